From an optimization exercise on the open Yosys and OpenROAD flow, aimed at small area; shortcuts taken in it are not production practice.
At most, simulation tests tie the RTL to the original design; equivalence was not proved.
Runs are listed by start time; runs that overlapped did not see each other's results, and the first one shown may already differ from the original design.
Some runs may be left out. An edit can pass the tests and still lose a function that they never use.
For runs 2 to 4, only the layout was checked, not whether the RTL still works.
Power figures rest on the tool's default switching activity, not on a simulated workload.

## flow/config.mk

```make
export PLATFORM = sky130hd
export DESIGN_NAME = YM2149
export DESIGN_NICKNAME = YM2149
export VERILOG_FILES = /design/flow/design.v
export SDC_FILE = /design/flow/constraint.sdc
export NUM_CORES = 4
export LEC_CHECK = 0
export CAP_MARGIN = 20
export CORE_MARGIN = 2
export CORE_UTILIZATION = 40
export SLEW_MARGIN = 20
```

## flow/constraint.sdc

```tcl
create_clock -name core_clock -period 10.0 [get_ports {CLK}]
set_input_delay 2.0000 -clock core_clock [delete_from_list [all_inputs] [get_ports {CLK}]]
set_output_delay 2.0000 -clock core_clock [all_outputs]
set_load 0.01 [all_outputs]
```

## flow/design.v

```verilog
module YM2149 (
	input      [7:0] I_DA,
	output reg [7:0] O_DA,
	output           O_DA_OE_L,
	input            I_A9_L,
	input            I_A8,
	input            I_BDIR,
	input            I_BC2,
	input            I_BC1,
	input            I_SEL_L,
	input            I_STEREO,
	output reg [7:0] O_AUDIO,
	output reg [1:0] O_CHAN,
	output reg [9:0] O_AUDIO_L,
	output reg [9:0] O_AUDIO_R,
	input      [7:0] I_IOA,
	output     [7:0] O_IOA,
	output           O_IOA_OE_L,
	input      [7:0] I_IOB,
	output     [7:0] O_IOB,
	output           O_IOB_OE_L,
	input            ENA,  
	input            RESET_L,
	input            CLK
);
reg  [3:0] cnt_div;
reg  [3:0] cnt_div_t1;
reg        noise_div;
reg        ena_div;
reg        ena_div_noise;
reg [16:0] poly17;
reg  [7:0] addr;
reg        busctrl_addr;
reg        busctrl_we;
reg        busctrl_re;
reg  [7:0] regs [0:15];
reg        env_reset;
reg  [7:0] ioa_inreg;
reg  [7:0] iob_inreg;
reg  [4:0] noise_gen_cnt;
wire       noise_gen_op;
reg [11:0] tone_gen_cnt1, tone_gen_cnt2, tone_gen_cnt3;
reg  [3:1] tone_gen_op;
reg [15:0] env_gen_cnt;
reg        env_ena;
reg        env_hold;
reg        env_inc;
reg  [4:0] env_vol;
reg        tone_ena_l;
reg        tone_src;
reg        noise_ena_l;
reg  [4:0] chan_vol;
reg  [7:0] dac_amp;
reg  [9:0] vol_l;
reg  [9:0] vol_r;
reg  [9:0] vol_mixer_l;
reg  [9:0] vol_mixer_r;
always @(*) begin : p_busdecode
	reg cs;
	busctrl_addr = 1'b0;
	busctrl_we = 1'b0;
	busctrl_re = 1'b0;
	cs = (!I_A9_L) && I_A8 && (addr[7:4] == 4'b0000);
	case ({I_BDIR, I_BC2, I_BC1})
		3'b001: busctrl_addr = 1'b1;
		3'b011: busctrl_re   = cs;
		3'b100: busctrl_addr = 1'b1;
		3'b110: busctrl_we   = cs;
		3'b111: busctrl_addr = 1'b1;
		default: ;
	endcase
end
assign O_DA_OE_L = ~busctrl_re;
always @(posedge CLK or negedge RESET_L) begin : p_waddr
	if (!RESET_L)
		addr <= 8'd0;
	else if (busctrl_addr)
		addr <= I_DA;
end
always @(posedge CLK or negedge RESET_L) begin : p_wdata
	integer i;
	if (!RESET_L) begin
		for (i = 0; i < 16; i = i + 1) regs[i] <= 8'd0;
		env_reset <= 1'b1;
	end else begin
		env_reset <= 1'b0;
		if (busctrl_we) begin
			regs[addr[3:0]] <= I_DA;
			if (addr[3:0] == 4'hD)
				env_reset <= 1'b1;
		end
	end
end
always @(*) begin : p_rdata
	O_DA = 8'd0;
	if (busctrl_re) begin
		case (addr[3:0])
			4'h0: O_DA = regs[0];
			4'h1: O_DA = {4'b0000, regs[1][3:0]};
			4'h2: O_DA = regs[2];
			4'h3: O_DA = {4'b0000, regs[3][3:0]};
			4'h4: O_DA = regs[4];
			4'h5: O_DA = {4'b0000, regs[5][3:0]};
			4'h6: O_DA = {3'b000, regs[6][4:0]};
			4'h7: O_DA = regs[7];
			4'h8: O_DA = {3'b000, regs[8][4:0]};
			4'h9: O_DA = {3'b000, regs[9][4:0]};
			4'hA: O_DA = {3'b000, regs[10][4:0]};
			4'hB: O_DA = regs[11];
			4'hC: O_DA = regs[12];
			4'hD: O_DA = {4'b0000, regs[13][3:0]};
			4'hE: O_DA = ioa_inreg;  
			4'hF: O_DA = iob_inreg;
			default: ;
		endcase
	end
end
always @(posedge CLK or negedge RESET_L) begin : p_divider
	if (!RESET_L) begin
		cnt_div <= 4'd0;
		noise_div <= 1'b0;
		ena_div <= 1'b0;
		ena_div_noise <= 1'b0;
	end else if (ENA) begin
		ena_div <= 1'b0;
		ena_div_noise <= 1'b0;
		if (cnt_div == 4'b0000) begin
			cnt_div <= {~I_SEL_L, 3'b111};
			ena_div <= 1'b1;
			noise_div <= ~noise_div;
			if (noise_div)
				ena_div_noise <= 1'b1;
		end else
			cnt_div <= cnt_div - 4'd1;
	end
end
wire [4:0] noise_gen_comp = (regs[6][4:0] == 5'b00000) ? 5'b00000 : (regs[6][4:0] - 5'd1);
wire       poly17_zero = (poly17 == 17'd0);
always @(posedge CLK or negedge RESET_L) begin : p_noise_gen
	if (!RESET_L) begin
		noise_gen_cnt <= 5'd0;
		poly17 <= 17'd0;
	end else if (ENA && ena_div_noise) begin  
		if (noise_gen_cnt >= noise_gen_comp) begin
			noise_gen_cnt <= 5'b00000;
			poly17 <= {poly17[0] ^ poly17[2] ^ poly17_zero, poly17[16:1]};
		end else
			noise_gen_cnt <= noise_gen_cnt + 5'd1;
	end
end
assign noise_gen_op = poly17[0];
wire [11:0] tone_gen_freq1 = {regs[1][3:0], regs[0]};
wire [11:0] tone_gen_freq2 = {regs[3][3:0], regs[2]};
wire [11:0] tone_gen_freq3 = {regs[5][3:0], regs[4]};
wire [11:0] tone_gen_comp1 = (tone_gen_freq1 == 12'h000) ? 12'h000 : (tone_gen_freq1 - 12'd1);
wire [11:0] tone_gen_comp2 = (tone_gen_freq2 == 12'h000) ? 12'h000 : (tone_gen_freq2 - 12'd1);
wire [11:0] tone_gen_comp3 = (tone_gen_freq3 == 12'h000) ? 12'h000 : (tone_gen_freq3 - 12'd1);
always @(posedge CLK or negedge RESET_L) begin : p_tone_gens
	if (!RESET_L) begin
		tone_gen_cnt1 <= 12'd0;
		tone_gen_cnt2 <= 12'd0;
		tone_gen_cnt3 <= 12'd0;
		tone_gen_op <= 3'b000;
	end else if (ENA && ena_div) begin  
		if (tone_gen_cnt1 >= tone_gen_comp1) begin
			tone_gen_cnt1 <= 12'h000;
			tone_gen_op[1] <= ~tone_gen_op[1];
		end else
			tone_gen_cnt1 <= tone_gen_cnt1 + 12'd1;
		if (tone_gen_cnt2 >= tone_gen_comp2) begin
			tone_gen_cnt2 <= 12'h000;
			tone_gen_op[2] <= ~tone_gen_op[2];
		end else
			tone_gen_cnt2 <= tone_gen_cnt2 + 12'd1;
		if (tone_gen_cnt3 >= tone_gen_comp3) begin
			tone_gen_cnt3 <= 12'h000;
			tone_gen_op[3] <= ~tone_gen_op[3];
		end else
			tone_gen_cnt3 <= tone_gen_cnt3 + 12'd1;
	end
end
wire [15:0] env_gen_freq = {regs[12], regs[11]};
wire [15:0] env_gen_comp = (env_gen_freq == 16'h0000) ? 16'h0000 : (env_gen_freq - 16'd1);
always @(posedge CLK or negedge RESET_L) begin : p_envelope_freq
	if (!RESET_L) begin
		env_gen_cnt <= 16'd0;
		env_ena <= 1'b0;
	end else if (ENA) begin
		env_ena <= 1'b0;
		if (ena_div) begin  
			if (env_gen_cnt >= env_gen_comp) begin
				env_gen_cnt <= 16'h0000;
				env_ena <= 1'b1;
			end else
				env_gen_cnt <= env_gen_cnt + 16'd1;
		end
	end
end
wire is_bot    = (env_vol == 5'b00000);
wire is_bot_p1 = (env_vol == 5'b00001);
wire is_top_m1 = (env_vol == 5'b11110);
wire is_top    = (env_vol == 5'b11111);
always @(posedge CLK) begin : p_envelope_shape
	if (env_reset) begin
		if (!regs[13][2]) begin  
			env_vol <= 5'b11111;
			env_inc <= 1'b0;  
		end else begin
			env_vol <= 5'b00000;
			env_inc <= 1'b1;  
		end
		env_hold <= 1'b0;
	end else begin
		if (ENA && env_ena) begin
			if (!env_hold) begin
				if (env_inc)
					env_vol <= env_vol + 5'b00001;
				else
					env_vol <= env_vol + 5'b11111;
			end
			if (!regs[13][3]) begin
				if (!env_inc) begin  
					if (is_bot_p1) env_hold <= 1'b1;
				end else begin
					if (is_top) env_hold <= 1'b1;
				end
			end else begin
				if (regs[13][0]) begin  
					if (!env_inc) begin  
						if (regs[13][1]) begin  
							if (is_bot) env_hold <= 1'b1;
						end else begin
							if (is_bot_p1) env_hold <= 1'b1;
						end
					end else begin
						if (regs[13][1]) begin  
							if (is_top) env_hold <= 1'b1;
						end else begin
							if (is_top_m1) env_hold <= 1'b1;
						end
					end
				end else if (regs[13][1]) begin  
					if (!env_inc) begin  
						if (is_bot_p1) env_hold <= 1'b1;
						if (is_bot) begin env_hold <= 1'b0; env_inc <= 1'b1; end
					end else begin
						if (is_top_m1) env_hold <= 1'b1;
						if (is_top) begin env_hold <= 1'b0; env_inc <= 1'b0; end
					end
				end
			end
		end
	end
end
always @(*) begin : p_chan_mixer
	tone_ena_l  = 1'b1; tone_src = 1'b1;
	noise_ena_l = 1'b1; chan_vol = 5'b00000;
	case (cnt_div[1:0])
		2'b00: begin
			tone_ena_l  = regs[7][0]; tone_src = tone_gen_op[1]; chan_vol = regs[8][4:0];
			noise_ena_l = regs[7][3];
		end
		2'b01: begin
			tone_ena_l  = regs[7][1]; tone_src = tone_gen_op[2]; chan_vol = regs[9][4:0];
			noise_ena_l = regs[7][4];
		end
		2'b10: begin
			tone_ena_l  = regs[7][2]; tone_src = tone_gen_op[3]; chan_vol = regs[10][4:0];
			noise_ena_l = regs[7][5];
		end
		default: ;  
	endcase
end
wire       chan_mixed = (tone_ena_l | tone_src) & (noise_ena_l | noise_gen_op);
reg  [4:0] chan_amp;
always @(*) begin : p_chan_amp
	chan_amp = 5'b00000;
	if (chan_mixed) begin
		if (!chan_vol[4]) begin
			if (chan_vol[3:0] == 4'b0000)  
				chan_amp = 5'b00000;
			else
				chan_amp = {chan_vol[3:0], 1'b1};  
		end else
			chan_amp = env_vol[4:0];
	end
end
always @(posedge CLK or negedge RESET_L) begin : p_op_mixer
	if (!RESET_L) begin
		dac_amp <= 8'h00;
		cnt_div_t1 <= 4'd0;
	end else if (ENA) begin
		case (chan_amp)
			5'b11111: dac_amp <= 8'hFF;
			5'b11110: dac_amp <= 8'hD9;
			5'b11101: dac_amp <= 8'hBA;
			5'b11100: dac_amp <= 8'h9F;
			5'b11011: dac_amp <= 8'h88;
			5'b11010: dac_amp <= 8'h74;
			5'b11001: dac_amp <= 8'h63;
			5'b11000: dac_amp <= 8'h54;
			5'b10111: dac_amp <= 8'h48;
			5'b10110: dac_amp <= 8'h3D;
			5'b10101: dac_amp <= 8'h34;
			5'b10100: dac_amp <= 8'h2C;
			5'b10011: dac_amp <= 8'h25;
			5'b10010: dac_amp <= 8'h1F;
			5'b10001: dac_amp <= 8'h1A;
			5'b10000: dac_amp <= 8'h16;
			5'b01111: dac_amp <= 8'h13;
			5'b01110: dac_amp <= 8'h10;
			5'b01101: dac_amp <= 8'h0D;
			5'b01100: dac_amp <= 8'h0B;
			5'b01011: dac_amp <= 8'h09;
			5'b01010: dac_amp <= 8'h08;
			5'b01001: dac_amp <= 8'h07;
			5'b01000: dac_amp <= 8'h06;
			5'b00111: dac_amp <= 8'h05;
			5'b00110: dac_amp <= 8'h04;
			5'b00101: dac_amp <= 8'h03;
			5'b00100: dac_amp <= 8'h03;
			5'b00011: dac_amp <= 8'h02;
			5'b00010: dac_amp <= 8'h02;
			5'b00001: dac_amp <= 8'h01;
			default:  dac_amp <= 8'h00;
		endcase
		cnt_div_t1 <= cnt_div;
	end
end
always @(posedge CLK or negedge RESET_L) begin : p_audio_output
	if (!RESET_L) begin
		O_AUDIO <= 8'd0;
		O_CHAN  <= 2'd0;
	end else if (ENA) begin
		O_AUDIO <= dac_amp[7:0];
		O_CHAN  <= cnt_div_t1[1:0];
	end
end
always @(posedge CLK or negedge RESET_L) begin : p_chan_mixer_linear
	if (!RESET_L) begin
		vol_l <= 10'd0;
		vol_r <= 10'd0;
		vol_mixer_l <= 10'd0;
		vol_mixer_r <= 10'd0;
	end else if (ENA) begin
		case (cnt_div_t1[1:0])
			2'b10: begin  
				vol_r <= {2'b00, dac_amp};
				if (!I_STEREO)
					vol_l <= {2'b00, dac_amp};
				else
					vol_l <= 10'd0;
			end
			2'b01: begin  
				vol_l <= vol_l + dac_amp;
				vol_r <= vol_r + dac_amp;
			end
			2'b00: begin  
				if (!I_STEREO)
					vol_r <= vol_r + dac_amp;
				vol_l <= vol_l + dac_amp;
			end
			default: begin
				vol_mixer_l <= vol_l;
				vol_mixer_r <= vol_r;
			end
		endcase
	end
end
always @(posedge CLK) begin : p_vol_out
	if (!RESET_L) begin
		O_AUDIO_L <= 10'd0;
		O_AUDIO_R <= 10'd0;
	end else begin
		O_AUDIO_L <= vol_mixer_l;
		O_AUDIO_R <= vol_mixer_r;
	end
end
assign O_IOA      = regs[14];
assign O_IOA_OE_L = ~regs[7][6];
assign O_IOB      = regs[15];
assign O_IOB_OE_L = ~regs[7][7];
always @(posedge CLK) begin : p_io_ports_inreg
	ioa_inreg <= I_IOA;
	iob_inreg <= I_IOB;
end
endmodule
```

## flow/run.sh

```bash
#!/bin/bash
# synth_recipe.tcl (not shown) runs the flow's synth.tcl, then flattens the netlist and writes it again
# the make line also repeats each setting of config.mk as NAME=value (left out here)
make -C /OpenROAD-flow-scripts/flow DESIGN_CONFIG=/design/flow/config.mk WORK_HOME=/design/flow/orfs CLKGATE_MAP_FILE= SYNTH_SCRIPT=/design/flow/synth_recipe.tcl finish
```

==> summary.md, run 1 <==
| Metric | Value |
|---|---|
| Gr ovfl total | 0 |
| H-tree depth | 2 |
| Slew headroom | 0.273 |
| Synth Register Bits | between 200 and 300 |
| Mean post-synth cell area | around 10 um^2 |
| Synth Net Count | ~1,800 |
| Synth async-reset ratio | 0.855 |
| Max Cap Violations | 0 |
| Most frequent cells after synthesis | 253 x dfrtp_1, 166 x nand2_1, 155 x mux2_2, 122 x nor2_1, 102 x ha_1 |
| Antenna viol nets, final | 0 |
| Clock Skews | roughly 0.028 ns |
| Clock latency on the worst-skew pair | 0.55 ns |
| Synth top area cells | dfrtp_1 38%, mux2_2 11%, ha_1 7.7%, dfxtp_1 4.5%, nand2_1 3.8% |
| Worst path max stage delay | around 0.61 ns |
| Die area | 0.0428 mm^2 |
| Post-cts resize count | 0 |
| Hold Crit Class | flop to flop |
| Post-synth EDFFs | 6 |
| Netlist cell types | 79 |
| Worst setup EP type | primary output |
| Vias | 12,487 |
| Routability cong. | ~0.9 |
| Final period util | 0.611 |
| Initial Utilization | 0.404 |
| Detailed Route WL | ~41,000 um |
| Buf+Inv Stages, Crit Path | 3 |
| Initial antenna violation count | 0 |
| RSZ-0062 raised after global routing | false |
| Core Region | 0.0407 mm^2 |
| CP top delay family | buffers and inverters |
| Clock sink count | about 300 |
| Final TNS setup | 0 ns |
| Peak supply drop | between 0.09 and 0.1 mV |
| Drc violations | 0 |
| Seq/Total Area, Yosys | 0.442 |
| Cell Pwr Density | roughly 180 mW/mm^2 |
| Placed Cells | between 2,000 and 2,500 |
| Final Hold Viols | 0 |
| Static leakage power | ~8.8 nW |
| Io pins | between 90 and 100 |
| Vias in the first global route | around 12,000 |
| Area leader, netlist | dfrtp_1 |
| DP Wirelength | 29,400 um |
| Via/cell ratio | roughly 5.5 |
| Postcts setup bufs | 0 |
| Worst-path fanout max | 7 |
| Critical path's slowest cell | clkdlybuf4s50_1 |
| Worst path most repeated cell | clkdlybuf4s50_1 |
| Num CTS Buffers | 35 |
| Max Clk Rate | 164 MHz |
| Mapped Cells | about 1,600 |
| Synth Cell Area | 0.0165 mm^2 |
| Most numerous cell in the Yosys netlist | dfrtp_1 |
| Drt pass-1 iters | 5 |
| Status | timing/DRC/antenna clean |
| Nets | approximately 1,900 |
| Layout area overhead | 16.0% |
| WL per Instance | around 18 um |
| Cell Rows | 74 |
| Die width | 207 um |
| Yosys top cell area share | 0.384 |
| Final worst slack | roughly 3.9 ns |
| Share of post-route cells with drive strength above 1 | 0.139 |
| GRT Total Usage | 0.198 |
| Largest net degree at the start of global routing | approximately 110 |
| Count of input and output buffers | 90 |
| Final setup viols | 0 |
| Hold-fix buffers, CTS | 0 |
| Clock Tree Buf Depth | 3 |
| Clk root buf | clkbuf_16 |
| Worst Tran Pin Value | 1.09 ns |
| Non-filler cells, final | about 2,300 |
| Max Transition Viols Final | 0 |
| Placement Setup Slack | just under 4 ns |
| CP startpoint kind | input port |
| Clk pin slew, worst setup/hold paths | 0.06 ns |
| First DRT Iteration DRCs | 770 |
| First-pass GRT wire length | between 60,000 and 70,000 um |
| CP cell instances | clkdlybuf4s50_1, nand4b_1, nor3b_1, buf_4, o21ai_0, a21oi_1, clkdlybuf4s50_1 |
| WP data arrival | ~4.1 ns |
| Fin crit period | between 6 and 7 ns |
| Synth warn | 2 |
| Most used DFF post-synth | dfrtp_1 |
| Critical path class | input port to primary output |
| Height of the die | 207 um |
| CP required | approximately 8.0 ns |
| CTS tree | done |
## through the flow
| stage | total power [mW] | utilization | hold slack, ns | area [um^2] |
|---|---|---|---|---|
| 2_1_floorplan | 1.96 | - | 0.436 | 16500 |
| 3_3_place_gp | 2.17 | 0.439 | 0.457 | 17900 |
| 3_5_place_dp | 2.19 | 0.439 | 0.457 | 17900 |
| 4_1_cts | 3.55 | 0.469 | 0.473 | 19100 |
| 5_1_grt | 3.71 | 0.469 | 0.483 | 19100 |
| 6_report | 3.51 | 0.469 | 0.471 | 19100 |
## per-layer routing
layer | global-route usage | routed length, um
met2 | 0.316 | 19100
met3 | 0.0361 | 2180
met5 | 0 | 0
met1 | 0.271 | 19100
met4 | 0.0669 | 1070
## worst reg2reg max path: stages, from the launching register on
cell and delay, ns:
dfrtp_1 0.45, or4_1 0.61, nor4_1 0.29, nand4_1 0.55
and2_1 0.38, ha_1 0.26, nand2b_1 0.14, a21o_1 0.18
a211oi_1 0.26, o21ai_0 0.13, a21o_1 0.22, and2_1 0.36
nor3_1 0.27
## final timing paths
check                             endpoint           start  cells past startpoint  slack [ns]
min in group asynchronous   env_gen_cnt[5]         RESET_L                      1        1.46
min reg2reg                   O_AUDIO_L[0]  vol_mixer_l[0]                      1        0.47
max in group asynchronous       poly17[12]         RESET_L                      2        7.17
max reg2reg                env_gen_cnt[12]     regs[12][3]                     12        5.81
min                           O_AUDIO_L[0]  vol_mixer_l[0]                      1        0.47
max                                O_DA[3]           I_BC2                      7        3.89
## flip-flops by register name (all words and copies together), names as in the netlist, 2 cells and up
name	cells
vol_r	10
cnt_div	4
cnt_div_t1	2
tone_gen_op	3
vol_mixer_l	10
iob_inreg	8
addr	8
env_gen_cnt	16
dac_amp	8
noise_gen_cnt	5
poly17	17
O_AUDIO_L	10
O_CHAN	2
tone_gen_cnt1	12
vol_l	10
vol_mixer_r	10
env_vol	5
regs	100
O_AUDIO_R	10
ioa_inreg	8
tone_gen_cnt2	12
O_AUDIO	8
tone_gen_cnt3	12
## layout by cell type (no fill, tap or decap), types with 52 or more instances in the layout
cell / n
a21oi_1: 70
clkdlybuf4s50_1: 89
dfrtp_1: 253
ha_1: 102
inv_1: 62
mux2_2: 155
nand2_1: 166
nor2_1: 122
o21ai_0: 85
xor2_1: 52
## area by class of cell
class                           count  area [um^2]
Fill cell                        3874        21600
Multi-Input combinational cell   1213         8710
Sequential cell                   297         7280
Clock buffer                       48         1050
Timing Repair Buffer              102          996
Tap cell                          532          666
Inverter                           63          236
Clock inverter                     16          171
Antenna cell                        1         2.50
## logic make-up after synthesis
group	after synthesis	share of synthesized area
and+or+nand+nor	528	0.156
AOI/OAI and AO/OA	317	0.126
DFF	297	0.442
muxes	179	0.121
buffers and inverters	124	0.0292
adders and majority gates	105	0.0811
xor gates and xnor gates	84	0.0447
## power breakdown
| part | leakage [nW] | internal (mW) | switching [mW] | total, mW |
|---|---|---|---|---|
| logic | 4.40 | 0.317 | 0.381 | 0.698 |
| registers | 3.74 | 1.34 | 0.138 | 1.48 |
| clock network | 0.608 | 0.814 | 0.523 | 1.34 |
| total | 8.75 | 2.47 | 1.04 | 3.51 |
==> run 2: changes to the inputs <==
==> flow/design.v (replaced) <==
module YM2149 (
	input      [7:0] I_DA,
	output reg [7:0] O_DA,
	output           O_DA_OE_L,
	input            I_A9_L,
	input            I_A8,
	input            I_BDIR,
	input            I_BC2,
	input            I_BC1,
	input            I_SEL_L,
	input            I_STEREO,
	output reg [7:0] O_AUDIO,
	output reg [1:0] O_CHAN,
	output reg [9:0] O_AUDIO_L,
	output reg [9:0] O_AUDIO_R,
	input      [7:0] I_IOA,
	output     [7:0] O_IOA,
	output           O_IOA_OE_L,
	input      [7:0] I_IOB,
	output     [7:0] O_IOB,
	output           O_IOB_OE_L,
	input            ENA,  
	input            RESET_L,
	input            CLK
);
wire rst = ~RESET_L;
reg  [3:0] addr;      
reg        addr_lo;   
wire [2:0] mode = {I_BDIR, I_BC2, I_BC1};
wire busctrl_addr = (mode == 3'b001) | (mode == 3'b100) | (mode == 3'b111);
wire cs = ~I_A9_L & I_A8 & addr_lo;
wire busctrl_we = cs & (mode == 3'b110);
wire busctrl_re = cs & (mode == 3'b011);
assign O_DA_OE_L = ~busctrl_re;
always @(posedge CLK) begin
	if (rst) begin
		addr    <= 4'd0;
		addr_lo <= 1'b1;
	end else if (busctrl_addr) begin
		addr    <= I_DA[3:0];
		addr_lo <= (I_DA[7:4] == 4'd0);
	end
end
reg [7:0] r0, r2, r4, r7, r11, r12, r14, r15;
reg [3:0] r1, r3, r5, r13;
reg [4:0] r6, r8, r9, r10;
reg       env_reset;
wire [15:0] wsel = busctrl_we ? (16'd1 << addr) : 16'd0;
always @(posedge CLK) begin
	if (rst | wsel[0])  r0  <= rst ? 8'd0 : I_DA;
	if (rst | wsel[1])  r1  <= rst ? 4'd0 : I_DA[3:0];
	if (rst | wsel[2])  r2  <= rst ? 8'd0 : I_DA;
	if (rst | wsel[3])  r3  <= rst ? 4'd0 : I_DA[3:0];
	if (rst | wsel[4])  r4  <= rst ? 8'd0 : I_DA;
	if (rst | wsel[5])  r5  <= rst ? 4'd0 : I_DA[3:0];
	if (rst | wsel[6])  r6  <= rst ? 5'd0 : I_DA[4:0];
	if (rst | wsel[7])  r7  <= rst ? 8'd0 : I_DA;
	if (rst | wsel[8])  r8  <= rst ? 5'd0 : I_DA[4:0];
	if (rst | wsel[9])  r9  <= rst ? 5'd0 : I_DA[4:0];
	if (rst | wsel[10]) r10 <= rst ? 5'd0 : I_DA[4:0];
	if (rst | wsel[11]) r11 <= rst ? 8'd0 : I_DA;
	if (rst | wsel[12]) r12 <= rst ? 8'd0 : I_DA;
	if (rst | wsel[13]) r13 <= rst ? 4'd0 : I_DA[3:0];
	if (rst | wsel[14]) r14 <= rst ? 8'd0 : I_DA;
	if (rst | wsel[15]) r15 <= rst ? 8'd0 : I_DA;
	env_reset <= rst | wsel[13];
end
reg [7:0] ioa_inreg, iob_inreg;
always @(posedge CLK) begin
	ioa_inreg <= I_IOA;
	iob_inreg <= I_IOB;
end
always @(*) begin
	case (addr)
		4'h0: O_DA = r0;
		4'h1: O_DA = {4'd0, r1};
		4'h2: O_DA = r2;
		4'h3: O_DA = {4'd0, r3};
		4'h4: O_DA = r4;
		4'h5: O_DA = {4'd0, r5};
		4'h6: O_DA = {3'd0, r6};
		4'h7: O_DA = r7;
		4'h8: O_DA = {3'd0, r8};
		4'h9: O_DA = {3'd0, r9};
		4'hA: O_DA = {3'd0, r10};
		4'hB: O_DA = r11;
		4'hC: O_DA = r12;
		4'hD: O_DA = {4'd0, r13};
		4'hE: O_DA = ioa_inreg;
		default: O_DA = iob_inreg;
	endcase
end
reg [3:0] cnt_div;
reg       noise_div;
reg       ena_div;
wire div_zero = (cnt_div == 4'd0);
always @(posedge CLK) begin
	cnt_div   <= rst ? 4'd0 : (ENA & div_zero) ? {~I_SEL_L, 3'b111} : cnt_div - {3'b000, ENA};
	noise_div <= ~rst & (noise_div ^ (ENA & div_zero));
	ena_div   <= ~rst & (ENA ? div_zero : ena_div);
end
wire tick       = ENA & ena_div;
wire tick_noise = tick & ~noise_div;
reg  [4:0] noise_gen_cnt;
reg [16:0] poly17;
wire [5:0] noise_inc  = {1'b0, noise_gen_cnt} + {5'd0, tick_noise};
wire       noise_wrap = (noise_inc >= {1'b0, r6});
wire       noise_step = tick_noise & noise_wrap;
always @(posedge CLK) begin
	noise_gen_cnt <= (rst | noise_step) ? 5'd0 : noise_inc[4:0];
	if (rst | noise_step)
		poly17 <= rst ? 17'd0 : {poly17[0] ^ poly17[2] ^ (poly17 == 17'd0), poly17[16:1]};
end
reg [11:0] tone_gen_cnt1, tone_gen_cnt2, tone_gen_cnt3;
reg  [3:1] tone_gen_op;
wire [12:0] tinc1 = {1'b0, tone_gen_cnt1} + {12'd0, tick};
wire [12:0] tinc2 = {1'b0, tone_gen_cnt2} + {12'd0, tick};
wire [12:0] tinc3 = {1'b0, tone_gen_cnt3} + {12'd0, tick};
wire twrap1 = tick & (tinc1 >= {1'b0, r1, r0});
wire twrap2 = tick & (tinc2 >= {1'b0, r3, r2});
wire twrap3 = tick & (tinc3 >= {1'b0, r5, r4});
always @(posedge CLK) begin
	tone_gen_cnt1 <= (rst | twrap1) ? 12'd0 : tinc1[11:0];
	tone_gen_cnt2 <= (rst | twrap2) ? 12'd0 : tinc2[11:0];
	tone_gen_cnt3 <= (rst | twrap3) ? 12'd0 : tinc3[11:0];
	tone_gen_op   <= rst ? 3'd0 : (tone_gen_op ^ {twrap3, twrap2, twrap1});
end
reg [15:0] env_gen_cnt;
reg        env_ena;
wire [16:0] einc  = {1'b0, env_gen_cnt} + {16'd0, tick};
wire        ewrap = tick & (einc >= {1'b0, r12, r11});
always @(posedge CLK) begin
	env_gen_cnt <= (rst | ewrap) ? 16'd0 : einc[15:0];
	env_ena     <= ~rst & (ENA ? ewrap : env_ena);
end
reg        env_hold;
reg        env_inc;
reg  [4:0] env_vol;
wire is_bot    = (env_vol == 5'b00000);
wire is_bot_p1 = (env_vol == 5'b00001);
wire is_top_m1 = (env_vol == 5'b11110);
wire is_top    = (env_vol == 5'b11111);
always @(posedge CLK) begin
	if (env_reset) begin
		env_vol  <= r13[2] ? 5'b00000 : 5'b11111;
		env_inc  <= r13[2];
		env_hold <= 1'b0;
	end else if (ENA & env_ena) begin
		if (!env_hold)
			env_vol <= env_inc ? env_vol + 5'd1 : env_vol - 5'd1;
		if (!r13[3]) begin
			if (env_inc ? is_top : is_bot_p1) env_hold <= 1'b1;
		end else if (r13[0]) begin  
			if (!env_inc) begin
				if (r13[1] ? is_bot : is_bot_p1) env_hold <= 1'b1;
			end else begin
				if (r13[1] ? is_top : is_top_m1) env_hold <= 1'b1;
			end
		end else if (r13[1]) begin  
			if (!env_inc) begin
				if (is_bot_p1) env_hold <= 1'b1;
				if (is_bot) begin env_hold <= 1'b0; env_inc <= 1'b1; end
			end else begin
				if (is_top_m1) env_hold <= 1'b1;
				if (is_top) begin env_hold <= 1'b0; env_inc <= 1'b0; end
			end
		end
	end
end
reg       tone_ena_l, tone_src, noise_ena_l;
reg [4:0] chan_vol;
always @(*) begin
	tone_ena_l  = 1'b1; tone_src = 1'b1;
	noise_ena_l = 1'b1; chan_vol = 5'b00000;
	case (cnt_div[1:0])
		2'b00: begin tone_ena_l = r7[0]; tone_src = tone_gen_op[1]; chan_vol = r8;  noise_ena_l = r7[3]; end
		2'b01: begin tone_ena_l = r7[1]; tone_src = tone_gen_op[2]; chan_vol = r9;  noise_ena_l = r7[4]; end
		2'b10: begin tone_ena_l = r7[2]; tone_src = tone_gen_op[3]; chan_vol = r10; noise_ena_l = r7[5]; end
		default: ;
	endcase
end
wire chan_mixed = (tone_ena_l | tone_src) & (noise_ena_l | poly17[0]);
wire [4:0] chan_amp = ~chan_mixed ? 5'd0 :
                      chan_vol[4] ? env_vol :
                      (chan_vol[3:0] == 4'd0) ? 5'd0 : {chan_vol[3:0], 1'b1};
reg  [4:0] amp;         
reg  [1:0] cnt_div_t1;
reg  [7:0] dac_amp;
always @(*) begin
	case (amp)
		5'b11111: dac_amp = 8'hFF;
		5'b11110: dac_amp = 8'hD9;
		5'b11101: dac_amp = 8'hBA;
		5'b11100: dac_amp = 8'h9F;
		5'b11011: dac_amp = 8'h88;
		5'b11010: dac_amp = 8'h74;
		5'b11001: dac_amp = 8'h63;
		5'b11000: dac_amp = 8'h54;
		5'b10111: dac_amp = 8'h48;
		5'b10110: dac_amp = 8'h3D;
		5'b10101: dac_amp = 8'h34;
		5'b10100: dac_amp = 8'h2C;
		5'b10011: dac_amp = 8'h25;
		5'b10010: dac_amp = 8'h1F;
		5'b10001: dac_amp = 8'h1A;
		5'b10000: dac_amp = 8'h16;
		5'b01111: dac_amp = 8'h13;
		5'b01110: dac_amp = 8'h10;
		5'b01101: dac_amp = 8'h0D;
		5'b01100: dac_amp = 8'h0B;
		5'b01011: dac_amp = 8'h09;
		5'b01010: dac_amp = 8'h08;
		5'b01001: dac_amp = 8'h07;
		5'b01000: dac_amp = 8'h06;
		5'b00111: dac_amp = 8'h05;
		5'b00110: dac_amp = 8'h04;
		5'b00101: dac_amp = 8'h03;
		5'b00100: dac_amp = 8'h03;
		5'b00011: dac_amp = 8'h02;
		5'b00010: dac_amp = 8'h02;
		5'b00001: dac_amp = 8'h01;
		default:  dac_amp = 8'h00;
	endcase
end
always @(posedge CLK) begin
	if (rst | ENA) begin
		amp        <= rst ? 5'd0 : chan_amp;
		cnt_div_t1 <= rst ? 2'd0 : cnt_div[1:0];
		O_AUDIO    <= rst ? 8'd0 : dac_amp;
		O_CHAN     <= rst ? 2'd0 : cnt_div_t1;
	end
end
reg [9:0] vol_l, vol_r;
reg       mix_done;    
wire first = (cnt_div_t1 == 2'b10);  
wire acc   = ENA & (cnt_div_t1 != 2'b11);
wire [9:0] base_l = (ENA & first) ? 10'd0 : vol_l;
wire [9:0] base_r = (ENA & first) ? 10'd0 : vol_r;
wire [7:0] add_l  = (acc & ~(first & I_STEREO)) ? dac_amp : 8'd0;
wire [7:0] add_r  = (acc & ~(cnt_div_t1 == 2'b00 & I_STEREO)) ? dac_amp : 8'd0;
always @(posedge CLK) begin
	vol_l    <= rst ? 10'd0 : base_l + {2'b00, add_l};
	vol_r    <= rst ? 10'd0 : base_r + {2'b00, add_r};
	mix_done <= ~rst & ENA & (cnt_div_t1 == 2'b11);
	if (rst | mix_done) begin
		O_AUDIO_L <= vol_l;
		O_AUDIO_R <= vol_r;
	end
end
assign O_IOA      = r14;
assign O_IOA_OE_L = ~r7[6];
assign O_IOB      = r15;
assign O_IOB_OE_L = ~r7[7];
endmodule
==> run 2 against run 1 <==
Largest power group unchanged. Register-to-register slack improved by 0.49 ns. Global-route usage fell by 1.9 points. Clock skew rose by 0.0024 ns. Non-clock buffer count rose by 1. Utilization rose by 0.92 points. Highest routed layer unchanged.
==> summary.md, run 2 <==
| Metric | Value |
|---|---|
| Status | timing/DRC/antenna clean (unchanged) |
| Slew headroom | 0.290 (was 0.273) |
| Max reg flops | 17 (was 100) |
| Hold Crit Start | vol_r[4] (was vol_mixer_l[0]) |
| Switch share | 0.255 (was 0.297) |
| Synth warn | 1 (was 2) |
| DP Wirelength | 22,800 um (was 29,400 um) |
| Final period util | 0.611 (about the same) |
| Hold path endpoint | O_AUDIO_R[4] (was O_AUDIO_L[0]) |
| Synth top area cells | edfxtp_1 35%, dfxtp_1 17%, ha_1 9.1%, and2_1 3.0%, inv_1 2.6% (was dfrtp_1 38%, mux2_2 11%, ha_1 7.7%, dfxtp_1 4.5%, nand2_1 3.8%) |
| Post-cts resize count | 0 (unchanged) |
| Io pins | 91 (unchanged) |
| Cell Rows | 67 (was 74) |
| CP required | 8.00 ns (about the same) |
| H-tree depth | 1 (was 2) |
| Vias in the first global route | 9,380 (was 12,209) |
| Most numerous cell in the Yosys netlist | edfxtp_1 (was dfrtp_1) |
| Detailed Route WL | 31,900 um (was 41,400 um) |
| Core Region | 0.0335 mm^2 (was 0.0407 mm^2) |
| Gr ovfl total | 0 (unchanged) |
| Most frequent cells after synthesis | 160 x edfxtp_1, 119 x dfxtp_1, 99 x ha_1, 95 x inv_1, 86 x nor2_1 (was 253 x dfrtp_1, 166 x nand2_1, 155 x mux2_2, 122 x nor2_1, 102 x ha_1) |
| Combinational group share of total power | 0.134 (was 0.199) |
| Mean post-synth cell area | 10.7 um^2 (was 10.1 um^2) |
| ANT cells | 0 (was 1) |
| Post-synth EDFFs | 160 (was 6) |
| Hold Crit Class | flop to flop (unchanged) |
| R2R cell count | 16 (was 12) |
| Layout area overhead | 17.5% (was 16.0%) |
| Fin crit period | 6.11 ns (about the same) |
| RSZ-0062 raised after global routing | false (unchanged) |
| Most frequent cells in the layout | 160 x edfxtp_1, 119 x dfxtp_1, 99 x ha_1, 95 x inv_1, 89 x clkdlybuf4s50_1 (was 253 x dfrtp_1, 166 x nand2_1, 155 x mux2_2, 122 x nor2_1, 102 x ha_1) |
| Die area | 0.0356 mm^2 (was 0.0428 mm^2) |
| Worst setup EP type | primary output (unchanged) |
| Seq/Total Area, Yosys | 0.527 (was 0.442) |
| Area leader, netlist | edfxtp_1 (was dfrtp_1) |
| Routability cong. | 0.878 (was 0.895) |
| Synth Cell Area | 0.0136 mm^2 (was 0.0165 mm^2) |
| Max Clk Rate | 164 MHz (about the same) |
| RR Startpoint | ena_div (was regs[12][3]) |
| Netlist cell types | 75 (was 79) |
| Nets | 1,495 (was 1,851) |
| Final TNS setup | 0 ns (unchanged) |
| P_int | 2.17 mW (was 2.47 mW) |
| WP data arrival | 4.11 ns (about the same) |
| Cell Pwr Density | 182 mW/mm^2 (was 184 mW/mm^2) |
| Final setup viols | 0 (unchanged) |
| CP startpoint kind | flop (was input port) |
| Clock latency on the worst-skew pair | 0.58 ns (was 0.55 ns) |
| Final Hold Viols | 0 (unchanged) |
| Drt pass-1 iters | 5 (unchanged) |
| Most used DFF post-synth | edfxtp_1 (was dfrtp_1) |
| Antenna viol nets, final | 0 (unchanged) |
| Synth async-reset ratio | 0 (was 0.855) |
| WHS | 0.424 ns (was 0.471 ns) |
| WHS Path Cells | 0 (was 1) |
| Commonest non-fill, non-tap cell in the layout | edfxtp_1 (was dfrtp_1) |
| Vias | 9,607 (was 12,487) |
| Initial antenna violation count | 0 (unchanged) |
| Mapped Cells | 1,272 (was 1,634) |
| Clock sink count | 279 (was 297) |
| Largest registers | poly17: 17 flops, env_gen_cnt: 16 flops (was regs: 100 flops, poly17: 17 flops, env_gen_cnt: 16 flops) |
| Synth Net Count | 1,407 (was 1,773) |
| Peak supply drop | 0.130 mV (was 0.0987 mV) |
| Sequential power share | 0.470 (was 0.420) |
| Share of post-route cells with drive strength above 1 | 0.0628 (was 0.139) |
| Clk root buf | clkbuf_16 (unchanged) |
| Synth Register Bits | 279 (was 297) |
| Crit path from | addr[3] (was I_BC2) |
| Yosys top cell area share | 0.352 (was 0.384) |
| Static leakage power | 6.59 nW (was 8.75 nW) |
| Critical path class | flop to primary output (was input port to primary output) |
| Clock power frac | 0.396 (was 0.381) |
| Die width | 189 um (was 207 um) |
| Height of the die | 189 um (was 207 um) |
| Postcts setup bufs | 0 (unchanged) |
| Max Cap Violations | 0 (unchanged) |
| WL per Instance | 17.4 um (was 18.2 um) |
| Clk pin slew, worst setup/hold paths | 0.06 ns (about the same) |
| Clock Tree Buf Depth | 3 (unchanged) |
| Via/cell ratio | 5.24 (was 5.50) |
| First DRT Iteration DRCs | 704 (was 770) |
| Initial Utilization | 0.407 (was 0.404) |
| Clock Skews | 0.0299 ns (was 0.0276 ns) |
| Reg with most FFs | poly17 (was regs) |
| Pwr Total | 2.91 mW (was 3.51 mW) |
| Worst Tran Pin Value | 1.06 ns (was 1.09 ns) |
| Sw Pwr | 742 uW (was 1.04 mW) |
| Worst-path fanout max | 30 (was 7) |
| FF-to-FF End | tone_gen_cnt2[5] (was env_gen_cnt[12]) |
| Count of input and output buffers | 90 (unchanged) |
| Largest net degree at the start of global routing | 69 (was 105) |
| Num CTS Buffers | 31 (was 35) |
| Hold-fix buffers, CTS | 0 (unchanged) |
| R2R Setup Slk | 6.30 ns (was 5.81 ns) |
| CTS tree | done (unchanged) |
| Drc violations | 0 (unchanged) |
| Max Transition Viols Final | 0 (unchanged) |
| First-pass GRT wire length | 50,700 um (was 66,600 um) |
| GRT Total Usage | 0.179 (was 0.198) |
[run 2: through the flow]
step,instances,worst slack [ns],util,cell area [um^2]
4_1_cts,1832,3.89,0.478,16000
6_report,1833,3.89,0.478,16000
3_5_place_dp,1774,3.61,0.447,15000
2_1_floorplan,1272,4.28,-,13600
5_1_grt,1833,3.70,0.478,16000
3_3_place_gp,1774,3.71,0.447,15000
[run 2: logic make-up (layout without fill, tap and decap cells)]
kind of cell	Yosys count	after routing	share of synthesized area
mux	25	25	0.0210
fa+ha+maj	101	101	0.0937
buf+inv	143	256	0.0419
simple gates	409	409	0.157
compound gates	251	251	0.119
flops	279	279	0.527
xor+xnor	64	64	0.0411
[run 2: cell type report]
cell class / count / area [um^2]
Clock buffer: 42 / 878
Clock inverter: 16 / 166
Fill cell: 3114 / 17500
Inverter: 95 / 357
Multi-Input combinational cell: 850 / 5900
Sequential cell: 279 / 7190
Tap cell: 448 / 561
Timing Repair Buffer: 103 / 991
[run 2: layer usage]
layer / part of all wire / vias up / global-route usage / wire (um)
met5: 0 / - / 0 / 0
met4: 0.028 / 0 / 0.0553 / 892
met3: 0.054 / 60 / 0.0270 / 1730
met2: 0.46 / 273 / 0.296 / 14700
met1: 0.46 / 4576 / 0.243 / 14600
li1: - / 4698 / - / -
[run 2: worst max path at each step]
stage	to	slack, ns	depth (start not counted)
floorplan	poly17[0]	4.28	13
global placement	tone_gen_cnt2[9]	3.71	17
detailed placement	tone_gen_cnt2[2]	3.61	17
CTS	O_DA[4]	3.89	9
global route	O_DA[4]	3.70	9
finish	O_DA[4]	3.89	9
[run 2: critical path, stage by stage (launching register included)]
cell	delay, ns
dfxtp_1	1.01
inv_1	0.60
nor2_1	0.47
nand2_1	0.08
o21ai_0	0.11
a22oi_1	0.12
o21ai_0	0.20
o21ai_0	0.14
a2bb2oi_1	0.21
clkdlybuf4s50_1	0.58
[run 2: power groups by stage]
stage	Clock (mW)	Sequential [mW]	Combinational, mW
after global placement	0	1.39	0.385
after detailed placement	0	1.39	0.390
after floorplan	0	1.37	0.261
final	1.15	1.37	0.392
after CTS	1.18	1.37	0.394
after global routing	1.23	1.38	0.438
==> run 3: changes to the inputs <==
--- a/flow/config.mk
+++ b/flow/config.mk
@@ -8,4 +8,6 @@
 export CAP_MARGIN = 20
 export CORE_MARGIN = 2
-export CORE_UTILIZATION = 40
+export CORE_UTILIZATION = 60
+export CTS_BUF_LIST = sky130_fd_sc_hd__clkbuf_4
+export PLACE_DENSITY = 0.7
 export SLEW_MARGIN = 20
==> run 3 against run 2 <==
The layout now fails its checks (antenna violations). Synthesized cell count is the same. Cell area decreased by 1.1%. Worst setup slack better by 0.60 ns. Final cell count decreased by 4.0%. Power decreased by 2.0%. Worst hold slack improved by 0.0016 ns. Critical endpoint is now O_DA[1].
==> summary.md, run 3 <==
| Metric | Value |
|---|---|
| Mean post-synth cell area | 10.7 um^2 (unchanged) |
| R2R Setup Slk | 6.41 ns (was 6.30 ns) |
| Clock Tree Buf Depth | 3 (unchanged) |
| CP required | 8.00 ns (about the same) |
| WHS Path Cells | 0 (unchanged) |
| First DRT Iteration DRCs | 778 (was 704) |
| R2R cell count | 16 (unchanged) |
| Worst setup EP type | primary output (unchanged) |
| Mux share of post-synthesis cell area | 0.0210 (unchanged) |
| Largest registers | poly17: 17 flops, env_gen_cnt: 16 flops (unchanged) |
| Vias | 9,980 (was 9,607) |
| Die width | 155 um (was 189 um) |
| Static leakage power | 6.71 nW (was 6.59 nW) |
| Largest family of logic cells by synthesized area | simple AND/OR/NAND/NOR gates (unchanged) |
| Gr ovfl total | 0 (unchanged) |
| Failing Checks | antenna violations |
| Worst Tran Pin Value | 1.01 ns (was 1.06 ns) |
| Post-cts resize count | 0 (unchanged) |
| Clock Skews | 0.0390 ns (was 0.0299 ns) |
| Antenna viol nets, final | 1 (was 0) |
| Post-synth EDFFs | 160 (unchanged) |
| First-pass GRT wire length | 51,700 um (was 50,700 um) |
| Most frequent cells in the layout | 160 x edfxtp_1, 119 x dfxtp_1, 117 x clkbuf_4, 99 x ha_1, 95 x inv_1 (was 160 x edfxtp_1, 119 x dfxtp_1, 99 x ha_1, 95 x inv_1, 89 x clkdlybuf4s50_1) |
| Synth warn | 1 (unchanged) |
| Most frequent cells after synthesis | 160 x edfxtp_1, 119 x dfxtp_1, 99 x ha_1, 95 x inv_1, 86 x nor2_1 (unchanged) |
| Clk pin slew, worst setup/hold paths | 0.07 ns (was 0.06 ns) |
| Max Clk Rate | 182 MHz (was 164 MHz) |
| Via/cell ratio | 5.67 (was 5.24) |
| Sw Pwr | 762 uW (was 742 uW) |
| Sequential power share | 0.480 (was 0.470) |
| Clock sink count | 279 (unchanged) |
| DP Area | 0.0148 mm^2 (was 0.0150 mm^2) |
| Routability cong. | 0.942 (was 0.878) |
| CP cell instances | buf_4, nor2b_1, a22o_1, a221oi_1, a21oi_1, a221oi_1, a21oi_1, clkdlybuf4s50_1 (was inv_1, nor2_1, nand2_1, o21ai_0, a22oi_1, o21ai_0, o21ai_0, a2bb2oi_1, clkdlybuf4s50_1) |
| Netlist cell types | 75 (unchanged) |
| Initial Utilization | 0.607 (was 0.407) |
| Non-filler cells, final | 1,759 (was 1,833) |
| XOR/XNOR share of the synthesized area | 0.0411 (unchanged) |
| Yosys top cell area share | 0.352 (unchanged) |
| Clock power frac | 0.381 (was 0.396) |
| Detailed Route WL | 33,100 um (was 31,900 um) |
| Synth async-reset ratio | 0 (unchanged) |
| Share of post-route cells with drive strength above 1 | 0.112 (was 0.0628) |
| Switch share | 0.267 (was 0.255) |
| Max Cap Violations | 0 (unchanged) |
| Height of the die | 155 um (was 189 um) |
| FF-to-FF End | tone_gen_cnt2[9] (was tone_gen_cnt2[5]) |
| Post-synthesis compound-gate area fraction | 0.119 (unchanged) |
| Combinational group share of total power | 0.140 (was 0.134) |
| Final TNS setup | 0 ns (unchanged) |
| WL per Instance | 18.8 um (was 17.4 um) |
| Cell Pwr Density | 180 mW/mm^2 (was 182 mW/mm^2) |
| Peak supply drop | 0.125 mV (was 0.130 mV) |
| Initial antenna violation count | 2 (was 0) |
| Max Transition Viols Final | 0 (unchanged) |
| Synth Cell Area | 0.0136 mm^2 (unchanged) |
| Hold Crit Class | flop to flop (unchanged) |
| Seq/Total Area, Yosys | 0.527 (unchanged) |
| Nets | 1,541 (was 1,495) |
| Commonest non-fill, non-tap cell in the layout | edfxtp_1 (unchanged) |
| Critical Path End | O_DA[1] (was O_DA[4]) |
| Drt pass-1 iters | 6 (was 5) |
| Worst path max stage delay | 0.73 ns (was 1.01 ns) |
| Num CTS Buffers | 76 (was 31) |
| RR Startpoint | ena_div (unchanged) |
| Synth top area cells | edfxtp_1 35%, dfxtp_1 17%, ha_1 9.1%, and2_1 3.0%, inv_1 2.6% (unchanged) |
| Area leader, netlist | edfxtp_1 (unchanged) |
| Hold-fix buffers, CTS | 0 (unchanged) |
| Clock latency on the worst-skew pair | 0.68 ns (was 0.58 ns) |
| Count of input and output buffers | 90 (unchanged) |
| Max reg flops | 17 (unchanged) |
| Final period util | 0.551 (was 0.611) |
| Io pins | 91 (unchanged) |
| Crit path from | addr[2] (was addr[3]) |
| WP data arrival | 3.51 ns (was 4.11 ns) |
| Critical path class | flop to primary output (unchanged) |
| Postcts setup bufs | 0 (unchanged) |
| Placed Cells | 1,613 (was 1,774) |
| Synth Register Bits | 279 (unchanged) |
| Pwr Total | 2.86 mW (was 2.91 mW) |
| H-tree depth | 3 (was 1) |
| Fin crit period | 5.51 ns (was 6.11 ns) |
| Post-synthesis adder-cell area fraction | 0.0937 (unchanged) |
| GRT Total Usage | 0.280 (was 0.179) |
| Synth Net Count | 1,407 (unchanged) |
| Slew headroom | 0.322 (was 0.290) |
| Reg with most FFs | poly17 (unchanged) |
| P_int | 2.09 mW (was 2.17 mW) |
| Mapped Cells | 1,272 (unchanged) |
| Largest net degree at the start of global routing | 69 (unchanged) |
| Final setup viols | 0 (unchanged) |
| Cell Rows | 55 (was 67) |
| RSZ-0062 raised after global routing | false (unchanged) |
| DP Wirelength | 23,300 um (was 22,800 um) |
| Post-Synth Simple-Gate Area | 0.157 (unchanged) |
| CP startpoint kind | flop (unchanged) |
| Clk root buf | clkbuf_4 (was clkbuf_16) |
| Drc violations | 0 (unchanged) |
| Vias in the first global route | 9,597 (was 9,380) |
| Final Hold Viols | 0 (unchanged) |
| CTS tree | done (unchanged) |
| Die area | 0.0240 mm^2 (was 0.0356 mm^2) |
| Most numerous cell in the Yosys netlist | edfxtp_1 (unchanged) |
| Most used DFF post-synth | edfxtp_1 (unchanged) |
| Status | failed layout checks (was timing/DRC/antenna clean) |
| Critical path's slowest cell | nor2b_1 (was dfxtp_1) |
| Layout fillers | 1,736 (was 3,114) |
| Layout area overhead | 16.2% (was 17.5%) |
| Core Region | 0.0225 mm^2 (was 0.0335 mm^2) |
| Fin area | 0.0159 mm^2 (was 0.0160 mm^2) |
| Worst-path fanout max | 35 (was 30) |
==> run 3: cell counts after synthesis <==
No cell type changed its count.
==> run 3: cells by family after synthesis <==
kind of cell / Yosys count
flip-flops: 279
adder cells (fa/ha/maj): 101
AO/OA/AOI/OAI: 251
XOR/XNOR: 64
multiplexers: 25
buffers and inverters: 143
AND/OR/NAND/NOR: 409
==> run 3: worst min path at each step <==
stage	start	end	slack, ns
global route	vol_r[5]	O_AUDIO_R[5]	0.44
detailed placement	vol_l[5]	O_AUDIO_L[5]	0.41
floorplan	vol_l[0]	O_AUDIO_L[0]	0.40
global placement	vol_l[6]	O_AUDIO_L[6]	0.40
finish	vol_l[0]	O_AUDIO_L[0]	0.43
CTS	vol_l[0]	O_AUDIO_L[0]	0.43
==> run 3: layer usage <==
metal	vias to the layer above	wire [um]	GRT usage
met3	65	2960	0.0698
li1	4851	-	-
met1	4640	14700	0.397
met5	-	0	0
met2	424	14700	0.424
met4	0	753	0.0908
==> run 3: metrics by stage <==
stage	setup slack (ns)	hold WS [ns]	utilization
global placement	4.18	0.405	0.658
CTS	4.57	0.428	0.704
global route	4.31	0.438	0.704
detailed placement	4.02	0.407	0.658
floorplan	4.28	0.400	-
finish	4.49	0.425	0.705
==> run 3: area by class of cell <==
class / count / area (um^2) / share of cell area
antenna: 6 / 15.0 / 0.000947
clock buffer: 117 / 878 / 0.0554
clock inverter: 23 / 173 / 0.0109
inverter: 95 / 357 / 0.0225
multi-input combinational: 850 / 5900 / 0.372
sequential: 279 / 7190 / 0.453
tap: 285 / 357 / 0.0225
timing repair buffer: 104 / 1000 / 0.0631
==> run 3: power by group through the flow <==
stage	Combinational [mW]	Clock [mW]	Sequential, mW
detailed placement	0.393	0	1.39
global route	0.442	1.16	1.38
CTS	0.396	1.11	1.37
floorplan	0.261	0	1.37
finish	0.399	1.09	1.37
global placement	0.385	0	1.39
==> run 3: critical path: cells and delay by family (launching register included) <==
kind	cells	cell delay [ns]
compound gates	5	0.85
simple gates	1	0.73
flops	1	0.31
buf+inv	2	0.93
==> run 4: changes to the inputs <==
==> flow/flow/run.sh (new file) <==
#!/bin/bash
# Layout flow: the standard synthesis, then the combinational logic between the
# (unchanged) registers is re-mapped by ABC for area, then the standard layout steps
# with smaller port buffers and a clock tree of smaller buffers.
set -euo pipefail
W=$PWD
F=$W/flow
R=$W/orfs/results/${FLOW_PLATFORM}/YM2149/base
LIB=$FLOW_HOME/platforms/${FLOW_PLATFORM}/lib/sky130_fd_sc_hd__tt_025C_1v80.lib

if [[ -f $F/extra.mk ]]; then cat $F/extra.mk >> $W/config.mk; fi

# 1. standard synthesis
bash $W/standard.sh synth > $W/log_1_synth.txt 2>&1
cp $R/1_2_yosys.v $W/std_1_2_yosys.v

# 2. re-map the combinational logic; the flip-flop cells are kept as they are
python3 $F/gen_comb.py $LIB $W/comb_map.v > $W/log_2_gen_comb.txt 2>&1
sed -e "s|@LIB@|$LIB|g" -e "s|@F@|$F|g" -e "s|@W@|$W|g" -e "s|@IN@|$W/std_1_2_yosys.v|g" \
    -e "s|@OUT@|$W/resyn_1_2_yosys.v|g" -e "s|@TOP@|$FLOW_TOP|g" $F/resyn.ys > $W/resyn.ys
yosys -l $W/log_2_resyn.txt -q -s $W/resyn.ys > /dev/null 2>&1
cp $W/resyn_1_2_yosys.v $R/1_2_yosys.v
touch $R/1_2_yosys.v

# 3. standard layout from the re-mapped netlist
bash $W/standard.sh finish > $W/log_3_layout.txt 2>&1
==> flow/flow/extra.mk (new file) <==
export BUFFER_PORTS_ARGS = -buffer_cell sky130_fd_sc_hd__buf_1
export CTS_ARGS = -sink_clustering_enable -repair_clock_nets -dont_use_dummy_load -buf_list sky130_fd_sc_hd__clkbuf_16 -sink_clustering_size 25 -sink_clustering_max_diameter 100
==> flow/flow/gen_comb.py (new file) <==
# Writes a Verilog techmap file giving each combinational liberty cell its function,
# so a mapped netlist can be turned back into generic gates for re-mapping.
import re, sys
lib = open(sys.argv[1]).read()
out = []
pos = 0
cells = [(m.start(), m.group(1)) for m in re.finditer(r'\n\s*cell\s*\(\s*"?([\w]+)"?\s*\)\s*\{', lib)]
cells.append((len(lib), None))
for (s, name), (e, _) in zip(cells, cells[1:]):
    body = lib[s:e]
    if re.search(r'\b(ff|latch|statetable|ff_bank)\s*\(', body) or 'three_state' in body:
        continue
    pins = re.findall(r'\n\s*pin\s*\(\s*"?(\w+)"?\s*\)\s*\{(.*?)\n\s*\}', body, re.S)
    ins, outs = [], []
    for pn, pb in re.finditer(r'\n\s*pin\s*\(\s*"?(\w+)"?\s*\)', body) and [] or []:
        pass
    # split by pin blocks crudely
    for m in re.finditer(r'\n(\s*)pin\s*\(\s*"?(\w+)"?\s*\)\s*\{', body):
        pn = m.group(2)
        seg = body[m.end(): m.end() + 20000]
        d = re.search(r'direction\s*:\s*"?(\w+)"?', seg).group(1)
        if d == 'input':
            ins.append(pn)
        elif d == 'output':
            f = re.search(r'function\s*:\s*"([^"]*)"', seg)
            if not f:
                outs = None; break
            outs.append((pn, f.group(1)))
    if not outs:
        continue
    ports = ins + [o for o, _ in outs]
    v = 'module %s(%s);\n' % (name, ', '.join(ports))
    for i in ins: v += '  input %s;\n' % i
    for o, f in outs:
        v += '  output %s;\n  assign %s = %s;\n' % (o, o, f.replace('!', '~'))
    v += 'endmodule\n'
    out.append(v)
open(sys.argv[2], 'w').write(''.join(out))
print(len(out), 'cells')
==> flow/flow/resyn.abc (new file) <==
strash
fraig
dc2
dch -f
amap
topo
==> flow/flow/resyn.ys (new file) <==
read_liberty -lib @LIB@
read_verilog @IN@
hierarchy -top @TOP@
techmap -map @W@/comb_map.v
techmap
opt -fast
opt -purge
abc -liberty @LIB@ -dont_use *probe* -dont_use *lpflow* -script @F@/resyn.abc
opt_clean -purge
setundef -zero
hilomap -singleton -hicell sky130_fd_sc_hd__conb_1 HI -locell sky130_fd_sc_hd__conb_1 LO
splitnets
opt_clean -purge
insbuf -buf sky130_fd_sc_hd__buf_4 A X
check -assert -mapped
stat -liberty @LIB@
write_verilog -noattr -nohex -nodec @OUT@
==> flow/standard.sh (new file) <==
#!/bin/bash
# synth_recipe.tcl (not shown) runs the flow's synth.tcl, then flattens the netlist and writes it again
# the make line also repeats each setting of config.mk as NAME=value (left out here)
make -C /OpenROAD-flow-scripts/flow DESIGN_CONFIG=/design/flow/config.mk WORK_HOME=/design/flow/orfs CLKGATE_MAP_FILE= SYNTH_SCRIPT=/design/flow/synth_recipe.tcl "${@:-finish}"
--- a/flow/config.mk
+++ b/flow/config.mk
@@ -8,6 +8,6 @@
 export CAP_MARGIN = 20
 export CORE_MARGIN = 2
-export CORE_UTILIZATION = 60
-export CTS_BUF_LIST = sky130_fd_sc_hd__clkbuf_4
-export PLACE_DENSITY = 0.7
+export CORE_UTILIZATION = 40
 export SLEW_MARGIN = 20
+export BUFFER_PORTS_ARGS = -buffer_cell sky130_fd_sc_hd__buf_1
+export CTS_ARGS = -sink_clustering_enable -repair_clock_nets -dont_use_dummy_load -buf_list sky130_fd_sc_hd__clkbuf_16 -sink_clustering_size 25 -sink_clustering_max_diameter 100
removed: flow/run.sh
==> run 4 against run 3 <==
Now clean on timing, DRC and antenna. Sequential power is 3% lower. Die area is 27% higher. Critical endpoint is now O_DA[3]. Worst setup slack worse by 0.34 ns. Clock skew is 0.024 ns higher. Via count is 10% lower. Wire length is 14% lower. Critical path depth stayed put. Worst hold slack better by 0.0031 ns. Clock power is 43% lower.
==> summary.md, run 4 <==
| Metric | Value |
|---|---|
| Status | timing/DRC/antenna clean (was failed layout checks) |
| Synth warn | 1 (unchanged) |
| Static leakage power | 4.28 nW (was 6.71 nW) |
| Max Clk Rate | 171 MHz (was 182 MHz) |
| Placed Cells | 1,639 (was 1,613) |
| Placement Setup Slack | 3.62 ns (was 4.02 ns) |
| Drc violations | 0 (unchanged) |
| Height of the die | 175 um (was 155 um) |
| Vias in the first global route | 8,453 (was 9,597) |
| Mapped Cells | 1,154 (was 1,272) |
| Largest net degree at the start of global routing | 70 (was 69) |
| Die width | 175 um (was 155 um) |
| Util after Layout | 0.450 (was 0.705) |
| Fin crit period | 5.85 ns (was 5.51 ns) |
| DP Area | 0.0125 mm^2 (was 0.0148 mm^2) |
| Routability cong. | 0.927 (was 0.942) |
| WP data arrival | 3.85 ns (was 3.51 ns) |
| Core Region | 0.0287 mm^2 (was 0.0225 mm^2) |
| Final setup viols | 0 (unchanged) |
| Drt pass-1 iters | 5 (was 6) |
| Clk root buf | clkbuf_16 (was clkbuf_4) |
| Antenna viol nets, final | 0 (was 1) |
| Final worst slack | 4.15 ns (was 4.49 ns) |
| Postcts setup bufs | 0 (unchanged) |
| CP startpoint kind | flop (unchanged) |
| Mean post-synth cell area | 10.1 um^2 (was 10.7 um^2) |
| Worst setup EP type | primary output (unchanged) |
| ANT cells | 0 (was 6) |
| WL per Instance | 17.2 um (was 18.8 um) |
| Worst Tran Pin Value | 1.00 ns (was 1.01 ns) |
| Synth Net Count | 1,188 (was 1,407) |
| Max reg flops | 17 (unchanged) |
| CTS tree | done (unchanged) |
| Hold Crit Class | flop to flop (unchanged) |
| Pwr Total | 2.18 mW (was 2.86 mW) |
| Final Hold Viols | 0 (unchanged) |
| Synth Cell Area | 0.0116 mm^2 (was 0.0136 mm^2) |
| WHS | 0.429 ns (was 0.425 ns) |
| Non-filler cells, final | 1,654 (was 1,759) |
| CP required | 8.00 ns (about the same) |
| GRT Total Usage | 0.186 (was 0.280) |
| Largest registers | poly17: 17 flops, env_gen_cnt: 16 flops (unchanged) |
| Initial antenna violation count | 0 (was 2) |
| Peak supply drop | 0.139 mV (was 0.125 mV) |
| RSZ-0062 raised after global routing | false (unchanged) |
| Post-cts resize count | 0 (unchanged) |
| Most frequent cells in the layout | 201 x nor2_1, 160 x edfxtp_1, 126 x clkinv_1, 119 x dfxtp_1, 109 x nand2_1 (was 160 x edfxtp_1, 119 x dfxtp_1, 117 x clkbuf_4, 99 x ha_1, 95 x inv_1) |
| Slew headroom | 0.331 (was 0.322) |
| Via/cell ratio | 5.41 (was 5.67) |
| Final period util | 0.585 (was 0.551) |
| Initial Utilization | 0.405 (was 0.607) |
| Hold-fix buffers, CTS | 0 (unchanged) |
| Share of post-route cells with drive strength above 1 | 0.0236 (was 0.112) |
| Layout area overhead | 11.1% (was 16.2%) |
| Max Transition Viols Final | 0 (unchanged) |
| Cell Pwr Density | 169 mW/mm^2 (was 180 mW/mm^2) |
| Clock sink count | 279 (unchanged) |
| Commonest non-fill, non-tap cell in the layout | nor2_1 (was edfxtp_1) |
| Die area | 0.0305 mm^2 (was 0.0240 mm^2) |
| Gr ovfl total | 0 (unchanged) |
| H-tree depth | 1 (was 3) |
| Detailed Route WL | 28,400 um (was 33,100 um) |
| Num CTS Buffers | 15 (was 76) |
| Worst-path fanout max | 19 (was 35) |
| Io pins | 91 (unchanged) |
| Final TNS setup | 0 ns (unchanged) |
| Critical path class | flop to primary output (unchanged) |
| Fin area | 0.0129 mm^2 (was 0.0159 mm^2) |
| Clock latency on the worst-skew pair | 0.52 ns (was 0.68 ns) |
| Clock Tree Buf Depth | 3 (unchanged) |
| Clk pin slew, worst setup/hold paths | 0.11 ns (was 0.07 ns) |
| Vias | 8,955 (was 9,980) |
| Max Cap Violations | 0 (unchanged) |
| Clock Skews | 0.0629 ns (was 0.0390 ns) |
| First DRT Iteration DRCs | 964 (was 778) |
| DP Wirelength | 20,400 um (was 23,300 um) |
| Nets | 1,306 (was 1,541) |
| First-pass GRT wire length | 45,000 um (was 51,700 um) |
| Cell Rows | 62 (was 55) |
| Count of input and output buffers | 90 (unchanged) |
| Reg with most FFs | poly17 (unchanged) |
[run 4: power breakdown]
part           switching (mW)  total, mW  internal (mW)  leakage (nW)
clock                   0.347      0.617          0.270         0.185
combinational           0.157      0.232         0.0749          1.49
sequential             0.0494       1.33           1.28          2.60
total                   0.553       2.18           1.63          4.28
[run 4: final cells by class]
type	instances	area (um^2)
sequential	279	7190
tap	384	480
timing repair buffer	101	420
clock buffer	15	375
fill	2765	15800
inverter	127	477
multi-input combinational	748	3980
[run 4: worst max-delay path, stage by stage (launching register included)]
cell      delay, ns
dfxtp_1        0.79
clkinv_1       0.56
nor2_1         0.72
clkinv_1       0.28
nor2_1         0.14
o21ai_0        0.09
a31oi_1        0.30
o32a_1         0.26
buf_1          0.18
[run 4: path summary, 6_finish.rpt]
path,from,endpoint,slack (ns),cells after the start
worst max-delay path,addr[2],O_DA[3],4.15,8
worst min-delay path,vol_l[4],O_AUDIO_L[4],0.43,0
worst max register to register,cnt_div_t1[1],vol_r[9],5.69,20
worst min register to register,vol_l[4],O_AUDIO_L[4],0.43,0
[run 4: routing by layer]
layer / routed length, um / global-route usage
met5: 0 / 0
met4: 1000 / 0.0608
met3: 2250 / 0.0328
met2: 12200 / 0.292
met1: 13000 / 0.261
==> run 5: changes to the inputs <==
--- a/flow/design.v
+++ b/flow/design.v
@@ -185,6 +185,12 @@
                       (chan_vol[3:0] == 4'd0) ? 5'd0 : {chan_vol[3:0], 1'b1};
 reg  [4:0] amp;         
-reg  [1:0] cnt_div_t1;
 reg  [7:0] dac_amp;
+reg        ena_seen1, ena_seen2;
+wire [1:0] cnt_div_t1 = ena_seen1 ? cnt_div[1:0] + 2'd1 : 2'd0;
+always @(posedge CLK) begin
+	ena_seen1 <= ~rst & (ena_seen1 | ENA);
+	ena_seen2 <= ~rst & (ena_seen2 | (ena_seen1 & ENA));
+end
+always @(*) O_CHAN = ena_seen2 ? cnt_div[1:0] + 2'd2 : 2'd0;
 always @(*) begin
 	case (amp)
@@ -226,7 +232,5 @@
 	if (rst | ENA) begin
 		amp        <= rst ? 5'd0 : chan_amp;
-		cnt_div_t1 <= rst ? 2'd0 : cnt_div[1:0];
 		O_AUDIO    <= rst ? 8'd0 : dac_amp;
-		O_CHAN     <= rst ? 2'd0 : cnt_div_t1;
 	end
 end
==> run 5 against run 4 <==
Wire length is 6.3% higher. Critical path depth increased by 1. Worst setup slack got worse by 0.70 ns. Still clean. Clock skew shrank 0.031 ns. Worst hold slack worse by 0.0038 ns. Register-to-register slack got worse by 0.12 ns. Highest routed layer unchanged. Fmax decreased by 11%. Power is 0.26% higher. Cell area rose by 1.1%. Synthesized cell count is 5.6% higher.
==> summary.md, run 5 <==
| Metric | Value |
|---|---|
| Slew headroom | 0.339 (was 0.331) |
| H-tree depth | 1 (unchanged) |
| CP required | 8.00 ns (about the same) |
| DP Wirelength | 21,600 um (was 20,400 um) |
| Critical path class | flop to primary output (unchanged) |
| Max Transition Viols Final | 0 (unchanged) |
| Worst path max stage delay | 0.75 ns (was 0.79 ns) |
| Cell Pwr Density | 167 mW/mm^2 (was 169 mW/mm^2) |
| Core Region | 0.0288 mm^2 (was 0.0287 mm^2) |
| CP cell instances | clkinv_1, nor2_1, clkinv_1, nor2_1, nand2_1, nor2_1, nor4_1, or4_1, buf_1 (was clkinv_1, nor2_1, clkinv_1, nor2_1, o21ai_0, a31oi_1, o32a_1, buf_1) |
| Util after Layout | 0.454 (was 0.450) |
| Io pins | 91 (unchanged) |
| Reg with most FFs | poly17 (unchanged) |
| FF-to-FF End | env_gen_cnt[7] (was vol_r[9]) |
| Num CTS Buffers | 15 (unchanged) |
| Cell Rows | 62 (unchanged) |
| Layout area overhead | 11.2% (was 11.1%) |
| Drt pass-1 iters | 7 (was 5) |
| Detailed Route WL | 30,200 um (was 28,400 um) |
| Hold Crit Class | flop to flop (unchanged) |
| First DRT Iteration DRCs | 813 (was 964) |
| WL per Instance | 17.5 um (was 17.2 um) |
| Count of input and output buffers | 90 (unchanged) |
| First-pass GRT wire length | 47,600 um (was 45,000 um) |
| Share of post-route cells with drive strength above 1 | 0.0261 (was 0.0236) |
| Clock Tree Buf Depth | 3 (unchanged) |
| Largest registers | poly17: 17 flops, env_gen_cnt: 16 flops (unchanged) |
| Antenna viol nets, final | 0 (unchanged) |
| WHS Path Cells | 0 (unchanged) |
| Hold Crit Start | vol_l[5] (was vol_l[4]) |
| Static leakage power | 4.40 nW (was 4.28 nW) |
| ANT cells | 0 (unchanged) |
| Clk root buf | clkbuf_16 (unchanged) |
| Layout fillers | 2,733 (was 2,765) |
| Switch share | 0.260 (was 0.254) |
| CP startpoint kind | flop (unchanged) |
| Vias in the first global route | 8,601 (was 8,453) |
| Hold-fix buffers, CTS | 0 (unchanged) |
| R2R cell count | 40 (was 20) |
| Worst setup EP type | primary output (unchanged) |
| Sequential power share | 0.604 (was 0.611) |
| Fin area | 0.0131 mm^2 (was 0.0129 mm^2) |
| Routability cong. | 0.938 (was 0.927) |
| Height of the die | 175 um (about the same) |
| Crit path from | addr[2] (unchanged) |
| Die width | 175 um (about the same) |
| Synth Cell Area | 0.0117 mm^2 (was 0.0116 mm^2) |
| Fin crit period | 6.54 ns (was 5.85 ns) |
| Postcts setup bufs | 0 (unchanged) |
| Clock Skews | 0.0316 ns (was 0.0629 ns) |
| Via/cell ratio | 5.34 (was 5.41) |
| Multi-input gate area | 0.00411 mm^2 (was 0.00398 mm^2) |
| Final setup viols | 0 (unchanged) |
| Gr ovfl total | 0 (unchanged) |
| Worst Tran Pin Value | 0.987 ns (was 1.00 ns) |
| Peak supply drop | 0.120 mV (was 0.139 mV) |
| DP Area | 0.0127 mm^2 (was 0.0125 mm^2) |
| Sw Pwr | 569 uW (was 553 uW) |
| Worst-path fanout max | 13 (was 19) |
| Clock latency on the worst-skew pair | 0.51 ns (was 0.52 ns) |
| Hold path endpoint | O_AUDIO_L[5] (was O_AUDIO_L[4]) |
| Initial Utilization | 0.408 (was 0.405) |
| Final TNS setup | 0 ns (unchanged) |
| RR Startpoint | ena_div (was cnt_div_t1[1]) |
| Max reg flops | 17 (unchanged) |
| Largest net degree at the start of global routing | 63 (was 70) |
| Most frequent cells in the layout | 247 x nor2_1, 156 x edfxtp_1, 143 x clkinv_1, 121 x dfxtp_1, 119 x o21ai_0 (was 201 x nor2_1, 160 x edfxtp_1, 126 x clkinv_1, 119 x dfxtp_1, 109 x nand2_1) |
| GRT Total Usage | 0.197 (was 0.186) |
| Post-cts resize count | 0 (unchanged) |
| Synth Net Count | 1,253 (was 1,188) |
| Commonest non-fill, non-tap cell in the layout | nor2_1 (unchanged) |
| Mapped Cells | 1,219 (was 1,154) |
| Final period util | 0.654 (was 0.585) |
| Synth warn | 1 (unchanged) |
| Status | timing/DRC/antenna clean (unchanged) |
| Vias | 9,204 (was 8,955) |
| WHS | 0.425 ns (was 0.429 ns) |
| Clock sink count | 277 (was 279) |
| Max Cap Violations | 0 (unchanged) |
| Initial antenna violation count | 0 (unchanged) |
| Max Clk Rate | 153 MHz (was 171 MHz) |
| Register area | 0.00711 mm^2 (was 0.00719 mm^2) |
| Nets | 1,375 (was 1,306) |
| CTS tree | done (unchanged) |
| Worst path most repeated cell | nor2_1 |
| Clock power frac | 0.286 (was 0.283) |
| Final Hold Viols | 0 (unchanged) |
| R2R Setup Slk | 5.57 ns (was 5.69 ns) |
| Buf+Inv Stages, Crit Path | 3 (unchanged) |
| RSZ-0062 raised after global routing | false (unchanged) |
| Clk pin slew, worst setup/hold paths | 0.11 ns (about the same) |
| Mean post-synth cell area | 9.64 um^2 (was 10.1 um^2) |
| P_int | 1.62 mW (was 1.63 mW) |
| Critical path's slowest cell | nor2_1 (was dfxtp_1) |
| Drc violations | 0 (unchanged) |
| Combinational group share of total power | 0.110 (was 0.106) |
| Die area | 0.0308 mm^2 (was 0.0305 mm^2) |
| WP data arrival | 4.54 ns (was 3.85 ns) |
| CP top delay family | simple AND/OR/NAND/NOR gates (was buffers and inverters) |
==> run 5: power groups by stage <==
stage / clock (mW) / combinational (mW) / sequential, mW
2_1_floorplan: 0 / 0.147 / 1.33
3_3_place_gp: 0 / 0.236 / 1.34
3_5_place_dp: 0 / 0.237 / 1.34
4_1_cts: 0.642 / 0.238 / 1.32
5_1_grt: 0.680 / 0.267 / 1.33
6_report: 0.626 / 0.240 / 1.32
==> run 5: worst max-delay path by stage <==
stage | to | depth (start not counted) | slack [ns]
floorplan | poly17[0] | 15 | 4.37
global placement | env_gen_cnt[15] | 41 | 3.59
detailed placement | env_gen_cnt[11] | 41 | 3.46
CTS | O_DA[1] | 9 | 3.69
global route | env_gen_cnt[3] | 41 | 3.04
finish | O_DA[1] | 9 | 3.46
==> run 5: worst reg2reg max path, delay by kind of cell, from the launching register on <==
family,cells,cell delay [ns]
and+or+nand+nor,19,2.04
AOI/OAI and AO/OA,8,0.95
buffers and inverters,13,1.01
DFF,1,0.31
==> run 5: final cells by class <==
cell class,instances,area share
timing repair buffer,105,0.0345
inverter,144,0.0414
tap,384,0.0368
sequential,277,0.544
clock buffer,15,0.0287
multi-input combinational,798,0.315
==> run 5: metal layers <==
| metal | up-vias | global-route usage | share of wire |
|---|---|---|---|
| met5 | - | 0 | 0 |
| li1 | 4600 | - | - |
| met2 | 349 | 0.307 | 0.43 |
| met1 | 4185 | 0.275 | 0.46 |
| met4 | 0 | 0.0628 | 0.031 |
| met3 | 70 | 0.0413 | 0.078 |
==> run 5: metrics by stage <==
stage	power, mW	cells	worst slack, ns
3_5_place_dp	1.58	1708	3.46
4_1_cts	2.20	1723	3.69
6_report	2.19	1723	3.46
5_1_grt	2.27	1723	3.04
2_1_floorplan	1.48	1219	4.37
3_3_place_gp	1.58	1707	3.59
==> run 6: changes to the inputs <==
--- a/flow/design.v
+++ b/flow/design.v
@@ -107,8 +107,10 @@
 wire       noise_wrap = (noise_inc >= {1'b0, r6});
 wire       noise_step = tick_noise & noise_wrap;
+reg poly17_zero;
 always @(posedge CLK) begin
 	noise_gen_cnt <= (rst | noise_step) ? 5'd0 : noise_inc[4:0];
+	poly17_zero   <= rst | (poly17_zero & ~noise_step);
 	if (rst | noise_step)
-		poly17 <= rst ? 17'd0 : {poly17[0] ^ poly17[2] ^ (poly17 == 17'd0), poly17[16:1]};
+		poly17 <= rst ? 17'd0 : {poly17[0] ^ poly17[2] ^ poly17_zero, poly17[16:1]};
 end
 reg [11:0] tone_gen_cnt1, tone_gen_cnt2, tone_gen_cnt3;
@@ -232,5 +234,5 @@
 	if (rst | ENA) begin
 		amp        <= rst ? 5'd0 : chan_amp;
-		O_AUDIO    <= rst ? 8'd0 : dac_amp;
+		O_AUDIO    <= dac_amp;  
 	end
 end
@@ -238,12 +240,13 @@
 reg       mix_done;    
 wire first = (cnt_div_t1 == 2'b10);  
-wire acc   = ENA & (cnt_div_t1 != 2'b11);
-wire [9:0] base_l = (ENA & first) ? 10'd0 : vol_l;
-wire [9:0] base_r = (ENA & first) ? 10'd0 : vol_r;
+wire acc   = ~rst & ENA & (cnt_div_t1 != 2'b11);
+wire clr   = rst | (ENA & first);
+wire [9:0] base_l = clr ? 10'd0 : vol_l;
+wire [9:0] base_r = clr ? 10'd0 : vol_r;
 wire [7:0] add_l  = (acc & ~(first & I_STEREO)) ? dac_amp : 8'd0;
 wire [7:0] add_r  = (acc & ~(cnt_div_t1 == 2'b00 & I_STEREO)) ? dac_amp : 8'd0;
 always @(posedge CLK) begin
-	vol_l    <= rst ? 10'd0 : base_l + {2'b00, add_l};
-	vol_r    <= rst ? 10'd0 : base_r + {2'b00, add_r};
+	vol_l    <= base_l + {2'b00, add_l};
+	vol_r    <= base_r + {2'b00, add_r};
 	mix_done <= ~rst & ENA & (cnt_div_t1 == 2'b11);
 	if (rst | mix_done) begin
==> flow/flow/run.sh (replaced) <==
#!/bin/bash
# Layout flow: the standard synthesis; then the combinational logic between the
# registers (which are kept exactly as that synthesis made them) is re-mapped by ABC for
# area with a few scripts, keeping the smallest result; then the standard layout
# steps on that netlist, with buf_1 port buffers and a clock tree of fewer buffers
# (settings in extra.mk).
set -euo pipefail
W=$PWD
F=$W/flow
R=$W/orfs/results/${FLOW_PLATFORM}/YM2149/base
LIB=$FLOW_HOME/platforms/${FLOW_PLATFORM}/lib/sky130_fd_sc_hd__tt_025C_1v80.lib

if [[ -f $F/extra.mk ]]; then cat $F/extra.mk >> $W/config.mk; fi

# 1. standard synthesis
bash $W/standard.sh synth > $W/log_1_synth.txt 2>&1
cp $R/1_2_yosys.v $W/std_1_2_yosys.v

# 2. re-map the combinational logic; the flip-flop cells are kept as they are
python3 $F/gen_comb.py $LIB $W/comb_map.v > $W/log_2_gen_comb.txt 2>&1
best=""; best_area=""
for s in $F/abc*.abc; do
  n=$(basename $s .abc)
  sed -e "s|@LIB@|$LIB|g" -e "s|@W@|$W|g" -e "s|@ABC@|$s|g" -e "s|@IN@|$W/std_1_2_yosys.v|g" \
      -e "s|@OUT@|$W/resyn_$n.v|g" -e "s|@TOP@|$FLOW_TOP|g" $F/resyn.ys > $W/resyn_$n.ys
  if yosys -l $W/log_2_resyn_$n.txt -q -s $W/resyn_$n.ys > /dev/null 2>&1; then
    a=$(grep "Chip area for module" $W/log_2_resyn_$n.txt | tail -1 | awk '{print $NF}')
    echo "$n $a" >> $W/log_2_resyn_areas.txt
    if [[ -z "$best" ]] || awk -v a="$a" -v b="$best_area" 'BEGIN{exit !(a < b)}'; then
      best=$n; best_area=$a
    fi
  fi
done
echo "best $best $best_area" >> $W/log_2_resyn_areas.txt
if [[ -n "$best" ]]; then
  cp $W/resyn_$best.v $R/1_2_yosys.v
  touch $R/1_2_yosys.v
fi

# 3. standard layout from the re-mapped netlist
bash $W/standard.sh finish > $W/log_3_layout.txt 2>&1
==> flow/flow/abc1.abc (new file) <==
strash
fraig
dc2
rewrite -z
refactor -z
dc2
dch -f
amap -F 3 -A 8
topo
==> flow/flow/abc2.abc (new file) <==
strash
fraig
dc2
dch -f
amap
topo
==> flow/flow/abc3.abc (new file) <==
strash
fraig
dc2
dch -f
amap -F 3 -A 8
topo
==> flow/flow/abc4.abc (new file) <==
strash
fraig
resub -K 8
dc2
dch -f
amap -F 3 -A 8
topo
==> flow/flow/abc5.abc (new file) <==
strash
fraig
dc2
dc2
dc2
dch -f
amap -F 3 -A 8
topo
--- a/flow/flow/resyn.ys
+++ b/flow/flow/resyn.ys
@@ -6,5 +6,5 @@
 opt -fast
 opt -purge
-abc -liberty @LIB@ -dont_use *probe* -dont_use *lpflow* -script @F@/resyn.abc
+abc -liberty @LIB@ -dont_use *probe* -dont_use *lpflow* -script @ABC@
 opt_clean -purge
 setundef -zero
removed: flow/flow/resyn.abc
==> run 6 against run 5 <==
Utilization up 0.20 points. Clock skew up 0.0025 ns. Cell area down 2.5%. Final cell count down 5.3%.
==> summary.md, run 6 <==
| Metric | Value |
|---|---|
| Status | timing/DRC/antenna clean (unchanged) |
| First DRT Iteration DRCs | 664 (was 813) |
| Largest registers | poly17: 17 flops, env_gen_cnt: 16 flops (unchanged) |
| First-pass GRT wire length | 44,700 um (was 47,600 um) |
| Worst-path fanout max | 15 (was 13) |
| Critical path class | flop to primary output (unchanged) |
| Reg with most FFs | poly17 (unchanged) |
| Mean post-synth cell area | 10.1 um^2 (was 9.64 um^2) |
| Commonest non-fill, non-tap cell in the layout | nor2_1 (unchanged) |
| Buf+Inv Stages, Crit Path | 4 (was 3) |
| Clock Skews | 0.0341 ns (was 0.0316 ns) |
| WL per Instance | 17.6 um (was 17.5 um) |
| Fin crit period | 6.39 ns (was 6.54 ns) |
| Slew headroom | 0.310 (was 0.339) |
| CTS tree | done (unchanged) |
| Synth Net Count | 1,165 (was 1,253) |
| Placement Setup Slack | 3.60 ns (was 3.46 ns) |
| ANT cells | 0 (unchanged) |
| Largest net degree at the start of global routing | 32 (was 63) |
| Num CTS Buffers | 15 (unchanged) |
| Max reg flops | 17 (unchanged) |
| Share of post-route cells with drive strength above 1 | 0.0271 (was 0.0261) |
| Peak supply drop | 0.118 mV (was 0.120 mV) |
| Nets | 1,290 (was 1,375) |
| Drt pass-1 iters | 6 (was 7) |
| Hold-fix buffers, CTS | 0 (unchanged) |
| Io pins | 91 (unchanged) |
| Layout area overhead | 11.6% (was 11.2%) |
| Clock latency on the worst-skew pair | 0.51 ns (about the same) |
| Core Region | 0.0279 mm^2 (was 0.0288 mm^2) |
| Critical path's slowest cell | dfxtp_1 (was nor2_1) |
| DP Wirelength | 21,000 um (was 21,600 um) |
| Final TNS setup | 0 ns (unchanged) |
| Synth Cell Area | 0.0114 mm^2 (was 0.0117 mm^2) |
| Initial Utilization | 0.408 (about the same) |
| Max Clk Rate | 157 MHz (was 153 MHz) |
| Vias in the first global route | 8,274 (was 8,601) |
| Final worst slack | 3.61 ns (was 3.46 ns) |
| Final period util | 0.639 (was 0.654) |
| Initial antenna violation count | 0 (unchanged) |
| Gr ovfl total | 0 (unchanged) |
| Die width | 173 um (was 175 um) |
| P_int | 1.62 mW (about the same) |
| Routability cong. | 0.952 (was 0.938) |
| Antenna viol nets, final | 0 (unchanged) |
| Worst path most repeated cell | clkinv_1 (was nor2_1) |
| Post-cts resize count | 0 (unchanged) |
| Via/cell ratio | 5.44 (was 5.34) |
| Switch share | 0.254 (was 0.260) |
| WP data arrival | 4.39 ns (was 4.54 ns) |
| Max Cap Violations | 0 (unchanged) |
| Worst path max stage delay | 0.72 ns (was 0.75 ns) |
| Die area | 0.0299 mm^2 (was 0.0308 mm^2) |
| Drc violations | 0 (unchanged) |
| Final setup viols | 0 (unchanged) |
| Count of input and output buffers | 90 (unchanged) |
| Mapped Cells | 1,131 (was 1,219) |
| Max Transition Viols Final | 0 (unchanged) |
| Synth warn | 1 (unchanged) |
| Static leakage power | 4.25 nW (was 4.40 nW) |
| CP cell instances | clkinv_1, nor2_1, clkinv_1, nor2_1, clkinv_1, o221ai_1, a222oi_1, or3_1, buf_1 (was clkinv_1, nor2_1, clkinv_1, nor2_1, nand2_1, nor2_1, nor4_1, or4_1, buf_1) |
| Sw Pwr | 550 uW (was 569 uW) |
| CP top delay family | buffers and inverters (was simple AND/OR/NAND/NOR gates) |
| CP required | 8.00 ns (about the same) |
| Clock Tree Buf Depth | 3 (unchanged) |
| Hold Crit Class | flop to flop (unchanged) |
| CP startpoint kind | flop (unchanged) |
| Clock power frac | 0.287 (was 0.286) |
| Vias | 8,883 (was 9,204) |
| Postcts setup bufs | 0 (unchanged) |
| RSZ-0062 raised after global routing | false (unchanged) |
| Layout fillers | 2,655 (was 2,733) |
| Clk root buf | clkbuf_16 (unchanged) |
| Most frequent cells in the layout | 169 x nor2_1, 156 x edfxtp_1, 148 x o21ai_0, 127 x clkinv_1, 123 x nand2_1 (was 247 x nor2_1, 156 x edfxtp_1, 143 x clkinv_1, 121 x dfxtp_1, 119 x o21ai_0) |
| Cell Rows | 61 (was 62) |
| Sequential power share | 0.612 (was 0.604) |
| Worst setup EP type | primary output (unchanged) |
| Clk pin slew, worst setup/hold paths | 0.10 ns (was 0.11 ns) |
| Height of the die | 173 um (was 175 um) |
| H-tree depth | 1 (unchanged) |
| Worst Tran Pin Value | 1.03 ns (was 0.987 ns) |
| Cell Pwr Density | 170 mW/mm^2 (was 167 mW/mm^2) |
| GRT Total Usage | 0.187 (was 0.197) |
| Combinational group share of total power | 0.102 (was 0.110) |
| Clock sink count | 278 (was 277) |
| Detailed Route WL | 28,700 um (was 30,200 um) |
| Final Hold Viols | 0 (unchanged) |
-- run 6: power groups by stage --
stage | Clock [mW] | Combinational [mW] | Sequential, mW
after floorplan | 0 | 0.133 | 1.34
after global placement | 0 | 0.217 | 1.35
after detailed placement | 0 | 0.218 | 1.35
after CTS | 0.636 | 0.219 | 1.33
after global routing | 0.669 | 0.244 | 1.33
final | 0.621 | 0.221 | 1.33
-- run 6: layout make-up --
cell class | instances | area [um^2] | area share
multi-input cells | 726 | 3810 | 0.299
repair buffers | 108 | 473 | 0.0371
inverters | 127 | 477 | 0.0374
well taps | 378 | 473 | 0.0371
clock buffers | 15 | 375 | 0.0295
flip-flops and latches | 278 | 7130 | 0.560
-- run 6: worst paths after layout --
check	slack [ns]	start	cells after the start	to
worst max-delay path	3.61	addr[0]	9	O_DA[0]
worst min-delay path	0.44	vol_r[4]	0	O_AUDIO_R[4]
worst max register to register	5.59	ena_div	39	env_gen_cnt[15]
worst min register to register	0.44	vol_r[4]	0	O_AUDIO_R[4]
-- run 6: routing by layer --
layer,track usage,vias up,part of all wire
li1,-,4372,-
met1,0.254,4071,0.43
met2,0.309,384,0.46
met3,0.0299,56,0.079
met4,0.0576,0,0.032
met5,0,-,0
-- run 6: metrics by stage --
stage | util | hold slack, ns | area, um^2 | cells | power [mW]
finish | 0.456 | 0.435 | 12700 | 1632 | 2.17
global route | 0.456 | 0.454 | 12700 | 1632 | 2.25
CTS | 0.456 | 0.431 | 12700 | 1632 | 2.18
detailed placement | 0.442 | 0.411 | 12400 | 1617 | 1.57
global placement | 0.442 | 0.414 | 12400 | 1617 | 1.57
floorplan | - | 0.401 | 11400 | 1131 | 1.47
==> run 7: changes to the inputs <==
==> flow/flow/run.sh (replaced) <==
#!/bin/bash
# Layout flow: the standard synthesis; then the combinational logic between the
# registers (which are kept exactly as that synthesis made them) is re-mapped by ABC for
# area: each script s*.abc is tried, the smallest result is kept, and that is repeated
# from the kept netlist for a few rounds; then the standard layout steps on that
# netlist, with the settings in extra.mk (buf_1 port buffers, a clock tree of fewer
# buffers, no timing-driven placement).
set -euo pipefail
W=$PWD
F=$W/flow
R=$W/orfs/results/${FLOW_PLATFORM}/YM2149/base
LIB=$FLOW_HOME/platforms/${FLOW_PLATFORM}/lib/sky130_fd_sc_hd__tt_025C_1v80.lib
ROUNDS=3

if [[ -f $F/extra.mk ]]; then cat $F/extra.mk >> $W/config.mk; fi

# 1. standard synthesis
bash $W/standard.sh synth > $W/log_1_synth.txt 2>&1
cp $R/1_2_yosys.v $W/std_1_2_yosys.v

# 2. re-map the combinational logic; the flip-flop cells are kept as they are
python3 $F/gen_comb.py $LIB $W/comb_map.v > $W/log_2_gen_comb.txt 2>&1
mkdir -p $W/resyn
cur=$W/std_1_2_yosys.v
best_area=1e30
for r in $(seq 1 $ROUNDS); do
  found=""
  for s in $F/s*.abc; do
    n=r${r}_$(basename $s .abc)
    sed -e "s|@LIB@|$LIB|g" -e "s|@W@|$W|g" -e "s|@ABC@|$s|g" -e "s|@IN@|$cur|g" \
        -e "s|@OUT@|$W/resyn/$n.v|g" -e "s|@TOP@|$FLOW_TOP|g" $F/resyn.ys > $W/resyn/$n.ys
    if yosys -l $W/resyn/log_$n.txt -q -s $W/resyn/$n.ys > /dev/null 2>&1; then
      a=$(grep "Chip area for module" $W/resyn/log_$n.txt | tail -1 | awk '{print $NF}')
      echo "$n $a" >> $W/log_2_resyn_areas.txt
      if awk -v a="$a" -v b="$best_area" 'BEGIN{exit !(a < b)}'; then
        best_area=$a; found=$W/resyn/$n.v
      fi
    fi
  done
  [[ -z "$found" ]] && break
  cur=$found
  echo "round $r kept $cur $best_area" >> $W/log_2_resyn_areas.txt
done
if [[ "$cur" != "$W/std_1_2_yosys.v" ]]; then
  cp $cur $R/1_2_yosys.v
  touch $R/1_2_yosys.v
fi

# 3. standard layout from the re-mapped netlist
bash $W/standard.sh finish > $W/log_3_layout.txt 2>&1
==> flow/flow/extra.mk (replaced) <==
export BUFFER_PORTS_ARGS = -buffer_cell sky130_fd_sc_hd__buf_1
export CTS_ARGS = -sink_clustering_enable -repair_clock_nets -dont_use_dummy_load -buf_list sky130_fd_sc_hd__clkbuf_16 -root_buf sky130_fd_sc_hd__clkbuf_4 -sink_clustering_size 25 -sink_clustering_max_diameter 100
==> flow/flow/s01.abc (new file) <==
strash
fraig
dc2
rewrite -z
refactor -z
dc2
dch -f
amap -F 3 -A 8
topo
==> flow/flow/s02.abc (new file) <==
strash
fraig
dc2
dch -f
amap
topo
==> flow/flow/s03.abc (new file) <==
strash
fraig
dc2
rewrite -z
refactor -z
resub -z -K 10
dc2
dch -f
amap -F 3 -A 8
topo
==> flow/flow/s04.abc (new file) <==
strash
fraig
resub -K 8
dc2
dch -f
amap -F 3 -A 8
topo
==> flow/flow/s05.abc (new file) <==
strash
fraig
dc2
dc2
dc2
dch -f
amap -F 3 -A 8
topo
==> flow/flow/s06.abc (new file) <==
strash
fraig
rewrite
refactor
balance
rewrite -z
refactor -z
rewrite -z
balance
dch -f
amap -F 3 -A 8
topo
==> flow/flow/s07.abc (new file) <==
strash
fraig
dc2
rewrite -z
refactor -z
dc2
dch -f
amap -m -F 3 -A 8
topo
==> flow/flow/s08.abc (new file) <==
strash
fraig
resub -K 6 -N 2
refactor -N 12
dc2
dch -f
amap -F 3 -A 8
topo
==> flow/flow/s09.abc (new file) <==
strash
fraig
dc2
rewrite -z
refactor -z
dc2
dch -f
amap -F 2 -A 12 -C 1000
topo
==> flow/flow/s10.abc (new file) <==
strash
fraig
dc2
rewrite -z
refactor -z
dc2
dch
amap -F 3 -A 8
topo
==> flow/config.mk (replaced) <==
export PLATFORM = sky130hd
export DESIGN_NAME = YM2149
export DESIGN_NICKNAME = YM2149
export VERILOG_FILES = /design/flow/design.v
export SDC_FILE = /design/flow/constraint.sdc
export NUM_CORES = 4
export LEC_CHECK = 0
export CAP_MARGIN = 5
export CORE_MARGIN = 2
export CORE_UTILIZATION = 40
export GPL_TIMING_DRIVEN = 0
export SLEW_MARGIN = 5
export BUFFER_PORTS_ARGS = -buffer_cell sky130_fd_sc_hd__buf_1
export CTS_ARGS = -sink_clustering_enable -repair_clock_nets -dont_use_dummy_load -buf_list sky130_fd_sc_hd__clkbuf_16 -root_buf sky130_fd_sc_hd__clkbuf_4 -sink_clustering_size 25 -sink_clustering_max_diameter 100
removed: flow/flow/abc1.abc
removed: flow/flow/abc2.abc
removed: flow/flow/abc3.abc
removed: flow/flow/abc4.abc
removed: flow/flow/abc5.abc
==> run 7 against run 6 <==
Still clean. Non-clock buffer count shrank 14. Area after synthesis decreased by 0.20%. Fmax shrank 2.6%. Wire length is 0.99% lower. Count of clock-buffer cells in the layout did not move. Power decreased by 1.7%. Clock power decreased by 8.5%. Die area decreased by 0.19%. Flip-flop and latch count stayed put. Clock skew grew 0.0088 ns. Sequential power about the same. Critical endpoint unchanged.
==> summary.md, run 7 <==
| Metric | Value |
|---|---|
| Critical path's slowest cell | nor2_1 (was dfxtp_1) |
| Routability cong. | 0.921 (was 0.952) |
| Mean post-synth cell area | 10.0 um^2 (was 10.1 um^2) |
| Synth Cell Area | 0.0114 mm^2 (about the same) |
| Buf+Inv Stages, Crit Path | 4 (unchanged) |
| Clock sink count | 278 (unchanged) |
| Max Cap Violations | 0 (unchanged) |
| Via/cell ratio | 5.44 (about the same) |
| Layout area overhead | 10.7% (was 11.6%) |
| Cell Rows | 61 (unchanged) |
| Pwr Total | 2.13 mW (was 2.17 mW) |
| GRT Total Usage | 0.185 (was 0.187) |
| Layout fillers | 2,691 (was 2,655) |
| Max Transition Viols Final | 0 (unchanged) |
| Clock Skews | 0.0430 ns (was 0.0341 ns) |
| Share of post-route cells with drive strength above 1 | 0.0217 (was 0.0271) |
| Postcts setup bufs | 0 (unchanged) |
| Post-cts resize count | 0 (unchanged) |
| Core Region | 0.0279 mm^2 (unchanged) |
| Status | timing/DRC/antenna clean (unchanged) |
| Worst-path fanout max | 15 (unchanged) |
| Io pins | 91 (unchanged) |
| Final TNS setup | 0 ns (unchanged) |
| Most frequent cells in the layout | 179 x nor2_1, 156 x edfxtp_1, 146 x o21ai_0, 123 x clkinv_1, 123 x nand2_1 (was 169 x nor2_1, 156 x edfxtp_1, 148 x o21ai_0, 127 x clkinv_1, 123 x nand2_1) |
| CP cell instances | clkinv_1, nor2_1, clkinv_1, nor2_1, clkinv_1, nor2_1, a2111oi_0, o22ai_1, o211ai_1, buf_1 (was clkinv_1, nor2_1, clkinv_1, nor2_1, clkinv_1, o221ai_1, a222oi_1, or3_1, buf_1) |
| Synth Net Count | 1,171 (was 1,165) |
| CP top delay family | simple AND/OR/NAND/NOR gates (was buffers and inverters) |
| Largest net degree at the start of global routing | 39 (was 32) |
| Mapped Cells | 1,137 (was 1,131) |
| Die area | 0.0298 mm^2 (was 0.0299 mm^2) |
| Detailed Route WL | 28,400 um (was 28,700 um) |
| Vias | 8,843 (was 8,883) |
| Met2 Usage GRT | 0.304 (was 0.309) |
| CP required | 8.00 ns (about the same) |
| Max reg flops | 17 (unchanged) |
| CTS tree | done (unchanged) |
| Hold Crit Class | flop to flop (unchanged) |
| First-pass GRT wire length | 44,400 um (was 44,700 um) |
| Num CTS Buffers | 15 (unchanged) |
| Hold-fix buffers, CTS | 0 (unchanged) |
| Final setup viols | 0 (unchanged) |
| Worst setup EP type | primary output (unchanged) |
| H-tree depth | 1 (unchanged) |
| Worst Tran Pin Value | 1.16 ns (was 1.03 ns) |
| Cell Pwr Density | 169 mW/mm^2 (was 170 mW/mm^2) |
| Antenna viol nets, final | 0 (unchanged) |
| Clk pin slew, worst setup/hold paths | 0.11 ns (was 0.10 ns) |
| Count of input and output buffers | 90 (unchanged) |
| Worst path max stage delay | 0.87 ns (was 0.72 ns) |
| GRT met3 Usage | 0.0306 (was 0.0299) |
| DP Wirelength | 20,500 um (was 21,000 um) |
| CP startpoint kind | flop (unchanged) |
| Final period util | 0.656 (was 0.639) |
| Clock latency on the worst-skew pair | 0.69 ns (was 0.51 ns) |
| Largest registers | poly17: 17 flops, env_gen_cnt: 16 flops (unchanged) |
| Max Clk Rate | 153 MHz (was 157 MHz) |
| Commonest non-fill, non-tap cell in the layout | nor2_1 (unchanged) |
| Slew headroom | 0.216 (was 0.310) |
| Nets | 1,282 (was 1,290) |
| Critical path class | flop to primary output (unchanged) |
| Final Hold Viols | 0 (unchanged) |
| Fin crit period | 6.56 ns (was 6.39 ns) |
| Drt pass-1 iters | 7 (was 6) |
| Clock Tree Buf Depth | 3 (unchanged) |
| Met1 Resource Use GR | 0.257 (was 0.254) |
| Clk root buf | clkbuf_4 (was clkbuf_16) |
| Height of the die | 173 um (about the same) |
| WP data arrival | 4.56 ns (was 4.39 ns) |
| First DRT Iteration DRCs | 754 (was 664) |
| Peak supply drop | 0.124 mV (was 0.118 mV) |
| Die width | 173 um (about the same) |
| Static leakage power | 4.20 nW (was 4.25 nW) |
| Initial Utilization | 0.408 (about the same) |
| Gr ovfl total | 0 (unchanged) |
| Vias in the first global route | 8,204 (was 8,274) |
| RSZ-0062 raised after global routing | false (unchanged) |
| Reg with most FFs | poly17 (unchanged) |
| Gr busiest metal | met2 (unchanged) |
| WL per Instance | 17.5 um (was 17.6 um) |
| Drc violations | 0 (unchanged) |
| Initial antenna violation count | 1 (was 0) |
| Synth warn | 1 (unchanged) |
run 7: per-layer routing:
metal,vias to the layer above,share of wire,routed length [um]
met5,-,0,0
met1,4136,0.45,12800
li1,4352,-,-
met2,305,0.45,12800
met4,0,0.030,853
met3,50,0.066,1880
run 7: metrics by stage:
stage	instance area, um^2	utilization	cells	hold slack, ns	setup slack [ns]
finish	12600	0.451	1625	0.437	3.44
global route	12600	0.451	1625	0.449	2.82
CTS	12600	0.450	1622	0.435	2.80
detailed placement	12200	0.438	1607	0.411	2.07
global placement	12200	0.437	1605	0.409	0.864
floorplan	11400	-	1137	0.401	4.19
run 7: layout make-up:
type                            instances  area (um^2)  share of cell area
Antenna cell                            1         2.50            0.000199
Timing Repair Buffer                   94          394              0.0313
Clock buffer                           15          323              0.0256
Multi-Input combinational cell        736         3820               0.303
Tap cell                              378          473              0.0375
Sequential cell                       278         7130               0.565
Inverter                              123          462              0.0366
run 7: path summary, 6_finish.rpt:
| check | from | to | slack [ns] | depth (start not counted) |
|---|---|---|---|---|
| hold / removal | vol_r[2] | O_AUDIO_R[2] | 0.44 | 0 |
| setup reg to reg | ena_div | env_gen_cnt[11] | 5.23 | 34 |
| setup / recovery | addr[1] | O_DA[0] | 3.44 | 10 |
| hold reg to reg | vol_r[2] | O_AUDIO_R[2] | 0.44 | 0 |
run 7: where the power goes:
part           internal, mW  switching [mW]  total [mW]
clock                 0.225           0.342       0.568
sequential             1.28          0.0508        1.33
combinational        0.0724           0.157       0.230
==> run 8: changes to the inputs <==
--- a/flow/design.v
+++ b/flow/design.v
@@ -66,9 +66,8 @@
 	env_reset <= rst | wsel[13];
 end
-reg [7:0] ioa_inreg, iob_inreg;
-always @(posedge CLK) begin
-	ioa_inreg <= I_IOA;
-	iob_inreg <= I_IOB;
-end
+wire       addr0_next = busctrl_addr ? I_DA[0] : addr[0];
+reg  [7:0] io_inreg;
+always @(posedge CLK)
+	io_inreg <= addr0_next ? I_IOB : I_IOA;
 always @(*) begin
 	case (addr)
@@ -87,6 +86,5 @@
 		4'hC: O_DA = r12;
 		4'hD: O_DA = {4'd0, r13};
-		4'hE: O_DA = ioa_inreg;
-		default: O_DA = iob_inreg;
+		default: O_DA = io_inreg;  
 	endcase
 end
==> run 8 against run 7 <==
Die area down 1.1%. Worst hold slack worse by 0.0012 ns. Count of clock-buffer cells in the layout down 1. Fmax down 2.2%. Area after synthesis down 1.1%. Non-clock buffer count unchanged. Critical path type is now input port to flop. Critical endpoint is now env_gen_cnt[11]. Largest power group unchanged. Highest routed layer unchanged.
==> summary.md, run 8 <==
| Metric | Value |
|---|---|
| Status | timing/DRC/antenna clean (unchanged) |
| CP top delay family | compound AO/OA/AOI/OAI gates (was simple AND/OR/NAND/NOR gates) |
| Final setup viols | 0 (unchanged) |
| Most frequent cells in the layout | 176 x nor2_1, 156 x edfxtp_1, 137 x o21ai_0, 117 x clkinv_1, 116 x nand2_1 (was 179 x nor2_1, 156 x edfxtp_1, 146 x o21ai_0, 123 x clkinv_1, 123 x nand2_1) |
| Largest registers | poly17: 17 flops, env_gen_cnt: 16 flops (unchanged) |
| Peak supply drop | 0.0966 mV (was 0.124 mV) |
| DP Area | 0.0121 mm^2 (was 0.0122 mm^2) |
| CP startpoint kind | input port (was flop) |
| Synth Cell Area | 0.0113 mm^2 (was 0.0114 mm^2) |
| Non-filler cells, final | 1,606 (was 1,625) |
| Commonest non-fill, non-tap cell in the layout | nor2_1 (unchanged) |
| Final Hold Viols | 0 (unchanged) |
| Sw Pwr | 551 uW (was 550 uW) |
| Share of post-route cells with drive strength above 1 | 0.0204 (was 0.0217) |
| Mean post-synth cell area | 10.1 um^2 (was 10.0 um^2) |
| Worst Tran Pin Value | 1.26 ns (was 1.16 ns) |
| Max Cap Violations | 0 (unchanged) |
| Max Transition Viols Final | 0 (unchanged) |
| Die area | 0.0295 mm^2 (was 0.0298 mm^2) |
| Gr ovfl total | 0 (unchanged) |
| Static leakage power | 4.14 nW (was 4.20 nW) |
| Io pins | 91 (unchanged) |
| Slew headroom | 0.152 (was 0.216) |
| Cell Rows | 61 (unchanged) |
| Reg with most FFs | poly17 (unchanged) |
| Clk pin slew, worst setup/hold paths | 0.10 ns (was 0.11 ns) |
| Largest net degree at the start of global routing | 48 (was 39) |
| Postcts setup bufs | 0 (unchanged) |
| Clk root buf | clkbuf_4 (unchanged) |
| Worst path max stage delay | 0.86 ns (was 0.87 ns) |
| Clock sink count | 270 (was 278) |
| WHS | 0.436 ns (was 0.437 ns) |
| Vias | 8,625 (was 8,843) |
| First-pass GRT wire length | 43,000 um (was 44,400 um) |
| Max reg flops | 17 (unchanged) |
| Antenna viol nets, final | 0 (unchanged) |
| Layout fillers | 2,646 (was 2,691) |
| Sequential power share | 0.624 (was 0.626) |
| P_int | 1.54 mW (was 1.58 mW) |
| H-tree depth | 1 (unchanged) |
| Final worst slack | 3.30 ns (was 3.44 ns) |
| Switch share | 0.263 (was 0.258) |
| Final period util | 0.670 (was 0.656) |
| Die width | 172 um (was 173 um) |
| CP required | 10.55 ns (was 8.00 ns) |
| DP Wirelength | 19,800 um (was 20,500 um) |
| Count of input and output buffers | 90 (unchanged) |
| Buf+Inv Stages, Crit Path | 6 (was 4) |
| RSZ-0062 raised after global routing | false (unchanged) |
| Detailed Route WL | 27,400 um (was 28,400 um) |
| Cell Pwr Density | 168 mW/mm^2 (was 169 mW/mm^2) |
| Clock power frac | 0.258 (was 0.266) |
| Num CTS Buffers | 14 (was 15) |
| Synth Net Count | 1,153 (was 1,171) |
| Worst setup EP type | flop (was primary output) |
| Final TNS setup | 0 ns (unchanged) |
| Vias in the first global route | 7,856 (was 8,204) |
| Post-cts resize count | 0 (unchanged) |
| Clock latency on the worst-skew pair | 0.69 ns (about the same) |
| Util after Layout | 0.448 (was 0.451) |
| Drt pass-1 iters | 5 (was 7) |
| Worst-path fanout max | 16 (was 15) |
| Critical path's slowest cell | nor2_1 (unchanged) |
| GRT Total Usage | 0.187 (was 0.185) |
| Nets | 1,263 (was 1,282) |
| R2R Setup Slk | 5.06 ns (was 5.23 ns) |
| Initial antenna violation count | 1 (unchanged) |
| CTS tree | done (unchanged) |
| Hold Crit Class | flop to flop (unchanged) |
| Max Clk Rate | 149 MHz (was 153 MHz) |
| Initial Utilization | 0.406 (was 0.408) |
| Routability cong. | 0.955 (was 0.921) |
| Clock Tree Buf Depth | 3 (unchanged) |
| Layout area overhead | 10.4% (was 10.7%) |
| Hold-fix buffers, CTS | 0 (unchanged) |
| Worst path most repeated cell | clkinv_1 |
| Combinational group share of total power | 0.118 (was 0.108) |
| Height of the die | 172 um (was 173 um) |
| Via/cell ratio | 5.37 (was 5.44) |
| Mapped Cells | 1,119 (was 1,137) |
| Core Region | 0.0278 mm^2 (was 0.0279 mm^2) |
| Placement Setup Slack | 2.25 ns (was 2.07 ns) |
| Placed Cells | 1,591 (was 1,607) |
| Fin area | 0.0124 mm^2 (was 0.0126 mm^2) |
| WP data arrival | 7.25 ns (was 4.56 ns) |
| Synth warn | 1 (unchanged) |
| First DRT Iteration DRCs | 895 (was 754) |
| WL per Instance | 17.1 um (was 17.5 um) |
| Drc violations | 0 (unchanged) |
| Pwr Total | 2.09 mW (was 2.13 mW) |
| Clock Skews | 0.0523 ns (was 0.0430 ns) |
| Fin crit period | 6.70 ns (was 6.56 ns) |
| Critical path class | input port to flop (was flop to primary output) |
run 8: changes by cell type in the layout (fill, tap and decap cells not counted), moves of 6 or more:
cell,delta
a22o_1,+11
a21oi_1,-10
o21ai_0,-9
and2_0,+8
dfxtp_1,-8
nor2b_1,-8
or2_0,+8
nand2_1,-7
o221ai_1,-7
clkinv_1,-6
run 8: path summary, 6_finish.rpt:
check	cells after the start	to	start
worst min register to register	0	O_AUDIO_L[3]	vol_l[3]
worst max register to register	25	env_gen_cnt[11]	ena_div
worst max-delay path	26	env_gen_cnt[11]	ENA
worst min-delay path	0	O_AUDIO_L[3]	vol_l[3]
run 8: cell type report:
| type | instances | area [um^2] | area share |
|---|---|---|---|
| diodes | 1 | 2.50 | 0.000201 |
| clock buffers | 14 | 298 | 0.0239 |
| inverters | 118 | 444 | 0.0357 |
| multi-input cells | 731 | 3870 | 0.311 |
| flip-flops and latches | 270 | 6970 | 0.560 |
| well taps | 378 | 473 | 0.0380 |
| repair buffers | 94 | 384 | 0.0309 |
run 8: metal layers:
metal / share of wire / wire length [um] / GRT usage
met5: 0 / 0 / 0
met4: 0.025 / 690 / 0.0574
met3: 0.065 / 1780 / 0.0276
met2: 0.44 / 12100 / 0.293
met1: 0.47 / 12800 / 0.267
run 8: worst register-to-register path, stage by stage (launching register included):
cell      delay [ns]
dfxtp_1         0.33
clkinv_1        0.07
nor2_1          0.78
nand2_1         0.17
clkinv_1        0.09
nand2_1         0.07
clkinv_1        0.05
nand2_1         0.06
clkinv_1        0.05
o21ai_0         0.12
o22ai_1         0.18
a31oi_1         0.06
a221o_1         0.28
a222oi_1        0.25
clkinv_1        0.10
a222oi_1        0.22
nor3_1          0.09
a221o_1         0.27
a222oi_1        0.21
nor3_1          0.09
a221oi_1        0.20
o21bai_1        0.15
a311oi_1        0.06
a211o_1         0.33
nand2_1         0.48
nor2_1          0.09
run 8: power groups by stage:
stage,combinational [mW],sequential (mW),clock [mW]
final,0.247,1.31,0.540
after global routing,0.276,1.31,0.591
after CTS,0.247,1.31,0.556
after detailed placement,0.246,1.33,0
after global placement,0.241,1.33,0
after floorplan,0.155,1.32,0
==> run 9: changes to the inputs <==
--- a/flow/design.v
+++ b/flow/design.v
@@ -193,39 +193,14 @@
 end
 always @(*) O_CHAN = ena_seen2 ? cnt_div[1:0] + 2'd2 : 2'd0;
+wire [31:0] amp_sel = 32'd1 << amp;
 always @(*) begin
-	case (amp)
-		5'b11111: dac_amp = 8'hFF;
-		5'b11110: dac_amp = 8'hD9;
-		5'b11101: dac_amp = 8'hBA;
-		5'b11100: dac_amp = 8'h9F;
-		5'b11011: dac_amp = 8'h88;
-		5'b11010: dac_amp = 8'h74;
-		5'b11001: dac_amp = 8'h63;
-		5'b11000: dac_amp = 8'h54;
-		5'b10111: dac_amp = 8'h48;
-		5'b10110: dac_amp = 8'h3D;
-		5'b10101: dac_amp = 8'h34;
-		5'b10100: dac_amp = 8'h2C;
-		5'b10011: dac_amp = 8'h25;
-		5'b10010: dac_amp = 8'h1F;
-		5'b10001: dac_amp = 8'h1A;
-		5'b10000: dac_amp = 8'h16;
-		5'b01111: dac_amp = 8'h13;
-		5'b01110: dac_amp = 8'h10;
-		5'b01101: dac_amp = 8'h0D;
-		5'b01100: dac_amp = 8'h0B;
-		5'b01011: dac_amp = 8'h09;
-		5'b01010: dac_amp = 8'h08;
-		5'b01001: dac_amp = 8'h07;
-		5'b01000: dac_amp = 8'h06;
-		5'b00111: dac_amp = 8'h05;
-		5'b00110: dac_amp = 8'h04;
-		5'b00101: dac_amp = 8'h03;
-		5'b00100: dac_amp = 8'h03;
-		5'b00011: dac_amp = 8'h02;
-		5'b00010: dac_amp = 8'h02;
-		5'b00001: dac_amp = 8'h01;
-		default:  dac_amp = 8'h00;
-	endcase
+	dac_amp[0] = |(amp_sel & 32'hD24CBAB2);
+	dac_amp[1] = |(amp_sel & 32'hB207933C);
+	dac_amp[2] = |(amp_sel & 32'h957D23C0);
+	dac_amp[3] = |(amp_sel & 32'hF8D63C00);
+	dac_amp[4] = |(amp_sel & 32'hF567C000);
+	dac_amp[5] = |(amp_sel & 32'hA6780000);
+	dac_amp[6] = |(amp_sel & 32'hC7800000);
+	dac_amp[7] = |(amp_sel & 32'hF8000000);
 end
 always @(posedge CLK) begin
==> run 9 against run 8 <==
Still clean on timing, DRC and antenna. Clock skew about the same. Wire length increased by 0.96%. Die area decreased by 1.9%. Cell area decreased by 2.0%. Global-route usage increased by 0.29 points. Flip-flop and latch count decreased by 8. Synthesized cell count decreased by 1.8%. Sequential share of layout area decreased by 0.19 points. Count of clock-buffer cells in the layout unchanged. Non-clock buffer count increased by 1. Critical path type unchanged. Highest routed layer unchanged.
==> summary.md, run 9 <==
| Metric | Value |
|---|---|
| Final Hold Viols | 0 (unchanged) |
| WP data arrival | 7.78 ns (was 7.25 ns) |
| Clk pin slew, worst setup/hold paths | 0.09 ns (was 0.10 ns) |
| Clock sink count | 262 (was 270) |
| WHS Path Cells | 0 (unchanged) |
| Cell Rows | 60 (was 61) |
| Mean post-synth cell area | 10.1 um^2 (about the same) |
| Max Transition Viols Final | 0 (unchanged) |
| Final period util | 0.723 (was 0.670) |
| Nets | 1,244 (was 1,263) |
| Drt pass-1 iters | 7 (was 5) |
| WL per Instance | 17.9 um (was 17.1 um) |
| Vias | 8,581 (was 8,625) |
| Max Cap Violations | 0 (unchanged) |
| Synth Cell Area | 0.0111 mm^2 (was 0.0113 mm^2) |
| First-pass GRT wire length | 42,500 um (was 43,000 um) |
| Status | timing/DRC/antenna clean (unchanged) |
| Cell Pwr Density | 169 mW/mm^2 (was 168 mW/mm^2) |
| Vias in the first global route | 7,744 (was 7,856) |
| Clk root buf | clkbuf_4 (unchanged) |
| Crit path from | RESET_L (was ENA) |
| First DRT Iteration DRCs | 767 (was 895) |
| P_int | 1.51 mW (was 1.54 mW) |
| Core Region | 0.0270 mm^2 (was 0.0278 mm^2) |
| Initial antenna violation count | 1 (unchanged) |
| Io pins | 91 (unchanged) |
| CTS tree | done (unchanged) |
| Synth warn | 1 (unchanged) |
| Post-cts resize count | 0 (unchanged) |
| Detailed Route WL | 27,700 um (was 27,400 um) |
| Via/cell ratio | 5.54 (was 5.37) |
| Synth Net Count | 1,133 (was 1,153) |
| Worst Tran Pin Value | 1.29 ns (was 1.26 ns) |
| Fin crit period | 7.23 ns (was 6.70 ns) |
| Reg with most FFs | poly17 (unchanged) |
| Initial Utilization | 0.409 (was 0.406) |
| GRT Total Usage | 0.190 (was 0.187) |
| FF-to-FF End | env_gen_cnt[2] (was env_gen_cnt[11]) |
| Hold-fix buffers, CTS | 0 (unchanged) |
| Hold Crit Class | flop to flop (unchanged) |
| RSZ-0062 raised after global routing | false (unchanged) |
| Critical path class | input port to flop (unchanged) |
| Largest registers | poly17: 17 flops, env_gen_cnt: 16 flops (unchanged) |
| Peak supply drop | 0.0893 mV (was 0.0966 mV) |
| R2R cell count | 28 (was 25) |
| Combinational group share of total power | 0.123 (was 0.118) |
| Final TNS setup | 0 ns (unchanged) |
| Num CTS Buffers | 14 (unchanged) |
| Antenna viol nets, final | 0 (unchanged) |
| Die width | 170 um (was 172 um) |
| RR Startpoint | ena_div (unchanged) |
| Die area | 0.0290 mm^2 (was 0.0295 mm^2) |
| Drc violations | 0 (unchanged) |
| Most frequent cells in the layout | 174 x nor2_1, 156 x edfxtp_1, 126 x o21ai_0, 115 x nand2_1, 114 x clkinv_1 (was 176 x nor2_1, 156 x edfxtp_1, 137 x o21ai_0, 117 x clkinv_1, 116 x nand2_1) |
| Max Clk Rate | 138 MHz (was 149 MHz) |
| Final setup viols | 0 (unchanged) |
| Clock power frac | 0.257 (was 0.258) |
| R2R Setup Slk | 5.08 ns (was 5.06 ns) |
| CP startpoint kind | input port (unchanged) |
| Clock Skews | 0.0522 ns (was 0.0523 ns) |
| Static leakage power | 4.03 nW (was 4.14 nW) |
| Gr ovfl total | 0 (unchanged) |
| Height of the die | 170 um (was 172 um) |
| Commonest non-fill, non-tap cell in the layout | nor2_1 (unchanged) |
| WHS | 0.436 ns (about the same) |
| Multi-input gate area | 0.00383 mm^2 (was 0.00387 mm^2) |
| Max reg flops | 17 (unchanged) |
| Clock latency on the worst-skew pair | 0.68 ns (was 0.69 ns) |
| Sw Pwr | 548 uW (was 551 uW) |
| Mapped Cells | 1,099 (was 1,119) |
| Worst setup EP type | flop (unchanged) |
| Worst-path fanout max | 49 (was 16) |
| Count of input and output buffers | 90 (unchanged) |
| Hold Crit Start | vol_l[3] (unchanged) |
| Slew headroom | 0.141 (was 0.152) |
| Register area | 0.00681 mm^2 (was 0.00697 mm^2) |
| Clock Tree Buf Depth | 3 (unchanged) |
| Sequential power share | 0.621 (was 0.624) |
| Switch share | 0.266 (was 0.263) |
| DP Wirelength | 20,400 um (was 19,800 um) |
| H-tree depth | 1 (unchanged) |
| Largest net degree at the start of global routing | 50 (was 48) |
| Postcts setup bufs | 0 (unchanged) |
| Critical Path End | vol_l[9] (was env_gen_cnt[11]) |
| Layout area overhead | 10.3% (was 10.4%) |
| Layout fillers | 2,559 (was 2,646) |
| CP required | 10.56 ns (was 10.55 ns) |
| Routability cong. | 0.956 (was 0.955) |
| Share of post-route cells with drive strength above 1 | 0.0207 (was 0.0204) |
run 9: power groups by stage:
stage          sequential, mW  combinational (mW)  clock (mW)
2_1_floorplan            1.28               0.157           0
3_3_place_gp             1.30               0.247           0
3_5_place_dp             1.30               0.251           0
4_1_cts                  1.28               0.252       0.547
5_1_grt                  1.28               0.282       0.577
6_report                 1.28               0.253       0.528
run 9: stage by stage:
| step | setup WS [ns] | cell area, um^2 | instances | power (mW) | util |
|---|---|---|---|---|---|
| 2_1_floorplan | 3.46 | 11100 | 1099 | 1.44 | - |
| 3_3_place_gp | 0.216 | 11800 | 1530 | 1.55 | 0.437 |
| 3_5_place_dp | 2.12 | 11900 | 1534 | 1.55 | 0.440 |
| 4_1_cts | 2.83 | 12200 | 1548 | 2.07 | 0.451 |
| 5_1_grt | 2.17 | 12200 | 1550 | 2.14 | 0.451 |
| 6_report | 2.77 | 12200 | 1550 | 2.06 | 0.451 |
run 9: how the worst min path moves through the flow:
stage	endpoint	slack [ns]
after CTS	O_AUDIO_L[3]	0.44
after floorplan	O_AUDIO_L[0]	0.40
after detailed placement	O_AUDIO_L[3]	0.42
final	O_AUDIO_L[3]	0.44
after global routing	O_AUDIO_L[3]	0.46
after global placement	O_AUDIO_L[3]	0.41
run 9: layout make-up:
| type | instances | share of cell area |
|---|---|---|
| diodes | 1 | 0.000205 |
| well taps | 341 | 0.0350 |
| repair buffers | 95 | 0.0327 |
| clock buffers | 14 | 0.0244 |
| multi-input cells | 722 | 0.314 |
| inverters | 115 | 0.0355 |
| flip-flops and latches | 262 | 0.558 |
run 9: worst max-delay path, cell delays in order:
cell      delay (ns)
buf_1           0.92
clkinv_2        1.03
a31oi_2         0.82
buf_6           0.23
clkinv_1        0.21
nor2b_1         0.27
nor2_1          0.06
o21ai_0         0.32
clkinv_1        0.10
o21ai_0         0.28
o22ai_1         0.17
clkinv_1        0.06
o21ai_0         0.10
nor2_1          0.13
a31oi_1         0.08
o22ai_1         0.26
a31oi_1         0.06
nor2_1          0.18
and2_0          0.21
nor2_1          0.05
a211oi_1        0.20
run 9: layer usage:
metal | track usage | vias up | share of wire
li1 | - | 4252 | -
met1 | 0.268 | 3979 | 0.45
met2 | 0.302 | 319 | 0.45
met3 | 0.0381 | 31 | 0.081
met4 | 0.0420 | 0 | 0.018
met5 | 0 | - | 0
==> run 10: changes to the inputs <==
==> flow/flow/extra.mk (replaced) <==
export BUFFER_PORTS_ARGS = -buffer_cell sky130_fd_sc_hd__buf_1
export CTS_ARGS = -sink_clustering_enable -repair_clock_nets -dont_use_dummy_load -buf_list sky130_fd_sc_hd__clkbuf_16 -root_buf sky130_fd_sc_hd__clkbuf_4 -sink_clustering_size 30 -sink_clustering_max_diameter 80
==> flow/config.mk (replaced) <==
export PLATFORM = sky130hd
export DESIGN_NAME = YM2149
export DESIGN_NICKNAME = YM2149
export VERILOG_FILES = /design/flow/design.v
export SDC_FILE = /design/flow/constraint.sdc
export NUM_CORES = 4
export LEC_CHECK = 0
export CAP_MARGIN = 5
export CORE_MARGIN = 2
export CORE_UTILIZATION = 65
export GPL_TIMING_DRIVEN = 0
export PLACE_DENSITY = 0.8
export SLEW_MARGIN = 5
export BUFFER_PORTS_ARGS = -buffer_cell sky130_fd_sc_hd__buf_1
export CTS_ARGS = -sink_clustering_enable -repair_clock_nets -dont_use_dummy_load -buf_list sky130_fd_sc_hd__clkbuf_16 -root_buf sky130_fd_sc_hd__clkbuf_4 -sink_clustering_size 30 -sink_clustering_max_diameter 80
==> run 10 against run 9 <==
Still clean. Clock skew decreased by 0.022 ns. Sequential share of layout area is 0.96 points higher. Worst hold slack worse by 0.012 ns. Die area fell by 38%. Worst setup slack gained 0.28 ns. Critical path type unchanged. Largest cell class unchanged. Largest power group unchanged. Highest routed layer unchanged.
==> summary.md, run 10 <==
| Metric | Value |
|---|---|
| Antenna viol nets, final | 0 (unchanged) |
| Final period util | 0.695 (was 0.723) |
| Mean post-synth cell area | 10.1 um^2 (unchanged) |
| DP Wirelength | 19,900 um (was 20,400 um) |
| Clk pin slew, worst setup/hold paths | 0.11 ns (was 0.09 ns) |
| Routability cong. | 0.964 (was 0.956) |
| CP startpoint kind | input port (unchanged) |
| Non-filler cells, final | 1,426 (was 1,550) |
| Nets | 1,241 (was 1,244) |
| Worst setup EP type | flop (unchanged) |
| Synth Cell Area | 0.0111 mm^2 (unchanged) |
| Static leakage power | 4.00 nW (was 4.03 nW) |
| R2R Setup Slk | 5.09 ns (was 5.08 ns) |
| Clock Skews | 0.0299 ns (was 0.0522 ns) |
| WHS | 0.424 ns (was 0.436 ns) |
| Cell Pwr Density | 170 mW/mm^2 (was 169 mW/mm^2) |
| Layout area overhead | 8.48% (was 10.3%) |
| Reg with most FFs | poly17 (unchanged) |
| RSZ-0062 raised after global routing | false (unchanged) |
| CP required | 10.57 ns (was 10.56 ns) |
| Final Hold Viols | 0 (unchanged) |
| Count of input and output buffers | 90 (unchanged) |
| Worst Tran Pin Value | 1.37 ns (was 1.29 ns) |
| Height of the die | 134 um (was 170 um) |
| Post-cts resize count | 0 (unchanged) |
| CTS tree | done (unchanged) |
| Drc violations | 0 (unchanged) |
| Layout fillers | 1,290 (was 2,559) |
| GRT Total Usage | 0.305 (was 0.190) |
| Die area | 0.0181 mm^2 (was 0.0290 mm^2) |
| Synth warn | 1 (unchanged) |
| Hold Crit Start | vol_r[6] (was vol_l[3]) |
| Peak supply drop | 0.142 mV (was 0.0893 mV) |
| Postcts setup bufs | 0 (unchanged) |
| Clock latency on the worst-skew pair | 0.65 ns (was 0.68 ns) |
| Max reg flops | 17 (unchanged) |
| Commonest non-fill, non-tap cell in the layout | nor2_1 (unchanged) |
| Core Region | 0.0166 mm^2 (was 0.0270 mm^2) |
| Worst-path fanout max | 49 (unchanged) |
| Detailed Route WL | 27,400 um (was 27,700 um) |
| Clk root buf | clkbuf_4 (unchanged) |
| Hold-fix buffers, CTS | 0 (unchanged) |
| Max Cap Violations | 0 (unchanged) |
| Die width | 134 um (was 170 um) |
| Clock Tree Buf Depth | 3 (unchanged) |
| Max Transition Viols Final | 0 (unchanged) |
| Fin crit period | 6.95 ns (was 7.23 ns) |
| Mapped Cells | 1,099 (unchanged) |
| Largest registers | poly17: 17 flops, env_gen_cnt: 16 flops (unchanged) |
| RR Startpoint | ena_div (unchanged) |
| Num CTS Buffers | 13 (was 14) |
| DP Area | 0.0117 mm^2 (was 0.0119 mm^2) |
| Synth Net Count | 1,133 (unchanged) |
| Drt pass-1 iters | 8 (was 7) |
| WL per Instance | 19.2 um (was 17.9 um) |
| Slew headroom | 0.0867 (was 0.141) |
| Pwr Total | 2.03 mW (was 2.06 mW) |
| Critical path class | input port to flop (unchanged) |
| Vias in the first global route | 8,007 (was 7,744) |
| Via/cell ratio | 6.29 (was 5.54) |
| H-tree depth | 1 (unchanged) |
| Max Clk Rate | 144 MHz (was 138 MHz) |
| Hold Crit Class | flop to flop (unchanged) |
| First DRT Iteration DRCs | 967 (was 767) |
| Clock sink count | 262 (unchanged) |
| Largest net degree at the start of global routing | 50 (unchanged) |
| Vias | 8,963 (was 8,581) |
| Status | timing/DRC/antenna clean (unchanged) |
| Placed Cells | 1,411 (was 1,534) |
| First-pass GRT wire length | 42,800 um (was 42,500 um) |
| Cell Rows | 47 (was 60) |
| Most frequent cells in the layout | 174 x nor2_1, 156 x edfxtp_1, 125 x o21ai_0, 115 x nand2_1, 114 x clkinv_1 (was 174 x nor2_1, 156 x edfxtp_1, 126 x o21ai_0, 115 x nand2_1, 114 x clkinv_1) |
| Final setup viols | 0 (unchanged) |
| Io pins | 91 (unchanged) |
| Initial Utilization | 0.666 (was 0.409) |
| Initial antenna violation count | 1 (unchanged) |
| Fin area | 0.0120 mm^2 (was 0.0122 mm^2) |
| Share of post-route cells with drive strength above 1 | 0.0183 (was 0.0207) |
| Final TNS setup | 0 ns (unchanged) |
| WP data arrival | 7.52 ns (was 7.78 ns) |
| Gr ovfl total | 0 (unchanged) |
| Crit path from | RESET_L (unchanged) |
==> run 10: report_power, final <==
part	total, mW	internal (mW)	switching (mW)
Sequential	1.28	1.22	0.0576
Combinational	0.253	0.0801	0.173
Clock	0.502	0.192	0.310
Total	2.03	1.49	0.540
==> run 10: through the flow <==
step           setup WS, ns   util
6_report               3.05  0.723
5_1_grt                2.53  0.723
4_1_cts                3.29  0.722
3_5_place_dp           2.61  0.706
3_3_place_gp          0.446  0.703
2_1_floorplan          3.46      -
==> run 10: per-layer routing <==
layer | global-route usage | part of all wire | vias up
met5 | 0 | 0 | -
met4 | 0.0842 | 0.026 | 0
met3 | 0.0597 | 0.11 | 59
met2 | 0.476 | 0.45 | 457
met1 | 0.441 | 0.42 | 4193
li1 | - | - | 4254
==> run 10: worst paths after layout <==
path | end | depth (start not counted)
worst max-delay path | vol_l[9] | 21
worst min-delay path | O_AUDIO_R[6] | 0
worst max register to register | env_gen_cnt[13] | 30
worst min register to register | O_AUDIO_R[6] | 0
==> run 10: final cells by class <==
class | instances | area (um^2) | area share
antenna | 1 | 2.50 | 0.000209
clock buffer | 13 | 273 | 0.0228
tap | 220 | 275 | 0.0230
timing repair buffer | 93 | 369 | 0.0308
multi-input combinational | 722 | 3830 | 0.319
sequential | 262 | 6810 | 0.568
inverter | 115 | 433 | 0.0361
==> run 10: worst max-delay path, stage by stage <==
cell,delay (ns)
buf_1,0.97
clkinv_2,1.03
a31oi_2,0.43
buf_6,0.23
clkinv_1,0.26
nor2b_1,0.22
nand2_1,0.13
o21ai_0,0.31
clkinv_1,0.10
o21ai_0,0.27
o22ai_1,0.16
clkinv_1,0.07
o21ai_0,0.11
nor2_1,0.14
a31oi_1,0.08
o22ai_1,0.26
a31oi_1,0.07
nor2_1,0.17
and2_0,0.24
nor2_1,0.06
a211oi_1,0.19
==> run 11: changes to the inputs <==
--- a/flow/design.v
+++ b/flow/design.v
@@ -184,14 +184,14 @@
                       chan_vol[4] ? env_vol :
                       (chan_vol[3:0] == 4'd0) ? 5'd0 : {chan_vol[3:0], 1'b1};
-reg  [4:0] amp;         
+reg  [4:0] amp, amp_d;
 reg  [7:0] dac_amp;
 reg        ena_seen1, ena_seen2;
-wire [1:0] cnt_div_t1 = ena_seen1 ? cnt_div[1:0] + 2'd1 : 2'd0;
+wire [1:0] chan_d = ena_seen2 ? cnt_div[1:0] + 2'd2 : 2'd0;
 always @(posedge CLK) begin
 	ena_seen1 <= ~rst & (ena_seen1 | ENA);
 	ena_seen2 <= ~rst & (ena_seen2 | (ena_seen1 & ENA));
 end
-always @(*) O_CHAN = ena_seen2 ? cnt_div[1:0] + 2'd2 : 2'd0;
-wire [31:0] amp_sel = 32'd1 << amp;
+always @(*) O_CHAN = chan_d;
+wire [31:0] amp_sel = 32'd1 << amp_d;
 always @(*) begin
 	dac_amp[0] = |(amp_sel & 32'hD24CBAB2);
@@ -204,23 +204,27 @@
 	dac_amp[7] = |(amp_sel & 32'hF8000000);
 end
+always @(*) O_AUDIO = dac_amp;
 always @(posedge CLK) begin
 	if (rst | ENA) begin
-		amp        <= rst ? 5'd0 : chan_amp;
-		O_AUDIO    <= dac_amp;  
+		amp   <= rst ? 5'd0 : chan_amp;
+		amp_d <= amp;  
 	end
 end
 reg [9:0] vol_l, vol_r;
 reg       mix_done;    
-wire first = (cnt_div_t1 == 2'b10);  
-wire acc   = ~rst & ENA & (cnt_div_t1 != 2'b11);
+reg       stereo_d;    
+always @(posedge CLK)
+	if (ENA) stereo_d <= I_STEREO;
+wire first = (chan_d == 2'b10);  
+wire acc   = ~rst & ENA & (chan_d != 2'b11);
 wire clr   = rst | (ENA & first);
 wire [9:0] base_l = clr ? 10'd0 : vol_l;
 wire [9:0] base_r = clr ? 10'd0 : vol_r;
-wire [7:0] add_l  = (acc & ~(first & I_STEREO)) ? dac_amp : 8'd0;
-wire [7:0] add_r  = (acc & ~(cnt_div_t1 == 2'b00 & I_STEREO)) ? dac_amp : 8'd0;
+wire [7:0] add_l  = (acc & ~(first & stereo_d)) ? dac_amp : 8'd0;
+wire [7:0] add_r  = (acc & ~(chan_d == 2'b00 & stereo_d)) ? dac_amp : 8'd0;
 always @(posedge CLK) begin
 	vol_l    <= base_l + {2'b00, add_l};
 	vol_r    <= base_r + {2'b00, add_r};
-	mix_done <= ~rst & ENA & (cnt_div_t1 == 2'b11);
+	mix_done <= ~rst & ENA & (chan_d == 2'b00);
 	if (rst | mix_done) begin
 		O_AUDIO_L <= vol_l;
==> flow/flow/extra.mk (replaced) <==
export BUFFER_PORTS_ARGS = -buffer_cell sky130_fd_sc_hd__buf_1
export CTS_ARGS = -sink_clustering_enable -repair_clock_nets -dont_use_dummy_load -buf_list sky130_fd_sc_hd__clkbuf_16 -root_buf sky130_fd_sc_hd__clkbuf_4 -sink_clustering_size 25 -sink_clustering_max_diameter 100
==> flow/config.mk (replaced) <==
export PLATFORM = sky130hd
export DESIGN_NAME = YM2149
export DESIGN_NICKNAME = YM2149
export VERILOG_FILES = /design/flow/design.v
export SDC_FILE = /design/flow/constraint.sdc
export NUM_CORES = 4
export LEC_CHECK = 0
export CAP_MARGIN = 5
export CORE_MARGIN = 2
export CORE_UTILIZATION = 40
export GPL_TIMING_DRIVEN = 0
export SLEW_MARGIN = 5
export BUFFER_PORTS_ARGS = -buffer_cell sky130_fd_sc_hd__buf_1
export CTS_ARGS = -sink_clustering_enable -repair_clock_nets -dont_use_dummy_load -buf_list sky130_fd_sc_hd__clkbuf_16 -root_buf sky130_fd_sc_hd__clkbuf_4 -sink_clustering_size 25 -sink_clustering_max_diameter 100
==> run 11 against run 10 <==
Still clean. Final cell count increased by 9.7%. Area after synthesis decreased by 0.36%. Fmax increased by 4.3%. Utilization decreased by 27 points. Die area increased by 60%. Register-to-register slack got worse by 0.16 ns. Global-route usage decreased by 11 points. Synthesized cell count increased by 1.4%. Cell area increased by 1.2%. Largest power group unchanged. Highest routed layer unchanged.
==> summary.md, run 11 <==
| Metric | Value |
|---|---|
| Reg with most FFs | poly17 (unchanged) |
| Worst Tran Pin Value | 1.30 ns (was 1.37 ns) |
| Count of input and output buffers | 90 (unchanged) |
| Routability cong. | 0.978 (was 0.964) |
| Peak supply drop | 0.113 mV (was 0.142 mV) |
| Worst path most repeated cell | nand2_1 |
| Status | timing/DRC/antenna clean (unchanged) |
| Final Hold Viols | 0 (unchanged) |
| Synth Cell Area | 0.0110 mm^2 (was 0.0111 mm^2) |
| Mapped Cells | 1,114 (was 1,099) |
| Critical path's slowest cell | nor2_1 (was clkinv_2) |
| Cell Pwr Density | 165 mW/mm^2 (was 170 mW/mm^2) |
| Via/cell ratio | 5.57 (was 6.29) |
| Clock Tree Buf Depth | 3 (unchanged) |
| Synth Net Count | 1,148 (was 1,133) |
| Share of post-route cells with drive strength above 1 | 0.0196 (was 0.0183) |
| Clock latency on the worst-skew pair | 0.67 ns (was 0.65 ns) |
| Hold path endpoint | amp_d[1] (was O_AUDIO_R[6]) |
| Slew headroom | 0.127 (was 0.0867) |
| Critical path class | input port to flop (unchanged) |
| Commonest non-fill, non-tap cell in the layout | nor2_1 (unchanged) |
| Register area | 0.00675 mm^2 (was 0.00681 mm^2) |
| Synth warn | 1 (unchanged) |
| Vias in the first global route | 7,828 (was 8,007) |
| RSZ-0062 raised after global routing | false (unchanged) |
| Final period util | 0.666 (was 0.695) |
| Die area | 0.0289 mm^2 (was 0.0181 mm^2) |
| Initial Utilization | 0.407 (was 0.666) |
| Core Region | 0.0270 mm^2 (was 0.0166 mm^2) |
| Final setup viols | 0 (unchanged) |
| Postcts setup bufs | 0 (unchanged) |
| Die width | 170 um (was 134 um) |
| Max reg flops | 17 (unchanged) |
| Hold-fix buffers, CTS | 0 (unchanged) |
| First DRT Iteration DRCs | 842 (was 967) |
| Drt pass-1 iters | 6 (was 8) |
| CP required | 10.55 ns (was 10.57 ns) |
| Hold Crit Start | amp[1] (was vol_r[6]) |
| Clock Skews | 0.0464 ns (was 0.0299 ns) |
| Clk root buf | clkbuf_4 (unchanged) |
| WP data arrival | 7.21 ns (was 7.52 ns) |
| H-tree depth | 1 (unchanged) |
| Io pins | 91 (unchanged) |
| First-pass GRT wire length | 43,400 um (was 42,800 um) |
| Multi-input gate area | 0.00382 mm^2 (was 0.00383 mm^2) |
| DP Wirelength | 20,700 um (was 19,900 um) |
| WL per Instance | 18.1 um (was 19.2 um) |
| Post-cts resize count | 0 (unchanged) |
| CTS tree | done (unchanged) |
| FF-to-FF End | env_gen_cnt[6] (was env_gen_cnt[13]) |
| Layout fillers | 2,613 (was 1,290) |
| Clk pin slew, worst setup/hold paths | 0.10 ns (was 0.11 ns) |
| Max Clk Rate | 150 MHz (was 144 MHz) |
| Mean post-synth cell area | 9.88 um^2 (was 10.1 um^2) |
| Antenna viol nets, final | 0 (unchanged) |
| GRT Total Usage | 0.193 (was 0.305) |
| Layout area overhead | 10.2% (was 8.48%) |
| Max Cap Violations | 0 (unchanged) |
| Final TNS setup | 0 ns (unchanged) |
| Fin crit period | 6.66 ns (was 6.95 ns) |
| Largest net degree at the start of global routing | 44 (was 50) |
| Nets | 1,258 (was 1,241) |
| Num CTS Buffers | 14 (was 13) |
| Most frequent cells in the layout | 194 x nor2_1, 154 x edfxtp_1, 131 x o21ai_0, 121 x nand2_1, 119 x clkinv_1 (was 174 x nor2_1, 156 x edfxtp_1, 125 x o21ai_0, 115 x nand2_1, 114 x clkinv_1) |
| WHS Path Cells | 0 (unchanged) |
| Clock sink count | 260 (was 262) |
| Cell Rows | 60 (was 47) |
| Height of the die | 170 um (was 134 um) |
| Detailed Route WL | 28,400 um (was 27,400 um) |
| Hold Crit Class | flop to flop (unchanged) |
| R2R Setup Slk | 4.93 ns (was 5.09 ns) |
| Drc violations | 0 (unchanged) |
| WHS | 0.413 ns (was 0.424 ns) |
| Largest registers | poly17: 17 flops, env_gen_cnt: 16 flops (unchanged) |
| Gr ovfl total | 0 (unchanged) |
| CP startpoint kind | input port (unchanged) |
| Initial antenna violation count | 1 (unchanged) |
| Max Transition Viols Final | 0 (unchanged) |
| Static leakage power | 4.07 nW (was 4.00 nW) |
| Vias | 8,714 (was 8,963) |
| R2R cell count | 40 (was 30) |
| RR Startpoint | ena_div (unchanged) |
| Worst path max stage delay | 0.88 ns (was 1.03 ns) |
| Worst-path fanout max | 16 (was 49) |
| Worst setup EP type | flop (unchanged) |
## run 11: power by group
part	total (mW)	leakage (nW)	internal [mW]	switching, mW
logic	0.222	1.47	0.0689	0.153
clock network	0.531	0.149	0.209	0.322
registers	1.25	2.46	1.20	0.0486
## run 11: worst max-delay path, delay by kind of cell
family	cells	cell delay (ns)
simple gates	19	2.75
buf+inv	15	1.28
compound gates	7	1.14
## run 11: worst max path at each step
stage / slack [ns] / start / depth (start not counted) / end
2_1_floorplan: 4.49 / ENA / 40 / env_gen_cnt[0]
3_3_place_gp: 2.18 / RESET_L / 16 / vol_l[9]
3_5_place_dp: 2.68 / ENA / 41 / env_gen_cnt[6]
4_1_cts: 3.32 / ENA / 41 / env_gen_cnt[6]
5_1_grt: 2.61 / ENA / 41 / env_gen_cnt[4]
6_report: 3.34 / ENA / 41 / env_gen_cnt[6]
## run 11: stage by stage
stage / util / instances / total power, mW / worst slack (ns) / area, um^2
detailed placement: 0.437 / 1548 / 1.49 / 2.68 / 11800
global placement: 0.436 / 1545 / 1.49 / 2.18 / 11800
CTS: 0.448 / 1562 / 2.01 / 3.32 / 12100
finish: 0.449 / 1564 / 2.00 / 3.34 / 12100
floorplan: - / 1114 / 1.39 / 4.49 / 11000
global route: 0.449 / 1564 / 2.08 / 2.61 / 12100
## run 11: per-layer routing
layer	part of all wire	GRT usage	vias to the layer above
met5	0	0	-
met1	0.46	0.277	4054
li1	-	-	4264
met3	0.078	0.0300	49
met4	0.028	0.0576	0
met2	0.44	0.304	347
## run 11: cell type report
cell class,count,area share
Timing Repair Buffer,94,0.0315
Sequential cell,260,0.556
Tap cell,341,0.0352
Antenna cell,1,0.000206
Inverter,120,0.0371
Multi-Input combinational cell,734,0.315
Clock buffer,14,0.0245
==> run 12: changes to the inputs <==
--- a/flow/flow/run.sh
+++ b/flow/flow/run.sh
@@ -11,5 +11,5 @@
 R=$W/orfs/results/${FLOW_PLATFORM}/YM2149/base
 LIB=$FLOW_HOME/platforms/${FLOW_PLATFORM}/lib/sky130_fd_sc_hd__tt_025C_1v80.lib
-ROUNDS=3
+ROUNDS=4
 
 if [[ -f $F/extra.mk ]]; then cat $F/extra.mk >> $W/config.mk; fi
==> flow/flow/extra.mk (replaced) <==
export BUFFER_PORTS_ARGS = -buffer_cell sky130_fd_sc_hd__buf_1
export CTS_ARGS = -sink_clustering_enable -repair_clock_nets -dont_use_dummy_load -buf_list sky130_fd_sc_hd__clkbuf_16 -root_buf sky130_fd_sc_hd__clkbuf_4 -sink_clustering_size 30 -sink_clustering_max_diameter 80
==> flow/flow/s11.abc (new file) <==
strash
fraig
&get -n
&deepsyn -I 4 -J 50
&put
dc2
dch -f
amap -F 3 -A 8
topo
==> flow/flow/s12.abc (new file) <==
strash
fraig
dc2
rewrite -z
refactor -z
resub -z -K 10
dc2
rewrite -z
refactor -z
resub -z -K 10
dc2
dch -f
amap -F 3 -A 8
topo
==> flow/flow/s13.abc (new file) <==
strash
fraig
&get -n
&st
&sopb
&put
dc2
dch -f
amap -F 3 -A 8
topo
==> flow/flow/s14.abc (new file) <==
strash
fraig
&get -n
&st
&dsdb
&put
dc2
dch -f
amap -F 3 -A 8
topo
==> flow/flow/s15.abc (new file) <==
strash
fraig
dc2
rewrite -z
refactor -z
dc2
dch -f
amap -F 4 -A 16 -C 2000
topo
==> flow/config.mk (replaced) <==
export PLATFORM = sky130hd
export DESIGN_NAME = YM2149
export DESIGN_NICKNAME = YM2149
export VERILOG_FILES = /design/flow/design.v
export SDC_FILE = /design/flow/constraint.sdc
export NUM_CORES = 4
export LEC_CHECK = 0
export CAP_MARGIN = 5
export CORE_MARGIN = 2
export CORE_UTILIZATION = 65
export GPL_TIMING_DRIVEN = 0
export PLACE_DENSITY = 0.8
export SLEW_MARGIN = 5
export BUFFER_PORTS_ARGS = -buffer_cell sky130_fd_sc_hd__buf_1
export CTS_ARGS = -sink_clustering_enable -repair_clock_nets -dont_use_dummy_load -buf_list sky130_fd_sc_hd__clkbuf_16 -root_buf sky130_fd_sc_hd__clkbuf_4 -sink_clustering_size 30 -sink_clustering_max_diameter 80
==> run 12 against run 11 <==
Count of clock-buffer cells in the layout is 1 lower. Utilization is 27 points higher. Synthesized cell count is 2.4% lower. Worst setup slack worse by 1.5 ns. Flip-flop and latch count stayed put. Register-to-register slack worse by 0.86 ns. Critical path depth is 11 lower. Via count is 1.8% lower. First-iteration DRC count is 5.8% higher. Die area is 38% lower. Largest cell class unchanged. Highest routed layer unchanged.
==> summary.md, run 12 <==
| Metric | Value |
|---|---|
| Routability cong. | 0.976 (was 0.978) |
| Core Region | 0.0165 mm^2 (was 0.0270 mm^2) |
| Final worst slack | 1.85 ns (was 3.34 ns) |
| CP required | 10.51 ns (was 10.55 ns) |
| Worst path most repeated cell | o21ai_0 (was nand2_1) |
| Antenna viol nets, final | 0 (unchanged) |
| Mapped Cells | 1,087 (was 1,114) |
| Post-cts resize count | 0 (unchanged) |
| Final setup viols | 0 (unchanged) |
| Initial antenna violation count | 1 (unchanged) |
| Reg with most FFs | poly17 (unchanged) |
| WP data arrival | 8.65 ns (was 7.21 ns) |
| Cell Pwr Density | 176 mW/mm^2 (was 165 mW/mm^2) |
| Detailed Route WL | 25,500 um (was 28,400 um) |
| Max Transition Viols Final | 0 (unchanged) |
| Clk root buf | clkbuf_4 (unchanged) |
| Worst setup EP type | flop (unchanged) |
| Mean post-synth cell area | 10.0 um^2 (was 9.88 um^2) |
| Io pins | 91 (unchanged) |
| Final period util | 0.815 (was 0.666) |
| Commonest non-fill, non-tap cell in the layout | nor2_1 (unchanged) |
| Clock Skews | 0.0395 ns (was 0.0464 ns) |
| Worst Tran Pin Value | 1.29 ns (was 1.30 ns) |
| Count of input and output buffers | 90 (unchanged) |
| Max Clk Rate | 123 MHz (was 150 MHz) |
| Util after Layout | 0.717 (was 0.449) |
| Share of post-route cells with drive strength above 1 | 0.0159 (was 0.0196) |
| DP Wirelength | 18,900 um (was 20,700 um) |
| Placed Cells | 1,399 (was 1,548) |
| Largest net degree at the start of global routing | 31 (was 44) |
| Critical path class | input port to flop (unchanged) |
| Clock Tree Buf Depth | 3 (unchanged) |
| Postcts setup bufs | 0 (unchanged) |
| Via/cell ratio | 6.05 (was 5.57) |
| Final TNS setup | 0 ns (unchanged) |
| Worst path max stage delay | 1.03 ns (was 0.88 ns) |
| Non-filler cells, final | 1,414 (was 1,564) |
| Initial Utilization | 0.660 (was 0.407) |
| CP startpoint kind | input port (unchanged) |
| Drt pass-1 iters | 6 (unchanged) |
| Drc violations | 0 (unchanged) |
| Max reg flops | 17 (unchanged) |
| Clock latency on the worst-skew pair | 0.63 ns (was 0.67 ns) |
| Worst-path fanout max | 24 (was 16) |
| Cell Rows | 47 (was 60) |
| Placement Setup Slack | 1.42 ns (was 2.68 ns) |
| Num CTS Buffers | 13 (was 14) |
| First DRT Iteration DRCs | 891 (was 842) |
| Synth warn | 1 (unchanged) |
| Layout area overhead | 8.61% (was 10.2%) |
| Status | timing/DRC/antenna clean (unchanged) |
| Synth Net Count | 1,121 (was 1,148) |
| Fin crit period | 8.15 ns (was 6.66 ns) |
| Final Hold Viols | 0 (unchanged) |
| Static leakage power | 3.95 nW (was 4.07 nW) |
| Largest registers | poly17: 17 flops, env_gen_cnt: 16 flops (unchanged) |
| GRT Total Usage | 0.290 (was 0.193) |
| RSZ-0062 raised after global routing | false (unchanged) |
| Slew headroom | 0.132 (was 0.127) |
| WL per Instance | 18.1 um (about the same) |
| CTS tree | done (unchanged) |
| WHS | 0.428 ns (was 0.413 ns) |
| Critical path's slowest cell | clkinv_1 (was nor2_1) |
| Gr ovfl total | 0 (unchanged) |
| First-pass GRT wire length | 40,300 um (was 43,400 um) |
| Clk pin slew, worst setup/hold paths | 0.09 ns (was 0.10 ns) |
| Hold-fix buffers, CTS | 0 (unchanged) |
| Vias in the first global route | 7,858 (was 7,828) |
| Die width | 134 um (was 170 um) |
| Synth Cell Area | 0.0109 mm^2 (was 0.0110 mm^2) |
| Max Cap Violations | 0 (unchanged) |
| Hold Crit Class | flop to flop (unchanged) |
| H-tree depth | 1 (unchanged) |
| Height of the die | 134 um (was 170 um) |
| Die area | 0.0178 mm^2 (was 0.0289 mm^2) |
| Peak supply drop | 0.136 mV (was 0.113 mV) |
| Clock sink count | 260 (unchanged) |
| Vias | 8,557 (was 8,714) |
| Most frequent cells in the layout | 170 x nor2_1, 154 x edfxtp_1, 140 x o21ai_0, 122 x clkinv_1, 110 x nand2_1 (was 194 x nor2_1, 154 x edfxtp_1, 131 x o21ai_0, 121 x nand2_1, 119 x clkinv_1) |
| Nets | 1,228 (was 1,258) |
==> run 12: layout make-up <==
cell class | count | area [um^2]
inverters | 122 | 458
flip-flops and latches | 260 | 6750
repair buffers | 92 | 377
well taps | 220 | 275
diodes | 2 | 5.00
clock buffers | 13 | 273
fillers | 1205 | 4670
multi-input cells | 705 | 3720
==> run 12: report_power, final <==
part | internal, mW | total (mW) | switching, mW | leakage, nW
Clock | 0.192 | 0.494 | 0.301 | 0.137
Combinational | 0.0990 | 0.293 | 0.194 | 1.39
Sequential | 1.24 | 1.30 | 0.0584 | 2.43
Total | 1.53 | 2.09 | 0.554 | 3.95
==> run 12: final timing paths <==
path                    from            to  slack (ns)  cells past startpoint
hold / removal      vol_r[2]  O_AUDIO_R[2]        0.43                      0
setup / recovery     RESET_L      vol_r[9]        1.85                     30
hold reg to reg     vol_r[2]  O_AUDIO_R[2]        0.43                      0
setup reg to reg  cnt_div[0]      vol_l[9]        4.07                     26
==> run 12: per-stage QoR <==
step           instance area, um^2  power [mW]
3_3_place_gp                 11500        1.60
6_report                     11900        2.09
4_1_cts                      11800        2.09
3_5_place_dp                 11600        1.61
5_1_grt                      11900        2.18
2_1_floorplan                10900        1.50
==> run 12: metal layers <==
metal,wire length (um),up-vias,global-route usage
li1,-,4177,-
met1,10600,3875,0.398
met2,11600,427,0.469
met3,2360,78,0.0495
met4,941,0,0.106
met5,0,-,0
==> run 12: worst max-delay path, delay by kind of cell <==
family,cells,cell delay (ns)
and+or+nand+nor,12,1.72
buffers and inverters,3,2.32
AOI/OAI and AO/OA,15,2.56

## afterwards: timing with drivers on the ports
The results above use ideal ports. As a check the final layouts listed here were re-extracted and re-timed, cells and wires unchanged. Step 1 assumes that a clkbuf_16 drives the clock port and a buf_2 every other input. Step 2 adds t to the input delays and takes it off the output delays; t is the mean of the earliest and latest rising clock arrival at the registers after step 1. Input paths then give back, and output paths get back, about the clock's delay inside the block. a / b / c = no drivers / after step 1 / after step 2; a / b = the first two.
| run | t, ns | slack for setup (ns) | worst setup path after step 2 | clock arrival spread, ns | cell pins on the clock port's net |
|---|---|---|---|---|---|
| run 1 | 0.593 | 3.889 / 3.866 / 3.866 | input to output | 0.027 / 0.028 | 1 |
| run 2 | 0.610 | 3.888 / 3.838 / 3.600 | input to register | 0.032 / 0.032 | 1 |
| run 3 | 0.703 | 4.491 / 4.447 / 3.984 | input to register | 0.039 / 0.039 | 1 |
| run 4 | 0.538 | 4.153 / 4.104 / 3.644 | input to register | 0.063 / 0.063 | 1 |
| run 5 | 0.547 | 3.456 / 3.407 / 3.423 | input to register | 0.032 / 0.032 | 1 |
| run 6 | 0.537 | 3.612 / 3.565 / 3.540 | input to register | 0.034 / 0.034 | 1 |
| run 7 | 0.708 | 3.443 / 3.403 / 2.777 | input to register | 0.052 / 0.052 | 1 |
| run 8 | 0.704 | 3.297 / 3.296 / 2.592 | input to register | 0.055 / 0.055 | 1 |
| run 9 | 0.701 | 2.771 / 2.774 / 2.074 | input to register | 0.054 / 0.053 | 1 |
| run 10 | 0.675 | 3.052 / 3.055 / 2.380 | input to register | 0.032 / 0.032 | 1 |
| run 11 | 0.686 | 3.342 / 3.360 / 2.674 | input to register | 0.047 / 0.048 | 1 |
| run 12 | 0.656 | 1.855 / 1.867 / 1.211 | input to register | 0.052 / 0.052 | 1 |
For run 8, which loses most, drivers alone change the setup slack by -0.001 ns; drivers and shift together by -0.705 ns.
